What follows belongs to an exercise in optimizing a design on an open flow for small area; a production flow would make more cautious choices.
At most, simulation tests tie the RTL to the original design; equivalence was not proved.
The runs stand in the order in which they began. Some may have run side by side, so a run need not build on the results above it, and the first need not be the original design.
Not every run is shown, and edits may drop behaviour that the tests do not exercise.
The RTL of runs 3 to 9 was laid out without a check of its function.
In runs 9 to 17 the design's own scripts or RTL, not TritonCTS, make the clock network.
The flow treats the clock pin as an ideal source. Dropping or thinning the clock tree relies on that and would not hold on a real chip.
Power figures rest on the tool's default switching activity, not on a simulated workload.

## flow/config.mk

```make
export PLATFORM = sky130hd
export DESIGN_NAME = main
export DESIGN_NICKNAME = main
export VERILOG_FILES = /design/flow/design.v
export SDC_FILE = /design/flow/constraint.sdc
export NUM_CORES = 4
export LEC_CHECK = 0
export CAP_MARGIN = 20
export CORE_MARGIN = 2
export CORE_UTILIZATION = 40
export SLEW_MARGIN = 20
```

## flow/constraint.sdc

```tcl
create_clock -name core_clock -period 6.0 [get_ports {clk}]
set_input_delay 1.2000 -clock core_clock [delete_from_list [all_inputs] [get_ports {clk}]]
set_output_delay 1.2000 -clock core_clock [all_outputs]
set_load 0.01 [all_outputs]
```

## flow/run.sh

```bash
#!/bin/bash
# synth_recipe.tcl (not shown) runs the flow's synth.tcl, then flattens the netlist and writes it again
# the make line also repeats each setting of config.mk as NAME=value (left out here)
make -C /OpenROAD-flow-scripts/flow DESIGN_CONFIG=/design/flow/config.mk WORK_HOME=/design/flow/orfs CLKGATE_MAP_FILE= SYNTH_SCRIPT=/design/flow/synth_recipe.tcl finish
```

## flow/design.v

```verilog
module clock_divider(in, reset, out);
  parameter integer IF = 50000000;
  parameter integer OF = 9600;
  parameter integer Scale = IF/OF;
  localparam integer MiddleTick = Scale/2;
  input in, reset;
  output out;
  generate
    if(Scale <= 1)
    begin : trivial_scale
      assign out = in;
    end
    else
    begin : nontrivial_scale
      localparam integer TickW = $clog2(Scale);
      reg [TickW-1:0] tickreg;
      reg to_out;
      always @(posedge in, posedge reset)
        if(reset) tickreg <= 0;
        else tickreg <= (tickreg + 1) % Scale;
      always @(posedge in, posedge reset)
        if(reset) to_out <= 0;
        else if(tickreg == 0 || tickreg == MiddleTick) to_out <= !out;
      assign out = to_out;
    end
  endgenerate
endmodule
module serializer(in, save, shift, clock, enable, out, last_bit);
  parameter integer W = 8;
  parameter integer Mode = 0;  
  input [W-1:0] in;
  input save, shift, clock, enable;
  output out, last_bit;
  localparam integer CW = (W == 1)
                          ? 1
                          : $clog2(W);
  reg [W-1:0] stored;
  reg [CW-1:0] bits_left;
  always @(posedge clock)
    if(enable) begin
      if(save) begin
        stored <= in;
        bits_left <= W-1;
      end
      else
      begin
        if(shift && bits_left > 0)
        begin
          if(Mode == 0) stored <= {1'bx, stored[W-1:1]};
          else stored <= {stored[W-2:0], 1'bx};
          bits_left <= bits_left - 1;
        end
      end
    end
  assign out = (Mode == 0) ? stored[0] : stored[W-1];
  assign last_bit = (bits_left == 0);
endmodule
module shift_register_l(in, load, clock, out);
  parameter integer W = 8;
  parameter integer Mode = 0;
  input in, load, clock;
  output reg [W-1:0] out;
  always @(posedge clock)
    if(load)
    begin
      if(Mode == 0) out <= {out[W-2:0], in};
      else out <= {in, out[W-1:1]};
    end
endmodule
module uart_deserializer(rx, clock, reset, data, valid, busy);
  parameter integer W = 8;
  parameter integer Mode = 0;  
  parameter integer Parity = 0;  
  parameter integer Precision = 1;  
  input rx, clock, reset;
  output [W-1:0] data;
  output reg valid, busy;
  localparam integer TicksTact = Precision;
  localparam integer TicksHalfTact = (Precision-1)/2;
  localparam integer CouW = (TicksTact >= 1) ? $clog2(TicksTact+1) : 1;
  localparam integer DataW = W >= 2
                             ? $clog2(W)
                             : 1;
  reg store;
  shift_register_l #(
    .W(W),
    .Mode(1-Mode)
  )
  _received_data(
    .in(rx),
    .load(store),
    .clock(clock),
    .out(data)
  );
  reg [3:0] state, n_state;
  reg [CouW-1:0] tick_counter, n_tick_counter;
  localparam integer S_IDLE = 0;
  localparam integer S_START_DELAY = 1;
  localparam integer S_START = 2;
  localparam integer S_BIT_READ_DELAY = 3;
  localparam integer S_BIT_READ = 4;
  localparam integer S_PARITY_DELAY = 5;
  localparam integer S_PARITY = 6;
  localparam integer S_STOP_DELAY = 7;
  localparam integer S_STOP = 8;
  always @(posedge clock, posedge reset)
    if(reset)
    begin
      state <= S_IDLE;
      tick_counter <= 0;
    end
    else
    begin
      if(tick_counter == 0)
      begin
        state <= n_state;
        tick_counter <= n_tick_counter;
      end
      else
        tick_counter <= tick_counter - 1;
    end
  reg parity_bit, n_parity_bit;
  always @(posedge clock)
    if(tick_counter == 0) parity_bit <= n_parity_bit;
  reg n_valid;
  always @(posedge clock, posedge reset)
    if(reset) valid <= 0;
    else if(tick_counter == 0) valid <= n_valid;
  reg [DataW-1:0] bits_left, n_bits_left;
  always @(posedge clock)
    if(tick_counter == 0) bits_left <= n_bits_left;
  always @(*)
  begin
    n_state = state;
    n_tick_counter = 0;
    case(state)
    S_IDLE:
      if(!rx)
      begin
        if(TicksHalfTact == 0)
          n_state = S_START;
        else
        begin
          n_state = S_START_DELAY;
          n_tick_counter = TicksHalfTact-1;
        end
      end
    S_START_DELAY:
      n_state = S_START;
    S_START:
      if(rx)
        n_state = S_IDLE;
      else
      begin
        n_state = S_BIT_READ_DELAY;
        n_tick_counter = TicksTact;
      end
    S_BIT_READ_DELAY:
      n_state = S_BIT_READ;
    S_BIT_READ:
      if(bits_left > 0)
      begin
        n_state = S_BIT_READ_DELAY;
        n_tick_counter = TicksTact;
      end
      else
        if(Parity == 0)
        begin
          n_state = S_STOP_DELAY;
          n_tick_counter = TicksTact;
        end
        else
        begin
          n_state = S_PARITY_DELAY;
          n_tick_counter = TicksTact;
        end
    S_PARITY_DELAY:
      n_state = S_PARITY;
    S_PARITY:
      if(rx == parity_bit)
      begin
        n_state = S_STOP_DELAY;
        n_tick_counter = TicksTact;
      end
      else
        n_state = S_IDLE;
    S_STOP_DELAY:
      n_state = S_STOP;
    S_STOP:
      n_state = S_IDLE;
    endcase
  end
  always @(*)
  begin
    busy = 1;
    store = 0;
    n_parity_bit = parity_bit;
    n_valid = valid;
    n_bits_left = bits_left;
    case(state)
    S_IDLE:
    begin
      busy = 0;
      if(!rx)
      begin
        n_parity_bit = 0;
        if(Parity == 2) n_parity_bit = 1;
        n_valid = 0;
        n_bits_left = W-1;
      end
    end
    S_BIT_READ:
    begin
      store = 1;
      n_parity_bit = parity_bit ^ rx;
      if(bits_left > 0) n_bits_left = bits_left - 1;
    end
    S_STOP:
      if(rx) n_valid = 1;
    endcase
  end
endmodule
module uart_transmitter(data, start, clock, reset, tx, busy);
  parameter integer IF = 50000000;
  parameter integer UF = 9600;
  parameter integer W = 8;
  parameter integer Mode = 0;  
  parameter integer Parity = 0;  
  parameter integer AdditionalStopbits = 0;  
  input [W-1:0] data;
  input start, clock, reset;
  output tx, busy;
  wire uclock_rise, slow_mode, message_bit, last_bit, sender_finished, save, shift;
  localparam integer Scale = IF/UF;
  localparam integer MiddleTick = Scale/2;
  generate
    if(Scale <= 1)
    begin : trivial_scale
      assign uclock_rise = 1'b1;
    end
    else
    begin : nontrivial_scale
      localparam integer TickW = $clog2(Scale);
      reg [TickW-1:0] tickreg;
      reg to_out;
      always @(posedge clock, posedge reset)
        if(reset) tickreg <= 0;
        else if(!slow_mode) tickreg <= 0;
        else tickreg <= (tickreg + 1) % Scale;
      always @(posedge clock, posedge reset)
        if(reset) to_out <= 0;
        else if(!slow_mode) to_out <= 0;
        else if(tickreg == 0 || tickreg == MiddleTick) to_out <= !to_out;
      assign uclock_rise = slow_mode && !to_out && (tickreg == 0 || tickreg == MiddleTick);
    end
  endgenerate
  serializer #(
    .W(W),
    .Mode(Mode)
  )
  _uart_message(
    .in(data),
    .save(save),
    .shift(shift),
    .clock(clock),
    .enable(slow_mode ? uclock_rise : 1'b1),
    .out(message_bit),
    .last_bit(last_bit)
  );
  uart_transmitter_fsm
  _fsm(
    .start(start),
    .sender_finished(sender_finished),
    .clock(clock),
    .reset(reset),
    .busy(busy),
    .slow_mode(slow_mode),
    .save(save)
  );
  uart_transmitter_sender #(
    .Parity(Parity),
    .AdditionalStopbits(AdditionalStopbits)
  )
  _sender (
    .message_bit(message_bit),
    .last_bit(last_bit),
    .clock(clock),
    .enable(uclock_rise),
    .reset(reset),
    .clear(!slow_mode),
    .shift(shift),
    .tx(tx),
    .finished(sender_finished)
  );
endmodule
module mul_vectors
#(parameter N = 8, parameter WIDTH = 8)
(
    input [WIDTH * N - 1:0] vec1,
    input [WIDTH * N - 1:0] vec2,
    output [WIDTH * 2 * N - 1:0] result
);
    wire [WIDTH * 2 * N - 1:0] tmp;
    genvar i;
    generate
        for (i = 0; i < N; i = i + 1) begin:step
            multiplier 
            #(
                .WIDTH(WIDTH)
            )
            elem
            (
                .a  (vec1[(i + 1) * WIDTH - 1:WIDTH * i]),
                .b  (vec2[(i + 1) * WIDTH - 1:WIDTH * i]),
                .out(tmp[2 * (i + 1) * WIDTH - 1:2 * i * WIDTH]  )
            );
         end
    endgenerate
    assign result = tmp;
endmodule
module uart_receiver(rx, clock, reset, data, valid, busy);
  parameter integer IF = 50000000;
  parameter integer UF = 9600;
  parameter integer W = 8;
  parameter integer Mode = 0;  
  parameter integer Parity = 0;  
  parameter integer Precision = 1;  
  input rx, clock, reset;
  output [W-1:0] data;
  output valid, busy;
  wire uart_clock;
  clock_divider #(
    .IF(IF),
    .OF(UF*(Precision+2))
  )
  _divider(
    .in(clock),
    .reset(reset),
    .out(uart_clock)
  );
  uart_deserializer #(
    .W(W),
    .Mode(Mode),
    .Parity(Parity),
    .Precision(Precision)
  )
  _deserializer(
    .rx(rx),
    .clock(uart_clock),
    .reset(reset),
    .data(data),
    .valid(valid),
    .busy(busy)
  );
endmodule
module main
#(parameter N = 8, parameter WIDTH = 8)
(
    input clk,
    input rst,
    input rx,
    output tx,
    output busy
);
    assign busy = input_done;
    reg [2 * N - 1:0] counter;  
    reg waiting, start, input_done, processing_new_value;
    wire [WIDTH - 1:0] input_value;  
    reg [2 * WIDTH - 1:0] output_value;  
    wire [N * WIDTH - 1:0] vec1;
    wire [N * WIDTH - 1:0] vec2;
    reg [WIDTH - 1:0] read_tmp[N * 2 - 1:0];  
    wire [2 * N * WIDTH - 1:0] result_vec;  
    reg [2 * N * WIDTH - 1:0] result_tmp;  
    wire [2 * WIDTH - 1:0] result_to_send[N-1:0];  
    wire valid_input, busy_rec, busy_trans;
    uart_receiver 
    #(
        .IF(2),
        .UF(1),
        .Precision(0)
    )
    receiver
    (
        .rx     (rx         ), 
        .clock  (clk        ), 
        .reset  (rst        ), 
        .data   (input_value), 
        .valid  (valid_input   ), 
        .busy   (busy_rec   )
    );
    uart_transmitter 
    #(
        .IF(2),
        .UF(1),
        .W(WIDTH*2)
    )
    transmitter
    (
        .data   (output_value  ),
        .start  (start  ),
        .clock  (clk        ),
        .reset  (rst        ),
        .tx     (tx         ),
        .busy   (busy_trans )
    );
    mul_vectors
    #(
        .N      (N      ), 
        .WIDTH  (WIDTH  )
    )
    mul_vec
    (
        .vec1(vec1),
        .vec2(vec2),
        .result(result_vec)
    );
    genvar i;
    generate 
        for (i = 0; i < 2 * N; i = i + 1)
            if (i < N)
            	assign vec1[(i + 1) * WIDTH - 1:i * WIDTH] = read_tmp[i];
            else
            	assign vec2[((i - N) + 1) * WIDTH - 1:(i - N) * WIDTH] = read_tmp[i];
    endgenerate
    generate 
        for (i = 0; i < N; i = i + 1)
            assign result_to_send[i] = result_tmp[(i + 1) * 2 * WIDTH - 1:i * 2 * WIDTH];
     endgenerate
    always @(posedge clk, posedge rst) begin
        if (rst) begin
            counter <= 0;
            result_tmp <= 0;
            start <= 0;
            input_done <= 0;
            processing_new_value <= 0;
        end
        else if (!input_done && valid_input && !processing_new_value) begin
            processing_new_value <= 1;
            if (counter < N * 2) begin
                read_tmp[counter] <= input_value;
                counter <= counter + 1;
            end
        end
        else if (!input_done && !valid_input && processing_new_value) begin
        	processing_new_value <= 0;
        end
        else if (!input_done && counter == N * 2) begin
            input_done <= 1;
            result_tmp <= result_vec;
            counter <= 0;
        end
        else if (input_done) begin
        	if (start) begin
        		start <= 0;
        	end
        	else if (counter < N && !busy_trans) begin
        		output_value <= result_to_send[counter];
        		counter <= counter + 1;
        		start <= 1;
        	end
        	else if (counter == N) begin
        		counter <= 0;
        		input_done <= 0;
        		start <= 0;
        	end
        end
    end
endmodule
module multiplier
#(parameter WIDTH = 8)
(
    input [WIDTH - 1:0] a,
    input [WIDTH - 1:0] b,
    output [2 * WIDTH - 1:0] out
);
    assign out = a * b;
endmodule
module uart_transmitter_fsm(start, sender_finished, clock, reset, busy, slow_mode, save);
  input start, sender_finished, clock, reset;
  output reg busy, slow_mode, save;
  reg [1:0] state, n_state;
  localparam integer S_IDLE = 0;
  localparam integer S_STOP_SAVE = 1;
  localparam integer S_SEND = 2;
  always @(posedge clock, posedge reset)
    if(reset) state <= S_IDLE;
    else state <= n_state;
  always @(*)
  begin
    n_state = state;
    busy = 1;
    slow_mode = 0;
    save = 0;
    case(state)
    S_IDLE:
    begin
      if(start) n_state = S_STOP_SAVE;
      busy = 0;
      save = 1;
    end
    S_STOP_SAVE:
      n_state = S_SEND;
    S_SEND:
    begin
      if(sender_finished) n_state = S_IDLE;
      slow_mode = 1;
    end
    endcase
  end
endmodule
module uart_transmitter_sender(message_bit, last_bit, clock, enable, reset, clear, shift, tx, finished);
  parameter integer Parity = 0;
  parameter integer AdditionalStopbits = 0;
  input message_bit, last_bit, clock, enable, reset, clear;
  output shift;
  output reg tx;
  output finished;
  reg [2:0] state, n_state;
  localparam integer S_IDLE = 0;
  localparam integer S_START = 1;
  localparam integer S_DATA = 2;
  localparam integer S_PARITY = 3;
  localparam integer S_STOP = 4;
  localparam integer S_FINISH = 5;
  always @(posedge clock, posedge reset)
    if(reset) state <= S_IDLE;
    else if(clear) state <= S_IDLE;
    else if(enable) state <= n_state;
  reg parity_bit, n_parity_bit;
  always @(posedge clock)
    if(enable) parity_bit <= n_parity_bit;
  localparam SCW = (AdditionalStopbits == 0)
                   ? 1
                   : $clog2(AdditionalStopbits + 1);
  reg [SCW-1:0] stopbits_remain, n_stopbits_remain;
  always @(posedge clock)
    if(enable) stopbits_remain <= n_stopbits_remain;
  always @(*)
  begin
    n_state = state;
    case(state)
    S_IDLE:
      n_state = S_START;
    S_START:
      n_state = S_DATA;
    S_DATA:
      if(last_bit)
      begin
        if(Parity == 0) n_state = S_STOP;
        else n_state = S_PARITY;
      end
    S_PARITY:
      n_state = S_STOP;
    S_STOP:
      if(stopbits_remain == 0) n_state = S_FINISH;
    endcase
  end
  always @(*)
  begin
    n_parity_bit = parity_bit;
    case(state)
    S_START:
      if(Parity == 2) n_parity_bit = 1;
      else n_parity_bit = 0;
    S_DATA:
      n_parity_bit = parity_bit ^ message_bit;
    endcase
  end
  always @(*)
  begin
    n_stopbits_remain = 0;
    case(state)
    S_DATA:
      if(Parity == 0) n_stopbits_remain = AdditionalStopbits;
    S_PARITY:
      n_stopbits_remain = AdditionalStopbits;
    S_STOP:
      if(stopbits_remain > 0) n_stopbits_remain = stopbits_remain - 1;
    endcase
  end
  assign shift = (state == S_DATA);
  assign finished = (state == S_FINISH);
  always @(*)
  begin
    tx = 1;
    case(state)
    S_START:
      tx = 0;
    S_DATA:
      tx = message_bit;
    S_PARITY:
      tx = parity_bit;
    endcase
  end
endmodule
```

==> results of run 1 <==
## routing by layer
layer | vias to the layer above | GRT usage | routed length (um)
met5 | - | 0 | 0
met4 | 0 | 0.0508 | 1690
met3 | 106 | 0.0302 | 3410
met2 | 384 | 0.306 | 31200
met1 | 9859 | 0.254 | 30900
li1 | 9423 | - | -
## critical path: stages (launching register included)
cell                       delay [ns]
sky130_fd_sc_hd__edfxtp_1        0.51
sky130_fd_sc_hd__and2_1          0.24
sky130_fd_sc_hd__fa_1            0.45
sky130_fd_sc_hd__fa_1            0.49
sky130_fd_sc_hd__inv_1           0.05
sky130_fd_sc_hd__fa_1            0.49
sky130_fd_sc_hd__fa_1            0.49
sky130_fd_sc_hd__inv_1           0.04
sky130_fd_sc_hd__ha_1            0.32
sky130_fd_sc_hd__o21a_1          0.20
sky130_fd_sc_hd__o31a_1          0.12
sky130_fd_sc_hd__o41ai_1         0.67
sky130_fd_sc_hd__o21ai_0         0.25
sky130_fd_sc_hd__xnor2_1         0.18
sky130_fd_sc_hd__o21ai_0         0.09
## placed cells by master, fill, tap and decap left out, types with 51 or more instances in the layout
master                       n
sky130_fd_sc_hd__nand2_1   366
sky130_fd_sc_hd__dfrtp_1   158
sky130_fd_sc_hd__nor2_1     82
sky130_fd_sc_hd__xor2_1     51
sky130_fd_sc_hd__edfxtp_1  178
sky130_fd_sc_hd__a21oi_1    71
sky130_fd_sc_hd__inv_1     417
sky130_fd_sc_hd__o21ai_0   156
sky130_fd_sc_hd__fa_1      288
sky130_fd_sc_hd__ha_1      301
sky130_fd_sc_hd__and2_1    414
## report_power, final
group	switching, mW	leakage (nW)	internal (mW)
combinational	1.27	10.3	0.867
sequential	0.218	3.79	2.76
clock	1.05	0.711	1.61
total	2.53	14.9	5.23
## cells by family (layout without fill, tap and decap cells)
logic type,Yosys count,after routing,synth area share
AND/OR/NAND/NOR,972,972,0.170
adder cells (fa/ha/maj),589,589,0.326
XOR/XNOR,85,85,0.0254
buffers and inverters,484,513,0.0631
AO/OA/AOI/OAI,375,375,0.0798
other,1,1,0.000128
multiplexers,48,48,0.0184
flip-flops,336,336,0.318
## registers in the layout, indices dropped and copies added, names as in the netlist, 2 cells and up
register                                   count
counter                                       16
output_value                                  16
read_tmp                                     128
receiver._deserializer._received_data.out      8
receiver._deserializer.bits_left               3
receiver._deserializer.state                   4
result_tmp                                   128
transmitter._fsm.state                         2
transmitter._sender.state                      3
transmitter._uart_message.bits_left            4
transmitter._uart_message.stored              16
## per-stage QoR
stage                     std cells  worst slack [ns]  hold WS (ns)
final                          3878              1.24         0.382
after global routing           3878             0.990         0.393
after CTS                      3878              1.27         0.382
after detailed placement       3803              1.30         0.367
after global placement         3802              1.40         0.365
after floorplan                2890             0.537         0.430
## worst max path at each step
stage                                   start                     endpoint  cells after the start
finish              read_tmp[14][2]$_DFFE_PP_  result_tmp[109]$_DFFE_PP0P_                     14
global route        read_tmp[14][2]$_DFFE_PP_  result_tmp[111]$_DFFE_PP0P_                     14
CTS                 read_tmp[14][2]$_DFFE_PP_  result_tmp[109]$_DFFE_PP0P_                     14
detailed placement   read_tmp[3][5]$_DFFE_PP_   result_tmp[63]$_DFFE_PP0P_                     14
global placement     read_tmp[3][5]$_DFFE_PP_   result_tmp[63]$_DFFE_PP0P_                     14
floorplan                                 rst       counter[0]$_DFFE_PP0P_                      1
## area by class of cell
class / count / area (um2) / area share
inverter: 418 / 1570 / 0.0495
timing repair buffer: 20 / 168 / 0.00527
multi-input combinational: 2070 / 18100 / 0.570
tap: 959 / 1200 / 0.0377
clock inverter: 19 / 248 / 0.00779
sequential: 336 / 9300 / 0.292
clock buffer: 56 / 1180 / 0.0372
==> metrics.md, run 1 <==
| Metric | Value |
|---|---|
| Placement Cell Area | `30400 um2` |
| Setup Skew | `0.0326 ns` |
| Width of the chip | `274 um` |
| Synth area leader | `sky130_fd_sc_hd__fa_1` |
| Slew at the pin closest to its max-slew limit | `1.04 ns` |
| Reg2reg setup slack | `1.24 ns` |
| Final cell area excluding filler cells | `31800 um2` |
| Period utilization | `0.793` |
| Cell count of the worst reg-to-reg path | `14` |
| Sequential cell area fraction in the yosys report | `0.318` |
| Category of the worst setup path capture point | `flip-flop` |
| Synthesized Nets | `3482` |
| Clock net sink count | `336` |
| Worst r2r dst | `result_tmp[109]$_DFFE_PP0P_` |
| Portion of synthesized cell area occupied by the leading cell type | `0.197` |
| Main synth FF type | `sky130_fd_sc_hd__edfxtp_1` |
| Iter 0 DRT Violations | `1379` |
| PnR Total Power | `7.77 mW` |
| Crit start category | `flip-flop` |
| Wirelength, routed | `67200 um` |
| Average via count per standard cell | `5.10` |
| Port Buf Inserts | `4` |
| Deepest clock path buffer count | `3` |
| Fmax | `210 MHz` |
| Buffer cell driving the clock tree root | `sky130_fd_sc_hd__clkbuf_16` |
| Number of cells on the worst hold path | `0` |
| Slew HR | `0.305` |
| Async set-reset flop share out of synthesis | `0.470` |
| HPWL reported at the end of detailed placement | `51500 um` |
| RePlAce Congestion | `0.859` |
| Final critical path time including I/O delays and setup | `4.76 ns` |
| Commonest cells post-synth | `sky130_fd_sc_hd__inv_1 (418), sky130_fd_sc_hd__and2_1 (414), sky130_fd_sc_hd__nand2_1 (366)` |
| Maximum number of pins on one net before global-route repair | `110` |
| I/O Pins | `5` |
| Clock latency on the worst-skew pair | `0.57 ns` |
| Category of the critical setup timing path | `reg2reg` |
| Count of unique library cells instantiated by Yosys | `65` |
| CTS tree | `yes` |
| Setup repair after global routing missed its margin | `no` |
| Die height | `274 um` |
| Number of buffers created by CTS | `41` |
| Number of antenna violations at the first check in global routing | `4` |
| Clock transition at the register clock pins on the worst setup and hold paths after CTS | `0.06 ns` |
| Data required time at the worst endpoint | `6.39 ns` |
| Most instantiated library cell after synthesis | `sky130_fd_sc_hd__inv_1` |
| Worst hold path endpoint | `counter[5]$_DFFE_PP0P_` |
| Number of inserted filler cells in the final layout | `6807` |
| Proportion of layout cells with a drive suffix above 1 | `0.0507` |
| Run status | `no timing/DRC/antenna violations` |
| Area added between synthesis and finish | `8.73%` |
| Post-cts sizing count | `0` |
| Mean Syn Cell Area | `10.1 um2` |
| Initial cell density of the core | `0.402` |
| Max Slew Vio Count | `0` |
| Reg-to-reg startpoint | `read_tmp[14][2]$_DFFE_PP_` |
| Number of cell rows | `99` |
| Detailed-route via count | `19800` |
| Detailed-route wire length per cell | `17.3 um` |
| Max-cap violation count | `0` |
| H-tree depth reported by CTS | `2` |
| Number of failing setup endpoints in the final timing report | `0` |
| Leakage power total | `14.9 nW` |
| Power density of the placed cells | `244 nW/um2` |
| Post-CTS Setup Bufs | `0` |
| First-pass detailed-route iteration total | `8` |
| Hold wc startpoint | `counter[5]$_DFFE_PP0P_` |
| Congestion Overflow GR | `0` |
| Hold Violations, Final | `0` |
| Final Core Density | `0.438` |
| Post-synthesis cell count | `2890` |
| Sum of negative setup slack | `0 ns` |
| Maximum ir drop on the vdd rail | `169 uV` |
| Crit Path Max Fanout | `8` |
| Classification of the worst-slack hold path | `reg2reg` |
| Via count of the first global-routing pass | `21300` |
| Count of unresolved DRC violations after routing | `0` |
| Yosys synthesis warning count | `8` |
| Arrival time of the worst setup path | `5.14 ns` |
| Global routing usage summed across all routing layers | `0.186` |
| Count of inserted antenna diode cells | `0` |
| Area enclosed by the die boundary | `75300 um2` |
| Main area contributors after synthesis | `sky130_fd_sc_hd__fa_1 (20%), sky130_fd_sc_hd__edfxtp_1 (18%), sky130_fd_sc_hd__dfrtp_1 (14%)` |
| Global-route wire length before repair | `112000 um` |
| Count of antenna-violating nets left after detailed routing | `0` |
| Synthesis-stage register bit count | `336` |
| Area of the core | `72700 um2` |
| Layout Nets | `3479` |
| Post-synthesis cell area | `29300 um2` |
| Number of buffers added to fix hold violations after cts | `0` |
| Number of enable flip-flop cells after synthesis | `178` |
==> run 2: changes to the inputs <==
==> flow/design.v (replaced) <==
module main (
    input  clk,
    input  rst,
    input  rx,
    output tx,
    output busy
);
    reg        mode;       
    reg  [5:0] cnt;        
    reg  [3:0] k;          
    reg        txr;        
    reg  [7:0] acc;        
    reg  [7:0] s [0:14];
    reg  [7:0] r;
    assign tx   = txr;
    assign busy = mode;
    wire sample  = !mode && cnt[0] && cnt != 6'd1 && cnt != 6'd19;  
    wire commit  = !mode && cnt == 6'd19 && rx;
    wire bitend  = mode && cnt[0];               
    wire [4:0] n = cnt[5:1];                     
    wire fend    = mode && cnt == 6'd35;         
    wire       bj  = (n[4:3] == 2'b00) ? s[8][n[2:0]] : 1'b0;
    wire [8:0] sum = {1'b0, acc} + (bj ? {1'b0, s[0]} : 9'd0);
    wire shift = (commit && k != 4'd15) || fend;
    integer m;
    always @(posedge clk) begin
        if (sample) r <= {rx, r[7:1]};
        if (shift) begin
            for (m = 0; m < 14; m = m + 1) s[m] <= s[m+1];
            s[14] <= r;
        end
    end
    always @(posedge clk or posedge rst) begin
        if (rst) begin
            mode <= 1'b0;
            cnt  <= 6'd0;
            k    <= 4'd0;
            txr  <= 1'b1;
            acc  <= 8'd0;
        end else if (!mode) begin
            if (cnt == 6'd0) begin
                if (!rx) cnt <= 6'd1;
            end else if (cnt == 6'd1 && rx) begin
                cnt <= 6'd0;                        
            end else if (cnt == 6'd19) begin
                cnt <= 6'd0;
                if (rx) begin
                    k <= k + 4'd1;
                    if (k == 4'd15) begin
                        mode <= 1'b1;
                        txr  <= 1'b0;               
                    end
                end
            end else begin
                cnt <= cnt + 6'd1;
            end
        end else begin
            cnt <= fend ? 6'd0 : cnt + 6'd1;
            if (bitend) begin
                if (n < 5'd16) begin
                    txr <= sum[0];
                    acc <= sum[8:1];
                end else if (n == 5'd16) begin
                    txr <= 1'b1;                    
                end else begin
                    k <= k + 4'd1;
                    if (k == 4'd7) begin
                        k    <= 4'd0;
                        mode <= 1'b0;
                    end else begin
                        txr <= 1'b0;                
                    end
                end
            end
        end
    end
endmodule
==> metrics.md, run 2 <==
| Metric | Value |
|---|---|
| Count of antenna-violating nets left after detailed routing | `0` |
| Mux contribution to synthesized area | `0.0219` |
| Clock net sink count | `148` |
| Number of buffers created by CTS | `17` |
| Data required time at the worst endpoint | `6.31 ns` |
| Largest family of logic cells by synthesized area | `simple AND/OR/NAND/NOR gates` |
| CTS tree | `yes` |
| Crit start category | `flip-flop` |
| RePlAce Congestion | `0.810` |
| Arrival time of the worst setup path | `3.56 ns` |
| Main area contributors after synthesis | `sky130_fd_sc_hd__edfxtp_1 (71%), sky130_fd_sc_hd__dfrtp_1 (8.8%), sky130_fd_sc_hd__ha_1 (2.8%)` |
| Number of antenna violations at the first check in global routing | `0` |
| Count of unique library cells instantiated by Yosys | `51` |
| Post-synthesis share of cell area spent on and, or, nand and nor gates | `0.0595` |
| Via count of the first global-routing pass | `2359` |
| Average via count per standard cell | `4.87` |
| Leading cell type in the layout, fill and taps excluded | `sky130_fd_sc_hd__edfxtp_1` |
| Final cell area excluding filler cells | `6210 um2` |
| Final critical path time including I/O delays and setup | `3.25 ns` |
| Crit Path Max Fanout | `8` |
| Setup Skew | `0.00698 ns` |
| Async set-reset flop share out of synthesis | `0.135` |
| Post-cts sizing count | `0` |
| Number of buffers added to fix hold violations after cts | `0` |
| Fmax | `308 MHz` |
| Count of inserted antenna diode cells | `0` |
| Area enclosed by the die boundary | `14400 um2` |
| Wirelength, routed | `7020 um` |
| Number of cell rows | `42` |
| Classification of the worst-slack hold path | `reg2reg` |
| Slew HR | `0.450` |
| Max Slew Vio Count | `0` |
| Port Buf Inserts | `4` |
| Max FFs per register | `120` |
| Die height | `120 um` |
| First-pass detailed-route iteration total | `4` |
| Max-cap violation count | `0` |
| Commonest cells post-synth | `sky130_fd_sc_hd__edfxtp_1 (128), sky130_fd_sc_hd__nand2_1 (21), sky130_fd_sc_hd__dfrtp_1 (19)` |
| Yosys synthesis warning count | `2` |
| Final Core Density | `0.471` |
| Detailed-route via count | `2460` |
| Post-synthesis cell count | `294` |
| Category of the critical setup timing path | `reg2reg` |
| H-tree depth reported by CTS | `4` |
| Mean Syn Cell Area | `18.3 um2` |
| Maximum number of pins on one net before global-route repair | `58` |
| Cell breakdown of the critical path | `mux4_1 > mux2i_1 > nor3_2 > and2_1 > ha_1 > fa_1 > a21oi_1 > o211ai_1 > o21a_1 > o31ai_1` |
| Global routing usage summed across all routing layers | `0.106` |
| Category of the worst setup path capture point | `flip-flop` |
| Hold Violations, Final | `0` |
| Proportion of layout cells with a drive suffix above 1 | `0.137` |
| Most instantiated library cell after synthesis | `sky130_fd_sc_hd__edfxtp_1` |
| Buffer cell driving the clock tree root | `sky130_fd_sc_hd__clkbuf_16` |
| Iter 0 DRT Violations | `190` |
| Post-synthesis xor/xnor area fraction | `0.00651` |
| Clock transition at the register clock pins on the worst setup and hold paths after CTS | `0.06 ns` |
| Synthesis-stage register bit count | `148` |
| Area added between synthesis and finish | `15.5%` |
| Most used cells in the layout excluding fill and tap cells | `sky130_fd_sc_hd__edfxtp_1 (128), sky130_fd_sc_hd__nand2_1 (21), sky130_fd_sc_hd__dfrtp_1 (19)` |
| I/O Pins | `5` |
| Initial cell density of the core | `0.408` |
| Global-route wire length before repair | `11400 um` |
| Post-synthesis cell area | `5380 um2` |
| Main synth FF type | `sky130_fd_sc_hd__edfxtp_1` |
| Deepest clock path buffer count | `2` |
| Number of failing setup endpoints in the final timing report | `0` |
| Sum of negative setup slack | `0 ns` |
| Congestion Overflow GR | `0` |
| Slew at the pin closest to its max-slew limit | `0.824 ns` |
| Period utilization | `0.541` |
| Count of unresolved DRC violations after routing | `0` |
| Layout Nets | `332` |
| Biggest registers after layout | `s (120), acc (8), r (8)` |
| Longest individual stage delay on the worst path | `0.63 ns` |
| Area of the core | `13200 um2` |
| Share of the synthesized area in compound gates (AO/OA/AOI/OAI) | `0.0591` |
| Sequential cell area fraction in the yosys report | `0.808` |
| Clock latency on the worst-skew pair | `0.41 ns` |
| Register area | `4350 um2` |
| Register name with the most flops | `s` |
| Width of the chip | `120 um` |
| Number of inserted filler cells in the final layout | `1119` |
| Detailed-route wire length per cell | `13.9 um` |
| Run status | `no timing/DRC/antenna violations` |
| Post-Synth Adder-Cell Area | `0.0316` |
| Setup repair after global routing missed its margin | `no` |
| Slowest-stage cell, CP | `sky130_fd_sc_hd__mux4_1` |
| Synthesized Nets | `310` |
| Number of enable flip-flop cells after synthesis | `128` |
| Post-CTS Setup Bufs | `0` |
| Synth area leader | `sky130_fd_sc_hd__edfxtp_1` |
| Combined area of the multi-input logic cells | `976 um2` |
| Portion of synthesized cell area occupied by the leading cell type | `0.715` |
| Placement Cell Area | `5660 um2` |
| HPWL reported at the end of detailed placement | `4150 um` |
run 2: cell types whose count changed after synthesis, moves of 46 or more:
cell,change
sky130_fd_sc_hd__mux2_2,-46
sky130_fd_sc_hd__inv_1,-409
sky130_fd_sc_hd__a21oi_1,-67
sky130_fd_sc_hd__nor2_1,-76
sky130_fd_sc_hd__nand2_1,-345
sky130_fd_sc_hd__ha_1,-289
sky130_fd_sc_hd__and2_1,-405
sky130_fd_sc_hd__dfrtp_1,-139
sky130_fd_sc_hd__clkbuf_1,-48
sky130_fd_sc_hd__edfxtp_1,-50
sky130_fd_sc_hd__o21ai_0,-153
sky130_fd_sc_hd__fa_1,-287
sky130_fd_sc_hd__xor2_1,-49
run 2: through the flow:
stage | instances | setup WS [ns] | hold WS, ns
floorplan | 294 | 0.333 | 0.400
global placement | 472 | 2.15 | 0.401
detailed placement | 472 | 2.05 | 0.405
CTS | 504 | 2.51 | 0.414
global route | 505 | 2.51 | 0.418
finish | 505 | 2.75 | 0.415
run 2: worst max-delay path: cells and delay by family (launching register included):
family	cells	cell delay, ns
adder cells (fa/ha/maj)	2	0.64
AND/OR/NAND/NOR	2	0.29
flip-flops	1	0.52
multiplexers	2	0.83
AO/OA/AOI/OAI	4	0.86
run 2: final timing paths:
| kind | startpoint | endpoint | slack [ns] | cells past startpoint |
|---|---|---|---|---|
| worst max-delay path | cnt[1]$_DFFE_PP0P_ | acc[5]$_DFFE_PP0P_ | 2.75 | 10 |
| worst min-delay path | s[3][6]$_DFFE_PP_ | s[2][6]$_DFFE_PP_ | 0.42 | 0 |
| worst max register to register | cnt[1]$_DFFE_PP0P_ | acc[5]$_DFFE_PP0P_ | 2.75 | 10 |
| worst min register to register | s[3][6]$_DFFE_PP_ | s[2][6]$_DFFE_PP_ | 0.42 | 0 |
| max in group asynchronous | rst | cnt[4]$_DFFE_PP0P_ | 4.23 | 2 |
| min in group asynchronous | rst | k[2]$_DFFE_PP0P_ | 1.26 | 2 |
run 2: cell type report:
cell class | count | share of cell area
Tap cell | 176 | 0.0354
Multi-Input combinational cell | 130 | 0.157
Clock buffer | 18 | 0.0691
Timing Repair Buffer | 9 | 0.0151
Sequential cell | 148 | 0.699
Inverter | 10 | 0.00604
Clock inverter | 14 | 0.0181
run 2: cells by family (layout without fill, tap and decap cells):
kind of cell	Yosys count	count (layout)
DFF	148	148
and+or+nand+nor	62	62
AOI/OAI and AO/OA	44	44
buffers and inverters	16	51
adders and majority gates	13	13
muxes	7	7
xor gates and xnor gates	4	4
run 2: routing by layer:
metal | vias up | global-route usage | wire, um
met4 | 0 | 0.0551 | 91
met2 | 24 | 0.155 | 3350
met3 | 8 | 0.0456 | 224
met5 | - | 0 | 0
li1 | 1177 | - | -
met1 | 1251 | 0.133 | 3360
Power of run 2 is not shown: the default activity estimate is doubtful for this run.
==> run 3: changes to the inputs <==
==> flow/design.v (replaced) <==
module main (
    input  clk,
    input  rst,
    input  rx,
    output tx,
    output busy
);
    reg        mode;       
    reg  [5:0] cnt;        
    reg  [3:0] k;          
    reg        txr;        
    reg  [7:0] acc;        
    reg  [1:0] ph;         
    reg        pend;       
    reg  [7:0] r;          
    reg  [7:0] f0 [0:3];   
    reg  [7:0] f1 [0:3];
    reg  [7:0] f2 [0:3];
    reg  [7:0] f3 [0:3];   
    assign tx   = txr;
    assign busy = mode;
    wire sample = !mode && cnt[0] && cnt != 6'd1 && cnt != 6'd19;
    wire commit = !mode && cnt == 6'd19 && rx;
    wire shreq  = mode ? (cnt == 6'd36) : ((commit && k != 4'd15) || pend);
    wire shift  = shreq && ph == 2'd0;
    wire [7:0] a_op = ph[1] ? f1[0] : f3[0];      
    wire [7:0] b_op = ph[1] ? f1[2] : f3[2];      
    wire [4:0] n    = cnt[5:1];                    
    wire       bj   = (n[4:3] == 2'b00) ? b_op[n[2:0]] : 1'b0;
    wire [8:0] sum  = {1'b0, acc} + (bj ? {1'b0, a_op} : 9'd0);
    integer m;
    always @(posedge clk) begin
        if (sample) r <= {rx, r[7:1]};
        for (m = 0; m < 4; m = m + 1) begin
            f0[m] <= shift ? (m == 3 ? r : f3[m+1]) : f3[m];
            f1[m] <= f0[m];
            f2[m] <= f1[m];
            f3[m] <= f2[m];
        end
    end
    always @(posedge clk or posedge rst) begin
        if (rst) begin
            ph <= 2'd0;
            pend <= 1'b0;
        end else begin
            ph <= shift ? 2'd0 : ph + 2'd1;
            pend <= !mode && ((commit && k != 4'd15) || pend) && !shift;
        end
    end
    always @(posedge clk or posedge rst) begin
        if (rst) begin
            mode <= 1'b0;
            cnt  <= 6'd0;
            k    <= 4'd0;
            txr  <= 1'b1;
            acc  <= 8'd0;
        end else if (!mode) begin
            if (cnt == 6'd0) begin
                if (!rx) cnt <= 6'd1;
            end else if (cnt == 6'd1 && rx) begin
                cnt <= 6'd0;                        
            end else if (cnt == 6'd19) begin
                cnt <= 6'd0;
                if (rx) begin
                    k <= k + 4'd1;
                    if (k == 4'd15) begin
                        mode <= 1'b1;               
                        cnt  <= 6'd36;
                    end
                end
            end else begin
                cnt <= cnt + 6'd1;
            end
        end else if (cnt == 6'd36) begin
            if (shift) cnt <= 6'd37;
        end else if (cnt == 6'd37) begin
            cnt <= 6'd0;                            
            txr <= 1'b0;
        end else begin
            cnt <= cnt + 6'd1;
            if (cnt[0]) begin
                if (n < 5'd16) begin
                    txr <= sum[0];
                    acc <= sum[8:1];
                end else if (n == 5'd16) begin
                    txr <= 1'b1;                    
                end else begin
                    k <= k + 4'd1;
                    cnt <= 6'd36;                   
                    if (k == 4'd7) begin
                        k    <= 4'd0;
                        mode <= 1'b0;
                        cnt  <= 6'd0;
                    end
                end
            end
        end
    end
endmodule
--- a/flow/config.mk
+++ b/flow/config.mk
@@ -8,4 +8,5 @@
 export CAP_MARGIN = 20
 export CORE_MARGIN = 2
-export CORE_UTILIZATION = 40
+export CORE_UTILIZATION = 60
+export CTS_BUF_LIST = sky130_fd_sc_hd__clkbuf_4 sky130_fd_sc_hd__clkbuf_8
 export SLEW_MARGIN = 20
==> metrics.md, run 3 <==
| Metric | Value |
|---|---|
| Post-synthesis cell area | `5240 um2` |
| Synth area leader | `sky130_fd_sc_hd__dfxtp_1` |
| Count of inserted antenna diode cells | `0` |
| Yosys synthesis warning count | `5` |
| Reg2reg setup slack | `2.20 ns` |
| I/O Pins | `5` |
| Post-CTS Setup Bufs | `0` |
| Sum of negative setup slack | `0 ns` |
| Slew at the pin closest to its max-slew limit | `0.933 ns` |
| Reg-to-reg startpoint | `ph[1]$_DFF_PP0_` |
| Via count of the first global-routing pass | `2714` |
| Net Sw Power | `653 uW` |
| Number of failing setup endpoints in the final timing report | `0` |
| Number of buffers created by CTS | `17` |
| First-pass detailed-route iteration total | `4` |
| Main synth FF type | `sky130_fd_sc_hd__dfxtp_1` |
| Leading cell type in the layout, fill and taps excluded | `sky130_fd_sc_hd__dfxtp_1` |
| Portion of synthesized cell area occupied by the leading cell type | `0.489` |
| Initial cell density of the core | `0.609` |
| Global routing usage summed across all routing layers | `0.188` |
| Period utilization | `0.634` |
| Congestion Overflow GR | `0` |
| Layout Nets | `411` |
| Buffer cell driving the clock tree root | `sky130_fd_sc_hd__clkbuf_8` |
| Async set-reset flop share out of synthesis | `0.145` |
| Crit Path Max Fanout | `17` |
| Category of the worst setup path capture point | `flip-flop` |
| Main area contributors after synthesis | `sky130_fd_sc_hd__dfxtp_1 (49%), sky130_fd_sc_hd__dfrtp_1 (11%), sky130_fd_sc_hd__mux2_4 (8.6%)` |
| Most instantiated library cell after synthesis | `sky130_fd_sc_hd__dfxtp_1` |
| Synthesis-stage register bit count | `159` |
| Leakage power total | `2.53 nW` |
| Crit start category | `flip-flop` |
| Number of cells on the worst hold path | `0` |
| Hold wc startpoint | `f2[0][7]$_DFF_P_` |
| Final critical path time including I/O delays and setup | `3.80 ns` |
| Maximum number of pins on one net before global-route repair | `33` |
| HPWL reported at the end of detailed placement | `5200 um` |
| Fraction of power consumed by sequential logic | `0.552` |
| Post-cts sizing count | `0` |
| Number of enable flip-flop cells after synthesis | `8` |
| Number of cell rows | `34` |
| Setup Skew | `0.0196 ns` |
| Iter 0 DRT Violations | `98` |
| Switching part of the total | `0.296` |
| Clock latency on the worst-skew pair | `0.44 ns` |
| Deepest clock path buffer count | `2` |
| Detailed-route wire length per cell | `15.3 um` |
| Detailed-route via count | `2720` |
| Run status | `no timing/DRC/antenna violations` |
| Clk pwr share | `0.340` |
| Data required time at the worst endpoint | `6.34 ns` |
| Hold WS | `0.318 ns` |
| Power density of the placed cells | `386 nW/um2` |
| Count of unique library cells instantiated by Yosys | `62` |
| Number of buffers added to fix hold violations after cts | `0` |
| Worst r2r dst | `acc[5]$_DFFE_PP0P_` |
| Wirelength, routed | `7890 um` |
| Clock net sink count | `159` |
| Global-route wire length before repair | `13700 um` |
| Arrival time of the worst setup path | `4.14 ns` |
| Cell count of the worst reg-to-reg path | `12` |
| Area enclosed by the die boundary | `9490 um2` |
| Sequential cell area fraction in the yosys report | `0.645` |
| Max-cap violation count | `0` |
| CTS tree | `yes` |
| Number of antenna violations at the first check in global routing | `0` |
| Die height | `97.4 um` |
| Mean Syn Cell Area | `13.5 um2` |
| Area of the core | `8590 um2` |
| Count of antenna-violating nets left after detailed routing | `0` |
| Slew HR | `0.377` |
| Count of unresolved DRC violations after routing | `0` |
| Commonest cells post-synth | `sky130_fd_sc_hd__dfxtp_1 (128), sky130_fd_sc_hd__mux2_4 (30), sky130_fd_sc_hd__nor2_1 (23)` |
| Area added between synthesis and finish | `9.15%` |
| Post-synthesis cell count | `387` |
| Fraction of power consumed by combinational cells | `0.108` |
| Average via count per standard cell | `5.28` |
| Fmax | `263 MHz` |
| Most used cells in the layout excluding fill and tap cells | `sky130_fd_sc_hd__dfxtp_1 (128), sky130_fd_sc_hd__mux2_4 (30), sky130_fd_sc_hd__nor2_1 (23)` |
| H-tree depth reported by CTS | `4` |
| Maximum ir drop on the vdd rail | `262 uV` |
| Port Buf Inserts | `4` |
| Width of the chip | `97.4 um` |
| Hold Violations, Final | `0` |
| Max Slew Vio Count | `0` |
| Category of the critical setup timing path | `reg2reg` |
| RePlAce Congestion | `0.861` |
| Worst hold path endpoint | `f3[0][7]$_DFF_P_` |
| Clock transition at the register clock pins on the worst setup and hold paths after CTS | `0.09 ns` |
| Synthesized Nets | `404` |
| Proportion of layout cells with a drive suffix above 1 | `0.194` |
| Setup repair after global routing missed its margin | `no` |
| Cell internal power dissipation | `1.56 mW` |
| Classification of the worst-slack hold path | `reg2reg` |
-- run 3: stage by stage --
stage,area (um2),power [mW],utilization,setup slack (ns),instances
global placement,5320,1.48,0.619,2.31,483
floorplan,5240,1.42,-,2.90,387
CTS,5710,2.23,0.665,2.15,515
finish,5720,2.21,0.665,2.20,515
detailed placement,5320,1.48,0.619,2.21,483
global route,5720,2.32,0.665,1.95,515
-- run 3: layer usage --
layer	GRT usage	routed length [um]	up-vias
met5	0	0	-
met2	0.268	3490	43
li1	-	-	1384
met4	0.0737	129	0
met1	0.266	3990	1282
met3	0.0626	281	11
-- run 3: power by group through the flow --
stage | combinational [mW] | sequential (mW) | clock, mW
2_1_floorplan | 0.239 | 1.18 | 0
3_3_place_gp | 0.234 | 1.24 | 0
3_5_place_dp | 0.236 | 1.24 | 0
4_1_cts | 0.239 | 1.22 | 0.774
5_1_grt | 0.267 | 1.23 | 0.818
6_report | 0.239 | 1.22 | 0.750
-- run 3: worst max-delay path: stages, from the launching register on --
cell	delay (ns)
sky130_fd_sc_hd__dfrtp_1	0.87
sky130_fd_sc_hd__mux4_2	0.60
sky130_fd_sc_hd__mux2i_1	0.19
sky130_fd_sc_hd__nor4b_2	0.09
sky130_fd_sc_hd__a31oi_4	0.26
sky130_fd_sc_hd__nor2_1	0.08
sky130_fd_sc_hd__ha_1	0.23
sky130_fd_sc_hd__fa_1	0.42
sky130_fd_sc_hd__a21o_1	0.19
sky130_fd_sc_hd__a22o_1	0.21
sky130_fd_sc_hd__o21a_1	0.18
sky130_fd_sc_hd__o21a_1	0.16
sky130_fd_sc_hd__o31ai_1	0.22
-- run 3: layout make-up --
cell class / count / area [um2]
repair buffers: 4 / 40.0
flip-flops and latches: 159 / 3380
multi-input cells: 206 / 1740
fillers: 649 / 2880
clock buffers: 17 / 234
well taps: 108 / 135
clock inverters: 15 / 161
inverters: 6 / 22.5
-- run 3: worst max path at each step --
stage / depth (start not counted) / endpoint / from / slack, ns
floorplan: 13 / acc[5]$_DFFE_PP0P_ / ph[1]$_DFF_PP0_ / 2.90
global placement: 12 / acc[5]$_DFFE_PP0P_ / ph[1]$_DFF_PP0_ / 2.31
detailed placement: 12 / acc[5]$_DFFE_PP0P_ / ph[1]$_DFF_PP0_ / 2.21
CTS: 12 / acc[5]$_DFFE_PP0P_ / ph[1]$_DFF_PP0_ / 2.15
global route: 12 / acc[5]$_DFFE_PP0P_ / ph[1]$_DFF_PP0_ / 1.95
finish: 12 / acc[5]$_DFFE_PP0P_ / ph[1]$_DFF_PP0_ / 2.20
-- run 3: cells by family after synthesis --
family / Yosys count / synth area share
AO/OA/AOI/OAI: 59 / 0.0815
buffers and inverters: 22 / 0.0227
adder cells (fa/ha/maj): 14 / 0.0349
XOR/XNOR: 7 / 0.0117
multiplexers: 49 / 0.129
flip-flops: 159 / 0.645
AND/OR/NAND/NOR: 77 / 0.0755
==> run 4: changes to the inputs <==
--- a/flow/config.mk
+++ b/flow/config.mk
@@ -8,5 +8,5 @@
 export CAP_MARGIN = 20
 export CORE_MARGIN = 2
-export CORE_UTILIZATION = 60
-export CTS_BUF_LIST = sky130_fd_sc_hd__clkbuf_4 sky130_fd_sc_hd__clkbuf_8
+export CORE_UTILIZATION = 40
+export CTS_BUF_LIST = sky130_fd_sc_hd__clkbuf_8
 export SLEW_MARGIN = 20
==> metrics.md, run 4 <==
| Metric | Value |
|---|---|
| Global-route wire length before repair | `13600 um` |
| Crit Path Max Fanout | `17` |
| RePlAce Congestion | `0.878` |
| Sequential cell area fraction in the yosys report | `0.645` |
| Fraction of power consumed by sequential logic | `0.548` |
| Detailed-route via count | `2784` |
| Port Buf Inserts | `4` |
| CTS tree | `yes` |
| Count of antenna-violating nets left after detailed routing | `0` |
| Number of buffers added to fix hold violations after cts | `0` |
| Synthesis-stage register bit count | `159` |
| Leading cell type in the layout, fill and taps excluded | `sky130_fd_sc_hd__dfxtp_1` |
| Main area contributors after synthesis | `sky130_fd_sc_hd__dfxtp_1 (49%), sky130_fd_sc_hd__dfrtp_1 (11%), sky130_fd_sc_hd__mux2_4 (8.6%)` |
| Setup Skew | `0.0101 ns` |
| Period utilization | `0.632` |
| Maximum ir drop on the vdd rail | `303 uV` |
| Count of unique library cells instantiated by Yosys | `62` |
| Async set-reset flop share out of synthesis | `0.145` |
| Via count of the first global-routing pass | `2681` |
| Data required time at the worst endpoint | `6.35 ns` |
| Fmax | `264 MHz` |
| Most used cells in the layout excluding fill and tap cells | `sky130_fd_sc_hd__dfxtp_1 (128), sky130_fd_sc_hd__mux2_4 (30), sky130_fd_sc_hd__nor2_1 (23)` |
| Cell breakdown of the critical path | `mux4_2 > mux2i_1 > nor4b_2 > a31oi_4 > nor2_1 > ha_1 > fa_1 > a21o_1 > a22o_1 > o21a_1 > o21a_1 > o31ai_1` |
| Classification of the worst-slack hold path | `reg2reg` |
| Synthesized Nets | `404` |
| Area added between synthesis and finish | `10.7%` |
| Cell internal power dissipation | `1.62 mW` |
| Sum of negative setup slack | `0 ns` |
| Longest individual stage delay on the worst path | `0.89 ns` |
| Count of unresolved DRC violations after routing | `0` |
| Worst r2r dst | `acc[5]$_DFFE_PP0P_` |
| Wirelength, routed | `8040 um` |
| Final critical path time including I/O delays and setup | `3.79 ns` |
| Clock net sink count | `159` |
| Max Slew Vio Count | `0` |
| Power density of the placed cells | `384 nW/um2` |
| Reg2reg setup slack | `2.21 ns` |
| Synth area leader | `sky130_fd_sc_hd__dfxtp_1` |
| Die height | `118 um` |
| Detailed-route wire length per cell | `13.9 um` |
| Final Core Density | `0.456` |
| Number of failing setup endpoints in the final timing report | `0` |
| Congestion Overflow GR | `0` |
| Gate family responsible for the most delay along the worst path | `compound AO/OA/AOI/OAI gates` |
| Width of the chip | `118 um` |
| Post-synthesis cell count | `387` |
| Count of buffering cells on the critical path with inverters included | `0` |
| Switching part of the total | `0.274` |
| I/O Pins | `5` |
| Placement Cell Area | `5400 um2` |
| Stages on worst setup path | `12` |
| Crit start category | `flip-flop` |
| Hold Violations, Final | `0` |
| Fraction of power consumed by combinational cells | `0.109` |
| H-tree depth reported by CTS | `4` |
| Iter 0 DRT Violations | `127` |
| First-pass detailed-route iteration total | `4` |
| Deepest clock path buffer count | `2` |
| Setup repair after global routing missed its margin | `no` |
| Average via count per standard cell | `4.81` |
| Initial cell density of the core | `0.412` |
| Arrival time of the worst setup path | `4.14 ns` |
| Cell count of the worst reg-to-reg path | `12` |
| Max-cap violation count | `0` |
| Number of enable flip-flop cells after synthesis | `8` |
| Commonest cells post-synth | `sky130_fd_sc_hd__dfxtp_1 (128), sky130_fd_sc_hd__mux2_4 (30), sky130_fd_sc_hd__nor2_1 (23)` |
| Main synth FF type | `sky130_fd_sc_hd__dfxtp_1` |
| Portion of synthesized cell area occupied by the leading cell type | `0.489` |
| Final cell area excluding filler cells | `5800 um2` |
| Number of cell rows | `41` |
| Clock transition at the register clock pins on the worst setup and hold paths after CTS | `0.08 ns` |
| Crit path from | `ph[1]$_DFF_PP0_` |
| Slowest-stage cell, CP | `sky130_fd_sc_hd__dfrtp_1` |
| Post-cts sizing count | `0` |
| Area enclosed by the die boundary | `14000 um2` |
| Global routing usage summed across all routing layers | `0.126` |
| Leakage power total | `2.53 nW` |
| CP dominant cell by count | `sky130_fd_sc_hd__o21a_1` |
| Post-CTS Setup Bufs | `0` |
| Layout Nets | `411` |
| Reg-to-reg startpoint | `ph[1]$_DFF_PP0_` |
| Buffer cell driving the clock tree root | `sky130_fd_sc_hd__clkbuf_8` |
| Slew HR | `0.394` |
| Area of the core | `12700 um2` |
| Slew at the pin closest to its max-slew limit | `0.907 ns` |
| Count of inserted antenna diode cells | `0` |
| Yosys synthesis warning count | `5` |
| Proportion of layout cells with a drive suffix above 1 | `0.192` |
| Net Sw Power | `610 uW` |
| Run status | `no timing/DRC/antenna violations` |
| CP endpoint | `acc[5]$_DFFE_PP0P_` |
| Category of the worst setup path capture point | `flip-flop` |
| Post-synthesis cell area | `5240 um2` |
| Category of the critical setup timing path | `reg2reg` |
| HPWL reported at the end of detailed placement | `5260 um` |
| Clock latency on the worst-skew pair | `0.43 ns` |
| Maximum number of pins on one net before global-route repair | `33` |
| Mean Syn Cell Area | `13.5 um2` |
| Most instantiated library cell after synthesis | `sky130_fd_sc_hd__dfxtp_1` |
| Number of antenna violations at the first check in global routing | `0` |
| Clk pwr share | `0.343` |
| Number of buffers created by CTS | `17` |
run 4: logic make-up after synthesis:
logic type | synth area share
AND/OR/NAND/NOR | 0.0755
multiplexers | 0.129
XOR/XNOR | 0.0117
AO/OA/AOI/OAI | 0.0815
buffers and inverters | 0.0227
flip-flops | 0.645
adder cells (fa/ha/maj) | 0.0349
run 4: metal layers:
| layer | share of wire | track usage | vias to the layer above |
|---|---|---|---|
| li1 | - | - | 1378 |
| met2 | 0.46 | 0.191 | 50 |
| met3 | 0.035 | 0.0420 | 14 |
| met4 | 0.016 | 0.0513 | 0 |
| met5 | 0 | 0 | - |
| met1 | 0.49 | 0.165 | 1342 |
run 4: final cells by class:
type / count / area [um2]
Fill cell: 1182 / 6930
Tap cell: 172 / 215
Timing Repair Buffer: 4 / 40.0
Clock buffer: 17 / 234
Inverter: 6 / 22.5
Sequential cell: 159 / 3380
Clock inverter: 15 / 161
Multi-Input combinational cell: 206 / 1740
run 4: power groups by stage:
stage	clock network [mW]	registers [mW]	logic, mW
floorplan	0	1.18	0.239
global placement	0	1.24	0.239
detailed placement	0	1.24	0.242
CTS	0.790	1.22	0.243
global route	0.837	1.23	0.270
finish	0.764	1.22	0.243
run 4: stage by stage:
stage	instances	total power, mW	hold WS [ns]	setup WS (ns)
after detailed placement	547	1.48	0.312	2.22
after global placement	547	1.48	0.310	2.27
final	579	2.23	0.323	2.21
after CTS	579	2.25	0.326	2.18
after global routing	579	2.34	0.328	1.93
after floorplan	387	1.42	0.310	2.90
run 4: worst min path at each step:
stage / slack [ns] / endpoint / cells after the start / startpoint
after global routing: 0.33 / f1[0][0]$_DFF_P_ / 0 / f0[0][0]$_DFF_P_
after global placement: 0.31 / f1[0][7]$_DFF_P_ / 0 / f0[0][7]$_DFF_P_
after CTS: 0.33 / f1[0][0]$_DFF_P_ / 0 / f0[0][0]$_DFF_P_
after floorplan: 0.31 / f1[0][0]$_DFF_P_ / 0 / f0[0][0]$_DFF_P_
final: 0.32 / f3[2][6]$_DFF_P_ / 0 / f2[2][6]$_DFF_P_
after detailed placement: 0.31 / f1[1][2]$_DFF_P_ / 0 / f0[1][2]$_DFF_P_
==> run 5: changes to the inputs <==
--- a/flow/config.mk
+++ b/flow/config.mk
@@ -8,5 +8,7 @@
 export CAP_MARGIN = 20
 export CORE_MARGIN = 2
-export CORE_UTILIZATION = 40
+export CORE_UTILIZATION = 60
 export CTS_BUF_LIST = sky130_fd_sc_hd__clkbuf_8
+export CTS_CLUSTER_DIAMETER = 60
+export CTS_CLUSTER_SIZE = 25
 export SLEW_MARGIN = 20
==> metrics.md, run 5 <==
| Metric | Value |
|---|---|
| Via count of the first global-routing pass | `2714` |
| Fmax | `263 MHz` |
| Maximum number of pins on one net before global-route repair | `33` |
| Wirelength, routed | `7890 um` |
| Number of failing setup endpoints in the final timing report | `0` |
| CTS tree | `yes` |
| Number of inserted filler cells in the final layout | `649` |
| Clock net sink count | `159` |
| Setup repair after global routing missed its margin | `no` |
| Post-layout worst setup margin | `2.20 ns` |
| Highest routed metal layer | `met4` |
| Max-cap violation count | `0` |
| Crit start category | `flip-flop` |
| Data required time at the worst endpoint | `6.34 ns` |
| Yosys synthesis warning count | `5` |
| Category of the critical setup timing path | `reg2reg` |
| Final critical path time including I/O delays and setup | `3.80 ns` |
| Leakage power total | `2.53 nW` |
| Classification of the worst-slack hold path | `reg2reg` |
| I/O Pins | `5` |
| Number of enable flip-flop cells after synthesis | `8` |
| Detailed-route via count | `2720` |
| Worst setup timing slack at the placement stage | `2.21 ns` |
| Run status | `no timing/DRC/antenna violations` |
| Post-synthesis cell count | `387` |
| Synth area leader | `sky130_fd_sc_hd__dfxtp_1` |
| Arrival time of the worst setup path | `4.14 ns` |
| Category of the worst setup path capture point | `flip-flop` |
| Number of buffers added to fix hold violations after cts | `0` |
| Deepest clock path buffer count | `2` |
| Period utilization | `0.634` |
| Routed wl met3 | `281 um` |
| First-pass detailed-route iteration total | `4` |
| Detailed-route wire length per cell | `15.3 um` |
| Synthesized Nets | `404` |
| Reg2reg setup slack | `2.20 ns` |
| Max Slew Vio Count | `0` |
| Sum of negative setup slack | `0 ns` |
| Leading cell type in the layout, fill and taps excluded | `sky130_fd_sc_hd__dfxtp_1` |
| Main synth FF type | `sky130_fd_sc_hd__dfxtp_1` |
| Setup Skew | `0.0196 ns` |
| Most used cells in the layout excluding fill and tap cells | `sky130_fd_sc_hd__dfxtp_1 (128), sky130_fd_sc_hd__mux2_4 (30), sky130_fd_sc_hd__nor2_1 (23)` |
| Portion of synthesized cell area occupied by the leading cell type | `0.489` |
| HPWL reported at the end of detailed placement | `5200 um` |
| Mean Syn Cell Area | `13.5 um2` |
| Global routing usage summed across all routing layers | `0.188` |
| Power density of the placed cells | `386 nW/um2` |
| RePlAce Congestion | `0.861` |
| Count of unique library cells instantiated by Yosys | `62` |
| Final Core Density | `0.665` |
| Global-route wire length before repair | `13700 um` |
| Sequential cell area fraction in the yosys report | `0.645` |
| Synthesis-stage register bit count | `159` |
| Hold WS | `0.318 ns` |
| Clock latency on the worst-skew pair | `0.44 ns` |
| Maximum ir drop on the vdd rail | `262 uV` |
| Wire length on met2 | `3490 um` |
| Congestion Overflow GR | `0` |
| Clock transition at the register clock pins on the worst setup and hold paths after CTS | `0.09 ns` |
| Hold Violations, Final | `0` |
| Number of cell rows | `34` |
| Die height | `97.4 um` |
| H-tree depth reported by CTS | `4` |
| Count of inserted antenna diode cells | `0` |
| Initial cell density of the core | `0.609` |
| Post-synthesis cell area | `5240 um2` |
| Average via count per standard cell | `5.28` |
| Most instantiated library cell after synthesis | `sky130_fd_sc_hd__dfxtp_1` |
| Buffer cell driving the clock tree root | `sky130_fd_sc_hd__clkbuf_8` |
| Count of unresolved DRC violations after routing | `0` |
| Async set-reset flop share out of synthesis | `0.145` |
| Area of the core | `8590 um2` |
| Crit Path Max Fanout | `17` |
| Width of the chip | `97.4 um` |
| Number of antenna violations at the first check in global routing | `0` |
| Slew HR | `0.377` |
| Area enclosed by the die boundary | `9490 um2` |
| Post-CTS Setup Bufs | `0` |
| Number of buffers created by CTS | `17` |
| Layout Nets | `411` |
| Proportion of layout cells with a drive suffix above 1 | `0.194` |
| Iter 0 DRT Violations | `98` |
| Post-cts sizing count | `0` |
| Port Buf Inserts | `4` |
| Main area contributors after synthesis | `sky130_fd_sc_hd__dfxtp_1 (49%), sky130_fd_sc_hd__dfrtp_1 (11%), sky130_fd_sc_hd__mux2_4 (8.6%)` |
| PnR Total Power | `2.21 mW` |
| Count of antenna-violating nets left after detailed routing | `0` |
| Met1 Routed Length | `3990 um` |
| Area added between synthesis and finish | `9.15%` |
| Commonest cells post-synth | `sky130_fd_sc_hd__dfxtp_1 (128), sky130_fd_sc_hd__mux2_4 (30), sky130_fd_sc_hd__nor2_1 (23)` |
| Slew at the pin closest to its max-slew limit | `0.933 ns` |
-- run 5: cell types whose count changed in the layout (fill, tap and decap cells not counted), sizes merged --
| cell | change |
|---|---|
| clkinvlp | -2 |
| bufinv | -2 |
| inv | +4 |
-- run 5: final timing paths --
kind	start	to	cells after the start
setup / recovery	ph[1]$_DFF_PP0_	acc[5]$_DFFE_PP0P_	12
hold / removal	f2[0][7]$_DFF_P_	f3[0][7]$_DFF_P_	0
setup reg to reg	ph[1]$_DFF_PP0_	acc[5]$_DFFE_PP0P_	12
hold reg to reg	f2[0][7]$_DFF_P_	f3[0][7]$_DFF_P_	0
max in group asynchronous	rst	acc[2]$_DFFE_PP0P_	2
min in group asynchronous	rst	cnt[2]$_DFFE_PP0P_	2
-- run 5: critical path: stages, from the launching register on --
cell	delay [ns]
sky130_fd_sc_hd__dfrtp_1	0.87
sky130_fd_sc_hd__mux4_2	0.60
sky130_fd_sc_hd__mux2i_1	0.19
sky130_fd_sc_hd__nor4b_2	0.09
sky130_fd_sc_hd__a31oi_4	0.26
sky130_fd_sc_hd__nor2_1	0.08
sky130_fd_sc_hd__ha_1	0.23
sky130_fd_sc_hd__fa_1	0.42
sky130_fd_sc_hd__a21o_1	0.19
sky130_fd_sc_hd__a22o_1	0.21
sky130_fd_sc_hd__o21a_1	0.18
sky130_fd_sc_hd__o21a_1	0.16
sky130_fd_sc_hd__o31ai_1	0.22
-- run 5: power by group --
| group | leakage, nW | internal (mW) | total (mW) | switching, mW |
|---|---|---|---|---|
| clock | 0.201 | 0.315 | 0.750 | 0.435 |
| sequential | 1.42 | 1.14 | 1.22 | 0.0829 |
| combinational | 0.917 | 0.104 | 0.239 | 0.135 |
| total | 2.53 | 1.56 | 2.21 | 0.653 |
-- run 5: cells by family (layout without fill, tap and decap cells) --
kind of cell	Yosys count	after routing	share of synthesized area
xor+xnor	7	7	0.0117
fa+ha+maj	14	14	0.0349
buf+inv	22	42	0.0227
simple gates	77	77	0.0755
flops	159	159	0.645
mux	49	49	0.129
compound gates	59	59	0.0815
-- run 5: metal layers --
metal  GRT usage  up-vias
met2       0.268       43
met3      0.0626       11
met4      0.0737        0
met5           0        -
li1            -     1384
met1       0.266     1282
-- run 5: layout make-up --
cell class	instances	area, um2	share of cell area
clock buffers	17	234	0.0409
clock inverters	15	161	0.0282
inverters	6	22.5	0.00394
multi-input cells	206	1740	0.305
flip-flops and latches	159	3380	0.591
well taps	108	135	0.0236
repair buffers	4	40.0	0.00700
-- run 5: metrics by stage --
step	cells	instance area (um2)
after floorplan	387	5240
after global placement	483	5320
after detailed placement	483	5320
after CTS	515	5710
after global routing	515	5720
final	515	5720
==> run 6: changes to the inputs <==
--- a/flow/config.mk
+++ b/flow/config.mk
@@ -9,6 +9,6 @@
 export CORE_MARGIN = 2
 export CORE_UTILIZATION = 60
-export CTS_BUF_LIST = sky130_fd_sc_hd__clkbuf_8
-export CTS_CLUSTER_DIAMETER = 60
-export CTS_CLUSTER_SIZE = 25
+export CTS_BUF_LIST = sky130_fd_sc_hd__clkbuf_16
+export CTS_CLUSTER_DIAMETER = 100
+export CTS_CLUSTER_SIZE = 50
 export SLEW_MARGIN = 20
==> metrics.md, run 6 <==
| Metric | Value |
|---|---|
| Run status | `no timing/DRC/antenna violations` |
| Iter 0 DRT Violations | `125` |
| Number of antenna violations at the first check in global routing | `0` |
| Number of inserted filler cells in the final layout | `634` |
| Maximum number of pins on one net before global-route repair | `33` |
| Layout Nets | `411` |
| Power density of the placed cells | `421 nW/um2` |
| Cell breakdown of the critical path | `mux4_2 > mux2i_1 > nor4b_2 > a31oi_4 > nor2_1 > ha_1 > fa_1 > a21o_1 > a22o_1 > o21a_1 > o21a_1 > o31ai_1` |
| Most instantiated library cell after synthesis | `sky130_fd_sc_hd__dfxtp_1` |
| H-tree depth reported by CTS | `4` |
| Die height | `97.4 um` |
| Global-route wire length before repair | `13900 um` |
| Leading cell type in the layout, fill and taps excluded | `sky130_fd_sc_hd__dfxtp_1` |
| Wirelength, routed | `8090 um` |
| Non-filler instance count after layout | `515` |
| Number of cell rows | `34` |
| Crit Path Max Fanout | `17` |
| Via count of the first global-routing pass | `2744` |
| Number of cells in the design after placement | `483` |
| Post-synthesis cell area | `5240 um2` |
| Commonest cells post-synth | `sky130_fd_sc_hd__dfxtp_1 (128), sky130_fd_sc_hd__mux2_4 (30), sky130_fd_sc_hd__nor2_1 (23)` |
| Switching part of the total | `0.277` |
| Category of the critical setup timing path | `reg2reg` |
| Port Buf Inserts | `4` |
| Combined area of the multi-input logic cells | `1740 um2` |
| Period utilization | `0.633` |
| Slowest-stage cell, CP | `sky130_fd_sc_hd__dfrtp_1` |
| Deepest clock path buffer count | `2` |
| Clock net sink count | `159` |
| Portion of synthesized cell area occupied by the leading cell type | `0.489` |
| Post-cts sizing count | `0` |
| Buffer cell driving the clock tree root | `sky130_fd_sc_hd__clkbuf_16` |
| Setup Skew | `0.0119 ns` |
| Congestion Overflow GR | `0` |
| Sequential cell area fraction in the yosys report | `0.645` |
| Classification of the worst-slack hold path | `reg2reg` |
| Global routing usage summed across all routing layers | `0.189` |
| Clock latency on the worst-skew pair | `0.41 ns` |
| Max-cap violation count | `0` |
| HPWL reported at the end of detailed placement | `5200 um` |
| Synthesis-stage register bit count | `159` |
| Post-CTS Setup Bufs | `0` |
| Detailed-route wire length per cell | `15.7 um` |
| Hold Violations, Final | `0` |
| Leakage power total | `2.62 nW` |
| RePlAce Congestion | `0.861` |
| Post-synthesis cell count | `387` |
| Proportion of layout cells with a drive suffix above 1 | `0.194` |
| Slew HR | `0.377` |
| Yosys synthesis warning count | `5` |
| I/O Pins | `5` |
| Async set-reset flop share out of synthesis | `0.145` |
| Crit start category | `flip-flop` |
| First-pass detailed-route iteration total | `6` |
| Fraction of power consumed by sequential logic | `0.490` |
| Area of the core | `8590 um2` |
| Max Slew Vio Count | `0` |
| Number of buffers added to fix hold violations after cts | `0` |
| Number of enable flip-flop cells after synthesis | `8` |
| Clock transition at the register clock pins on the worst setup and hold paths after CTS | `0.06 ns` |
| Main synth FF type | `sky130_fd_sc_hd__dfxtp_1` |
| Synth area leader | `sky130_fd_sc_hd__dfxtp_1` |
| CP dominant cell by count | `sky130_fd_sc_hd__o21a_1` |
| Slew at the pin closest to its max-slew limit | `0.933 ns` |
| Clk pwr share | `0.414` |
| Maximum ir drop on the vdd rail | `304 uV` |
| Most used cells in the layout excluding fill and tap cells | `sky130_fd_sc_hd__dfxtp_1 (128), sky130_fd_sc_hd__mux2_4 (30), sky130_fd_sc_hd__nor2_1 (23)` |
| Sum of negative setup slack | `0 ns` |
| Setup repair after global routing missed its margin | `no` |
| Data required time at the worst endpoint | `6.32 ns` |
| Longest individual stage delay on the worst path | `0.86 ns` |
| CTS tree | `yes` |
| Area enclosed by the die boundary | `9490 um2` |
| Count of unresolved DRC violations after routing | `0` |
| Average via count per standard cell | `5.30` |
| Detailed-route via count | `2730` |
| Count of unique library cells instantiated by Yosys | `62` |
| Number of failing setup endpoints in the final timing report | `0` |
| Count of antenna-violating nets left after detailed routing | `0` |
| Synthesized Nets | `404` |
| Mean Syn Cell Area | `13.5 um2` |
| Cell internal power dissipation | `1.80 mW` |
| Initial cell density of the core | `0.609` |
| Number of buffers created by CTS | `17` |
| Final critical path time including I/O delays and setup | `3.80 ns` |
| Fmax | `263 MHz` |
| Hold WS | `0.320 ns` |
| Area added between synthesis and finish | `12.8%` |
| Main area contributors after synthesis | `sky130_fd_sc_hd__dfxtp_1 (49%), sky130_fd_sc_hd__dfrtp_1 (11%), sky130_fd_sc_hd__mux2_4 (8.6%)` |
| Fraction of power consumed by combinational cells | `0.096` |
| Width of the chip | `97.4 um` |
| Net Sw Power | `690 uW` |
| Arrival time of the worst setup path | `4.11 ns` |
| Count of inserted antenna diode cells | `0` |
| Register area | `3380 um2` |
| Category of the worst setup path capture point | `flip-flop` |
run 6: cell counts after synthesis:
Identical to the previous run, type by type.
run 6: stage by stage:
| step | worst slack (ns) | util | total power, mW | instance area, um2 |
|---|---|---|---|---|
| 4_1_cts | 2.17 | 0.687 | 2.51 | 5900 |
| 3_5_place_dp | 2.21 | 0.619 | 1.48 | 5320 |
| 5_1_grt | 1.94 | 0.688 | 2.59 | 5910 |
| 6_report | 2.20 | 0.688 | 2.49 | 5910 |
| 3_3_place_gp | 2.31 | 0.619 | 1.48 | 5320 |
| 2_1_floorplan | 2.90 | - | 1.42 | 5240 |
run 6: final cells by class:
class | count | share of cell area
sequential | 159 | 0.572
multi-input combinational | 206 | 0.295
timing repair buffer | 4 | 0.00678
clock inverter | 15 | 0.0273
clock buffer | 17 | 0.0720
inverter | 6 | 0.00381
tap | 108 | 0.0229
run 6: metal layers:
| layer | GRT usage | vias to the layer above | share of wire | wire length, um |
|---|---|---|---|---|
| met5 | 0 | - | 0 | 0 |
| met4 | 0.0609 | 0 | 0.0094 | 76 |
| met3 | 0.0669 | 7 | 0.033 | 268 |
| met2 | 0.273 | 35 | 0.45 | 3660 |
| met1 | 0.270 | 1308 | 0.50 | 4080 |
| li1 | - | 1380 | - | - |
run 6: kinds of logic (layout without fill, tap and decap cells):
| family | Yosys count | after routing | share of synthesized area |
|---|---|---|---|
| AO/OA/AOI/OAI | 59 | 59 | 0.0815 |
| XOR/XNOR | 7 | 7 | 0.0117 |
| adder cells (fa/ha/maj) | 14 | 14 | 0.0349 |
| buffers and inverters | 22 | 42 | 0.0227 |
| flip-flops | 159 | 159 | 0.645 |
| multiplexers | 49 | 49 | 0.129 |
| AND/OR/NAND/NOR | 77 | 77 | 0.0755 |
run 6: worst paths after layout:
check / slack, ns / from / endpoint / cells past startpoint
max reg2reg: 2.20 / ph[1]$_DFF_PP0_ / acc[5]$_DFFE_PP0P_ / 12
max: 2.20 / ph[1]$_DFF_PP0_ / acc[5]$_DFFE_PP0P_ / 12
min reg2reg: 0.32 / f2[0][7]$_DFF_P_ / f3[0][7]$_DFF_P_ / 0
min: 0.32 / f2[0][7]$_DFF_P_ / f3[0][7]$_DFF_P_ / 0
min in group asynchronous: 1.30 / rst / cnt[2]$_DFFE_PP0P_ / 2
max in group asynchronous: 4.13 / rst / acc[0]$_DFFE_PP0P_ / 2
run 6: power by group through the flow:
stage | Clock, mW | Combinational, mW | Sequential, mW
floorplan | 0 | 0.239 | 1.18
global placement | 0 | 0.234 | 1.24
detailed placement | 0 | 0.236 | 1.24
CTS | 1.05 | 0.238 | 1.22
global route | 1.10 | 0.267 | 1.23
finish | 1.03 | 0.238 | 1.22
run 6: critical path, delay by kind of cell, from the launching register on:
kind,cells,cell delay (ns)
compound gates,6,1.23
fa+ha+maj,2,0.64
flops,1,0.86
mux,2,0.79
simple gates,2,0.18
==> run 7: changes to the inputs <==
==> flow/design.v (replaced) <==
module main (
    input  clk,
    input  rst,
    input  rx,
    output tx,
    output busy
);
    localparam [4:0] WSHIFT = 5'd31;   
    localparam [4:0] WSTART = 5'd30;   
    reg        mode;       
    reg  [4:0] cnt;        
    reg  [3:0] k;          
    reg        txr;        
    reg  [7:0] acc;        
    reg  [1:0] ph;         
    reg        pend;       
    reg  [7:0] r;          
    reg  [7:0] f0 [0:3];   
    reg  [7:0] f1 [0:3];
    reg  [7:0] f2 [0:3];
    reg  [7:0] f3 [0:3];   
    assign tx   = txr;
    assign busy = mode;
    wire last   = (k == 4'd15);
    wire sample = !mode && cnt[0] && cnt != 5'd1 && cnt != 5'd19;
    wire commit = !mode && cnt == 5'd19 && rx;
    wire shreq  = mode ? (cnt == WSHIFT) : ((commit && !last) || pend);
    wire shift  = shreq && ph == 2'd0;
    wire [7:0] a_op = ph[1] ? f1[0] : f3[0];      
    wire [7:0] b_op = ph[1] ? f1[2] : f3[2];      
    wire       bj   = !cnt[4] && !cnt[3] && b_op[cnt[2:0]];
    wire [8:0] sum  = {1'b0, acc} + (bj ? {1'b0, a_op} : 9'd0);
    wire       bitend = !ph[0];                   
    integer m;
    always @(posedge clk) begin
        if (sample) r <= {rx, r[7:1]};
        for (m = 0; m < 4; m = m + 1) begin
            f0[m] <= shift ? (m == 3 ? r : f3[m+1]) : f3[m];
            f1[m] <= f0[m];
            f2[m] <= f1[m];
            f3[m] <= f2[m];
        end
    end
    always @(posedge clk or posedge rst) begin
        if (rst) begin
            ph   <= 2'd0;
            pend <= 1'b0;
        end else begin
            ph   <= shift ? 2'd0 : ph + 2'd1;
            pend <= !mode && ((commit && !last) || pend) && !shift;
        end
    end
    always @(posedge clk or posedge rst) begin
        if (rst) begin
            mode <= 1'b0;
            cnt  <= 5'd0;
            k    <= 4'd0;
            txr  <= 1'b1;
            acc  <= 8'd0;
        end else if (!mode) begin
            if (cnt == 5'd0) begin
                if (!rx) cnt <= 5'd1;
            end else if ((cnt == 5'd1 && rx) || cnt == 5'd19) begin
                cnt <= 5'd0;                        
                if (commit) begin
                    k <= k + 4'd1;
                    if (last) begin
                        mode <= 1'b1;               
                        cnt  <= WSHIFT;
                    end
                end
            end else begin
                cnt <= cnt + 5'd1;
            end
        end else if (cnt == WSHIFT) begin
            if (shift) cnt <= WSTART;
        end else if (cnt == WSTART) begin
            cnt <= 5'd0;                            
            txr <= 1'b0;
        end else if (bitend) begin
            cnt <= cnt + 5'd1;
            if (!cnt[4]) begin
                txr <= sum[0];
                acc <= sum[8:1];
            end else if (!cnt[0]) begin
                txr <= 1'b1;                        
            end else begin
                k   <= k + 4'd1;
                cnt <= WSHIFT;                      
                if (k == 4'd7) begin
                    k    <= 4'd0;
                    mode <= 1'b0;
                    cnt  <= 5'd0;
                end
            end
        end
    end
endmodule
==> flow/flow/run.sh (new file) <==
#!/bin/bash
# Layout flow: the standard synthesis, then its combinational logic mapped
# again for area (registers kept as the standard synthesis made them, same
# names and cells), then the standard layout steps from floorplan on.
set -euo pipefail
W=$(pwd)
R=$W/orfs/results/$FLOW_PLATFORM/main/base
LIB=$FLOW_HOME/platforms/$FLOW_PLATFORM/lib/sky130_fd_sc_hd__tt_025C_1v80.lib

bash standard.sh synth > $W/synth.log 2>&1

cp $R/1_2_yosys.v $W/synth_standard.v
DU=$(sed -n '/DONT_USE_CELLS += /,/^#/p' $FLOW_HOME/platforms/$FLOW_PLATFORM/config.mk \
     | grep -oE "sky130_fd_sc_hd__[a-z0-9_]+" | sed 's/^/-dont_use /' | tr '\n' ' ')
sed -e "s#@LIB@#$LIB#g" -e "s#@DU@#$DU#g" -e "s#@IN@#$W/synth_standard.v#g" \
    -e "s#@OUT@#$W/synth_remap.v#g" -e "s#@STAT@#$W/remap_stat.txt#g" \
    flow/remap.ys > $W/remap_run.ys
yosys -s $W/remap_run.ys > $W/remap.log 2>&1
cp $W/synth_remap.v $R/1_2_yosys.v

bash standard.sh > $W/layout.log 2>&1
==> flow/flow/remap.ys (new file) <==
# Map the standard synthesis's combinational cells again, for area. Register
# cells (and tie cells) stay black boxes, so they keep their names and cells.
read_liberty -ignore_miss_func @LIB@
blackbox sky130_fd_sc_hd__df* sky130_fd_sc_hd__edf* sky130_fd_sc_hd__sdf* sky130_fd_sc_hd__sedf* sky130_fd_sc_hd__dl* sky130_fd_sc_hd__conb_1
read_verilog @IN@
hierarchy -top main
rename -hide c:_*
flatten
hierarchy -top main
opt -purge
abc -liberty @LIB@ @DU@
opt_clean -purge
tee -o @STAT@ stat -liberty @LIB@
write_verilog -noattr @OUT@
==> flow/standard.sh (new file) <==
#!/bin/bash
# synth_recipe.tcl (not shown) runs the flow's synth.tcl, then flattens the netlist and writes it again
# the make line also repeats each setting of config.mk as NAME=value (left out here)
make -C /OpenROAD-flow-scripts/flow DESIGN_CONFIG=/design/flow/config.mk WORK_HOME=/design/flow/orfs CLKGATE_MAP_FILE= SYNTH_SCRIPT=/design/flow/synth_recipe.tcl "${@:-finish}"
--- a/flow/config.mk
+++ b/flow/config.mk
@@ -9,6 +9,4 @@
 export CORE_MARGIN = 2
 export CORE_UTILIZATION = 60
-export CTS_BUF_LIST = sky130_fd_sc_hd__clkbuf_16
-export CTS_CLUSTER_DIAMETER = 100
-export CTS_CLUSTER_SIZE = 50
+export CTS_BUF_LIST = sky130_fd_sc_hd__clkbuf_8
 export SLEW_MARGIN = 20
removed: flow/run.sh
==> metrics.md, run 7 <==
| Metric | Value |
|---|---|
| Crit start category | `flip-flop` |
| Area added between synthesis and finish | `13.0%` |
| Combined area of the multi-input logic cells | `1440 um2` |
| Longest individual stage delay on the worst path | `0.83 ns` |
| Placement Cell Area | `5040 um2` |
| Average via count per standard cell | `5.47` |
| Max Slew Vio Count | `0` |
| Category of the worst setup path capture point | `flip-flop` |
| Non-filler instance count after layout | `521` |
| Maximum number of pins on one net before global-route repair | `23` |
| Final critical path time including I/O delays and setup | `3.77 ns` |
| Setup Skew | `0.0147 ns` |
| Clock latency on the worst-skew pair | `0.43 ns` |
| Setup repair after global routing missed its margin | `no` |
| Congestion Overflow GR | `0` |
| Crit Path Max Fanout | `20` |
| Clock transition at the register clock pins on the worst setup and hold paths after CTS | `0.09 ns` |
| Post-CTS Setup Bufs | `0` |
| Category of the critical setup timing path | `reg2reg` |
| Fmax | `266 MHz` |
| Post-synthesis cell count | `381` |
| Port Buf Inserts | `4` |
| I/O Pins | `5` |
| Clock net sink count | `158` |
| Post-synthesis cell area | `4820 um2` |
| Leading cell type in the layout, fill and taps excluded | `sky130_fd_sc_hd__dfxtp_1` |
| GRT Max-Usage Layer | `met2` |
| Slowest-stage cell, CP | `sky130_fd_sc_hd__dfrtp_1` |
| Arrival time of the worst setup path | `4.08 ns` |
| Classification of the worst-slack hold path | `reg2reg` |
| Yosys synthesis warning count | `5` |
| Wirelength, routed | `8270 um` |
| Initial cell density of the core | `0.620` |
| Number of inserted filler cells in the final layout | `553` |
| Met2 Usage GRT | `0.335` |
| Proportion of layout cells with a drive suffix above 1 | `0.0883` |
| Final cell area excluding filler cells | `5440 um2` |
| CP dominant cell by count | `sky130_fd_sc_hd__o21ai_0` |
| Cell breakdown of the critical path | `mux2i_1 > a2111oi_0 > or4b_1 > o21ai_0 > buf_4 > o2111ai_1 > a311o_1 > a21oi_1 > o21a_1 > o311ai_0 > o21ai_0 > o21ai_0` |
| Sum of negative setup slack | `0 ns` |
| Final Core Density | `0.701` |
| Mean Syn Cell Area | `12.6 um2` |
| Synthesized Nets | `384` |
| Count of unresolved DRC violations after routing | `0` |
| Count of inserted antenna diode cells | `0` |
| Iter 0 DRT Violations | `113` |
| Number of antenna violations at the first check in global routing | `0` |
| Post-cts sizing count | `0` |
| Number of buffers added to fix hold violations after cts | `0` |
| Area of the core | `7770 um2` |
| CTS tree | `yes` |
| Global-route wire length before repair | `14100 um` |
| Layout Nets | `409` |
| Detailed-route wire length per cell | `15.9 um` |
| Number of cell rows | `32` |
| Via count of the first global-routing pass | `2934` |
| Deepest clock path buffer count | `2` |
| Met1 Usage GRT | `0.275` |
| Count of antenna-violating nets left after detailed routing | `0` |
| Period utilization | `0.628` |
| RePlAce Congestion | `0.883` |
| Reg2reg setup slack | `2.23 ns` |
| Number of cells in the design after placement | `489` |
| Data required time at the worst endpoint | `6.32 ns` |
| Width of the chip | `93.6 um` |
| Register area | `3350 um2` |
| HPWL reported at the end of detailed placement | `5540 um` |
| Hold Violations, Final | `0` |
| Number of failing setup endpoints in the final timing report | `0` |
| First-pass detailed-route iteration total | `5` |
| Run status | `no timing/DRC/antenna violations` |
| Most used cells in the layout excluding fill and tap cells | `sky130_fd_sc_hd__dfxtp_1 (128), sky130_fd_sc_hd__mux2_1 (38), sky130_fd_sc_hd__nand2_1 (31)` |
| GR Util met3 | `0.0677` |
| Number of buffers created by CTS | `17` |
| Detailed-route via count | `2851` |
| H-tree depth reported by CTS | `4` |
| Max-cap violation count | `0` |
| Die height | `93.6 um` |
| Slew at the pin closest to its max-slew limit | `0.951 ns` |
| Area enclosed by the die boundary | `8770 um2` |
| Global routing usage summed across all routing layers | `0.213` |
| Buffer cell driving the clock tree root | `sky130_fd_sc_hd__clkbuf_8` |
| Slew HR | `0.364` |
-- run 7: cell types whose count changed in the layout (fill, tap and decap cells not counted), moves of 10 or more --
cell,previous run,this run
sky130_fd_sc_hd__clkbuf_8,0,17
sky130_fd_sc_hd__nand2_1,21,31
sky130_fd_sc_hd__clkinv_1,1,12
sky130_fd_sc_hd__mux2_4,30,0
sky130_fd_sc_hd__clkbuf_16,17,0
sky130_fd_sc_hd__ha_1,13,0
sky130_fd_sc_hd__a21oi_1,11,24
sky130_fd_sc_hd__mux2_1,2,38
-- run 7: routing by layer --
metal | vias up | wire length [um]
li1 | 1403 | -
met5 | - | 0
met3 | 14 | 426
met2 | 67 | 3860
met4 | 0 | 93
met1 | 1367 | 3890
-- run 7: metrics by stage --
stage                     hold WS [ns]  setup slack [ns]
final                            0.323              2.23
after global routing             0.326              1.81
after CTS                        0.327              2.26
after detailed placement         0.312              2.23
after global placement           0.310              2.23
after floorplan                  0.310              1.23
-- run 7: layout make-up --
cell class / instances / area share
timing repair buffer: 6 / 0.0138
clock inverter: 15 / 0.0313
tap: 102 / 0.0234
sequential: 158 / 0.616
multi-input combinational: 211 / 0.264
inverter: 12 / 0.00827
clock buffer: 17 / 0.0430
-- run 7: critical path: cells and delay by family (launching register included) --
| kind | cells | cell delay (ns) |
|---|---|---|
| muxes | 1 | 0.15 |
| and+or+nand+nor | 1 | 0.46 |
| buffers and inverters | 1 | 0.24 |
| AOI/OAI and AO/OA | 9 | 1.99 |
| DFF | 1 | 0.83 |
-- run 7: path summary, 6_finish.rpt --
| kind | startpoint | to | depth (start not counted) |
|---|---|---|---|
| max in group asynchronous | rst | mode$_DFF_PP0_ | 2 |
| min reg2reg | f2[1][1]$_DFF_P_ | f3[1][1]$_DFF_P_ | 0 |
| max reg2reg | ph[1]$_DFF_PP0_ | acc[6]$_DFFE_PP0P_ | 12 |
| max | ph[1]$_DFF_PP0_ | acc[6]$_DFFE_PP0P_ | 12 |
| min in group asynchronous | rst | cnt[1]$_DFFE_PP0P_ | 2 |
| min | f2[1][1]$_DFF_P_ | f3[1][1]$_DFF_P_ | 0 |
Power of run 7 is not shown: the default activity estimate is doubtful for this run.
==> run 8: changes to the inputs <==
--- a/flow/flow/run.sh
+++ b/flow/flow/run.sh
@@ -19,3 +19,7 @@
 cp $W/synth_remap.v $R/1_2_yosys.v
 
+# layout: no dummy clock loads, small port buffers, no oversized repair buffers
+export CTS_ARGS="-sink_clustering_enable -repair_clock_nets -dont_use_dummy_load -buf_list sky130_fd_sc_hd__clkbuf_8"
+export BUFFER_PORTS_ARGS="-buffer_cell sky130_fd_sc_hd__buf_1"
+export DONT_USE_CELLS="sky130_fd_sc_hd__buf_16 sky130_fd_sc_hd__buf_12 sky130_fd_sc_hd__bufbuf_16 sky130_fd_sc_hd__bufbuf_8 sky130_fd_sc_hd__bufinv_16 sky130_fd_sc_hd__bufinv_8 sky130_fd_sc_hd__inv_16 sky130_fd_sc_hd__inv_12"
 bash standard.sh > $W/layout.log 2>&1
--- a/flow/config.mk
+++ b/flow/config.mk
@@ -9,4 +9,4 @@
 export CORE_MARGIN = 2
 export CORE_UTILIZATION = 60
-export CTS_BUF_LIST = sky130_fd_sc_hd__clkbuf_8
+export GPL_TIMING_DRIVEN = 0
 export SLEW_MARGIN = 20
==> metrics.md, run 8 <==
| Metric | Value |
|---|---|
| HPWL reported at the end of detailed placement | `5470 um` |
| Final cell area excluding filler cells | `5260 um2` |
| Number of buffers created by CTS | `17` |
| Number of cell rows | `32` |
| Number of failing setup endpoints in the final timing report | `0` |
| CTS tree | `yes` |
| Layout Nets | `410` |
| Post-synthesis cell area | `4820 um2` |
| Number of buffers added to fix hold violations after cts | `0` |
| Slew at the pin closest to its max-slew limit | `0.897 ns` |
| Leading cell type in the layout, fill and taps excluded | `sky130_fd_sc_hd__dfxtp_1` |
| Placement Cell Area | `5020 um2` |
| Area of the core | `7770 um2` |
| Post-CTS Setup Bufs | `0` |
| Classification of the worst-slack hold path | `reg2reg` |
| Count of unresolved DRC violations after routing | `0` |
| Yosys synthesis warning count | `5` |
| Final Core Density | `0.677` |
| I/O Pins | `5` |
| Max Slew Vio Count | `0` |
| Average via count per standard cell | `5.51` |
| Post-synthesis cell count | `381` |
| Detailed-route via count | `2796` |
| Maximum number of pins on one net before global-route repair | `23` |
| Clock net sink count | `158` |
| Slew HR | `0.402` |
| Count of antenna-violating nets left after detailed routing | `0` |
| Count of inserted antenna diode cells | `0` |
| Area enclosed by the die boundary | `8770 um2` |
| Category of the critical setup timing path | `reg2reg` |
| Max-cap violation count | `0` |
| Deepest clock path buffer count | `2` |
| Arrival time of the worst setup path | `4.49 ns` |
| Setup repair after global routing missed its margin | `no` |
| Number of cells in the design after placement | `490` |
| Iter 0 DRT Violations | `212` |
| Clock transition at the register clock pins on the worst setup and hold paths after CTS | `0.08 ns` |
| Global routing usage summed across all routing layers | `0.208` |
| Wirelength, routed | `8000 um` |
| Port Buf Inserts | `4` |
| Final critical path time including I/O delays and setup | `4.20 ns` |
| Proportion of layout cells with a drive suffix above 1 | `0.0568` |
| Period utilization | `0.700` |
| Run status | `no timing/DRC/antenna violations` |
| Post-cts sizing count | `0` |
| Worst setup timing slack at the placement stage | `1.76 ns` |
| Fmax | `238 MHz` |
| Area added between synthesis and finish | `9.06%` |
| Data required time at the worst endpoint | `6.29 ns` |
| Detailed-route wire length per cell | `15.8 um` |
| Congestion Overflow GR | `0` |
| Mean Syn Cell Area | `12.6 um2` |
| Initial cell density of the core | `0.620` |
| Number of antenna violations at the first check in global routing | `0` |
| Via count of the first global-routing pass | `2828` |
| Crit Path Max Fanout | `20` |
| Hold Violations, Final | `0` |
| Category of the worst setup path capture point | `flip-flop` |
| Global-route wire length before repair | `13700 um` |
| Cell count of the worst reg-to-reg path | `12` |
| Setup Skew | `0.0405 ns` |
| Number of inserted filler cells in the final layout | `586` |
| Clock latency on the worst-skew pair | `0.43 ns` |
| Synthesized Nets | `384` |
| Number of cells on the worst hold path | `0` |
| Post-layout worst setup margin | `1.80 ns` |
| Crit start category | `flip-flop` |
| H-tree depth reported by CTS | `4` |
| Die height | `93.6 um` |
| First-pass detailed-route iteration total | `5` |
| Non-filler instance count after layout | `507` |
| Width of the chip | `93.6 um` |
| Most used cells in the layout excluding fill and tap cells | `sky130_fd_sc_hd__dfxtp_1 (128), sky130_fd_sc_hd__mux2_1 (38), sky130_fd_sc_hd__nand2_1 (31)` |
| RePlAce Congestion | `0.857` |
| Buffer cell driving the clock tree root | `sky130_fd_sc_hd__clkbuf_8` |
run 8: cell type report:
cell class / instances / area (um2) / share of cell area
Timing Repair Buffer: 7 / 57.6 / 0.0109
Tap cell: 102 / 128 / 0.0243
Inverter: 12 / 45.0 / 0.00857
Sequential cell: 158 / 3350 / 0.638
Clock buffer: 17 / 234 / 0.0445
Multi-Input combinational cell: 211 / 1440 / 0.274
run 8: layer usage:
layer,global-route usage,routed length [um],up-vias
li1,-,-,1387
met3,0.0492,249,10
met1,0.282,3870,1348
met2,0.318,3770,51
met4,0.0990,105,0
met5,0,0,-
run 8: critical path: stages, from the launching register on:
cell	delay, ns
sky130_fd_sc_hd__dfrtp_1	0.93
sky130_fd_sc_hd__mux2i_1	0.21
sky130_fd_sc_hd__a2111oi_0	0.45
sky130_fd_sc_hd__or4b_1	0.46
sky130_fd_sc_hd__o21ai_1	0.36
sky130_fd_sc_hd__buf_4	0.28
sky130_fd_sc_hd__nand3_1	0.15
sky130_fd_sc_hd__a311o_1	0.36
sky130_fd_sc_hd__a21oi_1	0.33
sky130_fd_sc_hd__o21a_1	0.18
sky130_fd_sc_hd__o311ai_0	0.13
sky130_fd_sc_hd__o21ai_0	0.13
sky130_fd_sc_hd__o21ai_0	0.10
run 8: path summary, 6_finish.rpt:
| kind | startpoint | slack, ns | end |
|---|---|---|---|
| setup / recovery | ph[1]$_DFF_PP0_ | 1.80 | acc[6]$_DFFE_PP0P_ |
| hold / removal | f2[2][7]$_DFF_P_ | 0.30 | f3[2][7]$_DFF_P_ |
| min in group asynchronous | rst | 0.81 | mode$_DFF_PP0_ |
| setup reg to reg | ph[1]$_DFF_PP0_ | 1.80 | acc[6]$_DFFE_PP0P_ |
| max in group asynchronous | rst | 4.75 | ph[0]$_DFF_PP0_ |
| hold reg to reg | f2[2][7]$_DFF_P_ | 0.30 | f3[2][7]$_DFF_P_ |
run 8: metrics by stage:
stage	setup TNS (ns)	hold WS, ns
5_1_grt	0	0.301
3_5_place_dp	0	0.312
2_1_floorplan	0	0.310
4_1_cts	0	0.301
3_3_place_gp	-19.77	0.310
6_report	0	0.299
Power of run 8 is not shown: the default activity estimate is doubtful for this run.
==> run 9: changes to the inputs <==
--- a/flow/design.v
+++ b/flow/design.v
@@ -29,5 +29,5 @@
     wire [7:0] a_op = ph[1] ? f1[0] : f3[0];      
     wire [7:0] b_op = ph[1] ? f1[2] : f3[2];      
-    wire       bj   = !cnt[4] && !cnt[3] && b_op[cnt[2:0]];
+    wire       bj   = mode && !cnt[4] && !cnt[3] && b_op[cnt[2:0]];
     wire [8:0] sum  = {1'b0, acc} + (bj ? {1'b0, a_op} : 9'd0);
     wire       bitend = !ph[0];                   
@@ -35,4 +35,5 @@
     always @(posedge clk) begin
         if (sample) r <= {rx, r[7:1]};
+        if (bitend) acc <= bj ? sum[8:1] : {1'b0, acc[7:1]};
         for (m = 0; m < 4; m = m + 1) begin
             f0[m] <= shift ? (m == 3 ? r : f3[m+1]) : f3[m];
@@ -57,5 +58,4 @@
             k    <= 4'd0;
             txr  <= 1'b1;
-            acc  <= 8'd0;
         end else if (!mode) begin
             if (cnt == 5'd0) begin
@@ -82,5 +82,4 @@
             if (!cnt[4]) begin
                 txr <= sum[0];
-                acc <= sum[8:1];
             end else if (!cnt[0]) begin
                 txr <= 1'b1;                        
==> flow/flow/run.sh (replaced) <==
#!/bin/bash
# Layout flow: the standard synthesis; its combinational logic mapped again
# for area (register cells kept as the standard synthesis made them, same
# names and cells); then the standard layout steps, with a hand-built clock
# tree, small port buffers and no oversized repair buffers.
set -euo pipefail
W=$(pwd)
R=$W/orfs/results/$FLOW_PLATFORM/main/base
LIB=$FLOW_HOME/platforms/$FLOW_PLATFORM/lib/sky130_fd_sc_hd__tt_025C_1v80.lib

bash standard.sh synth > $W/synth.log 2>&1

cp $R/1_2_yosys.v $W/synth_standard.v
DU=$(sed -n '/DONT_USE_CELLS += /,/^#/p' $FLOW_HOME/platforms/$FLOW_PLATFORM/config.mk \
     | grep -oE "sky130_fd_sc_hd__[a-z0-9_]+" | sed 's/^/-dont_use /' | tr '\n' ' ')
sed -e "s#@LIB@#$LIB#g" -e "s#@DU@#$DU#g" -e "s#@IN@#$W/synth_standard.v#g" \
    -e "s#@OUT@#$W/synth_remap.v#g" -e "s#@STAT@#$W/remap_stat.txt#g" \
    flow/remap.ys > $W/remap_run.ys
yosys -s $W/remap_run.ys > $W/remap.log 2>&1
cp $W/synth_remap.v $R/1_2_yosys.v

export PRE_CTS_TCL=$W/flow/cts_pre.tcl
export PRE_FLOORPLAN_TCL=$W/flow/dont_use.tcl
export PRE_GLOBAL_PLACE_TCL=$W/flow/dont_use.tcl
export PRE_RESIZE_TCL=$W/flow/dont_use.tcl
export PRE_GLOBAL_ROUTE_TCL=$W/flow/dont_use.tcl
export BUFFER_PORTS_ARGS="-buffer_cell sky130_fd_sc_hd__buf_1"
bash standard.sh > $W/layout.log 2>&1
==> flow/flow/cts_pre.tcl (new file) <==
# Runs before ORFS's clock tree step: builds the clock tree by hand (the clock
# port drives one root buffer, which drives one leaf buffer per equal-sized
# group of registers), and makes the step's own tree builder a no-op.
source [file join [file dirname [info script]] mcts.tcl]
mcts_build2 4 sky130_fd_sc_hd__clkbuf_4 sky130_fd_sc_hd__clkbuf_8
proc clock_tree_synthesis {args} { puts "clock tree built by cts_pre.tcl" }
==> flow/flow/dont_use.tcl (new file) <==
# Keep repair steps from using oversized buffers and inverters.
set_dont_use {sky130_fd_sc_hd__buf_16 sky130_fd_sc_hd__buf_12 sky130_fd_sc_hd__buf_8 sky130_fd_sc_hd__buf_6 sky130_fd_sc_hd__bufbuf_16 sky130_fd_sc_hd__bufbuf_8 sky130_fd_sc_hd__bufinv_16 sky130_fd_sc_hd__bufinv_8 sky130_fd_sc_hd__inv_16 sky130_fd_sc_hd__inv_12 sky130_fd_sc_hd__inv_8 sky130_fd_sc_hd__inv_6}
==> flow/flow/mcts.tcl (new file) <==

proc mcts_kmeans {xs ys K} {
  set n [llength $xs]
  set idx [lsort -integer -indices [lmap x $xs y $ys {expr {int($x + $y)}}]]
  set cx {}; set cy {}
  for {set k 0} {$k < $K} {incr k} {
    set i [lindex $idx [expr {int(($k + 0.5) * $n / $K)}]]
    lappend cx [lindex $xs $i]; lappend cy [lindex $ys $i]
  }
  for {set iter 0} {$iter < 100} {incr iter} {
    set asg {}
    for {set k 0} {$k < $K} {incr k} { set sx($k) 0.0; set sy($k) 0.0; set sc($k) 0 }
    foreach x $xs y $ys {
      set best 0; set bd 1e30
      for {set k 0} {$k < $K} {incr k} {
        set d [expr {hypot($x - [lindex $cx $k], $y - [lindex $cy $k])}]
        if {$d < $bd} { set bd $d; set best $k }
      }
      lappend asg $best
      set sx($best) [expr {$sx($best) + $x}]; set sy($best) [expr {$sy($best) + $y}]; incr sc($best)
    }
    set cx {}; set cy {}
    for {set k 0} {$k < $K} {incr k} {
      if {$sc($k) == 0} { lappend cx [lindex $xs 0]; lappend cy [lindex $ys 0] } else {
        lappend cx [expr {$sx($k) / $sc($k)}]; lappend cy [expr {$sy($k) / $sc($k)}]
      }
    }
  }
  return [list $cx $cy $asg]
}

proc mcts_center {it} {
  set b [[$it getInst] getBBox]
  return [list [expr {([$b xMin] + [$b xMax]) / 2.0}] [expr {([$b yMin] + [$b yMax]) / 2.0}]]
}

proc mcts_add_buf {block master name innet x y} {
  set inst [odb::dbInst_create $block $master $name]
  set net [odb::dbNet_create $block "${name}_net"]
  $net setSigType CLOCK
  $inst setLocation [expr {int($x)}] [expr {int($y)}]
  $inst setPlacementStatus PLACED
  [$inst findITerm A] connect $innet
  [$inst findITerm X] connect $net
  return $net
}

proc mcts_build {K R leafbuf rootbuf} {
  set block [ord::get_db_block]
  set db [ord::get_db]
  set clknet [$block findNet clk]
  set sinks {}
  foreach it [$clknet getITerms] {
    if {[[[$it getInst] getMaster] isSequential]} { lappend sinks $it }
  }
  set xs {}; set ys {}
  foreach it $sinks { lassign [mcts_center $it] x y; lappend xs $x; lappend ys $y }
  lassign [mcts_kmeans $xs $ys $K] lx ly lasg
  lassign [mcts_kmeans $lx $ly $R] rx ry rasg
  for {set r 0} {$r < $R} {incr r} {
    set rnet($r) [mcts_add_buf $block [$db findMaster $rootbuf] "mcts_root_$r" $clknet [lindex $rx $r] [lindex $ry $r]]
  }
  for {set k 0} {$k < $K} {incr k} {
    set lnet($k) [mcts_add_buf $block [$db findMaster $leafbuf] "mcts_leaf_$k" $rnet([lindex $rasg $k]) [lindex $lx $k] [lindex $ly $k]]
  }
  foreach it $sinks k $lasg {
    $it disconnect
    $it connect $lnet($k)
  }
  puts "mcts: [llength $sinks] sinks, $K leaf buffers, $R root buffers"
}

# Split items (lists {x y payload}) into 2^levels groups of equal size by
# recursive median cuts along the wider side.
proc mcts_bisect {items levels} {
  if {$levels == 0 || [llength $items] < 2} { return [list $items] }
  set xs [lmap it $items {lindex $it 0}]; set ys [lmap it $items {lindex $it 1}]
  set w [expr {[tcl::mathfunc::max {*}$xs] - [tcl::mathfunc::min {*}$xs]}]
  set h [expr {[tcl::mathfunc::max {*}$ys] - [tcl::mathfunc::min {*}$ys]}]
  set key [expr {$w >= $h ? 0 : 1}]
  set sorted [lsort -real -index $key $items]
  set half [expr {[llength $sorted] / 2}]
  return [concat [mcts_bisect [lrange $sorted 0 [expr {$half - 1}]] [expr {$levels - 1}]] \
                 [mcts_bisect [lrange $sorted $half end] [expr {$levels - 1}]]]
}

proc mcts_mean {items} {
  set sx 0.0; set sy 0.0
  foreach it $items { set sx [expr {$sx + [lindex $it 0]}]; set sy [expr {$sy + [lindex $it 1]}] }
  return [list [expr {$sx / [llength $items]}] [expr {$sy / [llength $items]}]]
}

# levels: leaf groups = 2^levels; the clock port drives one root buffer that
# drives the leaf buffers.
proc mcts_build2 {levels leafbuf rootbuf} {
  set block [ord::get_db_block]
  set db [ord::get_db]
  set clknet [$block findNet clk]
  set items {}
  foreach it [$clknet getITerms] {
    if {[[[$it getInst] getMaster] isSequential]} {
      lassign [mcts_center $it] x y
      lappend items [list $x $y $it]
    }
  }
  set groups [mcts_bisect $items $levels]
  lassign [mcts_mean $items] mx my
  set leaves {}
  foreach g $groups { lappend leaves [mcts_mean $g] }
  lassign [mcts_mean [lmap l $leaves {list {*}$l 0}]] rx ry
  set rnet [mcts_add_buf $block [$db findMaster $rootbuf] "mcts_root" $clknet $rx $ry]
  set k 0
  foreach g $groups l $leaves {
    set net [mcts_add_buf $block [$db findMaster $leafbuf] "mcts_leaf_$k" $rnet {*}$l]
    foreach item $g { set it [lindex $item 2]; $it disconnect; $it connect $net }
    incr k
  }
  puts "mcts: [llength $items] sinks, $k leaf buffers"
}
--- a/flow/config.mk
+++ b/flow/config.mk
@@ -8,5 +8,5 @@
 export CAP_MARGIN = 20
 export CORE_MARGIN = 2
-export CORE_UTILIZATION = 60
+export CORE_UTILIZATION = 65
 export GPL_TIMING_DRIVEN = 0
 export SLEW_MARGIN = 20
==> metrics.md, run 9 <==
| Metric | Value |
|---|---|
| Crit Path Max Fanout | `21` |
| Number of failing setup endpoints in the final timing report | `0` |
| Longest individual stage delay on the worst path | `0.78 ns` |
| Congestion Overflow GR | `0` |
| Final critical path time including I/O delays and setup | `4.18 ns` |
| Data required time at the worst endpoint | `6.18 ns` |
| Initial cell density of the core | `0.661` |
| Fmax | `239 MHz` |
| Slowest-stage cell, CP | `sky130_fd_sc_hd__dfrtp_1` |
| Number of inserted filler cells in the final layout | `508` |
| Count of antenna-violating nets left after detailed routing | `0` |
| Cell count of the worst reg-to-reg path | `10` |
| Hold Violations, Final | `0` |
| Worst r2r dst | `acc[7]$_SDFFCE_PP0N_` |
| Average via count per standard cell | `5.43` |
| Number of cell rows | `31` |
| Maximum number of pins on one net before global-route repair | `22` |
| Number of cells on the worst hold path | `0` |
| Die height | `89.2 um` |
| Clock latency on the worst-skew pair | `0.43 ns` |
| Proportion of layout cells with a drive suffix above 1 | `0.0691` |
| Register area | `3390 um2` |
| Reg2reg setup slack | `1.82 ns` |
| Hold wc startpoint | `f2[2][4]$_DFF_P_` |
| Via count of the first global-routing pass | `2445` |
| Area added between synthesis and finish | `6.71%` |
| Combined area of the multi-input logic cells | `1320 um2` |
| Setup repair after global routing missed its margin | `no` |
| Yosys synthesis warning count | `5` |
| Classification of the worst-slack hold path | `reg2reg` |
| I/O Pins | `5` |
| Category of the worst setup path capture point | `flip-flop` |
| Slew at the pin closest to its max-slew limit | `0.798 ns` |
| Worst hold path endpoint | `f3[2][4]$_DFF_P_` |
| Cell breakdown of the critical path | `mux4_2 > nor2_1 > o32ai_1 > and2_0 > nor2b_1 > maj3_1 > maj3_1 > a211oi_1 > o31ai_1 > maj3_1` |
| Area of the core | `7140 um2` |
| RePlAce Congestion | `0.887` |
| Final Core Density | `0.705` |
| Leading cell type in the layout, fill and taps excluded | `sky130_fd_sc_hd__dfxtp_1` |
| Mean Syn Cell Area | `14.0 um2` |
| Number of buffers added to fix hold violations after cts | `0` |
| Wirelength, routed | `7020 um` |
| Layout Nets | `367` |
| Run status | `no timing/DRC/antenna violations` |
| Post-synthesis cell count | `338` |
| Placement Cell Area | `4900 um2` |
| Global routing usage summed across all routing layers | `0.181` |
| Wire length on met2 | `3090 um` |
| Detailed-route wire length per cell | `15.2 um` |
| Post-synthesis cell area | `4720 um2` |
| Number of antenna violations at the first check in global routing | `0` |
| Slew HR | `0.468` |
| Iter 0 DRT Violations | `123` |
| Port Buf Inserts | `4` |
| Count of unresolved DRC violations after routing | `0` |
| Post-cts sizing count | `0` |
| Period utilization | `0.696` |
| First-pass detailed-route iteration total | `4` |
| Post-CTS Setup Bufs | `0` |
| Highest routed metal layer | `met4` |
| Area enclosed by the die boundary | `7950 um2` |
| Detailed-route via count | `2502` |
| Synthesized Nets | `341` |
| Max-cap violation count | `0` |
| Arrival time of the worst setup path | `4.36 ns` |
| Met1 Routed Length | `3470 um` |
| HPWL reported at the end of detailed placement | `4690 um` |
| Most used cells in the layout excluding fill and tap cells | `sky130_fd_sc_hd__dfxtp_1 (128), sky130_fd_sc_hd__mux2_1 (38), sky130_fd_sc_hd__a21oi_1 (18)` |
| Clock transition at the register clock pins on the worst setup and hold paths after CTS | `0.11 ns` |
| Reg-to-reg startpoint | `cnt[0]$_DFFE_PP0P_` |
| Setup Skew | `0.0187 ns` |
| CP dominant cell by count | `sky130_fd_sc_hd__maj3_1` |
| Category of the critical setup timing path | `reg2reg` |
| Final cell area excluding filler cells | `5030 um2` |
| Max Slew Vio Count | `0` |
| Width of the chip | `89.2 um` |
| Global-route wire length before repair | `11400 um` |
| Count of inserted antenna diode cells | `0` |
| Crit start category | `flip-flop` |
| Routed wl met3 | `282 um` |
==> run 9: area by class of cell <==
cell class / count / share of cell area
repair buffers: 7 / 0.00696
inverters: 6 / 0.00448
multi-input cells: 174 / 0.263
well taps: 99 / 0.0246
flip-flops and latches: 158 / 0.675
plain buffers: 17 / 0.0266
==> run 9: how the worst max path moves through the flow <==
stage | endpoint | slack [ns] | from
detailed placement | acc[7]$_SDFFCE_PP0N_ | 1.88 | cnt[0]$_DFFE_PP0P_
floorplan | f0[0][0]$_DFF_P_ | 1.38 | rx
finish | acc[7]$_SDFFCE_PP0N_ | 1.82 | cnt[0]$_DFFE_PP0P_
global route | acc[7]$_SDFFCE_PP0N_ | 1.63 | cnt[0]$_DFFE_PP0P_
global placement | f0[3][1]$_DFF_P_ | -0.27 | rx
CTS | acc[7]$_SDFFCE_PP0N_ | 1.85 | cnt[0]$_DFFE_PP0P_
==> run 9: worst max-delay path: cells and delay by family, from the launching register on <==
| family | cells | cell delay [ns] |
|---|---|---|
| simple gates | 3 | 0.72 |
| flops | 1 | 0.78 |
| fa+ha+maj | 3 | 1.18 |
| mux | 1 | 0.59 |
| compound gates | 3 | 0.65 |
==> run 9: routing by layer <==
| metal | vias up | GRT usage |
|---|---|---|
| met2 | 43 | 0.293 |
| met5 | - | 0 |
| met1 | 1196 | 0.257 |
| li1 | 1250 | - |
| met4 | 0 | 0.0516 |
| met3 | 13 | 0.0286 |
==> run 9: through the flow <==
step / std cells / TNS (ns) / hold slack (ns) / worst slack [ns]
after floorplan: 338 / 0 / 0.310 / 1.38
after CTS: 461 / 0 / 0.312 / 1.85
final: 461 / 0 / 0.325 / 1.82
after global placement: 441 / -7.93 / 0.310 / -0.274
after global routing: 461 / 0 / 0.339 / 1.63
after detailed placement: 444 / 0 / 0.312 / 1.88
Power of run 9 is not shown: the default activity estimate is doubtful for this run.
==> run 10: changes to the inputs <==
--- a/flow/design.v
+++ b/flow/design.v
@@ -12,5 +12,4 @@
     reg  [3:0] k;          
     reg        txr;        
-    reg  [7:0] acc;        
     reg  [1:0] ph;         
     reg        pend;       
@@ -30,10 +29,15 @@
     wire [7:0] b_op = ph[1] ? f1[2] : f3[2];      
     wire       bj   = mode && !cnt[4] && !cnt[3] && b_op[cnt[2:0]];
-    wire [8:0] sum  = {1'b0, acc} + (bj ? {1'b0, a_op} : 9'd0);
+    wire [8:0] sum  = {1'b0, r} + (bj ? {1'b0, a_op} : 9'd0);
     wire       bitend = !ph[0];                   
     integer m;
     always @(posedge clk) begin
-        if (sample) r <= {rx, r[7:1]};
-        if (bitend) acc <= bj ? sum[8:1] : {1'b0, acc[7:1]};
+        if (!mode) begin
+            if (sample) r <= {rx, r[7:1]};
+        end else if (cnt == WSTART) begin
+            r <= 8'd0;
+        end else if (bitend && !cnt[4]) begin
+            r <= sum[8:1];
+        end
         for (m = 0; m < 4; m = m + 1) begin
             f0[m] <= shift ? (m == 3 ? r : f3[m+1]) : f3[m];
==> metrics.md, run 10 <==
| Metric | Value |
|---|---|
| Number of buffers added to fix hold violations after cts | `0` |
| Proportion of layout cells with a drive suffix above 1 | `0.0580` |
| Number of antenna violations at the first check in global routing | `0` |
| Area enclosed by the die boundary | `7690 um2` |
| Hold Violations, Final | `0` |
| Max-cap violation count | `0` |
| Area of the core | `6790 um2` |
| Global routing usage summed across all routing layers | `0.204` |
| Longest individual stage delay on the worst path | `0.87 ns` |
| Number of cell rows | `30` |
| Count of unresolved DRC violations after routing | `0` |
| Slew at the pin closest to its max-slew limit | `0.854 ns` |
| Setup repair after global routing missed its margin | `no` |
| Congestion Overflow GR | `0` |
| Category of the critical setup timing path | `reg2reg` |
| Sum of negative setup slack | `0 ns` |
| Post-synthesis cell area | `4560 um2` |
| HPWL reported at the end of detailed placement | `5050 um` |
| Synthesized Nets | `360` |
| Cell breakdown of the critical path | `mux4_2 > nor2_1 > nor4_1 > o221ai_1 > maj3_1 > a2111oi_0 > o21ai_0 > a311oi_1 > o21ai_0 > a32o_1` |
| Port Buf Inserts | `4` |
| Yosys synthesis warning count | `5` |
| Post-synthesis cell count | `357` |
| Number of cells in the design after placement | `458` |
| Detailed-route wire length per cell | `16.1 um` |
| Post-CTS Setup Bufs | `0` |
| Layout Nets | `384` |
| Leading cell type in the layout, fill and taps excluded | `sky130_fd_sc_hd__dfxtp_1` |
| CP dominant cell by count | `sky130_fd_sc_hd__o21ai_0` |
| RePlAce Congestion | `0.866` |
| Period utilization | `0.821` |
| Via count of the first global-routing pass | `2566` |
| Classification of the worst-slack hold path | `reg2reg` |
| Hold WS | `0.311 ns` |
| Final critical path time including I/O delays and setup | `4.92 ns` |
| Detailed-route via count | `2732` |
| I/O Pins | `5` |
| Wirelength, routed | `7660 um` |
| Fmax | `203 MHz` |
| Initial cell density of the core | `0.671` |
| Number of failing setup endpoints in the final timing report | `0` |
| Post-cts sizing count | `0` |
| Crit start category | `flip-flop` |
| Setup Skew | `0.0205 ns` |
| Non-filler instance count after layout | `475` |
| Area added between synthesis and finish | `6.32%` |
| Die height | `87.7 um` |
| First-pass detailed-route iteration total | `5` |
| Number of inserted filler cells in the final layout | `484` |
| Mean Syn Cell Area | `12.8 um2` |
| Width of the chip | `87.7 um` |
| Most used cells in the layout excluding fill and tap cells | `sky130_fd_sc_hd__dfxtp_1 (128), sky130_fd_sc_hd__mux2_1 (34), sky130_fd_sc_hd__nor2_1 (32)` |
| Crit Path Max Fanout | `23` |
| Global-route wire length before repair | `12600 um` |
| Max Slew Vio Count | `0` |
| Count of antenna-violating nets left after detailed routing | `0` |
| Clock latency on the worst-skew pair | `0.41 ns` |
| Data required time at the worst endpoint | `6.18 ns` |
| Slowest-stage cell, CP | `sky130_fd_sc_hd__dfrtp_1` |
| Slew HR | `0.416` |
| Average via count per standard cell | `5.75` |
| Category of the worst setup path capture point | `flip-flop` |
| Clock transition at the register clock pins on the worst setup and hold paths after CTS | `0.11 ns` |
| Run status | `no timing/DRC/antenna violations` |
| Maximum number of pins on one net before global-route repair | `24` |
| Count of inserted antenna diode cells | `0` |
| Arrival time of the worst setup path | `5.10 ns` |
| Iter 0 DRT Violations | `217` |
-- run 10: cell types whose count changed in the layout (fill, tap and decap cells not counted), moves of 5 or more --
cell                       change
sky130_fd_sc_hd__nand2_1       +7
sky130_fd_sc_hd__xnor2_1       -5
sky130_fd_sc_hd__edfxtp_1      -8
sky130_fd_sc_hd__nor2_1       +19
sky130_fd_sc_hd__nand3_1       +6
sky130_fd_sc_hd__a21oi_1       -7
-- run 10: path summary, 6_finish.rpt --
check                              startpoint                 end  slack, ns  cells after the start
setup / recovery           cnt[0]$_DFFE_PP0P_      r[6]$_DFFE_PP_       1.08                     10
hold / removal               f2[2][5]$_DFF_P_    f3[2][5]$_DFF_P_       0.31                      0
setup reg to reg           cnt[0]$_DFFE_PP0P_      r[6]$_DFFE_PP_       1.08                     10
hold reg to reg              f2[2][5]$_DFF_P_    f3[2][5]$_DFF_P_       0.31                      0
max in group asynchronous                 rst     txr$_DFFE_PP1P_       4.96                      2
min in group asynchronous                 rst  cnt[2]$_DFFE_PP0P_       0.71                      2
-- run 10: critical path, delay by kind of cell, from the launching register on --
kind	cells	cell delay, ns
flip-flops	1	0.87
adder cells (fa/ha/maj)	1	0.46
AND/OR/NAND/NOR	2	0.63
AO/OA/AOI/OAI	6	2.36
multiplexers	1	0.36
-- run 10: layer usage --
layer	track usage	wire length [um]	vias to the layer above
li1	-	-	1315
met1	0.298	3550	1306
met2	0.333	3590	96
met3	0.0226	406	15
met4	0.0378	119	0
met5	0	0	-
-- run 10: final cells by class --
cell class / instances / area (um2) / share of cell area
flip-flops and latches: 150 / 3150 / 0.651
repair buffers: 5 / 22.5 / 0.00465
well taps: 96 / 120 / 0.0248
plain buffers: 17 / 134 / 0.0276
inverters: 7 / 26.3 / 0.00542
multi-input cells: 200 / 1390 / 0.286
-- run 10: through the flow --
| stage | util | cell area [um2] | setup slack, ns |
|---|---|---|---|
| 3_5_place_dp | 0.693 | 4710 | 1.22 |
| 2_1_floorplan | - | 4560 | 1.34 |
| 5_1_grt | 0.713 | 4840 | 0.833 |
| 4_1_cts | 0.713 | 4840 | 1.23 |
| 6_report | 0.713 | 4840 | 1.08 |
| 3_3_place_gp | 0.690 | 4690 | -0.177 |
Power of run 10 is not shown: the default activity estimate is doubtful for this run.
==> run 11: changes to the inputs <==
==> flow/design.v (replaced) <==
module main (
    input  clk,
    input  rst,
    input  rx,
    output tx,
    output busy
);
    reg        mode;       
    reg  [4:0] cnt;        
    reg  [3:0] k;          
    reg        txr;        
    reg  [1:0] ph;         
    reg        pend;       
    reg  [7:0] r;          
    reg  [7:0] f0 [0:3];   
    reg  [7:0] f1 [0:3];
    reg  [7:0] f2 [0:3];
    reg  [7:0] f3 [0:3];   
    assign tx   = txr;
    assign busy = mode;
    wire last   = (k == 4'd15);
    wire c19    = (cnt == 5'd19);
    wire sample = !mode && cnt[0] && cnt != 5'd1 && !c19;
    wire commit = !mode && c19 && rx;
    wire shreq  = mode ? (cnt == 5'd18) : ((commit && !last) || pend);
    wire shift  = shreq && ph == 2'd0;
    wire [7:0] a_op = ph[1] ? f1[0] : f3[0];      
    wire [7:0] b_op = ph[1] ? f1[2] : f3[2];      
    wire       bj   = !cnt[4] && !cnt[3] && b_op[cnt[2:0]];
    wire [8:0] sum  = {1'b0, r} + (bj ? {1'b0, a_op} : 9'd0);
    wire       bitend = !ph[0];                   
    wire       dstep  = mode && bitend && !cnt[4];    
    integer m;
    always @(posedge clk) begin
        if (sample) r <= {rx, r[7:1]};
        else if (mode && c19) r <= 8'd0;
        else if (dstep) r <= sum[8:1];
        for (m = 0; m < 4; m = m + 1) begin
            f0[m] <= shift ? (m == 3 ? r : f3[m+1]) : f3[m];
            f1[m] <= f0[m];
            f2[m] <= f1[m];
            f3[m] <= f2[m];
        end
    end
    always @(posedge clk or posedge rst) begin
        if (rst) begin
            ph   <= 2'd0;
            pend <= 1'b0;
        end else begin
            ph   <= shift ? 2'd0 : ph + 2'd1;
            pend <= !mode && ((commit && !last) || pend) && !shift;
        end
    end
    always @(posedge clk or posedge rst) begin
        if (rst) begin
            mode <= 1'b0;
            cnt  <= 5'd0;
            k    <= 4'd0;
            txr  <= 1'b1;
        end else if (!mode) begin
            if ((cnt == 5'd0 && rx) || (cnt == 5'd1 && rx) || c19)
                cnt <= 5'd0;                        
            else
                cnt <= cnt + 5'd1;
            if (commit) begin
                k <= k + 4'd1;
                if (last) begin
                    mode <= 1'b1;                   
                    cnt  <= 5'd18;
                    k    <= 4'd8;                   
                end
            end
        end else begin
            if (c19) begin
                cnt <= 5'd0;                        
                txr <= 1'b0;
            end else if (cnt == 5'd18 ? shift : bitend) begin
                cnt <= cnt + 5'd1;
            end
            if (dstep) txr <= sum[0];
            if (bitend && cnt == 5'd16) txr <= 1'b1;    
            if (bitend && cnt == 5'd17) begin
                k <= k + 4'd1;                      
                if (last) begin
                    mode <= 1'b0;
                    cnt  <= 5'd0;
                end
            end
        end
    end
endmodule
--- a/flow/flow/remap.ys
+++ b/flow/flow/remap.ys
@@ -9,5 +9,5 @@
 hierarchy -top main
 opt -purge
-abc -liberty @LIB@ @DU@
+abc -liberty @LIB@ -script +strash;&get,-n;&fraig,-x;&put;scorr;dc2;dretime;strash;&get,-n;&dch,-f;&nf,-R,1000;&put;&get,-n;&dch,-f;&nf,-R,1000;&put @DU@
 opt_clean -purge
 tee -o @STAT@ stat -liberty @LIB@
==> metrics.md, run 11 <==
| Metric | Value |
|---|---|
| Run status | `no timing/DRC/antenna violations` |
| Post-CTS Setup Bufs | `0` |
| Data required time at the worst endpoint | `6.17 ns` |
| Maximum number of pins on one net before global-route repair | `20` |
| Area enclosed by the die boundary | `7470 um2` |
| Global routing usage summed across all routing layers | `0.186` |
| Number of cell rows | `30` |
| Sum of negative setup slack | `0 ns` |
| Port Buf Inserts | `4` |
| Arrival time of the worst setup path | `4.92 ns` |
| RePlAce Congestion | `0.803` |
| Max Slew Vio Count | `0` |
| Clock latency on the worst-skew pair | `0.42 ns` |
| Period utilization | `0.792` |
| HPWL reported at the end of detailed placement | `4350 um` |
| Most used cells in the layout excluding fill and tap cells | `sky130_fd_sc_hd__dfxtp_1 (128), sky130_fd_sc_hd__mux2_1 (36), sky130_fd_sc_hd__nand2_1 (24)` |
| Number of failing setup endpoints in the final timing report | `0` |
| Crit Path Max Fanout | `19` |
| Mean Syn Cell Area | `13.5 um2` |
| Post-synthesis cell count | `326` |
| Global-route wire length before repair | `11200 um` |
| Setup Skew | `0.0176 ns` |
| Layout Nets | `354` |
| Detailed-route wire length per cell | `15.1 um` |
| Number of antenna violations at the first check in global routing | `0` |
| Hold Violations, Final | `0` |
| Slew HR | `0.402` |
| Category of the worst setup path capture point | `flip-flop` |
| Width of the chip | `86.4 um` |
| Post-cts sizing count | `0` |
| Max-cap violation count | `0` |
| Iter 0 DRT Violations | `44` |
| Wirelength, routed | `6500 um` |
| Count of unresolved DRC violations after routing | `0` |
| Final critical path time including I/O delays and setup | `4.75 ns` |
| Area of the core | `6680 um2` |
| Count of antenna-violating nets left after detailed routing | `0` |
| Yosys synthesis warning count | `5` |
| Die height | `86.4 um` |
| Via count of the first global-routing pass | `2378` |
| Number of buffers added to fix hold violations after cts | `0` |
| Detailed-route via count | `2378` |
| Count of inserted antenna diode cells | `0` |
| Setup repair after global routing missed its margin | `no` |
| Clock transition at the register clock pins on the worst setup and hold paths after CTS | `0.10 ns` |
| Fmax | `210 MHz` |
| Average via count per standard cell | `5.54` |
| Congestion Overflow GR | `0` |
| Slew at the pin closest to its max-slew limit | `0.898 ns` |
| Crit start category | `flip-flop` |
| Post-synthesis cell area | `4420 um2` |
| Synthesized Nets | `329` |
| I/O Pins | `5` |
| Initial cell density of the core | `0.661` |
| First-pass detailed-route iteration total | `5` |
| Leading cell type in the layout, fill and taps excluded | `sky130_fd_sc_hd__dfxtp_1` |
| Area added between synthesis and finish | `6.12%` |
| Classification of the worst-slack hold path | `reg2reg` |
| Proportion of layout cells with a drive suffix above 1 | `0.0745` |
| Category of the critical setup timing path | `reg2reg` |
-- run 11: through the flow --
step / hold WS [ns] / std cells / instance area, um2 / utilization / setup slack [ns]
after floorplan: 0.310 / 326 / 4420 / - / 1.69
after global placement: 0.310 / 410 / 4530 / 0.678 / 0.496
after detailed placement: 0.312 / 412 / 4550 / 0.681 / 1.22
after CTS: 0.312 / 429 / 4690 / 0.701 / 1.22
after global routing: 0.337 / 429 / 4690 / 0.701 / 0.875
final: 0.318 / 429 / 4690 / 0.701 / 1.25
-- run 11: metal layers --
layer	GRT usage	share of wire
met4	0.0625	0.035
met3	0.0314	0.047
met5	0	0
met1	0.256	0.45
met2	0.303	0.46
-- run 11: critical path, stage by stage, from the launching register on --
cell                       delay [ns]
sky130_fd_sc_hd__dfrtp_1         0.94
sky130_fd_sc_hd__mux4_2          0.63
sky130_fd_sc_hd__a22oi_1         0.25
sky130_fd_sc_hd__a311oi_2        0.17
sky130_fd_sc_hd__buf_2           0.23
sky130_fd_sc_hd__o211a_1         0.18
sky130_fd_sc_hd__xnor2_1         0.18
sky130_fd_sc_hd__nor2_1          0.08
sky130_fd_sc_hd__a21oi_1         0.20
sky130_fd_sc_hd__nor2_1          0.07
sky130_fd_sc_hd__nor2_1          0.12
sky130_fd_sc_hd__nor2_1          0.07
sky130_fd_sc_hd__a31oi_1         0.23
sky130_fd_sc_hd__a21oi_1         0.16
sky130_fd_sc_hd__maj3_1          0.41
sky130_fd_sc_hd__maj3_1          0.37
sky130_fd_sc_hd__a22o_1          0.19
-- run 11: worst paths after layout --
| path | slack, ns | depth (start not counted) | end | from |
|---|---|---|---|---|
| min | 0.32 | 0 | f3[1][7]$_DFF_P_ | f2[1][7]$_DFF_P_ |
| max | 1.25 | 16 | r[7]$_DFFE_PP_ | ph[1]$_DFF_PP0_ |
| max in group asynchronous | 4.98 | 2 | txr$_DFFE_PP1P_ | rst |
| min reg2reg | 0.32 | 0 | f3[1][7]$_DFF_P_ | f2[1][7]$_DFF_P_ |
| max reg2reg | 1.25 | 16 | r[7]$_DFFE_PP_ | ph[1]$_DFF_PP0_ |
| min in group asynchronous | 0.70 | 2 | k[2]$_DFFE_PP0P_ | rst |
-- run 11: area by class of cell --
class                           instances  area [um2]
Buffer                                 17         134
Fill cell                             492        1990
Inverter                                8        30.0
Multi-Input combinational cell        168        1240
Sequential cell                       150        3150
Tap cell                               80         100
Timing Repair Buffer                    6        27.5
Power of run 11 is not shown: the default activity estimate is doubtful for this run.
==> run 12: changes to the inputs <==
--- a/flow/design.v
+++ b/flow/design.v
@@ -26,5 +26,6 @@
     wire shift  = shreq && ph == 2'd0;
     wire [7:0] a_op = ph[1] ? f1[0] : f3[0];      
-    wire [7:0] b_op = ph[1] ? f1[2] : f3[2];      
+    wire [7:0] b_op = {f3[2][7], f1[2][6], f3[2][5], f1[2][4],
+                       f3[2][3], f1[2][2], f3[2][1], f1[2][0]};
     wire       bj   = !cnt[4] && !cnt[3] && b_op[cnt[2:0]];
     wire [8:0] sum  = {1'b0, r} + (bj ? {1'b0, a_op} : 9'd0);
==> metrics.md, run 12 <==
| Metric | Value |
|---|---|
| Run status | `no timing/DRC/antenna violations` |
| Port Buf Inserts | `4` |
| RePlAce Congestion | `0.880` |
| Global-route wire length before repair | `10500 um` |
| Detailed-route wire length per cell | `15.1 um` |
| Setup Skew | `0.0202 ns` |
| Clock latency on the worst-skew pair | `0.42 ns` |
| Number of buffers added to fix hold violations after cts | `0` |
| Wirelength, routed | `6280 um` |
| Congestion Overflow GR | `0` |
| Crit start category | `flip-flop` |
| Iter 0 DRT Violations | `101` |
| First-pass detailed-route iteration total | `4` |
| Category of the worst setup path capture point | `flip-flop` |
| Setup repair after global routing missed its margin | `no` |
| Global routing usage summed across all routing layers | `0.174` |
| Yosys synthesis warning count | `5` |
| Proportion of layout cells with a drive suffix above 1 | `0.0559` |
| Area enclosed by the die boundary | `7410 um2` |
| Area of the core | `6420 um2` |
| Post-synthesis cell area | `4380 um2` |
| Placement Cell Area | `4490 um2` |
| Layout Nets | `345` |
| Clock transition at the register clock pins on the worst setup and hold paths after CTS | `0.11 ns` |
| Die height | `86.1 um` |
| I/O Pins | `5` |
| Area added between synthesis and finish | `5.63%` |
| Slew HR | `0.381` |
| HPWL reported at the end of detailed placement | `4050 um` |
| Fmax | `231 MHz` |
| Post-synthesis cell count | `319` |
| Classification of the worst-slack hold path | `reg2reg` |
| Leading cell type in the layout, fill and taps excluded | `sky130_fd_sc_hd__dfxtp_1` |
| Mean Syn Cell Area | `13.7 um2` |
| Sum of negative setup slack | `0 ns` |
| Arrival time of the worst setup path | `4.50 ns` |
| Detailed-route via count | `2316` |
| Period utilization | `0.721` |
| Post-CTS Setup Bufs | `0` |
| Hold Violations, Final | `0` |
| Max-cap violation count | `0` |
| Most used cells in the layout excluding fill and tap cells | `sky130_fd_sc_hd__dfxtp_1 (128), sky130_fd_sc_hd__mux2_1 (35), sky130_fd_sc_hd__nand2_1 (20)` |
| Crit Path Max Fanout | `11` |
| Number of antenna violations at the first check in global routing | `0` |
| Data required time at the worst endpoint | `6.18 ns` |
| Slew at the pin closest to its max-slew limit | `0.928 ns` |
| Final cell area excluding filler cells | `4620 um2` |
| Initial cell density of the core | `0.682` |
| Number of failing setup endpoints in the final timing report | `0` |
| Hold WS | `0.318 ns` |
| Count of inserted antenna diode cells | `0` |
| Maximum number of pins on one net before global-route repair | `34` |
| Final critical path time including I/O delays and setup | `4.33 ns` |
| Number of cell rows | `29` |
| Category of the critical setup timing path | `reg2reg` |
| Average via count per standard cell | `5.55` |
| Width of the chip | `86.1 um` |
| Max Slew Vio Count | `0` |
| Synthesized Nets | `322` |
| Via count of the first global-routing pass | `2265` |
| Number of inserted filler cells in the final layout | `443` |
| Count of unresolved DRC violations after routing | `0` |
| Count of antenna-violating nets left after detailed routing | `0` |
| Post-cts sizing count | `0` |
==> run 12: path summary, 6_finish.rpt <==
kind | from | end | slack, ns | cells past startpoint
min | f2[2][0]$_DFF_P_ | f3[2][0]$_DFF_P_ | 0.32 | 0
min reg2reg | f2[2][0]$_DFF_P_ | f3[2][0]$_DFF_P_ | 0.32 | 0
max reg2reg | cnt[0]$_DFF_PP0_ | r[6]$_DFFE_PP_ | 1.67 | 14
max in group asynchronous | rst | txr$_DFFE_PP1P_ | 5.01 | 2
min in group asynchronous | rst | cnt[1]$_DFF_PP0_ | 0.69 | 2
max | cnt[0]$_DFF_PP0_ | r[6]$_DFFE_PP_ | 1.67 | 14
==> run 12: cell type report <==
cell class                      count  area, um2  area share
Sequential cell                   150       3150       0.682
Inverter                            8       30.0     0.00649
Timing Repair Buffer                4       15.0     0.00325
Tap cell                           77       96.3      0.0208
Buffer                             17        134      0.0290
Multi-Input combinational cell    161       1190       0.258
==> run 12: worst max-delay path: stages, from the launching register on <==
cell	delay (ns)
sky130_fd_sc_hd__dfrtp_1	0.49
sky130_fd_sc_hd__and2_0	0.27
sky130_fd_sc_hd__a222oi_1	0.41
sky130_fd_sc_hd__a21oi_1	0.36
sky130_fd_sc_hd__and3_1	0.31
sky130_fd_sc_hd__clkinv_1	0.05
sky130_fd_sc_hd__a21oi_1	0.08
sky130_fd_sc_hd__maj3_1	0.42
sky130_fd_sc_hd__maj3_1	0.40
sky130_fd_sc_hd__maj3_1	0.40
sky130_fd_sc_hd__nor2_1	0.12
sky130_fd_sc_hd__nor2_1	0.07
sky130_fd_sc_hd__maj3_1	0.39
sky130_fd_sc_hd__xnor2_1	0.14
sky130_fd_sc_hd__a22o_1	0.19
==> run 12: metrics by stage <==
stage,cells,setup slack [ns],utilization
after floorplan,319,2.20,-
after global placement,400,1.70,0.699
after detailed placement,400,1.69,0.699
after CTS,417,1.71,0.720
after global routing,417,1.40,0.720
final,417,1.67,0.720
==> run 12: metal layers <==
metal,global-route usage,vias up,part of all wire
li1,-,1144,-
met1,0.251,1099,0.47
met2,0.278,57,0.44
met3,0.0212,16,0.058
met4,0.0534,0,0.025
met5,0,-,0
Power of run 12 is not shown: the default activity estimate is doubtful for this run.
==> run 13: changes to the inputs <==
==> flow/flow/cts_pre.tcl (replaced) <==
# Runs before ORFS's clock tree step: builds the clock tree by hand and makes
# the step's own tree builder (and its clock-inverter cloning) a no-op. The
# clock port drives one root inverter, which drives one leaf inverter per
# equal-sized group of registers (16 groups), so every register sees the
# clock inverted twice.
source [file join [file dirname [info script]] mcts.tcl]
mcts_build2 4 sky130_fd_sc_hd__inv_4 sky130_fd_sc_hd__inv_8
proc repair_clock_inverters {args} { puts "clock inverters left as built by cts_pre.tcl" }
proc clock_tree_synthesis {args} { puts "clock tree built by cts_pre.tcl" }
--- a/flow/flow/mcts.tcl
+++ b/flow/flow/mcts.tcl
@@ -1,32 +1,4 @@
-
-proc mcts_kmeans {xs ys K} {
-  set n [llength $xs]
-  set idx [lsort -integer -indices [lmap x $xs y $ys {expr {int($x + $y)}}]]
-  set cx {}; set cy {}
-  for {set k 0} {$k < $K} {incr k} {
-    set i [lindex $idx [expr {int(($k + 0.5) * $n / $K)}]]
-    lappend cx [lindex $xs $i]; lappend cy [lindex $ys $i]
-  }
-  for {set iter 0} {$iter < 100} {incr iter} {
-    set asg {}
-    for {set k 0} {$k < $K} {incr k} { set sx($k) 0.0; set sy($k) 0.0; set sc($k) 0 }
-    foreach x $xs y $ys {
-      set best 0; set bd 1e30
-      for {set k 0} {$k < $K} {incr k} {
-        set d [expr {hypot($x - [lindex $cx $k], $y - [lindex $cy $k])}]
-        if {$d < $bd} { set bd $d; set best $k }
-      }
-      lappend asg $best
-      set sx($best) [expr {$sx($best) + $x}]; set sy($best) [expr {$sy($best) + $y}]; incr sc($best)
-    }
-    set cx {}; set cy {}
-    for {set k 0} {$k < $K} {incr k} {
-      if {$sc($k) == 0} { lappend cx [lindex $xs 0]; lappend cy [lindex $ys 0] } else {
-        lappend cx [expr {$sx($k) / $sc($k)}]; lappend cy [expr {$sy($k) / $sc($k)}]
-      }
-    }
-  }
-  return [list $cx $cy $asg]
-}
+# Manual clock tree helpers: a root cell driven by the clock port, and one
+# leaf cell per equal-sized group of clock sinks, placed at the group's centre.
 
 proc mcts_center {it} {
@@ -42,31 +14,8 @@
   $inst setPlacementStatus PLACED
   [$inst findITerm A] connect $innet
-  [$inst findITerm X] connect $net
+  set out [$inst findITerm X]
+  if {$out == "NULL"} { set out [$inst findITerm Y] }
+  $out connect $net
   return $net
-}
-
-proc mcts_build {K R leafbuf rootbuf} {
-  set block [ord::get_db_block]
-  set db [ord::get_db]
-  set clknet [$block findNet clk]
-  set sinks {}
-  foreach it [$clknet getITerms] {
-    if {[[[$it getInst] getMaster] isSequential]} { lappend sinks $it }
-  }
-  set xs {}; set ys {}
-  foreach it $sinks { lassign [mcts_center $it] x y; lappend xs $x; lappend ys $y }
-  lassign [mcts_kmeans $xs $ys $K] lx ly lasg
-  lassign [mcts_kmeans $lx $ly $R] rx ry rasg
-  for {set r 0} {$r < $R} {incr r} {
-    set rnet($r) [mcts_add_buf $block [$db findMaster $rootbuf] "mcts_root_$r" $clknet [lindex $rx $r] [lindex $ry $r]]
-  }
-  for {set k 0} {$k < $K} {incr k} {
-    set lnet($k) [mcts_add_buf $block [$db findMaster $leafbuf] "mcts_leaf_$k" $rnet([lindex $rasg $k]) [lindex $lx $k] [lindex $ly $k]]
-  }
-  foreach it $sinks k $lasg {
-    $it disconnect
-    $it connect $lnet($k)
-  }
-  puts "mcts: [llength $sinks] sinks, $K leaf buffers, $R root buffers"
 }
 
--- a/flow/flow/remap.ys
+++ b/flow/flow/remap.ys
@@ -9,5 +9,5 @@
 hierarchy -top main
 opt -purge
-abc -liberty @LIB@ -script +strash;&get,-n;&fraig,-x;&put;scorr;dc2;dretime;strash;&get,-n;&dch,-f;&nf,-R,1000;&put;&get,-n;&dch,-f;&nf,-R,1000;&put @DU@
+abc -liberty @LIB@ -script +strash;dch,-f,-C,10000;amap,-F,20,-A,100 @DU@
 opt_clean -purge
 tee -o @STAT@ stat -liberty @LIB@
==> metrics.md, run 13 <==
| Metric | Value |
|---|---|
| Run status | `no timing/DRC/antenna violations` |
| Setup Skew | `0.0151 ns` |
| Max-cap violation count | `0` |
| Layout Nets | `366` |
| RePlAce Congestion | `0.827` |
| Max Slew Vio Count | `0` |
| Final critical path time including I/O delays and setup | `4.15 ns` |
| Leading cell type in the layout, fill and taps excluded | `sky130_fd_sc_hd__dfxtp_1` |
| Most used cells in the layout excluding fill and tap cells | `sky130_fd_sc_hd__dfxtp_1 (128), sky130_fd_sc_hd__nor2_1 (36), sky130_fd_sc_hd__o22a_1 (25)` |
| Proportion of layout cells with a drive suffix above 1 | `0.0582` |
| Arrival time of the worst setup path | `4.11 ns` |
| Cell breakdown of the critical path | `clkinv_1 > nor2_1 > a222oi_1 > a32o_1 > nor3_2 > o221ai_1 > a21oi_1 > and3_1 > nor2_1 > o22ai_1 > a21oi_1 > nor2_1 > nor4_1 > a211oi_1 > nand2_1 > o21ai_0 > o22ai_1` |
| Count of unresolved DRC violations after routing | `0` |
| Maximum number of pins on one net before global-route repair | `41` |
| Hold WS | `0.319 ns` |
| Number of failing setup endpoints in the final timing report | `0` |
| Clock latency on the worst-skew pair | `0.21 ns` |
| Global routing usage summed across all routing layers | `0.186` |
| Count of inserted antenna diode cells | `0` |
| Post-synthesis cell area | `4230 um2` |
| Gate family responsible for the most delay along the worst path | `compound AO/OA/AOI/OAI gates` |
| Detailed-route wire length per cell | `15.1 um` |
| Count of buffering cells on the critical path with inverters included | `1` |
| Number of antenna violations at the first check in global routing | `0` |
| Count of antenna-violating nets left after detailed routing | `0` |
| Category of the critical setup timing path | `reg2reg` |
| Category of the worst setup path capture point | `flip-flop` |
| Area enclosed by the die boundary | `7160 um2` |
| Post-cts sizing count | `0` |
| Number of buffers added to fix hold violations after cts | `0` |
| Setup repair after global routing missed its margin | `no` |
| Iter 0 DRT Violations | `140` |
| Via count of the first global-routing pass | `2424` |
| Yosys synthesis warning count | `5` |
| Clock transition at the register clock pins on the worst setup and hold paths after CTS | `0.09 ns` |
| Wire length on met2 | `2830 um` |
| Wirelength, routed | `6600 um` |
| Longest individual stage delay on the worst path | `0.53 ns` |
| Number of cell rows | `29` |
| Data required time at the worst endpoint | `5.96 ns` |
| Area of the core | `6310 um2` |
| Area added between synthesis and finish | `5.68%` |
| Die height | `84.6 um` |
| Slew HR | `0.483` |
| Crit Path Max Fanout | `8` |
| Global-route wire length before repair | `11100 um` |
| Post-CTS Setup Bufs | `0` |
| Post-synthesis cell count | `340` |
| Number of inserted filler cells in the final layout | `450` |
| Highest routed metal layer | `met4` |
| Hold Violations, Final | `0` |
| Fmax | `241 MHz` |
| Crit start category | `flip-flop` |
| Port Buf Inserts | `4` |
| Sum of negative setup slack | `0 ns` |
| Met1 Routed Length | `3230 um` |
| Synthesized Nets | `343` |
| Slew at the pin closest to its max-slew limit | `0.772 ns` |
| I/O Pins | `5` |
| Period utilization | `0.692` |
| HPWL reported at the end of detailed placement | `4200 um` |
| First-pass detailed-route iteration total | `4` |
| Mean Syn Cell Area | `12.4 um2` |
| Detailed-route via count | `2497` |
| Average via count per standard cell | `5.70` |
| Width of the chip | `84.6 um` |
| Initial cell density of the core | `0.669` |
| CP dominant cell by count | `sky130_fd_sc_hd__nor2_1` |
| Slowest-stage cell, CP | `sky130_fd_sc_hd__nor3_2` |
| Congestion Overflow GR | `0` |
| Combined area of the multi-input logic cells | `1000 um2` |
| Routed wl met3 | `366 um` |
| Reg2reg setup slack | `1.85 ns` |
| Classification of the worst-slack hold path | `reg2reg` |
| Register area | `3150 um2` |
-- run 13: cell type report --
type                       instances  share of cell area
inverter                          40              0.0445
timing repair buffer               4             0.00336
sequential                       150               0.706
tap                               77              0.0216
multi-input combinational        167               0.224
-- run 13: layer usage --
layer  up-vias  global-route usage
met3        18              0.0236
met2        54               0.292
li1       1265                   -
met1      1160               0.275
met4         0              0.0534
met5         -                   0
-- run 13: through the flow --
step / utilization / area (um2) / std cells / setup WS, ns
after global placement: 0.687 / 4340 / 421 / 0.0872
after floorplan: - / 4230 / 340 / 2.01
after detailed placement: 0.689 / 4350 / 421 / 1.58
after global routing: 0.707 / 4470 / 438 / 1.41
after CTS: 0.707 / 4460 / 438 / 1.56
final: 0.707 / 4470 / 438 / 1.85
-- run 13: worst paths after layout --
check,start,end,cells past startpoint
setup / recovery,cnt[0]$_DFF_PP0_,r[6]$_DFFE_PP_,17
hold / removal,f0[0][4]$_DFF_P_,f1[0][4]$_DFF_P_,0
setup reg to reg,cnt[0]$_DFF_PP0_,r[6]$_DFFE_PP_,17
hold reg to reg,f0[0][4]$_DFF_P_,f1[0][4]$_DFF_P_,0
max in group asynchronous,rst,txr$_DFFE_PP1P_,2
min in group asynchronous,rst,cnt[1]$_DFF_PP0_,2
Power of run 13 is not shown: the default activity estimate is doubtful for this run.
==> run 14: changes to the inputs <==
==> flow/flow/cts_pre.tcl (replaced) <==
# Runs before ORFS's clock tree step: builds the clock tree by hand and makes
# the step's own tree builder (and its clock-inverter cloning) a no-op. The
# clock port drives one root inverter, which drives one leaf inverter per
# equal-sized group of registers (8 groups), so every register sees the
# clock inverted twice.
source [file join [file dirname [info script]] mcts.tcl]
mcts_build2 3 sky130_fd_sc_hd__inv_8 sky130_fd_sc_hd__inv_6
proc repair_clock_inverters {args} { puts "clock inverters left as built by cts_pre.tcl" }
proc clock_tree_synthesis {args} { puts "clock tree built by cts_pre.tcl" }
--- a/flow/config.mk
+++ b/flow/config.mk
@@ -8,5 +8,5 @@
 export CAP_MARGIN = 20
 export CORE_MARGIN = 2
-export CORE_UTILIZATION = 65
+export CORE_UTILIZATION = 80
 export GPL_TIMING_DRIVEN = 0
 export SLEW_MARGIN = 20
==> metrics.md, run 14 <==
| Metric | Value |
|---|---|
| Congestion Overflow GR | `0` |
| Maximum number of pins on one net before global-route repair | `41` |
| First-pass detailed-route iteration total | `5` |
| Register area | `3150 um2` |
| Final cell area excluding filler cells | `4440 um2` |
| Number of inserted filler cells in the final layout | `243` |
| Yosys synthesis warning count | `5` |
| Post-cts sizing count | `0` |
| Number of buffers added to fix hold violations after cts | `0` |
| Slowest-stage cell, CP | `sky130_fd_sc_hd__nor3_2` |
| Stages on worst setup path | `17` |
| HPWL reported at the end of detailed placement | `5440 um` |
| Longest individual stage delay on the worst path | `0.53 ns` |
| Count of inserted antenna diode cells | `0` |
| Proportion of layout cells with a drive suffix above 1 | `0.0395` |
| Classification of the worst-slack hold path | `reg2reg` |
| Fmax | `235 MHz` |
| Clock latency on the worst-skew pair | `0.25 ns` |
| Post-CTS Setup Bufs | `0` |
| Via count of the first global-routing pass | `2736` |
| Setup Skew | `0.0186 ns` |
| Max Slew Vio Count | `0` |
| Number of failing setup endpoints in the final timing report | `0` |
| Crit start category | `flip-flop` |
| Most used cells in the layout excluding fill and tap cells | `sky130_fd_sc_hd__dfxtp_1 (128), sky130_fd_sc_hd__nor2_1 (36), sky130_fd_sc_hd__o22a_1 (25)` |
| Global-route wire length before repair | `13600 um` |
| Arrival time of the worst setup path | `4.26 ns` |
| Crit Path Max Fanout | `8` |
| Area of the core | `5110 um2` |
| Detailed-route via count | `2718` |
| Met1 Usage GRT | `0.366` |
| Cell count of the worst reg-to-reg path | `17` |
| Post-synthesis cell count | `340` |
| Area added between synthesis and finish | `5.15%` |
| Data required time at the worst endpoint | `6.01 ns` |
| Count of buffering cells on the critical path with inverters included | `1` |
| Non-filler instance count after layout | `424` |
| Combined area of the multi-input logic cells | `995 um2` |
| Slew at the pin closest to its max-slew limit | `0.711 ns` |
| RePlAce Congestion | `0.979` |
| Count of antenna-violating nets left after detailed routing | `0` |
| GRT Max-Usage Layer | `met2` |
| Cell breakdown of the critical path | `clkinv_1 > nor2_1 > a222oi_1 > a32o_1 > nor3_2 > o221ai_1 > a21oi_1 > and3_1 > nor2_1 > o22ai_1 > a21oi_1 > nor2_1 > nor4_1 > a211oi_1 > nand2_1 > o21ai_0 > o22ai_1` |
| CP dominant cell by count | `sky130_fd_sc_hd__nor2_1` |
| Period utilization | `0.710` |
| Layout Nets | `359` |
| Number of antenna violations at the first check in global routing | `0` |
| Port Buf Inserts | `4` |
| Die height | `76.7 um` |
| Iter 0 DRT Violations | `280` |
| Category of the worst setup path capture point | `flip-flop` |
| Max-cap violation count | `0` |
| Setup repair after global routing missed its margin | `no` |
| Count of unresolved DRC violations after routing | `0` |
| Number of cell rows | `26` |
| GR Util met3 | `0.0329` |
| Met2 Usage GRT | `0.520` |
| Post-synthesis cell area | `4230 um2` |
| Area enclosed by the die boundary | `5880 um2` |
| Sum of negative setup slack | `0 ns` |
| Synthesized Nets | `343` |
| Number of cells on the worst hold path | `0` |
| Number of cells in the design after placement | `415` |
| Initial cell density of the core | `0.828` |
| Mean Syn Cell Area | `12.4 um2` |
| I/O Pins | `5` |
| Average via count per standard cell | `6.41` |
| Run status | `no timing/DRC/antenna violations` |
| Clock transition at the register clock pins on the worst setup and hold paths after CTS | `0.10 ns` |
| Leading cell type in the layout, fill and taps excluded | `sky130_fd_sc_hd__dfxtp_1` |
| Category of the critical setup timing path | `reg2reg` |
| Hold Violations, Final | `0` |
| Wirelength, routed | `8420 um` |
| Gate family responsible for the most delay along the worst path | `compound AO/OA/AOI/OAI gates` |
| Global routing usage summed across all routing layers | `0.293` |
| Slew HR | `0.526` |
| Final critical path time including I/O delays and setup | `4.26 ns` |
| Width of the chip | `76.7 um` |
| Placement Cell Area | `4340 um2` |
| Detailed-route wire length per cell | `19.9 um` |
[run 14: through the flow]
stage	hold WS, ns	setup WS, ns	util
3_3_place_gp	0.310	0.238	0.848
3_5_place_dp	0.312	1.59	0.850
2_1_floorplan	0.310	2.01	-
5_1_grt	0.338	1.34	0.870
4_1_cts	0.312	1.48	0.869
6_report	0.321	1.74	0.870
[run 14: path summary, 6_finish.rpt]
kind	start	endpoint	slack [ns]
min in group asynchronous	rst	cnt[0]$_DFF_PP0_	0.87
worst min register to register	f0[2][6]$_DFF_P_	f1[2][6]$_DFF_P_	0.32
worst max-delay path	cnt[0]$_DFF_PP0_	r[6]$_DFFE_PP_	1.74
worst max register to register	cnt[0]$_DFF_PP0_	r[6]$_DFFE_PP_	1.74
max in group asynchronous	rst	txr$_DFFE_PP1P_	4.83
worst min-delay path	f0[2][6]$_DFF_P_	f1[2][6]$_DFF_P_	0.32
[run 14: final cells by class]
class	instances	area share
multi-input cells	167	0.224
inverters	32	0.0417
repair buffers	5	0.00507
well taps	70	0.0197
flip-flops and latches	150	0.710
[run 14: worst register-to-register path, cell delays in order, from the launching register on]
cell,delay (ns)
sky130_fd_sc_hd__dfrtp_1,0.46
sky130_fd_sc_hd__clkinv_1,0.19
sky130_fd_sc_hd__nor2_1,0.38
sky130_fd_sc_hd__a222oi_1,0.16
sky130_fd_sc_hd__a32o_1,0.29
sky130_fd_sc_hd__nor3_2,0.53
sky130_fd_sc_hd__o221ai_1,0.29
sky130_fd_sc_hd__a21oi_1,0.23
sky130_fd_sc_hd__and3_1,0.22
sky130_fd_sc_hd__nor2_1,0.07
sky130_fd_sc_hd__o22ai_1,0.22
sky130_fd_sc_hd__a21oi_1,0.13
sky130_fd_sc_hd__nor2_1,0.19
sky130_fd_sc_hd__nor4_1,0.08
sky130_fd_sc_hd__a211oi_1,0.33
sky130_fd_sc_hd__nand2_1,0.08
sky130_fd_sc_hd__o21ai_0,0.09
sky130_fd_sc_hd__o22ai_1,0.08
[run 14: layer usage]
metal / share of wire / up-vias
met5: 0 / -
met4: 0.039 / 0
met3: 0.067 / 35
met2: 0.51 / 165
met1: 0.38 / 1274
li1: - / 1244
Power of run 14 is not shown: the default activity estimate is doubtful for this run.
==> run 15: changes to the inputs <==
--- a/flow/flow/remap.ys
+++ b/flow/flow/remap.ys
@@ -9,5 +9,5 @@
 hierarchy -top main
 opt -purge
-abc -liberty @LIB@ -script +strash;dch,-f,-C,10000;amap,-F,20,-A,100 @DU@
+abc -liberty @LIB@ -script +strash;&get,-n;&deepsyn,-T,150;&put;dch,-f,-C,10000;amap,-F,20,-A,100 @DU@
 opt_clean -purge
 tee -o @STAT@ stat -liberty @LIB@
==> metrics.md, run 15 <==
| Metric | Value |
|---|---|
| Number of cell rows | `26` |
| Fmax | `182 MHz` |
| Hold Violations, Final | `0` |
| Post-cts sizing count | `0` |
| Yosys synthesis warning count | `5` |
| First-pass detailed-route iteration total | `4` |
| Routed wl met3 | `478 um` |
| Non-filler instance count after layout | `411` |
| Number of cells in the design after placement | `402` |
| Die height | `75.9 um` |
| Maximum number of pins on one net before global-route repair | `36` |
| Wire length on met2 | `3690 um` |
| Number of buffers added to fix hold violations after cts | `0` |
| Setup Skew | `0.0103 ns` |
| Crit Path Max Fanout | `10` |
| Post-synthesis cell area | `4140 um2` |
| Max-cap violation count | `0` |
| Highest routed metal layer | `met4` |
| Period utilization | `0.917` |
| Final critical path time including I/O delays and setup | `5.50 ns` |
| Mean Syn Cell Area | `12.7 um2` |
| Data required time at the worst endpoint | `5.98 ns` |
| Count of inserted antenna diode cells | `0` |
| Max Slew Vio Count | `0` |
| Global routing usage summed across all routing layers | `0.268` |
| Met1 Routed Length | `3240 um` |
| Arrival time of the worst setup path | `5.48 ns` |
| Final Core Density | `0.866` |
| Number of cells on the worst hold path | `0` |
| Post-synthesis cell count | `327` |
| Crit start category | `flip-flop` |
| Classification of the worst-slack hold path | `reg2reg` |
| Initial cell density of the core | `0.821` |
| Reg2reg setup slack | `0.50 ns` |
| Proportion of layout cells with a drive suffix above 1 | `0.0352` |
| Reg-to-reg startpoint | `cnt[1]$_DFF_PP0_` |
| Number of antenna violations at the first check in global routing | `0` |
| Global-route wire length before repair | `12400 um` |
| Sum of negative setup slack | `0 ns` |
| Hold wc startpoint | `f2[2][3]$_DFF_P_` |
| Setup repair after global routing missed its margin | `no` |
| Area enclosed by the die boundary | `5770 um2` |
| Clock transition at the register clock pins on the worst setup and hold paths after CTS | `0.10 ns` |
| Slowest-stage cell, CP | `sky130_fd_sc_hd__a2111oi_1` |
| Cell count of the worst reg-to-reg path | `28` |
| Run status | `no timing/DRC/antenna violations` |
| Detailed-route via count | `2530` |
| Worst hold path endpoint | `f3[2][3]$_DFF_P_` |
| Slew at the pin closest to its max-slew limit | `0.974 ns` |
| Longest individual stage delay on the worst path | `0.73 ns` |
| HPWL reported at the end of detailed placement | `5180 um` |
| Category of the critical setup timing path | `reg2reg` |
| Width of the chip | `75.9 um` |
| Detailed-route wire length per cell | `18.7 um` |
| Slew HR | `0.347` |
| Via count of the first global-routing pass | `2478` |
| Worst r2r dst | `r[6]$_DFFE_PP_` |
| Congestion Overflow GR | `0` |
| Port Buf Inserts | `4` |
| Synthesized Nets | `330` |
| Count of unresolved DRC violations after routing | `0` |
| Area of the core | `5040 um2` |
| Wirelength, routed | `7680 um` |
| Iter 0 DRT Violations | `150` |
| Layout Nets | `346` |
| Post-CTS Setup Bufs | `0` |
| Most used cells in the layout excluding fill and tap cells | `sky130_fd_sc_hd__dfxtp_1 (128), sky130_fd_sc_hd__nor2_1 (37), sky130_fd_sc_hd__o22a_1 (28)` |
| Clock latency on the worst-skew pair | `0.24 ns` |
| Category of the worst setup path capture point | `flip-flop` |
| RePlAce Congestion | `0.850` |
| Count of antenna-violating nets left after detailed routing | `0` |
| CP dominant cell by count | `sky130_fd_sc_hd__nor2_1` |
| Average via count per standard cell | `6.16` |
| Number of failing setup endpoints in the final timing report | `0` |
| Leading cell type in the layout, fill and taps excluded | `sky130_fd_sc_hd__dfxtp_1` |
| Area added between synthesis and finish | `5.44%` |
| I/O Pins | `5` |
[run 15: worst max-delay path, delay by kind of cell, from the launching register on]
kind	cells	cell delay (ns)
compound gates	11	2.60
buf+inv	1	0.10
flops	1	0.50
simple gates	16	2.06
[run 15: layout make-up]
class | instances | area [um2]
fillers | 236 | 677
inverters | 28 | 170
multi-input cells | 158 | 931
flip-flops and latches | 150 | 3150
well taps | 70 | 87.6
repair buffers | 5 | 22.5
[run 15: how the worst max path moves through the flow]
stage | start | to | slack, ns
after CTS | cnt[1]$_DFF_PP0_ | r[6]$_DFFE_PP_ | 0.44
final | cnt[1]$_DFF_PP0_ | r[6]$_DFFE_PP_ | 0.50
after global placement | rx | f0[3][0]$_DFF_P_ | 0.18
after floorplan | cnt[1]$_DFF_PP0_ | r[6]$_DFFE_PP_ | 1.61
after global routing | cnt[1]$_DFF_PP0_ | r[6]$_DFFE_PP_ | 0.04
after detailed placement | cnt[1]$_DFF_PP0_ | r[6]$_DFFE_PP_ | 0.46
[run 15: through the flow]
step	hold WS [ns]	setup slack, ns	cell area, um2
6_report	0.326	0.495	4370
3_3_place_gp	0.310	0.179	4240
2_1_floorplan	0.310	1.61	4140
3_5_place_dp	0.312	0.460	4270
5_1_grt	0.335	0.0404	4370
4_1_cts	0.312	0.435	4360
[run 15: routing by layer]
metal	global-route usage	vias up
met5	0	-
met4	0.0945	0
met3	0.0405	27
met2	0.454	98
met1	0.356	1225
li1	-	1180
Power of run 15 is not shown: the default activity estimate is doubtful for this run.
==> run 16: changes to the inputs <==
--- a/flow/flow/remap.ys
+++ b/flow/flow/remap.ys
@@ -9,5 +9,5 @@
 hierarchy -top main
 opt -purge
-abc -liberty @LIB@ -script +strash;&get,-n;&deepsyn,-T,150;&put;dch,-f,-C,10000;amap,-F,20,-A,100 @DU@
+abc -liberty @LIB@ -script +strash;&get,-n;&deepsyn,-T,300;&put;dch,-f,-C,10000;amap,-F,20,-A,100 @DU@
 opt_clean -purge
 tee -o @STAT@ stat -liberty @LIB@
--- a/flow/config.mk
+++ b/flow/config.mk
@@ -8,5 +8,5 @@
 export CAP_MARGIN = 20
 export CORE_MARGIN = 2
-export CORE_UTILIZATION = 80
+export CORE_UTILIZATION = 85
 export GPL_TIMING_DRIVEN = 0
 export SLEW_MARGIN = 20
==> metrics.md, run 16 <==
| Metric | Value |
|---|---|
| Placement Cell Area | `4290 um2` |
| Number of buffers added to fix hold violations after cts | `0` |
| Run status | `no timing/DRC/antenna violations` |
| I/O Pins | `5` |
| Leading cell type in the layout, fill and taps excluded | `sky130_fd_sc_hd__dfxtp_1` |
| Data required time at the worst endpoint | `6.00 ns` |
| Clock transition at the register clock pins on the worst setup and hold paths after CTS | `0.10 ns` |
| Final critical path time including I/O delays and setup | `5.33 ns` |
| Count of antenna-violating nets left after detailed routing | `0` |
| Reg2reg setup slack | `0.67 ns` |
| Setup repair after global routing missed its margin | `no` |
| Setup Skew | `0.0130 ns` |
| Iter 0 DRT Violations | `222` |
| Number of antenna violations at the first check in global routing | `0` |
| Crit Path Max Fanout | `8` |
| Number of inserted filler cells in the final layout | `123` |
| Period utilization | `0.889` |
| Hold Violations, Final | `0` |
| Cell count of the worst reg-to-reg path | `20` |
| Hold wc startpoint | `f0[0][7]$_DFF_P_` |
| Global routing usage summed across all routing layers | `0.351` |
| Max Slew Vio Count | `0` |
| Wire length on met2 | `4660 um` |
| Maximum number of pins on one net before global-route repair | `30` |
| Category of the worst setup path capture point | `flip-flop` |
| Met1 Routed Length | `3390 um` |
| Count of inserted antenna diode cells | `0` |
| Post-cts sizing count | `0` |
| Fmax | `187 MHz` |
| Initial cell density of the core | `0.883` |
| Port Buf Inserts | `4` |
| Clock latency on the worst-skew pair | `0.24 ns` |
| Post-synthesis cell area | `4170 um2` |
| Layout Nets | `350` |
| Max-cap violation count | `0` |
| Via count of the first global-routing pass | `2706` |
| Global-route wire length before repair | `14300 um` |
| Area of the core | `4720 um2` |
| Detailed-route via count | `2655` |
| Reg-to-reg startpoint | `cnt[1]$_DFF_PP0_` |
| Congestion Overflow GR | `0` |
| Arrival time of the worst setup path | `5.33 ns` |
| Detailed-route wire length per cell | `21.9 um` |
| Final cell area excluding filler cells | `4390 um2` |
| Die height | `74.0 um` |
| Slew at the pin closest to its max-slew limit | `1.05 ns` |
| Synthesized Nets | `333` |
| Worst hold path endpoint | `f1[0][7]$_DFF_P_` |
| RePlAce Congestion | `0.935` |
| Mean Syn Cell Area | `12.6 um2` |
| Classification of the worst-slack hold path | `reg2reg` |
| HPWL reported at the end of detailed placement | `5770 um` |
| Category of the critical setup timing path | `reg2reg` |
| Post-synthesis cell count | `330` |
| Final Core Density | `0.928` |
| Highest routed metal layer | `met4` |
| Area added between synthesis and finish | `5.16%` |
| First-pass detailed-route iteration total | `5` |
| Proportion of layout cells with a drive suffix above 1 | `0.0377` |
| Width of the chip | `74.0 um` |
| Wirelength, routed | `9030 um` |
| Average via count per standard cell | `6.44` |
| Worst r2r dst | `r[6]$_DFFE_PP_` |
| Most used cells in the layout excluding fill and tap cells | `sky130_fd_sc_hd__dfxtp_1 (128), sky130_fd_sc_hd__nor2_1 (32), sky130_fd_sc_hd__o22a_1 (29)` |
| Number of cells on the worst hold path | `0` |
| Post-CTS Setup Bufs | `0` |
| Number of cell rows | `25` |
| Slew HR | `0.298` |
| Number of failing setup endpoints in the final timing report | `0` |
| Crit start category | `flip-flop` |
| Count of unresolved DRC violations after routing | `0` |
| Sum of negative setup slack | `0 ns` |
| Area enclosed by the die boundary | `5480 um2` |
| Routed wl met3 | `539 um` |
| Yosys synthesis warning count | `5` |
-- run 16: metrics by stage --
step           cells  hold slack, ns  setup WS, ns
3_5_place_dp     403           0.312          1.24
4_1_cts          412           0.312         0.917
5_1_grt          412           0.333         0.296
2_1_floorplan    330           0.310         0.664
6_report         412           0.331         0.666
3_3_place_gp     401           0.309         -1.24
-- run 16: how the worst max path moves through the flow --
| stage | cells past startpoint | from | slack [ns] | endpoint |
|---|---|---|---|---|
| floorplan | 7 | rx | 0.66 | f0[0][0]$_DFF_P_ |
| global placement | 8 | rx | -1.24 | f0[3][1]$_DFF_P_ |
| detailed placement | 20 | cnt[1]$_DFF_PP0_ | 1.24 | r[6]$_DFFE_PP_ |
| CTS | 20 | cnt[1]$_DFF_PP0_ | 0.92 | r[6]$_DFFE_PP_ |
| global route | 19 | cnt[1]$_DFF_PP0_ | 0.30 | r[7]$_DFFE_PP_ |
| finish | 20 | cnt[1]$_DFF_PP0_ | 0.67 | r[6]$_DFFE_PP_ |
-- run 16: layout make-up --
type                            instances  area [um2]  share of cell area
Sequential cell                       150        3150               0.719
Multi-Input combinational cell        157         935               0.213
Inverter                               32         185              0.0422
Tap cell                               67        83.8              0.0191
Timing Repair Buffer                    6        27.5             0.00628
-- run 16: critical path, stage by stage, from the launching register on --
cell and delay, ns:
sky130_fd_sc_hd__dfrtp_1 0.53, sky130_fd_sc_hd__clkinv_1 0.19, sky130_fd_sc_hd__nor2_1 0.23, sky130_fd_sc_hd__nand2_1 0.16, sky130_fd_sc_hd__nand3_1 0.15, sky130_fd_sc_hd__nor2_1 0.09, sky130_fd_sc_hd__nor3_1 0.87, sky130_fd_sc_hd__o21ai_0 0.32
sky130_fd_sc_hd__o21bai_1 0.32, sky130_fd_sc_hd__nor2_1 0.22, sky130_fd_sc_hd__a21oi_1 0.10, sky130_fd_sc_hd__a21oi_1 0.34, sky130_fd_sc_hd__nor2_1 0.09, sky130_fd_sc_hd__a21oi_1 0.22, sky130_fd_sc_hd__or2_0 0.20, sky130_fd_sc_hd__o21ai_0 0.22
sky130_fd_sc_hd__o22ai_1 0.35, sky130_fd_sc_hd__and2_0 0.26, sky130_fd_sc_hd__nor2_1 0.07, sky130_fd_sc_hd__nor2_1 0.09, sky130_fd_sc_hd__a21oi_1 0.06
-- run 16: layer usage --
layer | track usage | vias up
met4 | 0.143 | 0
met5 | 0 | -
met3 | 0.0434 | 39
li1 | - | 1190
met1 | 0.414 | 1302
met2 | 0.648 | 124
Power of run 16 is not shown: the default activity estimate is doubtful for this run.
==> run 17: changes to the inputs <==
--- a/flow/flow/cts_pre.tcl
+++ b/flow/flow/cts_pre.tcl
@@ -5,5 +5,5 @@
 # clock inverted twice.
 source [file join [file dirname [info script]] mcts.tcl]
-mcts_build2 3 sky130_fd_sc_hd__inv_8 sky130_fd_sc_hd__inv_6
+mcts_build2 3 sky130_fd_sc_hd__inv_6 sky130_fd_sc_hd__inv_8
 proc repair_clock_inverters {args} { puts "clock inverters left as built by cts_pre.tcl" }
 proc clock_tree_synthesis {args} { puts "clock tree built by cts_pre.tcl" }
--- a/flow/flow/remap.ys
+++ b/flow/flow/remap.ys
@@ -9,5 +9,5 @@
 hierarchy -top main
 opt -purge
-abc -liberty @LIB@ -script +strash;&get,-n;&deepsyn,-T,300;&put;dch,-f,-C,10000;amap,-F,20,-A,100 @DU@
+abc -liberty @LIB@ -script +strash;&get,-n;&deepsyn,-T,150;&put;dch,-f,-C,10000;amap,-F,20,-A,100 @DU@
 opt_clean -purge
 tee -o @STAT@ stat -liberty @LIB@
--- a/flow/config.mk
+++ b/flow/config.mk
@@ -8,5 +8,5 @@
 export CAP_MARGIN = 20
 export CORE_MARGIN = 2
-export CORE_UTILIZATION = 85
+export CORE_UTILIZATION = 80
 export GPL_TIMING_DRIVEN = 0
 export SLEW_MARGIN = 20
==> metrics.md, run 17 <==
| Metric | Value |
|---|---|
| Non-filler instance count after layout | `411` |
| Worst r2r dst | `r[6]$_DFFE_PP_` |
| Maximum number of pins on one net before global-route repair | `36` |
| Data required time at the worst endpoint | `6.03 ns` |
| Reg-to-reg startpoint | `cnt[1]$_DFF_PP0_` |
| Slew HR | `0.355` |
| CP dominant cell by count | `sky130_fd_sc_hd__nor2_1` |
| Synthesized Nets | `330` |
| Count of inserted antenna diode cells | `0` |
| Area of the core | `5040 um2` |
| Reg2reg setup slack | `0.52 ns` |
| Global routing usage summed across all routing layers | `0.260` |
| Arrival time of the worst setup path | `5.51 ns` |
| Detailed-route via count | `2552` |
| Post-synthesis cell count | `327` |
| Via count of the first global-routing pass | `2495` |
| Count of antenna-violating nets left after detailed routing | `0` |
| Stages on worst setup path | `27` |
| RePlAce Congestion | `0.850` |
| Worst setup timing slack at the placement stage | `0.460 ns` |
| Gate family responsible for the most delay along the worst path | `compound AO/OA/AOI/OAI gates` |
| Setup Skew | `0.0132 ns` |
| HPWL reported at the end of detailed placement | `5180 um` |
| Post-cts sizing count | `0` |
| Leading cell type in the layout, fill and taps excluded | `sky130_fd_sc_hd__dfxtp_1` |
| Number of failing setup endpoints in the final timing report | `0` |
| Setup repair after global routing missed its margin | `no` |
| Fmax | `182 MHz` |
| Longest individual stage delay on the worst path | `0.70 ns` |
| Slew at the pin closest to its max-slew limit | `0.962 ns` |
| Category of the worst setup path capture point | `flip-flop` |
| Classification of the worst-slack hold path | `reg2reg` |
| Post-CTS Setup Bufs | `0` |
| Number of inserted filler cells in the final layout | `238` |
| Count of unresolved DRC violations after routing | `0` |
| Iter 0 DRT Violations | `178` |
| Cell count of the worst reg-to-reg path | `27` |
| Clock latency on the worst-skew pair | `0.20 ns` |
| Sum of negative setup slack | `0 ns` |
| Die height | `75.9 um` |
| Number of buffers added to fix hold violations after cts | `0` |
| Width of the chip | `75.9 um` |
| Max Slew Vio Count | `0` |
| Clock transition at the register clock pins on the worst setup and hold paths after CTS | `0.12 ns` |
| Yosys synthesis warning count | `5` |
| Most used cells in the layout excluding fill and tap cells | `sky130_fd_sc_hd__dfxtp_1 (128), sky130_fd_sc_hd__nor2_1 (37), sky130_fd_sc_hd__o22a_1 (28)` |
| Mean Syn Cell Area | `12.7 um2` |
| Final critical path time including I/O delays and setup | `5.48 ns` |
| Port Buf Inserts | `4` |
| Number of cell rows | `26` |
| Max-cap violation count | `0` |
| I/O Pins | `5` |
| Category of the critical setup timing path | `reg2reg` |
| First-pass detailed-route iteration total | `5` |
| Average via count per standard cell | `6.21` |
| Proportion of layout cells with a drive suffix above 1 | `0.0352` |
| Count of buffering cells on the critical path with inverters included | `1` |
| Post-layout worst setup margin | `0.516 ns` |
| Area added between synthesis and finish | `5.02%` |
| Post-synthesis cell area | `4140 um2` |
| Layout Nets | `346` |
| Hold Violations, Final | `0` |
| Congestion Overflow GR | `0` |
| Run status | `no timing/DRC/antenna violations` |
| Detailed-route wire length per cell | `18.3 um` |
| Number of antenna violations at the first check in global routing | `0` |
| Crit start category | `flip-flop` |
| Crit Path Max Fanout | `10` |
| Number of cells in the design after placement | `402` |
| Initial cell density of the core | `0.821` |
| Hold WS | `0.328 ns` |
| Wirelength, routed | `7520 um` |
| CP endpoint | `r[6]$_DFFE_PP_` |
| Slowest-stage cell, CP | `sky130_fd_sc_hd__a2111oi_1` |
| Area enclosed by the die boundary | `5770 um2` |
| Period utilization | `0.914` |
| Crit path from | `cnt[1]$_DFF_PP0_` |
| Global-route wire length before repair | `12100 um` |
run 17: through the flow:
| step | instance area (um2) | util |
|---|---|---|
| after detailed placement | 4270 | 0.846 |
| after floorplan | 4140 | - |
| after global routing | 4350 | 0.862 |
| after global placement | 4240 | 0.841 |
| final | 4350 | 0.862 |
| after CTS | 4350 | 0.862 |
run 17: worst min-delay path by stage:
stage | start | cells past startpoint | endpoint | slack [ns]
finish | f1[1][1]$_DFF_P_ | 0 | f2[1][1]$_DFF_P_ | 0.33
global route | f2[2][3]$_DFF_P_ | 0 | f3[2][3]$_DFF_P_ | 0.34
CTS | f1[3][6]$_DFF_P_ | 0 | f2[3][6]$_DFF_P_ | 0.31
detailed placement | f1[3][6]$_DFF_P_ | 0 | f2[3][6]$_DFF_P_ | 0.31
global placement | f0[2][4]$_DFF_P_ | 0 | f1[2][4]$_DFF_P_ | 0.31
floorplan | f0[0][0]$_DFF_P_ | 0 | f1[0][0]$_DFF_P_ | 0.31
run 17: metal layers:
metal / vias up / GRT usage / wire, um
li1: 1181 / - / -
met1: 1243 / 0.340 / 3090
met2: 105 / 0.442 / 3690
met3: 23 / 0.0440 / 476
met4: 0 / 0.0982 / 259
met5: - / 0 / 0
run 17: cell type report:
class	instances	area, um2	share of cell area
multi-input combinational	158	931	0.214
sequential	150	3150	0.725
tap	70	87.6	0.0201
timing repair buffer	5	22.5	0.00518
inverter	28	153	0.0351
Power of run 17 is not shown: the default activity estimate is doubtful for this run.

what the ideal ports hide:
The results above use ideal ports. As a check the final layouts listed here were re-extracted and re-timed, cells and wires unchanged. Step 1 sets driving cells, clkbuf_16 on the clock port and buf_2 on the other inputs (assumed; they add their load-dependent delay and slew). Step 2 also shifts input and output timing later by t, the mid clock arrival at the registers, as if the neighbouring blocks saw the same clock. a / b / c = ideal ports / drivers / drivers and shift; a / b = the first two.
run | shift t [ns] | setup WS [ns] | hold WS [ns] | slew at the worst register clock pin (ns) | worst data-port slew with drivers (ns)
run 1 | 0.617 | 1.245 / 1.245 / 1.245 | 0.382 / 0.382 / 0.382 | 0.06 / 0.06 | 0.03
run 2 | 0.442 | 2.753 / 2.753 / 2.466 | 0.415 / 0.415 / 0.415 | 0.06 / 0.06 | 0.03
run 3 | 0.460 | 2.197 / 2.197 / 2.197 | 0.318 / 0.318 / 0.318 | 0.10 / 0.10 | 0.03
run 4 | 0.459 | 2.210 / 2.210 / 2.210 | 0.323 / 0.323 / 0.323 | 0.08 / 0.08 | 0.03
run 5 | 0.460 | 2.197 / 2.197 / 2.197 | 0.318 / 0.318 / 0.318 | 0.10 / 0.10 | 0.03
run 6 | 0.445 | 2.203 / 2.203 / 2.203 | 0.320 / 0.320 / 0.320 | 0.07 / 0.07 | 0.03
run 7 | 0.461 | 2.234 / 2.234 / 2.234 | 0.323 / 0.323 / 0.323 | 0.09 / 0.09 | 0.03
run 8 | 0.442 | 1.801 / 1.801 / 1.801 | 0.299 / 0.299 / 0.299 | 0.08 / 0.08 | 0.03
run 9 | 0.450 | 1.821 / 1.821 / 1.821 | 0.325 / 0.325 / 0.325 | 0.11 / 0.11 | 0.03
run 10 | 0.430 | 1.076 / 1.076 / 1.076 | 0.311 / 0.311 / 0.311 | 0.11 / 0.11 | 0.03
run 11 | 0.435 | 1.248 / 1.248 / 1.248 | 0.318 / 0.318 / 0.318 | 0.10 / 0.10 | 0.03
run 12 | 0.436 | 1.672 / 1.672 / 1.672 | 0.318 / 0.318 / 0.318 | 0.11 / 0.11 | 0.03
run 13 | 0.254 | 1.848 / 1.848 / 1.848 | 0.319 / 0.319 / 0.319 | 0.09 / 0.09 | 0.03
run 14 | 0.281 | 1.742 / 1.742 / 1.742 | 0.321 / 0.321 / 0.321 | 0.10 / 0.10 | 0.03
run 15 | 0.276 | 0.495 / 0.495 / 0.495 | 0.326 / 0.326 / 0.326 | 0.10 / 0.10 | 0.03
run 16 | 0.281 | 0.666 / 0.666 / 0.666 | 0.331 / 0.331 / 0.331 | 0.10 / 0.10 | 0.03
run 17 | 0.238 | 0.516 / 0.516 / 0.516 | 0.328 / 0.328 / 0.328 | 0.12 / 0.12 | 0.03
After both steps setup and hold are still met in every run listed. For run 2, which loses most, drivers alone change the setup slack by 0.000 ns; drivers and shift together by -0.287 ns.
